From an optimization exercise on the open Yosys and OpenROAD flow, aimed at small area; shortcuts taken in it are not production practice.
At most, simulation tests tie the RTL to the original design; equivalence was not proved.
The runs stand in the order in which they began. Some may have run side by side, so a run need not build on the results above it, and the first need not be the original design.
The series may have gaps, and a smaller design here may also do less where the tests do not look.
Function not checked in runs 3 to 6: the RTL went through the layout flow alone.
In runs 10 to 20 the design's own scripts or RTL, not TritonCTS, make the clock network.
No driver is modelled on the clock port, so clock power and skew are understated where the tree is cut down; a real chip needs a root buffer or a tree.
No activity file was given, so power comes from the tool's default toggle rates.

<file path="flow/config.mk">
export PLATFORM = sky130hd
export DESIGN_NAME = LED_top
export DESIGN_NICKNAME = LED_top
export VERILOG_FILES = /design/flow/design.v
export SDC_FILE = /design/flow/constraint.sdc
export NUM_CORES = 4
export LEC_CHECK = 0
export CAP_MARGIN = 20
export CORE_MARGIN = 2
export CORE_UTILIZATION = 40
export SLEW_MARGIN = 20
</file>
<file path="flow/constraint.sdc">
create_clock -name core_clock -period 12.0 [get_ports {clk}]
set_input_delay 2.4000 -clock core_clock [delete_from_list [all_inputs] [get_ports {clk}]]
set_output_delay 2.4000 -clock core_clock [all_outputs]
set_load 0.01 [all_outputs]
</file>
<file path="flow/design.v">
module LED_top (
    input clk,
    input rst,
    input btn1in,
    input btn2in,
    input btn3in,
    output A,
    output B,
    output C,
    output D,
    output R0,
    output G0,
    output B0,
    output R1,
    output G1,
    output B1,
    output OE,
    output LAT,
    output clk_shft
);
reg [2:0] p;
always @(posedge clk or posedge rst)
    if (rst) p <= 3'd0;
    else     p <= p + 3'd1;
assign clk_shft = p[2];
wire tick = (p == 3'd3);
reg       h;
reg [4:0] k;
reg [1:0] y;
always @(posedge clk or posedge rst)
    if (rst) begin
        h <= 1'b0;
        k <= 5'd25;
        y <= 2'd0;
    end else if (tick) begin
        if (k == (h ? 5'd23 : 5'd25)) begin
            k <= 5'd0;
            h <= ~h;
            if (!h) y <= y + 2'd1;
        end else
            k <= k + 5'd1;
    end
wire game_tick = (p == 3'd7) && !h && (k == 5'd25) && (y == 2'd2);
reg [4:0] z;
reg       go;
always @(posedge clk or posedge rst)
    if (rst) begin
        z  <= 5'd0;
        go <= 1'b0;
    end else if (game_tick) begin
        z <= z + 5'd1;
        if (z == 5'd31) go <= 1'b1;
    end
wire first  = (z == 5'd0);
wire ready  = first && (y == 2'd1) && h && (k <= 5'd6);
wire md     = !(first && (y == 2'd0));
wire anybtn = btn1in | btn2in | btn3in;
reg [1:0] d;    
always @(posedge clk or posedge rst)
    if (rst) d <= 2'd0;
    else if (tick)
        case (d)
            2'd0: d <= (md && anybtn) ? 2'd1 : 2'd0;
            2'd1: d <= 2'd2;
            default: d <= anybtn ? 2'd3 : 2'd0;
        endcase
wire shift = (d == 2'd2);
wire Shift = shift | ready;
reg [1:0] lfsr, rnd;
always @(posedge clk or posedge rst)
    if (rst) begin
        lfsr <= 2'd1;
        rnd  <= 2'd0;
    end else if (tick && Shift) begin
        lfsr <= {lfsr[0], lfsr[1] ^ h};
        rnd  <= (lfsr == 2'd2) ? 2'd3 : (lfsr == 2'd1) ? 2'd2 : 2'd1;
    end
reg [1:0] m5, c4, c3, c2, c1, c0;
reg [1:0] i4, i3, i2, i1, i0;
always @(posedge clk or posedge rst)
    if (rst) begin
        m5 <= 2'd0;
        c4 <= 2'd0; c3 <= 2'd0; c2 <= 2'd0; c1 <= 2'd0; c0 <= 2'd0;
        i4 <= 2'd0; i3 <= 2'd0; i2 <= 2'd0; i1 <= 2'd0; i0 <= 2'd0;
    end else if (tick) begin
        if (go) begin
            m5 <= 2'd0;
            i4 <= 2'd0; i3 <= 2'd0; i2 <= 2'd0; i1 <= 2'd0; i0 <= 2'd0;
        end else begin
            if (Shift) m5 <= rnd;
            i4 <= c4; i3 <= c3; i2 <= c2; i1 <= c1; i0 <= c0;
        end
        if (Shift) begin
            c4 <= m5; c3 <= c4; c2 <= c3; c1 <= c2; c0 <= c1;
        end
    end
reg [2:0] tile;
reg [3:0] cm;
reg [3:0] row;
always @(posedge clk or posedge rst)
    if (rst) begin
        tile <= 3'd6;
        cm   <= 4'd6;
        row  <= 4'd0;
    end else if (tick) begin
        if (tile == 3'd6 && cm == 4'd7) begin
            tile <= 3'd0;
            cm   <= 4'd0;
        end else if (cm == 4'd9) begin
            tile <= tile + 3'd1;
            cm   <= 4'd0;
        end else
            cm <= cm + 4'd1;
        if (tile == 3'd6 && cm == 4'd5)
            row <= row + 4'd1;
    end
assign {D, C, B, A} = row - 4'd1;
assign OE  = !(tile == 3'd6 && cm[3:1] == 3'd3);
assign LAT = (tile == 3'd6 && cm == 4'd5);
wire [159:0] down_pic =
{ 160'b0000000000_0000100000_0101000110_0111101000_0010111110_0011110000_0010111110_0111101000_0101000110_0000100000_0000000000_0000000000_0000000000_0001111110_0011111000_0110101100};
wire [159:0] up_pic =
{ 160'b0111101000_0110101100_0011111000_0001111110_0000000000_0000000000_0000100000_0001111100_0010111110_0110111000_0011001110_0110111000_0010111110_0001111100_0000100000_0000000000 };
reg [1:0] code;
always @(*)
    case (tile)
        3'd0: code = i0;
        3'd1: code = i1;
        3'd2: code = i2;
        3'd3: code = i3;
        3'd4: code = i4;
        3'd5: code = m5;
        default: code = 2'd0;
    endcase
wire [7:0] pix = row * 4'd10 + cm;
wire up_bit = ((code == 2'd1 && row < 4'd10) || (code == 2'd2 && row >= 4'd10)) && up_pic[pix];
wire dn_bit = (code == 2'd2 && row < 4'd5 && down_pic[pix]) ||
              (code == 2'd3 && row >= 4'd4 && row != 4'd15 && down_pic[pix + 8'd10]);
reg U, L;
always @(posedge clk or posedge rst)
    if (rst) begin
        U <= 1'b0;
        L <= 1'b0;
    end else if (tick) begin
        U <= up_bit;
        L <= dn_bit;
    end
wire top_band = (row >= 4'd11);
assign R0 = U & top_band;
assign G0 = U & top_band;
assign B0 = U & !top_band;
assign R1 = L;
assign G1 = L & (row < 4'd6);
assign B1 = L & (row >= 4'd6);
endmodule
</file>
<file path="flow/run.sh">
#!/bin/bash
# synth_recipe.tcl (not shown) runs the flow's synth.tcl, then flattens the netlist and writes it again
# the make line also repeats each setting of config.mk as NAME=value (left out here)
make -C /OpenROAD-flow-scripts/flow DESIGN_CONFIG=/design/flow/config.mk WORK_HOME=/design/flow/orfs CLKGATE_MAP_FILE= SYNTH_SCRIPT=/design/flow/synth_recipe.tcl finish
</file>
==> results of run 1 <==
-- report_power, final --
group          internal [mW]  switching [mW]
logic                0.00324         0.00582
clock network         0.0800          0.0743
registers              0.199         0.00188
-- final cells by class --
type	count	area [µm²]	share of cell area
tap	136	170.2	0.03681
clock buffer	13	148.9	0.03221
clock inverter	3	17.52	0.003789
inverter	42	157.7	0.03410
multi-input combinational	351	2475	0.5353
sequential	58	1461	0.3161
timing repair buffer	20	192.7	0.04168
-- per-stage QoR --
step	hold slack [ns]	util	power, mW	instance area [µm²]	cells
floorplan	0.4006	-	0.2094	4203	475
global placement	0.4168	0.4337	0.2131	4457	607
detailed placement	0.4282	0.4337	0.2135	4457	607
CTS	0.4343	0.4498	0.3718	4623	623
global route	0.4850	0.4498	0.3802	4623	623
finish	0.4359	0.4498	0.3639	4623	623
-- registers in the layout (all words and copies together) (netlist names), 3 cells and up --
register	count
k	5
cm	4
z	5
p	3
tile	3
row	4
-- logic make-up (layout without fill, tap and decap cells) --
family / count (synthesis) / after routing / synth area share
compound gates: 116 / 116 / 0.1822
xor+xnor: 26 / 26 / 0.06817
fa+ha+maj: 40 / 40 / 0.1227
buf+inv: 66 / 78 / 0.06341
flops: 58 / 58 / 0.3477
mux: 14 / 14 / 0.03721
simple gates: 155 / 155 / 0.1786
-- synthesized netlist by cell type, drive strengths merged (7+ instances only) --
cell / count / share of area
buf: 9 / 0.013
o21ai: 47 / 0.056
nand2: 79 / 0.071
nand3: 10 / 0.012
a21oi: 16 / 0.021
dfrtp: 50 / 0.30
dfstp: 8 / 0.050
xnor2: 18 / 0.041
clkbuf: 15 / 0.013
and3: 7 / 0.010
inv: 42 / 0.038
mux2i: 10 / 0.024
nor3: 13 / 0.018
ha: 38 / 0.11
nor2: 14 / 0.014
-- metal layers --
| layer | vias up | global-route usage |
|---|---|---|
| li1 | 1684 | - |
| met1 | 1606 | 0.2492 |
| met3 | 12 | 0.03556 |
| met5 | - | 0 |
| met4 | 0 | 0.04453 |
| met2 | 71 | 0.2610 |
-- critical path: stages, from the launching register on --
cell             delay (ns)
dfstp_2                0.56
ha_1                   0.19
nand2_1                0.06
nor3_1                 0.34
and2_1                 0.22
clkdlybuf4s50_1        0.55
-- worst max path at each step --
stage / startpoint / end / cells past startpoint
3_5_place_dp: tile[1] / LAT / 5
4_1_cts: tile[1] / LAT / 5
2_1_floorplan: rst / L / 1
3_3_place_gp: tile[1] / LAT / 5
5_1_grt: tile[1] / LAT / 5
6_report: tile[1] / LAT / 5
==> run summary, run 1 <==
fill count 1028; RSZ-0062 raised after global routing false; r2r setup slk 8.05 ns; Cells after Synth 475; detailed placer's ending HPWL 6379 µm; min-delay src p[0]; worst hold path cell count 1; clock sink count 58; setup repair bufs after CTS 0; area grow syn2layout 10.00%; Hold-fix buffers, CTS 0; worst slack, placed 7.715 ns; Post-Syn Area 4203 µm²; routed vias/inst 5.414; antenna fix cells 0; critical path type flip-flop to primary output; Worst Path Required 9.60 ns; initial drt markers 199; yosys warns 1; headroom to the max-slew limit 0.4754; Min Clock Period, post-route 4.650 ns; crit path DAT 2.25 ns; chip height 106.5 µm; Total Neg Setup Slack 0 ns; first-pass GRT wire length 15840 µm; gr usage total 0.1717; Critical Path Start Type flip-flop; DR WL met2 3947 µm; synth unique cells 68; core area 10280 µm²; CTS max path bufs 2; Row Count 37; number of global-route vias before repair 3273; Pwr Density 78.70 nW/µm²; Vias 3373; final hold viol count 0; top layer in use met4; predominant post-synthesis flop cell dfrtp_1; final clock skew 0.01026 ns; grt total ovfl 0; commonest non-fill, non-tap cell in the layout nand2_1; Top Ports 18; Reg-to-Reg End L; Min-Delay Path Class flip-flop to flip-flop; post-cts repair resize count 0; r2r startpoint cm[1]; Reg clk slew, reported paths 0.06 ns; Post-Syn Nets 520; H-tree lvl count 3; cells on worst reg2reg path 12; outcome timing/DRC/antenna clean; maximum VDD drop 0.03966 mV; Port Buf Inserts 17; die area 11340 µm²; Root Driver clkbuf_8; largest net degree at the start of global routing 59; Max FO, Critical Path 5; wirelength, routed 8978 µm; CP Capture Type primary output; Initial Util 0.4089; period utilization 0.3875; most frequent cells in the layout nand2_1, dfrtp_1, o21ai_0; Final Max Slew Viols 0; FF+latch count, synth 58; TritonCTS clock tree yes; Lkg Pwr 2.077 nW; metal1 wirelength 4553 µm; post-route antenna net violation count 0; DRC Markers 0; max frequency 215.1 MHz; clock insertion delay at the later pin of the skew report 0.33 ns; Synth async-reset ratio 1.000; worst hold endpoint p[0]; Die Wd 106.5 µm; routed wl met3 370 µm; Final Setup Violations 0; Avg Synthesized Cell Area 8.848 µm²; total of max-cap violations 0; Worst Tran Pin Value 0.7831 ns; Placer Congestion 0.8985; fin nets 527; Routed WL per cell 14.41 µm; CTS buffer count 9; fin worst setup slack 7.350 ns; number of synthesized flops with an enable pin 0; initial antenna violation count 0; layout cell share with drive strength beyond 1 0.09651; register area share after synthesis 0.3477; drt pass-1 iters 5
==> run 2: changes to the inputs <==
==> flow/design.v (replaced) <==
module LED_top (
    input clk,
    input rst,
    input btn1in,
    input btn2in,
    input btn3in,
    output A,
    output B,
    output C,
    output D,
    output R0,
    output G0,
    output B0,
    output R1,
    output G1,
    output B1,
    output OE,
    output LAT,
    output clk_shft
);
reg [2:0] p;
always @(posedge clk or posedge rst)
    if (rst) p <= 3'd0;
    else     p <= p + 3'd1;
assign clk_shft = p[2];
wire tick = (p == 3'd3);
reg       h;
reg [4:0] k;
wire kwrap = h ? (k == 5'd23) : (k == 5'd25);
wire cnt0  = !h && (k == 5'd25);
always @(posedge clk or posedge rst)
    if (rst) begin
        h <= 1'b0;
        k <= 5'd25;
    end else begin
        k <= (tick && kwrap) ? 5'd0 : k + {4'd0, tick};
        h <= h ^ (tick && kwrap);
    end
reg [6:0] w;
always @(posedge clk or posedge rst)
    if (rst) w <= 7'd0;
    else     w <= w + {6'd0, tick && cnt0};
reg gx;
always @(posedge clk or posedge rst)
    if (rst) gx <= 1'b0;
    else if (tick && cnt0 && (w == 7'd126)) gx <= 1'b1;
wire ready  = (w == 7'd1) && h && (k <= 5'd6);
wire md     = (w != 7'd0);
wire anybtn = btn1in | btn2in | btn3in;
reg [1:0] d;    
always @(posedge clk or posedge rst)
    if (rst) d <= 2'd0;
    else if (tick)
        case (d)
            2'd0: d <= (md && anybtn) ? 2'd1 : 2'd0;
            2'd1: d <= 2'd2;
            default: d <= anybtn ? 2'd3 : 2'd0;
        endcase
wire shift = (d == 2'd2);
wire Shift = shift | ready;
reg [1:0] lfsr, rnd;
always @(posedge clk or posedge rst)
    if (rst) begin
        lfsr <= 2'd1;
        rnd  <= 2'd0;
    end else if (tick && Shift) begin
        lfsr <= {lfsr[0], lfsr[1] ^ h};
        rnd  <= {lfsr[1] ^ lfsr[0], lfsr[1] | ~lfsr[0]};    
    end
reg [1:0] m5, m5d, i4, i3, i2, i1, i0;
reg ls;
always @(posedge clk or posedge rst)
    if (rst) begin
        m5 <= 2'd0; m5d <= 2'd0;
        i4 <= 2'd0; i3 <= 2'd0; i2 <= 2'd0; i1 <= 2'd0; i0 <= 2'd0;
        ls <= 1'b0;
    end else if (tick) begin
        ls  <= Shift;
        m5d <= m5;
        if (Shift) m5 <= rnd;
        if (ls) begin
            i4 <= m5d; i3 <= i4; i2 <= i3; i1 <= i2; i0 <= i1;
        end
    end
reg [2:0] tile;
reg [3:0] cm;
reg [3:0] rm;
wire t6     = (tile == 3'd6);
wire cmwrap = t6 ? (cm == 4'd7) : (cm == 4'd9);
wire xmit   = t6 && (cm == 4'd5);
always @(posedge clk or posedge rst)
    if (rst) begin
        tile <= 3'd6;
        cm   <= 4'd6;
        rm   <= 4'd15;
    end else begin
        cm   <= (tick && cmwrap) ? 4'd0 : cm + {3'd0, tick};
        tile <= (tick && cmwrap && t6) ? 3'd0 : tile + {2'd0, tick && cmwrap};
        rm   <= rm + {3'd0, tick && xmit};
    end
assign {D, C, B, A} = rm;
assign OE  = !(t6 && cm[3:1] == 3'd3);
assign LAT = xmit;
reg [1:0] code;
always @(*)
    if (gx)
        code = 2'd0;
    else
        case (tile)
            3'd0: code = i0;
            3'd1: code = i1;
            3'd2: code = i2;
            3'd3: code = i3;
            3'd4: code = i4;
            3'd5: code = m5;
            default: code = 2'd0;
        endcase
reg pix_up, pix_dn;
always @(*)
    case ({code, rm, cm})
        10'd0: {pix_up, pix_dn} = 2'b00;
        10'd1: {pix_up, pix_dn} = 2'b00;
        10'd2: {pix_up, pix_dn} = 2'b00;
        10'd3: {pix_up, pix_dn} = 2'b00;
        10'd4: {pix_up, pix_dn} = 2'b00;
        10'd5: {pix_up, pix_dn} = 2'b00;
        10'd6: {pix_up, pix_dn} = 2'b00;
        10'd7: {pix_up, pix_dn} = 2'b00;
        10'd8: {pix_up, pix_dn} = 2'b00;
        10'd9: {pix_up, pix_dn} = 2'b00;
        10'd10: {pix_up, pix_dn} = 2'bxx;
        10'd11: {pix_up, pix_dn} = 2'bxx;
        10'd12: {pix_up, pix_dn} = 2'bxx;
        10'd13: {pix_up, pix_dn} = 2'bxx;
        10'd14: {pix_up, pix_dn} = 2'bxx;
        10'd15: {pix_up, pix_dn} = 2'bxx;
        10'd16: {pix_up, pix_dn} = 2'b00;
        10'd17: {pix_up, pix_dn} = 2'b00;
        10'd18: {pix_up, pix_dn} = 2'b00;
        10'd19: {pix_up, pix_dn} = 2'b00;
        10'd20: {pix_up, pix_dn} = 2'b00;
        10'd21: {pix_up, pix_dn} = 2'b00;
        10'd22: {pix_up, pix_dn} = 2'b00;
        10'd23: {pix_up, pix_dn} = 2'b00;
        10'd24: {pix_up, pix_dn} = 2'b00;
        10'd25: {pix_up, pix_dn} = 2'b00;
        10'd26: {pix_up, pix_dn} = 2'bxx;
        10'd27: {pix_up, pix_dn} = 2'bxx;
        10'd28: {pix_up, pix_dn} = 2'bxx;
        10'd29: {pix_up, pix_dn} = 2'bxx;
        10'd30: {pix_up, pix_dn} = 2'bxx;
        10'd31: {pix_up, pix_dn} = 2'bxx;
        10'd32: {pix_up, pix_dn} = 2'b00;
        10'd33: {pix_up, pix_dn} = 2'b00;
        10'd34: {pix_up, pix_dn} = 2'b00;
        10'd35: {pix_up, pix_dn} = 2'b00;
        10'd36: {pix_up, pix_dn} = 2'b00;
        10'd37: {pix_up, pix_dn} = 2'b00;
        10'd38: {pix_up, pix_dn} = 2'b00;
        10'd39: {pix_up, pix_dn} = 2'b00;
        10'd40: {pix_up, pix_dn} = 2'b00;
        10'd41: {pix_up, pix_dn} = 2'b00;
        10'd42: {pix_up, pix_dn} = 2'bxx;
        10'd43: {pix_up, pix_dn} = 2'bxx;
        10'd44: {pix_up, pix_dn} = 2'bxx;
        10'd45: {pix_up, pix_dn} = 2'bxx;
        10'd46: {pix_up, pix_dn} = 2'bxx;
        10'd47: {pix_up, pix_dn} = 2'bxx;
        10'd48: {pix_up, pix_dn} = 2'b00;
        10'd49: {pix_up, pix_dn} = 2'b00;
        10'd50: {pix_up, pix_dn} = 2'b00;
        10'd51: {pix_up, pix_dn} = 2'b00;
        10'd52: {pix_up, pix_dn} = 2'b00;
        10'd53: {pix_up, pix_dn} = 2'b00;
        10'd54: {pix_up, pix_dn} = 2'b00;
        10'd55: {pix_up, pix_dn} = 2'b00;
        10'd56: {pix_up, pix_dn} = 2'b00;
        10'd57: {pix_up, pix_dn} = 2'b00;
        10'd58: {pix_up, pix_dn} = 2'bxx;
        10'd59: {pix_up, pix_dn} = 2'bxx;
        10'd60: {pix_up, pix_dn} = 2'bxx;
        10'd61: {pix_up, pix_dn} = 2'bxx;
        10'd62: {pix_up, pix_dn} = 2'bxx;
        10'd63: {pix_up, pix_dn} = 2'bxx;
        10'd64: {pix_up, pix_dn} = 2'b00;
        10'd65: {pix_up, pix_dn} = 2'b00;
        10'd66: {pix_up, pix_dn} = 2'b00;
        10'd67: {pix_up, pix_dn} = 2'b00;
        10'd68: {pix_up, pix_dn} = 2'b00;
        10'd69: {pix_up, pix_dn} = 2'b00;
        10'd70: {pix_up, pix_dn} = 2'b00;
        10'd71: {pix_up, pix_dn} = 2'b00;
        10'd72: {pix_up, pix_dn} = 2'b00;
        10'd73: {pix_up, pix_dn} = 2'b00;
        10'd74: {pix_up, pix_dn} = 2'bxx;
        10'd75: {pix_up, pix_dn} = 2'bxx;
        10'd76: {pix_up, pix_dn} = 2'bxx;
        10'd77: {pix_up, pix_dn} = 2'bxx;
        10'd78: {pix_up, pix_dn} = 2'bxx;
        10'd79: {pix_up, pix_dn} = 2'bxx;
        10'd80: {pix_up, pix_dn} = 2'b00;
        10'd81: {pix_up, pix_dn} = 2'b00;
        10'd82: {pix_up, pix_dn} = 2'b00;
        10'd83: {pix_up, pix_dn} = 2'b00;
        10'd84: {pix_up, pix_dn} = 2'b00;
        10'd85: {pix_up, pix_dn} = 2'b00;
        10'd86: {pix_up, pix_dn} = 2'b00;
        10'd87: {pix_up, pix_dn} = 2'b00;
        10'd88: {pix_up, pix_dn} = 2'b00;
        10'd89: {pix_up, pix_dn} = 2'b00;
        10'd90: {pix_up, pix_dn} = 2'bxx;
        10'd91: {pix_up, pix_dn} = 2'bxx;
        10'd92: {pix_up, pix_dn} = 2'bxx;
        10'd93: {pix_up, pix_dn} = 2'bxx;
        10'd94: {pix_up, pix_dn} = 2'bxx;
        10'd95: {pix_up, pix_dn} = 2'bxx;
        10'd96: {pix_up, pix_dn} = 2'b00;
        10'd97: {pix_up, pix_dn} = 2'b00;
        10'd98: {pix_up, pix_dn} = 2'b00;
        10'd99: {pix_up, pix_dn} = 2'b00;
        10'd100: {pix_up, pix_dn} = 2'b00;
        10'd101: {pix_up, pix_dn} = 2'b00;
        10'd102: {pix_up, pix_dn} = 2'b00;
        10'd103: {pix_up, pix_dn} = 2'b00;
        10'd104: {pix_up, pix_dn} = 2'b00;
        10'd105: {pix_up, pix_dn} = 2'b00;
        10'd106: {pix_up, pix_dn} = 2'bxx;
        10'd107: {pix_up, pix_dn} = 2'bxx;
        10'd108: {pix_up, pix_dn} = 2'bxx;
        10'd109: {pix_up, pix_dn} = 2'bxx;
        10'd110: {pix_up, pix_dn} = 2'bxx;
        10'd111: {pix_up, pix_dn} = 2'bxx;
        10'd112: {pix_up, pix_dn} = 2'b00;
        10'd113: {pix_up, pix_dn} = 2'b00;
        10'd114: {pix_up, pix_dn} = 2'b00;
        10'd115: {pix_up, pix_dn} = 2'b00;
        10'd116: {pix_up, pix_dn} = 2'b00;
        10'd117: {pix_up, pix_dn} = 2'b00;
        10'd118: {pix_up, pix_dn} = 2'b00;
        10'd119: {pix_up, pix_dn} = 2'b00;
        10'd120: {pix_up, pix_dn} = 2'b00;
        10'd121: {pix_up, pix_dn} = 2'b00;
        10'd122: {pix_up, pix_dn} = 2'bxx;
        10'd123: {pix_up, pix_dn} = 2'bxx;
        10'd124: {pix_up, pix_dn} = 2'bxx;
        10'd125: {pix_up, pix_dn} = 2'bxx;
        10'd126: {pix_up, pix_dn} = 2'bxx;
        10'd127: {pix_up, pix_dn} = 2'bxx;
        10'd128: {pix_up, pix_dn} = 2'b00;
        10'd129: {pix_up, pix_dn} = 2'b00;
        10'd130: {pix_up, pix_dn} = 2'b00;
        10'd131: {pix_up, pix_dn} = 2'b00;
        10'd132: {pix_up, pix_dn} = 2'b00;
        10'd133: {pix_up, pix_dn} = 2'b00;
        10'd134: {pix_up, pix_dn} = 2'b00;
        10'd135: {pix_up, pix_dn} = 2'b00;
        10'd136: {pix_up, pix_dn} = 2'b00;
        10'd137: {pix_up, pix_dn} = 2'b00;
        10'd138: {pix_up, pix_dn} = 2'bxx;
        10'd139: {pix_up, pix_dn} = 2'bxx;
        10'd140: {pix_up, pix_dn} = 2'bxx;
        10'd141: {pix_up, pix_dn} = 2'bxx;
        10'd142: {pix_up, pix_dn} = 2'bxx;
        10'd143: {pix_up, pix_dn} = 2'bxx;
        10'd144: {pix_up, pix_dn} = 2'b00;
        10'd145: {pix_up, pix_dn} = 2'b00;
        10'd146: {pix_up, pix_dn} = 2'b00;
        10'd147: {pix_up, pix_dn} = 2'b00;
        10'd148: {pix_up, pix_dn} = 2'b00;
        10'd149: {pix_up, pix_dn} = 2'b00;
        10'd150: {pix_up, pix_dn} = 2'b00;
        10'd151: {pix_up, pix_dn} = 2'b00;
        10'd152: {pix_up, pix_dn} = 2'b00;
        10'd153: {pix_up, pix_dn} = 2'b00;
        10'd154: {pix_up, pix_dn} = 2'bxx;
        10'd155: {pix_up, pix_dn} = 2'bxx;
        10'd156: {pix_up, pix_dn} = 2'bxx;
        10'd157: {pix_up, pix_dn} = 2'bxx;
        10'd158: {pix_up, pix_dn} = 2'bxx;
        10'd159: {pix_up, pix_dn} = 2'bxx;
        10'd160: {pix_up, pix_dn} = 2'b00;
        10'd161: {pix_up, pix_dn} = 2'b00;
        10'd162: {pix_up, pix_dn} = 2'b00;
        10'd163: {pix_up, pix_dn} = 2'b00;
        10'd164: {pix_up, pix_dn} = 2'b00;
        10'd165: {pix_up, pix_dn} = 2'b00;
        10'd166: {pix_up, pix_dn} = 2'b00;
        10'd167: {pix_up, pix_dn} = 2'b00;
        10'd168: {pix_up, pix_dn} = 2'b00;
        10'd169: {pix_up, pix_dn} = 2'b00;
        10'd170: {pix_up, pix_dn} = 2'bxx;
        10'd171: {pix_up, pix_dn} = 2'bxx;
        10'd172: {pix_up, pix_dn} = 2'bxx;
        10'd173: {pix_up, pix_dn} = 2'bxx;
        10'd174: {pix_up, pix_dn} = 2'bxx;
        10'd175: {pix_up, pix_dn} = 2'bxx;
        10'd176: {pix_up, pix_dn} = 2'b00;
        10'd177: {pix_up, pix_dn} = 2'b00;
        10'd178: {pix_up, pix_dn} = 2'b00;
        10'd179: {pix_up, pix_dn} = 2'b00;
        10'd180: {pix_up, pix_dn} = 2'b00;
        10'd181: {pix_up, pix_dn} = 2'b00;
        10'd182: {pix_up, pix_dn} = 2'b00;
        10'd183: {pix_up, pix_dn} = 2'b00;
        10'd184: {pix_up, pix_dn} = 2'b00;
        10'd185: {pix_up, pix_dn} = 2'b00;
        10'd186: {pix_up, pix_dn} = 2'bxx;
        10'd187: {pix_up, pix_dn} = 2'bxx;
        10'd188: {pix_up, pix_dn} = 2'bxx;
        10'd189: {pix_up, pix_dn} = 2'bxx;
        10'd190: {pix_up, pix_dn} = 2'bxx;
        10'd191: {pix_up, pix_dn} = 2'bxx;
        10'd192: {pix_up, pix_dn} = 2'b00;
        10'd193: {pix_up, pix_dn} = 2'b00;
        10'd194: {pix_up, pix_dn} = 2'b00;
        10'd195: {pix_up, pix_dn} = 2'b00;
        10'd196: {pix_up, pix_dn} = 2'b00;
        10'd197: {pix_up, pix_dn} = 2'b00;
        10'd198: {pix_up, pix_dn} = 2'b00;
        10'd199: {pix_up, pix_dn} = 2'b00;
        10'd200: {pix_up, pix_dn} = 2'b00;
        10'd201: {pix_up, pix_dn} = 2'b00;
        10'd202: {pix_up, pix_dn} = 2'bxx;
        10'd203: {pix_up, pix_dn} = 2'bxx;
        10'd204: {pix_up, pix_dn} = 2'bxx;
        10'd205: {pix_up, pix_dn} = 2'bxx;
        10'd206: {pix_up, pix_dn} = 2'bxx;
        10'd207: {pix_up, pix_dn} = 2'bxx;
        10'd208: {pix_up, pix_dn} = 2'b00;
        10'd209: {pix_up, pix_dn} = 2'b00;
        10'd210: {pix_up, pix_dn} = 2'b00;
        10'd211: {pix_up, pix_dn} = 2'b00;
        10'd212: {pix_up, pix_dn} = 2'b00;
        10'd213: {pix_up, pix_dn} = 2'b00;
        10'd214: {pix_up, pix_dn} = 2'b00;
        10'd215: {pix_up, pix_dn} = 2'b00;
        10'd216: {pix_up, pix_dn} = 2'b00;
        10'd217: {pix_up, pix_dn} = 2'b00;
        10'd218: {pix_up, pix_dn} = 2'bxx;
        10'd219: {pix_up, pix_dn} = 2'bxx;
        10'd220: {pix_up, pix_dn} = 2'bxx;
        10'd221: {pix_up, pix_dn} = 2'bxx;
        10'd222: {pix_up, pix_dn} = 2'bxx;
        10'd223: {pix_up, pix_dn} = 2'bxx;
        10'd224: {pix_up, pix_dn} = 2'b00;
        10'd225: {pix_up, pix_dn} = 2'b00;
        10'd226: {pix_up, pix_dn} = 2'b00;
        10'd227: {pix_up, pix_dn} = 2'b00;
        10'd228: {pix_up, pix_dn} = 2'b00;
        10'd229: {pix_up, pix_dn} = 2'b00;
        10'd230: {pix_up, pix_dn} = 2'b00;
        10'd231: {pix_up, pix_dn} = 2'b00;
        10'd232: {pix_up, pix_dn} = 2'b00;
        10'd233: {pix_up, pix_dn} = 2'b00;
        10'd234: {pix_up, pix_dn} = 2'bxx;
        10'd235: {pix_up, pix_dn} = 2'bxx;
        10'd236: {pix_up, pix_dn} = 2'bxx;
        10'd237: {pix_up, pix_dn} = 2'bxx;
        10'd238: {pix_up, pix_dn} = 2'bxx;
        10'd239: {pix_up, pix_dn} = 2'bxx;
        10'd240: {pix_up, pix_dn} = 2'b00;
        10'd241: {pix_up, pix_dn} = 2'b00;
        10'd242: {pix_up, pix_dn} = 2'b00;
        10'd243: {pix_up, pix_dn} = 2'b00;
        10'd244: {pix_up, pix_dn} = 2'b00;
        10'd245: {pix_up, pix_dn} = 2'b00;
        10'd246: {pix_up, pix_dn} = 2'b00;
        10'd247: {pix_up, pix_dn} = 2'b00;
        10'd248: {pix_up, pix_dn} = 2'b00;
        10'd249: {pix_up, pix_dn} = 2'b00;
        10'd250: {pix_up, pix_dn} = 2'bxx;
        10'd251: {pix_up, pix_dn} = 2'bxx;
        10'd252: {pix_up, pix_dn} = 2'bxx;
        10'd253: {pix_up, pix_dn} = 2'bxx;
        10'd254: {pix_up, pix_dn} = 2'bxx;
        10'd255: {pix_up, pix_dn} = 2'bxx;
        10'd256: {pix_up, pix_dn} = 2'b00;
        10'd257: {pix_up, pix_dn} = 2'b00;
        10'd258: {pix_up, pix_dn} = 2'b00;
        10'd259: {pix_up, pix_dn} = 2'b00;
        10'd260: {pix_up, pix_dn} = 2'b00;
        10'd261: {pix_up, pix_dn} = 2'b10;
        10'd262: {pix_up, pix_dn} = 2'b00;
        10'd263: {pix_up, pix_dn} = 2'b00;
        10'd264: {pix_up, pix_dn} = 2'b00;
        10'd265: {pix_up, pix_dn} = 2'b00;
        10'd266: {pix_up, pix_dn} = 2'bxx;
        10'd267: {pix_up, pix_dn} = 2'bxx;
        10'd268: {pix_up, pix_dn} = 2'bxx;
        10'd269: {pix_up, pix_dn} = 2'bxx;
        10'd270: {pix_up, pix_dn} = 2'bxx;
        10'd271: {pix_up, pix_dn} = 2'bxx;
        10'd272: {pix_up, pix_dn} = 2'b00;
        10'd273: {pix_up, pix_dn} = 2'b00;
        10'd274: {pix_up, pix_dn} = 2'b10;
        10'd275: {pix_up, pix_dn} = 2'b10;
        10'd276: {pix_up, pix_dn} = 2'b10;
        10'd277: {pix_up, pix_dn} = 2'b10;
        10'd278: {pix_up, pix_dn} = 2'b10;
        10'd279: {pix_up, pix_dn} = 2'b00;
        10'd280: {pix_up, pix_dn} = 2'b00;
        10'd281: {pix_up, pix_dn} = 2'b00;
        10'd282: {pix_up, pix_dn} = 2'bxx;
        10'd283: {pix_up, pix_dn} = 2'bxx;
        10'd284: {pix_up, pix_dn} = 2'bxx;
        10'd285: {pix_up, pix_dn} = 2'bxx;
        10'd286: {pix_up, pix_dn} = 2'bxx;
        10'd287: {pix_up, pix_dn} = 2'bxx;
        10'd288: {pix_up, pix_dn} = 2'b00;
        10'd289: {pix_up, pix_dn} = 2'b10;
        10'd290: {pix_up, pix_dn} = 2'b10;
        10'd291: {pix_up, pix_dn} = 2'b10;
        10'd292: {pix_up, pix_dn} = 2'b10;
        10'd293: {pix_up, pix_dn} = 2'b10;
        10'd294: {pix_up, pix_dn} = 2'b00;
        10'd295: {pix_up, pix_dn} = 2'b10;
        10'd296: {pix_up, pix_dn} = 2'b00;
        10'd297: {pix_up, pix_dn} = 2'b00;
        10'd298: {pix_up, pix_dn} = 2'bxx;
        10'd299: {pix_up, pix_dn} = 2'bxx;
        10'd300: {pix_up, pix_dn} = 2'bxx;
        10'd301: {pix_up, pix_dn} = 2'bxx;
        10'd302: {pix_up, pix_dn} = 2'bxx;
        10'd303: {pix_up, pix_dn} = 2'bxx;
        10'd304: {pix_up, pix_dn} = 2'b00;
        10'd305: {pix_up, pix_dn} = 2'b00;
        10'd306: {pix_up, pix_dn} = 2'b00;
        10'd307: {pix_up, pix_dn} = 2'b10;
        10'd308: {pix_up, pix_dn} = 2'b10;
        10'd309: {pix_up, pix_dn} = 2'b10;
        10'd310: {pix_up, pix_dn} = 2'b00;
        10'd311: {pix_up, pix_dn} = 2'b10;
        10'd312: {pix_up, pix_dn} = 2'b10;
        10'd313: {pix_up, pix_dn} = 2'b00;
        10'd314: {pix_up, pix_dn} = 2'bxx;
        10'd315: {pix_up, pix_dn} = 2'bxx;
        10'd316: {pix_up, pix_dn} = 2'bxx;
        10'd317: {pix_up, pix_dn} = 2'bxx;
        10'd318: {pix_up, pix_dn} = 2'bxx;
        10'd319: {pix_up, pix_dn} = 2'bxx;
        10'd320: {pix_up, pix_dn} = 2'b00;
        10'd321: {pix_up, pix_dn} = 2'b10;
        10'd322: {pix_up, pix_dn} = 2'b10;
        10'd323: {pix_up, pix_dn} = 2'b10;
        10'd324: {pix_up, pix_dn} = 2'b00;
        10'd325: {pix_up, pix_dn} = 2'b00;
        10'd326: {pix_up, pix_dn} = 2'b10;
        10'd327: {pix_up, pix_dn} = 2'b10;
        10'd328: {pix_up, pix_dn} = 2'b00;
        10'd329: {pix_up, pix_dn} = 2'b00;
        10'd330: {pix_up, pix_dn} = 2'bxx;
        10'd331: {pix_up, pix_dn} = 2'bxx;
        10'd332: {pix_up, pix_dn} = 2'bxx;
        10'd333: {pix_up, pix_dn} = 2'bxx;
        10'd334: {pix_up, pix_dn} = 2'bxx;
        10'd335: {pix_up, pix_dn} = 2'bxx;
        10'd336: {pix_up, pix_dn} = 2'b00;
        10'd337: {pix_up, pix_dn} = 2'b00;
        10'd338: {pix_up, pix_dn} = 2'b00;
        10'd339: {pix_up, pix_dn} = 2'b10;
        10'd340: {pix_up, pix_dn} = 2'b10;
        10'd341: {pix_up, pix_dn} = 2'b10;
        10'd342: {pix_up, pix_dn} = 2'b00;
        10'd343: {pix_up, pix_dn} = 2'b10;
        10'd344: {pix_up, pix_dn} = 2'b10;
        10'd345: {pix_up, pix_dn} = 2'b00;
        10'd346: {pix_up, pix_dn} = 2'bxx;
        10'd347: {pix_up, pix_dn} = 2'bxx;
        10'd348: {pix_up, pix_dn} = 2'bxx;
        10'd349: {pix_up, pix_dn} = 2'bxx;
        10'd350: {pix_up, pix_dn} = 2'bxx;
        10'd351: {pix_up, pix_dn} = 2'bxx;
        10'd352: {pix_up, pix_dn} = 2'b00;
        10'd353: {pix_up, pix_dn} = 2'b10;
        10'd354: {pix_up, pix_dn} = 2'b10;
        10'd355: {pix_up, pix_dn} = 2'b10;
        10'd356: {pix_up, pix_dn} = 2'b10;
        10'd357: {pix_up, pix_dn} = 2'b10;
        10'd358: {pix_up, pix_dn} = 2'b00;
        10'd359: {pix_up, pix_dn} = 2'b10;
        10'd360: {pix_up, pix_dn} = 2'b00;
        10'd361: {pix_up, pix_dn} = 2'b00;
        10'd362: {pix_up, pix_dn} = 2'bxx;
        10'd363: {pix_up, pix_dn} = 2'bxx;
        10'd364: {pix_up, pix_dn} = 2'bxx;
        10'd365: {pix_up, pix_dn} = 2'bxx;
        10'd366: {pix_up, pix_dn} = 2'bxx;
        10'd367: {pix_up, pix_dn} = 2'bxx;
        10'd368: {pix_up, pix_dn} = 2'b00;
        10'd369: {pix_up, pix_dn} = 2'b00;
        10'd370: {pix_up, pix_dn} = 2'b10;
        10'd371: {pix_up, pix_dn} = 2'b10;
        10'd372: {pix_up, pix_dn} = 2'b10;
        10'd373: {pix_up, pix_dn} = 2'b10;
        10'd374: {pix_up, pix_dn} = 2'b10;
        10'd375: {pix_up, pix_dn} = 2'b00;
        10'd376: {pix_up, pix_dn} = 2'b00;
        10'd377: {pix_up, pix_dn} = 2'b00;
        10'd378: {pix_up, pix_dn} = 2'bxx;
        10'd379: {pix_up, pix_dn} = 2'bxx;
        10'd380: {pix_up, pix_dn} = 2'bxx;
        10'd381: {pix_up, pix_dn} = 2'bxx;
        10'd382: {pix_up, pix_dn} = 2'bxx;
        10'd383: {pix_up, pix_dn} = 2'bxx;
        10'd384: {pix_up, pix_dn} = 2'b00;
        10'd385: {pix_up, pix_dn} = 2'b00;
        10'd386: {pix_up, pix_dn} = 2'b00;
        10'd387: {pix_up, pix_dn} = 2'b00;
        10'd388: {pix_up, pix_dn} = 2'b00;
        10'd389: {pix_up, pix_dn} = 2'b10;
        10'd390: {pix_up, pix_dn} = 2'b00;
        10'd391: {pix_up, pix_dn} = 2'b00;
        10'd392: {pix_up, pix_dn} = 2'b00;
        10'd393: {pix_up, pix_dn} = 2'b00;
        10'd394: {pix_up, pix_dn} = 2'bxx;
        10'd395: {pix_up, pix_dn} = 2'bxx;
        10'd396: {pix_up, pix_dn} = 2'bxx;
        10'd397: {pix_up, pix_dn} = 2'bxx;
        10'd398: {pix_up, pix_dn} = 2'bxx;
        10'd399: {pix_up, pix_dn} = 2'bxx;
        10'd400: {pix_up, pix_dn} = 2'b00;
        10'd401: {pix_up, pix_dn} = 2'b00;
        10'd402: {pix_up, pix_dn} = 2'b00;
        10'd403: {pix_up, pix_dn} = 2'b00;
        10'd404: {pix_up, pix_dn} = 2'b00;
        10'd405: {pix_up, pix_dn} = 2'b00;
        10'd406: {pix_up, pix_dn} = 2'b00;
        10'd407: {pix_up, pix_dn} = 2'b00;
        10'd408: {pix_up, pix_dn} = 2'b00;
        10'd409: {pix_up, pix_dn} = 2'b00;
        10'd410: {pix_up, pix_dn} = 2'bxx;
        10'd411: {pix_up, pix_dn} = 2'bxx;
        10'd412: {pix_up, pix_dn} = 2'bxx;
        10'd413: {pix_up, pix_dn} = 2'bxx;
        10'd414: {pix_up, pix_dn} = 2'bxx;
        10'd415: {pix_up, pix_dn} = 2'bxx;
        10'd416: {pix_up, pix_dn} = 2'b00;
        10'd417: {pix_up, pix_dn} = 2'b00;
        10'd418: {pix_up, pix_dn} = 2'b00;
        10'd419: {pix_up, pix_dn} = 2'b00;
        10'd420: {pix_up, pix_dn} = 2'b00;
        10'd421: {pix_up, pix_dn} = 2'b00;
        10'd422: {pix_up, pix_dn} = 2'b00;
        10'd423: {pix_up, pix_dn} = 2'b00;
        10'd424: {pix_up, pix_dn} = 2'b00;
        10'd425: {pix_up, pix_dn} = 2'b00;
        10'd426: {pix_up, pix_dn} = 2'bxx;
        10'd427: {pix_up, pix_dn} = 2'bxx;
        10'd428: {pix_up, pix_dn} = 2'bxx;
        10'd429: {pix_up, pix_dn} = 2'bxx;
        10'd430: {pix_up, pix_dn} = 2'bxx;
        10'd431: {pix_up, pix_dn} = 2'bxx;
        10'd432: {pix_up, pix_dn} = 2'b00;
        10'd433: {pix_up, pix_dn} = 2'b00;
        10'd434: {pix_up, pix_dn} = 2'b00;
        10'd435: {pix_up, pix_dn} = 2'b00;
        10'd436: {pix_up, pix_dn} = 2'b00;
        10'd437: {pix_up, pix_dn} = 2'b00;
        10'd438: {pix_up, pix_dn} = 2'b00;
        10'd439: {pix_up, pix_dn} = 2'b00;
        10'd440: {pix_up, pix_dn} = 2'b00;
        10'd441: {pix_up, pix_dn} = 2'b00;
        10'd442: {pix_up, pix_dn} = 2'bxx;
        10'd443: {pix_up, pix_dn} = 2'bxx;
        10'd444: {pix_up, pix_dn} = 2'bxx;
        10'd445: {pix_up, pix_dn} = 2'bxx;
        10'd446: {pix_up, pix_dn} = 2'bxx;
        10'd447: {pix_up, pix_dn} = 2'bxx;
        10'd448: {pix_up, pix_dn} = 2'b00;
        10'd449: {pix_up, pix_dn} = 2'b00;
        10'd450: {pix_up, pix_dn} = 2'b00;
        10'd451: {pix_up, pix_dn} = 2'b00;
        10'd452: {pix_up, pix_dn} = 2'b00;
        10'd453: {pix_up, pix_dn} = 2'b00;
        10'd454: {pix_up, pix_dn} = 2'b00;
        10'd455: {pix_up, pix_dn} = 2'b00;
        10'd456: {pix_up, pix_dn} = 2'b00;
        10'd457: {pix_up, pix_dn} = 2'b00;
        10'd458: {pix_up, pix_dn} = 2'bxx;
        10'd459: {pix_up, pix_dn} = 2'bxx;
        10'd460: {pix_up, pix_dn} = 2'bxx;
        10'd461: {pix_up, pix_dn} = 2'bxx;
        10'd462: {pix_up, pix_dn} = 2'bxx;
        10'd463: {pix_up, pix_dn} = 2'bxx;
        10'd464: {pix_up, pix_dn} = 2'b00;
        10'd465: {pix_up, pix_dn} = 2'b00;
        10'd466: {pix_up, pix_dn} = 2'b00;
        10'd467: {pix_up, pix_dn} = 2'b00;
        10'd468: {pix_up, pix_dn} = 2'b00;
        10'd469: {pix_up, pix_dn} = 2'b00;
        10'd470: {pix_up, pix_dn} = 2'b00;
        10'd471: {pix_up, pix_dn} = 2'b00;
        10'd472: {pix_up, pix_dn} = 2'b00;
        10'd473: {pix_up, pix_dn} = 2'b00;
        10'd474: {pix_up, pix_dn} = 2'bxx;
        10'd475: {pix_up, pix_dn} = 2'bxx;
        10'd476: {pix_up, pix_dn} = 2'bxx;
        10'd477: {pix_up, pix_dn} = 2'bxx;
        10'd478: {pix_up, pix_dn} = 2'bxx;
        10'd479: {pix_up, pix_dn} = 2'bxx;
        10'd480: {pix_up, pix_dn} = 2'b00;
        10'd481: {pix_up, pix_dn} = 2'b00;
        10'd482: {pix_up, pix_dn} = 2'b00;
        10'd483: {pix_up, pix_dn} = 2'b00;
        10'd484: {pix_up, pix_dn} = 2'b00;
        10'd485: {pix_up, pix_dn} = 2'b00;
        10'd486: {pix_up, pix_dn} = 2'b00;
        10'd487: {pix_up, pix_dn} = 2'b00;
        10'd488: {pix_up, pix_dn} = 2'b00;
        10'd489: {pix_up, pix_dn} = 2'b00;
        10'd490: {pix_up, pix_dn} = 2'bxx;
        10'd491: {pix_up, pix_dn} = 2'bxx;
        10'd492: {pix_up, pix_dn} = 2'bxx;
        10'd493: {pix_up, pix_dn} = 2'bxx;
        10'd494: {pix_up, pix_dn} = 2'bxx;
        10'd495: {pix_up, pix_dn} = 2'bxx;
        10'd496: {pix_up, pix_dn} = 2'b00;
        10'd497: {pix_up, pix_dn} = 2'b00;
        10'd498: {pix_up, pix_dn} = 2'b00;
        10'd499: {pix_up, pix_dn} = 2'b00;
        10'd500: {pix_up, pix_dn} = 2'b00;
        10'd501: {pix_up, pix_dn} = 2'b00;
        10'd502: {pix_up, pix_dn} = 2'b00;
        10'd503: {pix_up, pix_dn} = 2'b00;
        10'd504: {pix_up, pix_dn} = 2'b00;
        10'd505: {pix_up, pix_dn} = 2'b00;
        10'd506: {pix_up, pix_dn} = 2'bxx;
        10'd507: {pix_up, pix_dn} = 2'bxx;
        10'd508: {pix_up, pix_dn} = 2'bxx;
        10'd509: {pix_up, pix_dn} = 2'bxx;
        10'd510: {pix_up, pix_dn} = 2'bxx;
        10'd511: {pix_up, pix_dn} = 2'bxx;
        10'd512: {pix_up, pix_dn} = 2'b00;
        10'd513: {pix_up, pix_dn} = 2'b00;
        10'd514: {pix_up, pix_dn} = 2'b00;
        10'd515: {pix_up, pix_dn} = 2'b01;
        10'd516: {pix_up, pix_dn} = 2'b01;
        10'd517: {pix_up, pix_dn} = 2'b01;
        10'd518: {pix_up, pix_dn} = 2'b01;
        10'd519: {pix_up, pix_dn} = 2'b01;
        10'd520: {pix_up, pix_dn} = 2'b00;
        10'd521: {pix_up, pix_dn} = 2'b00;
        10'd522: {pix_up, pix_dn} = 2'bxx;
        10'd523: {pix_up, pix_dn} = 2'bxx;
        10'd524: {pix_up, pix_dn} = 2'bxx;
        10'd525: {pix_up, pix_dn} = 2'bxx;
        10'd526: {pix_up, pix_dn} = 2'bxx;
        10'd527: {pix_up, pix_dn} = 2'bxx;
        10'd528: {pix_up, pix_dn} = 2'b00;
        10'd529: {pix_up, pix_dn} = 2'b01;
        10'd530: {pix_up, pix_dn} = 2'b01;
        10'd531: {pix_up, pix_dn} = 2'b01;
        10'd532: {pix_up, pix_dn} = 2'b01;
        10'd533: {pix_up, pix_dn} = 2'b01;
        10'd534: {pix_up, pix_dn} = 2'b01;
        10'd535: {pix_up, pix_dn} = 2'b00;
        10'd536: {pix_up, pix_dn} = 2'b00;
        10'd537: {pix_up, pix_dn} = 2'b00;
        10'd538: {pix_up, pix_dn} = 2'bxx;
        10'd539: {pix_up, pix_dn} = 2'bxx;
        10'd540: {pix_up, pix_dn} = 2'bxx;
        10'd541: {pix_up, pix_dn} = 2'bxx;
        10'd542: {pix_up, pix_dn} = 2'bxx;
        10'd543: {pix_up, pix_dn} = 2'bxx;
        10'd544: {pix_up, pix_dn} = 2'b00;
        10'd545: {pix_up, pix_dn} = 2'b00;
        10'd546: {pix_up, pix_dn} = 2'b00;
        10'd547: {pix_up, pix_dn} = 2'b00;
        10'd548: {pix_up, pix_dn} = 2'b00;
        10'd549: {pix_up, pix_dn} = 2'b00;
        10'd550: {pix_up, pix_dn} = 2'b00;
        10'd551: {pix_up, pix_dn} = 2'b00;
        10'd552: {pix_up, pix_dn} = 2'b00;
        10'd553: {pix_up, pix_dn} = 2'b00;
        10'd554: {pix_up, pix_dn} = 2'bxx;
        10'd555: {pix_up, pix_dn} = 2'bxx;
        10'd556: {pix_up, pix_dn} = 2'bxx;
        10'd557: {pix_up, pix_dn} = 2'bxx;
        10'd558: {pix_up, pix_dn} = 2'bxx;
        10'd559: {pix_up, pix_dn} = 2'bxx;
        10'd560: {pix_up, pix_dn} = 2'b00;
        10'd561: {pix_up, pix_dn} = 2'b00;
        10'd562: {pix_up, pix_dn} = 2'b00;
        10'd563: {pix_up, pix_dn} = 2'b00;
        10'd564: {pix_up, pix_dn} = 2'b00;
        10'd565: {pix_up, pix_dn} = 2'b00;
        10'd566: {pix_up, pix_dn} = 2'b00;
        10'd567: {pix_up, pix_dn} = 2'b00;
        10'd568: {pix_up, pix_dn} = 2'b00;
        10'd569: {pix_up, pix_dn} = 2'b00;
        10'd570: {pix_up, pix_dn} = 2'bxx;
        10'd571: {pix_up, pix_dn} = 2'bxx;
        10'd572: {pix_up, pix_dn} = 2'bxx;
        10'd573: {pix_up, pix_dn} = 2'bxx;
        10'd574: {pix_up, pix_dn} = 2'bxx;
        10'd575: {pix_up, pix_dn} = 2'bxx;
        10'd576: {pix_up, pix_dn} = 2'b00;
        10'd577: {pix_up, pix_dn} = 2'b00;
        10'd578: {pix_up, pix_dn} = 2'b00;
        10'd579: {pix_up, pix_dn} = 2'b00;
        10'd580: {pix_up, pix_dn} = 2'b00;
        10'd581: {pix_up, pix_dn} = 2'b00;
        10'd582: {pix_up, pix_dn} = 2'b00;
        10'd583: {pix_up, pix_dn} = 2'b00;
        10'd584: {pix_up, pix_dn} = 2'b00;
        10'd585: {pix_up, pix_dn} = 2'b00;
        10'd586: {pix_up, pix_dn} = 2'bxx;
        10'd587: {pix_up, pix_dn} = 2'bxx;
        10'd588: {pix_up, pix_dn} = 2'bxx;
        10'd589: {pix_up, pix_dn} = 2'bxx;
        10'd590: {pix_up, pix_dn} = 2'bxx;
        10'd591: {pix_up, pix_dn} = 2'bxx;
        10'd592: {pix_up, pix_dn} = 2'b00;
        10'd593: {pix_up, pix_dn} = 2'b00;
        10'd594: {pix_up, pix_dn} = 2'b00;
        10'd595: {pix_up, pix_dn} = 2'b00;
        10'd596: {pix_up, pix_dn} = 2'b00;
        10'd597: {pix_up, pix_dn} = 2'b00;
        10'd598: {pix_up, pix_dn} = 2'b00;
        10'd599: {pix_up, pix_dn} = 2'b00;
        10'd600: {pix_up, pix_dn} = 2'b00;
        10'd601: {pix_up, pix_dn} = 2'b00;
        10'd602: {pix_up, pix_dn} = 2'bxx;
        10'd603: {pix_up, pix_dn} = 2'bxx;
        10'd604: {pix_up, pix_dn} = 2'bxx;
        10'd605: {pix_up, pix_dn} = 2'bxx;
        10'd606: {pix_up, pix_dn} = 2'bxx;
        10'd607: {pix_up, pix_dn} = 2'bxx;
        10'd608: {pix_up, pix_dn} = 2'b00;
        10'd609: {pix_up, pix_dn} = 2'b00;
        10'd610: {pix_up, pix_dn} = 2'b00;
        10'd611: {pix_up, pix_dn} = 2'b00;
        10'd612: {pix_up, pix_dn} = 2'b00;
        10'd613: {pix_up, pix_dn} = 2'b00;
        10'd614: {pix_up, pix_dn} = 2'b00;
        10'd615: {pix_up, pix_dn} = 2'b00;
        10'd616: {pix_up, pix_dn} = 2'b00;
        10'd617: {pix_up, pix_dn} = 2'b00;
        10'd618: {pix_up, pix_dn} = 2'bxx;
        10'd619: {pix_up, pix_dn} = 2'bxx;
        10'd620: {pix_up, pix_dn} = 2'bxx;
        10'd621: {pix_up, pix_dn} = 2'bxx;
        10'd622: {pix_up, pix_dn} = 2'bxx;
        10'd623: {pix_up, pix_dn} = 2'bxx;
        10'd624: {pix_up, pix_dn} = 2'b00;
        10'd625: {pix_up, pix_dn} = 2'b00;
        10'd626: {pix_up, pix_dn} = 2'b00;
        10'd627: {pix_up, pix_dn} = 2'b00;
        10'd628: {pix_up, pix_dn} = 2'b00;
        10'd629: {pix_up, pix_dn} = 2'b00;
        10'd630: {pix_up, pix_dn} = 2'b00;
        10'd631: {pix_up, pix_dn} = 2'b00;
        10'd632: {pix_up, pix_dn} = 2'b00;
        10'd633: {pix_up, pix_dn} = 2'b00;
        10'd634: {pix_up, pix_dn} = 2'bxx;
        10'd635: {pix_up, pix_dn} = 2'bxx;
        10'd636: {pix_up, pix_dn} = 2'bxx;
        10'd637: {pix_up, pix_dn} = 2'bxx;
        10'd638: {pix_up, pix_dn} = 2'bxx;
        10'd639: {pix_up, pix_dn} = 2'bxx;
        10'd640: {pix_up, pix_dn} = 2'b00;
        10'd641: {pix_up, pix_dn} = 2'b00;
        10'd642: {pix_up, pix_dn} = 2'b00;
        10'd643: {pix_up, pix_dn} = 2'b00;
        10'd644: {pix_up, pix_dn} = 2'b00;
        10'd645: {pix_up, pix_dn} = 2'b00;
        10'd646: {pix_up, pix_dn} = 2'b00;
        10'd647: {pix_up, pix_dn} = 2'b00;
        10'd648: {pix_up, pix_dn} = 2'b00;
        10'd649: {pix_up, pix_dn} = 2'b00;
        10'd650: {pix_up, pix_dn} = 2'bxx;
        10'd651: {pix_up, pix_dn} = 2'bxx;
        10'd652: {pix_up, pix_dn} = 2'bxx;
        10'd653: {pix_up, pix_dn} = 2'bxx;
        10'd654: {pix_up, pix_dn} = 2'bxx;
        10'd655: {pix_up, pix_dn} = 2'bxx;
        10'd656: {pix_up, pix_dn} = 2'b00;
        10'd657: {pix_up, pix_dn} = 2'b00;
        10'd658: {pix_up, pix_dn} = 2'b00;
        10'd659: {pix_up, pix_dn} = 2'b00;
        10'd660: {pix_up, pix_dn} = 2'b00;
        10'd661: {pix_up, pix_dn} = 2'b00;
        10'd662: {pix_up, pix_dn} = 2'b00;
        10'd663: {pix_up, pix_dn} = 2'b00;
        10'd664: {pix_up, pix_dn} = 2'b00;
        10'd665: {pix_up, pix_dn} = 2'b00;
        10'd666: {pix_up, pix_dn} = 2'bxx;
        10'd667: {pix_up, pix_dn} = 2'bxx;
        10'd668: {pix_up, pix_dn} = 2'bxx;
        10'd669: {pix_up, pix_dn} = 2'bxx;
        10'd670: {pix_up, pix_dn} = 2'bxx;
        10'd671: {pix_up, pix_dn} = 2'bxx;
        10'd672: {pix_up, pix_dn} = 2'b00;
        10'd673: {pix_up, pix_dn} = 2'b00;
        10'd674: {pix_up, pix_dn} = 2'b00;
        10'd675: {pix_up, pix_dn} = 2'b00;
        10'd676: {pix_up, pix_dn} = 2'b00;
        10'd677: {pix_up, pix_dn} = 2'b00;
        10'd678: {pix_up, pix_dn} = 2'b00;
        10'd679: {pix_up, pix_dn} = 2'b00;
        10'd680: {pix_up, pix_dn} = 2'b00;
        10'd681: {pix_up, pix_dn} = 2'b00;
        10'd682: {pix_up, pix_dn} = 2'bxx;
        10'd683: {pix_up, pix_dn} = 2'bxx;
        10'd684: {pix_up, pix_dn} = 2'bxx;
        10'd685: {pix_up, pix_dn} = 2'bxx;
        10'd686: {pix_up, pix_dn} = 2'bxx;
        10'd687: {pix_up, pix_dn} = 2'bxx;
        10'd688: {pix_up, pix_dn} = 2'b00;
        10'd689: {pix_up, pix_dn} = 2'b10;
        10'd690: {pix_up, pix_dn} = 2'b10;
        10'd691: {pix_up, pix_dn} = 2'b10;
        10'd692: {pix_up, pix_dn} = 2'b10;
        10'd693: {pix_up, pix_dn} = 2'b10;
        10'd694: {pix_up, pix_dn} = 2'b10;
        10'd695: {pix_up, pix_dn} = 2'b00;
        10'd696: {pix_up, pix_dn} = 2'b00;
        10'd697: {pix_up, pix_dn} = 2'b00;
        10'd698: {pix_up, pix_dn} = 2'bxx;
        10'd699: {pix_up, pix_dn} = 2'bxx;
        10'd700: {pix_up, pix_dn} = 2'bxx;
        10'd701: {pix_up, pix_dn} = 2'bxx;
        10'd702: {pix_up, pix_dn} = 2'bxx;
        10'd703: {pix_up, pix_dn} = 2'bxx;
        10'd704: {pix_up, pix_dn} = 2'b00;
        10'd705: {pix_up, pix_dn} = 2'b00;
        10'd706: {pix_up, pix_dn} = 2'b00;
        10'd707: {pix_up, pix_dn} = 2'b10;
        10'd708: {pix_up, pix_dn} = 2'b10;
        10'd709: {pix_up, pix_dn} = 2'b10;
        10'd710: {pix_up, pix_dn} = 2'b10;
        10'd711: {pix_up, pix_dn} = 2'b10;
        10'd712: {pix_up, pix_dn} = 2'b00;
        10'd713: {pix_up, pix_dn} = 2'b00;
        10'd714: {pix_up, pix_dn} = 2'bxx;
        10'd715: {pix_up, pix_dn} = 2'bxx;
        10'd716: {pix_up, pix_dn} = 2'bxx;
        10'd717: {pix_up, pix_dn} = 2'bxx;
        10'd718: {pix_up, pix_dn} = 2'bxx;
        10'd719: {pix_up, pix_dn} = 2'bxx;
        10'd720: {pix_up, pix_dn} = 2'b00;
        10'd721: {pix_up, pix_dn} = 2'b00;
        10'd722: {pix_up, pix_dn} = 2'b10;
        10'd723: {pix_up, pix_dn} = 2'b10;
        10'd724: {pix_up, pix_dn} = 2'b00;
        10'd725: {pix_up, pix_dn} = 2'b10;
        10'd726: {pix_up, pix_dn} = 2'b00;
        10'd727: {pix_up, pix_dn} = 2'b10;
        10'd728: {pix_up, pix_dn} = 2'b10;
        10'd729: {pix_up, pix_dn} = 2'b00;
        10'd730: {pix_up, pix_dn} = 2'bxx;
        10'd731: {pix_up, pix_dn} = 2'bxx;
        10'd732: {pix_up, pix_dn} = 2'bxx;
        10'd733: {pix_up, pix_dn} = 2'bxx;
        10'd734: {pix_up, pix_dn} = 2'bxx;
        10'd735: {pix_up, pix_dn} = 2'bxx;
        10'd736: {pix_up, pix_dn} = 2'b00;
        10'd737: {pix_up, pix_dn} = 2'b00;
        10'd738: {pix_up, pix_dn} = 2'b00;
        10'd739: {pix_up, pix_dn} = 2'b10;
        10'd740: {pix_up, pix_dn} = 2'b00;
        10'd741: {pix_up, pix_dn} = 2'b10;
        10'd742: {pix_up, pix_dn} = 2'b10;
        10'd743: {pix_up, pix_dn} = 2'b10;
        10'd744: {pix_up, pix_dn} = 2'b10;
        10'd745: {pix_up, pix_dn} = 2'b00;
        10'd746: {pix_up, pix_dn} = 2'bxx;
        10'd747: {pix_up, pix_dn} = 2'bxx;
        10'd748: {pix_up, pix_dn} = 2'bxx;
        10'd749: {pix_up, pix_dn} = 2'bxx;
        10'd750: {pix_up, pix_dn} = 2'bxx;
        10'd751: {pix_up, pix_dn} = 2'bxx;
        10'd752: {pix_up, pix_dn} = 2'b00;
        10'd753: {pix_up, pix_dn} = 2'b00;
        10'd754: {pix_up, pix_dn} = 2'b01;
        10'd755: {pix_up, pix_dn} = 2'b01;
        10'd756: {pix_up, pix_dn} = 2'b00;
        10'd757: {pix_up, pix_dn} = 2'b01;
        10'd758: {pix_up, pix_dn} = 2'b00;
        10'd759: {pix_up, pix_dn} = 2'b01;
        10'd760: {pix_up, pix_dn} = 2'b01;
        10'd761: {pix_up, pix_dn} = 2'b00;
        10'd762: {pix_up, pix_dn} = 2'bxx;
        10'd763: {pix_up, pix_dn} = 2'bxx;
        10'd764: {pix_up, pix_dn} = 2'bxx;
        10'd765: {pix_up, pix_dn} = 2'bxx;
        10'd766: {pix_up, pix_dn} = 2'bxx;
        10'd767: {pix_up, pix_dn} = 2'bxx;
        10'd768: {pix_up, pix_dn} = 2'b00;
        10'd769: {pix_up, pix_dn} = 2'b00;
        10'd770: {pix_up, pix_dn} = 2'b00;
        10'd771: {pix_up, pix_dn} = 2'b00;
        10'd772: {pix_up, pix_dn} = 2'b00;
        10'd773: {pix_up, pix_dn} = 2'b00;
        10'd774: {pix_up, pix_dn} = 2'b00;
        10'd775: {pix_up, pix_dn} = 2'b00;
        10'd776: {pix_up, pix_dn} = 2'b00;
        10'd777: {pix_up, pix_dn} = 2'b00;
        10'd778: {pix_up, pix_dn} = 2'bxx;
        10'd779: {pix_up, pix_dn} = 2'bxx;
        10'd780: {pix_up, pix_dn} = 2'bxx;
        10'd781: {pix_up, pix_dn} = 2'bxx;
        10'd782: {pix_up, pix_dn} = 2'bxx;
        10'd783: {pix_up, pix_dn} = 2'bxx;
        10'd784: {pix_up, pix_dn} = 2'b00;
        10'd785: {pix_up, pix_dn} = 2'b00;
        10'd786: {pix_up, pix_dn} = 2'b00;
        10'd787: {pix_up, pix_dn} = 2'b00;
        10'd788: {pix_up, pix_dn} = 2'b00;
        10'd789: {pix_up, pix_dn} = 2'b00;
        10'd790: {pix_up, pix_dn} = 2'b00;
        10'd791: {pix_up, pix_dn} = 2'b00;
        10'd792: {pix_up, pix_dn} = 2'b00;
        10'd793: {pix_up, pix_dn} = 2'b00;
        10'd794: {pix_up, pix_dn} = 2'bxx;
        10'd795: {pix_up, pix_dn} = 2'bxx;
        10'd796: {pix_up, pix_dn} = 2'bxx;
        10'd797: {pix_up, pix_dn} = 2'bxx;
        10'd798: {pix_up, pix_dn} = 2'bxx;
        10'd799: {pix_up, pix_dn} = 2'bxx;
        10'd800: {pix_up, pix_dn} = 2'b00;
        10'd801: {pix_up, pix_dn} = 2'b00;
        10'd802: {pix_up, pix_dn} = 2'b00;
        10'd803: {pix_up, pix_dn} = 2'b00;
        10'd804: {pix_up, pix_dn} = 2'b00;
        10'd805: {pix_up, pix_dn} = 2'b00;
        10'd806: {pix_up, pix_dn} = 2'b00;
        10'd807: {pix_up, pix_dn} = 2'b00;
        10'd808: {pix_up, pix_dn} = 2'b00;
        10'd809: {pix_up, pix_dn} = 2'b00;
        10'd810: {pix_up, pix_dn} = 2'bxx;
        10'd811: {pix_up, pix_dn} = 2'bxx;
        10'd812: {pix_up, pix_dn} = 2'bxx;
        10'd813: {pix_up, pix_dn} = 2'bxx;
        10'd814: {pix_up, pix_dn} = 2'bxx;
        10'd815: {pix_up, pix_dn} = 2'bxx;
        10'd816: {pix_up, pix_dn} = 2'b00;
        10'd817: {pix_up, pix_dn} = 2'b00;
        10'd818: {pix_up, pix_dn} = 2'b00;
        10'd819: {pix_up, pix_dn} = 2'b00;
        10'd820: {pix_up, pix_dn} = 2'b00;
        10'd821: {pix_up, pix_dn} = 2'b00;
        10'd822: {pix_up, pix_dn} = 2'b00;
        10'd823: {pix_up, pix_dn} = 2'b00;
        10'd824: {pix_up, pix_dn} = 2'b00;
        10'd825: {pix_up, pix_dn} = 2'b00;
        10'd826: {pix_up, pix_dn} = 2'bxx;
        10'd827: {pix_up, pix_dn} = 2'bxx;
        10'd828: {pix_up, pix_dn} = 2'bxx;
        10'd829: {pix_up, pix_dn} = 2'bxx;
        10'd830: {pix_up, pix_dn} = 2'bxx;
        10'd831: {pix_up, pix_dn} = 2'bxx;
        10'd832: {pix_up, pix_dn} = 2'b00;
        10'd833: {pix_up, pix_dn} = 2'b00;
        10'd834: {pix_up, pix_dn} = 2'b00;
        10'd835: {pix_up, pix_dn} = 2'b00;
        10'd836: {pix_up, pix_dn} = 2'b00;
        10'd837: {pix_up, pix_dn} = 2'b01;
        10'd838: {pix_up, pix_dn} = 2'b00;
        10'd839: {pix_up, pix_dn} = 2'b00;
        10'd840: {pix_up, pix_dn} = 2'b00;
        10'd841: {pix_up, pix_dn} = 2'b00;
        10'd842: {pix_up, pix_dn} = 2'bxx;
        10'd843: {pix_up, pix_dn} = 2'bxx;
        10'd844: {pix_up, pix_dn} = 2'bxx;
        10'd845: {pix_up, pix_dn} = 2'bxx;
        10'd846: {pix_up, pix_dn} = 2'bxx;
        10'd847: {pix_up, pix_dn} = 2'bxx;
        10'd848: {pix_up, pix_dn} = 2'b00;
        10'd849: {pix_up, pix_dn} = 2'b01;
        10'd850: {pix_up, pix_dn} = 2'b01;
        10'd851: {pix_up, pix_dn} = 2'b00;
        10'd852: {pix_up, pix_dn} = 2'b00;
        10'd853: {pix_up, pix_dn} = 2'b00;
        10'd854: {pix_up, pix_dn} = 2'b01;
        10'd855: {pix_up, pix_dn} = 2'b00;
        10'd856: {pix_up, pix_dn} = 2'b01;
        10'd857: {pix_up, pix_dn} = 2'b00;
        10'd858: {pix_up, pix_dn} = 2'bxx;
        10'd859: {pix_up, pix_dn} = 2'bxx;
        10'd860: {pix_up, pix_dn} = 2'bxx;
        10'd861: {pix_up, pix_dn} = 2'bxx;
        10'd862: {pix_up, pix_dn} = 2'bxx;
        10'd863: {pix_up, pix_dn} = 2'bxx;
        10'd864: {pix_up, pix_dn} = 2'b00;
        10'd865: {pix_up, pix_dn} = 2'b00;
        10'd866: {pix_up, pix_dn} = 2'b00;
        10'd867: {pix_up, pix_dn} = 2'b01;
        10'd868: {pix_up, pix_dn} = 2'b00;
        10'd869: {pix_up, pix_dn} = 2'b01;
        10'd870: {pix_up, pix_dn} = 2'b01;
        10'd871: {pix_up, pix_dn} = 2'b01;
        10'd872: {pix_up, pix_dn} = 2'b01;
        10'd873: {pix_up, pix_dn} = 2'b00;
        10'd874: {pix_up, pix_dn} = 2'bxx;
        10'd875: {pix_up, pix_dn} = 2'bxx;
        10'd876: {pix_up, pix_dn} = 2'bxx;
        10'd877: {pix_up, pix_dn} = 2'bxx;
        10'd878: {pix_up, pix_dn} = 2'bxx;
        10'd879: {pix_up, pix_dn} = 2'bxx;
        10'd880: {pix_up, pix_dn} = 2'b00;
        10'd881: {pix_up, pix_dn} = 2'b01;
        10'd882: {pix_up, pix_dn} = 2'b01;
        10'd883: {pix_up, pix_dn} = 2'b01;
        10'd884: {pix_up, pix_dn} = 2'b01;
        10'd885: {pix_up, pix_dn} = 2'b01;
        10'd886: {pix_up, pix_dn} = 2'b00;
        10'd887: {pix_up, pix_dn} = 2'b01;
        10'd888: {pix_up, pix_dn} = 2'b00;
        10'd889: {pix_up, pix_dn} = 2'b00;
        10'd890: {pix_up, pix_dn} = 2'bxx;
        10'd891: {pix_up, pix_dn} = 2'bxx;
        10'd892: {pix_up, pix_dn} = 2'bxx;
        10'd893: {pix_up, pix_dn} = 2'bxx;
        10'd894: {pix_up, pix_dn} = 2'bxx;
        10'd895: {pix_up, pix_dn} = 2'bxx;
        10'd896: {pix_up, pix_dn} = 2'b00;
        10'd897: {pix_up, pix_dn} = 2'b00;
        10'd898: {pix_up, pix_dn} = 2'b00;
        10'd899: {pix_up, pix_dn} = 2'b00;
        10'd900: {pix_up, pix_dn} = 2'b01;
        10'd901: {pix_up, pix_dn} = 2'b01;
        10'd902: {pix_up, pix_dn} = 2'b01;
        10'd903: {pix_up, pix_dn} = 2'b01;
        10'd904: {pix_up, pix_dn} = 2'b00;
        10'd905: {pix_up, pix_dn} = 2'b00;
        10'd906: {pix_up, pix_dn} = 2'bxx;
        10'd907: {pix_up, pix_dn} = 2'bxx;
        10'd908: {pix_up, pix_dn} = 2'bxx;
        10'd909: {pix_up, pix_dn} = 2'bxx;
        10'd910: {pix_up, pix_dn} = 2'bxx;
        10'd911: {pix_up, pix_dn} = 2'bxx;
        10'd912: {pix_up, pix_dn} = 2'b00;
        10'd913: {pix_up, pix_dn} = 2'b01;
        10'd914: {pix_up, pix_dn} = 2'b01;
        10'd915: {pix_up, pix_dn} = 2'b01;
        10'd916: {pix_up, pix_dn} = 2'b01;
        10'd917: {pix_up, pix_dn} = 2'b01;
        10'd918: {pix_up, pix_dn} = 2'b00;
        10'd919: {pix_up, pix_dn} = 2'b01;
        10'd920: {pix_up, pix_dn} = 2'b00;
        10'd921: {pix_up, pix_dn} = 2'b00;
        10'd922: {pix_up, pix_dn} = 2'bxx;
        10'd923: {pix_up, pix_dn} = 2'bxx;
        10'd924: {pix_up, pix_dn} = 2'bxx;
        10'd925: {pix_up, pix_dn} = 2'bxx;
        10'd926: {pix_up, pix_dn} = 2'bxx;
        10'd927: {pix_up, pix_dn} = 2'bxx;
        10'd928: {pix_up, pix_dn} = 2'b00;
        10'd929: {pix_up, pix_dn} = 2'b00;
        10'd930: {pix_up, pix_dn} = 2'b00;
        10'd931: {pix_up, pix_dn} = 2'b01;
        10'd932: {pix_up, pix_dn} = 2'b00;
        10'd933: {pix_up, pix_dn} = 2'b01;
        10'd934: {pix_up, pix_dn} = 2'b01;
        10'd935: {pix_up, pix_dn} = 2'b01;
        10'd936: {pix_up, pix_dn} = 2'b01;
        10'd937: {pix_up, pix_dn} = 2'b00;
        10'd938: {pix_up, pix_dn} = 2'bxx;
        10'd939: {pix_up, pix_dn} = 2'bxx;
        10'd940: {pix_up, pix_dn} = 2'bxx;
        10'd941: {pix_up, pix_dn} = 2'bxx;
        10'd942: {pix_up, pix_dn} = 2'bxx;
        10'd943: {pix_up, pix_dn} = 2'bxx;
        10'd944: {pix_up, pix_dn} = 2'b00;
        10'd945: {pix_up, pix_dn} = 2'b01;
        10'd946: {pix_up, pix_dn} = 2'b01;
        10'd947: {pix_up, pix_dn} = 2'b00;
        10'd948: {pix_up, pix_dn} = 2'b00;
        10'd949: {pix_up, pix_dn} = 2'b00;
        10'd950: {pix_up, pix_dn} = 2'b01;
        10'd951: {pix_up, pix_dn} = 2'b00;
        10'd952: {pix_up, pix_dn} = 2'b01;
        10'd953: {pix_up, pix_dn} = 2'b00;
        10'd954: {pix_up, pix_dn} = 2'bxx;
        10'd955: {pix_up, pix_dn} = 2'bxx;
        10'd956: {pix_up, pix_dn} = 2'bxx;
        10'd957: {pix_up, pix_dn} = 2'bxx;
        10'd958: {pix_up, pix_dn} = 2'bxx;
        10'd959: {pix_up, pix_dn} = 2'bxx;
        10'd960: {pix_up, pix_dn} = 2'b00;
        10'd961: {pix_up, pix_dn} = 2'b00;
        10'd962: {pix_up, pix_dn} = 2'b00;
        10'd963: {pix_up, pix_dn} = 2'b00;
        10'd964: {pix_up, pix_dn} = 2'b00;
        10'd965: {pix_up, pix_dn} = 2'b01;
        10'd966: {pix_up, pix_dn} = 2'b00;
        10'd967: {pix_up, pix_dn} = 2'b00;
        10'd968: {pix_up, pix_dn} = 2'b00;
        10'd969: {pix_up, pix_dn} = 2'b00;
        10'd970: {pix_up, pix_dn} = 2'bxx;
        10'd971: {pix_up, pix_dn} = 2'bxx;
        10'd972: {pix_up, pix_dn} = 2'bxx;
        10'd973: {pix_up, pix_dn} = 2'bxx;
        10'd974: {pix_up, pix_dn} = 2'bxx;
        10'd975: {pix_up, pix_dn} = 2'bxx;
        10'd976: {pix_up, pix_dn} = 2'b00;
        10'd977: {pix_up, pix_dn} = 2'b00;
        10'd978: {pix_up, pix_dn} = 2'b00;
        10'd979: {pix_up, pix_dn} = 2'b00;
        10'd980: {pix_up, pix_dn} = 2'b00;
        10'd981: {pix_up, pix_dn} = 2'b00;
        10'd982: {pix_up, pix_dn} = 2'b00;
        10'd983: {pix_up, pix_dn} = 2'b00;
        10'd984: {pix_up, pix_dn} = 2'b00;
        10'd985: {pix_up, pix_dn} = 2'b00;
        10'd986: {pix_up, pix_dn} = 2'bxx;
        10'd987: {pix_up, pix_dn} = 2'bxx;
        10'd988: {pix_up, pix_dn} = 2'bxx;
        10'd989: {pix_up, pix_dn} = 2'bxx;
        10'd990: {pix_up, pix_dn} = 2'bxx;
        10'd991: {pix_up, pix_dn} = 2'bxx;
        10'd992: {pix_up, pix_dn} = 2'b00;
        10'd993: {pix_up, pix_dn} = 2'b00;
        10'd994: {pix_up, pix_dn} = 2'b00;
        10'd995: {pix_up, pix_dn} = 2'b00;
        10'd996: {pix_up, pix_dn} = 2'b00;
        10'd997: {pix_up, pix_dn} = 2'b00;
        10'd998: {pix_up, pix_dn} = 2'b00;
        10'd999: {pix_up, pix_dn} = 2'b00;
        10'd1000: {pix_up, pix_dn} = 2'b00;
        10'd1001: {pix_up, pix_dn} = 2'b00;
        10'd1002: {pix_up, pix_dn} = 2'bxx;
        10'd1003: {pix_up, pix_dn} = 2'bxx;
        10'd1004: {pix_up, pix_dn} = 2'bxx;
        10'd1005: {pix_up, pix_dn} = 2'bxx;
        10'd1006: {pix_up, pix_dn} = 2'bxx;
        10'd1007: {pix_up, pix_dn} = 2'bxx;
        10'd1008: {pix_up, pix_dn} = 2'b00;
        10'd1009: {pix_up, pix_dn} = 2'b00;
        10'd1010: {pix_up, pix_dn} = 2'b00;
        10'd1011: {pix_up, pix_dn} = 2'b00;
        10'd1012: {pix_up, pix_dn} = 2'b00;
        10'd1013: {pix_up, pix_dn} = 2'b00;
        10'd1014: {pix_up, pix_dn} = 2'b00;
        10'd1015: {pix_up, pix_dn} = 2'b00;
        10'd1016: {pix_up, pix_dn} = 2'b00;
        10'd1017: {pix_up, pix_dn} = 2'b00;
        10'd1018: {pix_up, pix_dn} = 2'bxx;
        10'd1019: {pix_up, pix_dn} = 2'bxx;
        10'd1020: {pix_up, pix_dn} = 2'bxx;
        10'd1021: {pix_up, pix_dn} = 2'bxx;
        10'd1022: {pix_up, pix_dn} = 2'bxx;
        10'd1023: {pix_up, pix_dn} = 2'bxx;
    endcase
reg U, L;
always @(posedge clk or posedge rst)
    if (rst) begin
        U <= 1'b0;
        L <= 1'b0;
    end else if (tick) begin
        U <= pix_up;
        L <= pix_dn;
    end
wire top_band = (rm >= 4'd10) && (rm != 4'd15);
wire low_band = (rm <= 4'd4) || (rm == 4'd15);
assign R0 = U & top_band;
assign G0 = U & top_band;
assign B0 = U & !top_band;
assign R1 = L;
assign G1 = L & low_band;
assign B1 = L & !low_band;
endmodule
==> run 2 against run 1 <==
Compared with the run above: still clean on timing, DRC and antenna; sequential share of layout area grew 7.8 points; worst setup slack gained 0.17 ns; routed wire length shrank 43%; sequential power shrank 12%; critical path depth is the same; design area shrank 29%.
==> run summary, run 2 <==
Total Neg Setup Slack 0 ns (unchanged); headroom to the max-slew limit 0.4160 (-0.05939); post-synth top area cell dfrtp_1; Post-Syn Nets 291 (-44%); Final Max Slew Viols 0 (unchanged); Die Wd 89.54 µm (-16%); placed inst area 3158 µm² (-29%); clock sink count 51 (-12%); layout cell share with drive strength beyond 1 0.1821 (+0.08563); post-route antenna net violation count 0 (unchanged); maximum VDD drop 0.07421 mV (+87%); Port Buf Inserts 17 (unchanged); critical path type flip-flop to primary output; grt total ovfl 0 (unchanged); most numerous cell in the Yosys netlist dfrtp_1; CTS max path bufs 2 (unchanged); die area 8017 µm² (-29%); initial drt markers 116 (-42%); CP Buf/Inv Count 2 (+1); Pwr Density 94.08 nW/µm² (+20%); Routed WL per cell 13.44 µm (-6.8%); setup repair bufs after CTS 0 (unchanged); area grow syn2layout 11.97%; clock insertion delay at the later pin of the skew report 0.30 ns (-0.03 ns); H-tree lvl count 2 (-1); max reg flops 7; total of max-cap violations 0 (unchanged); RSZ-0062 raised after global routing false; Synth top area share 0.3335 (+0.03577); fill count 669 (-35%); Min Clock Period, post-route 4.481 ns (-0.1689 ns); predominant post-synthesis flop cell dfrtp_1; Tot Pwr 0.3083 mW (-15%); Lkg Pwr 1.473 nW (-29%); Post-Syn Area 2927 µm² (-30%); Top Ports 18 (unchanged); routed vias/inst 5.190 (-4.1%); Critical Path Start Type flip-flop; Synth area leaders dfrtp_1, dfstp_2, ha_1; CTS buffer count 5 (-4); detailed placer's ending HPWL 3585 µm (-44%); Reg clk slew, reported paths 0.09 ns (+0.03 ns); synth unique cells 60 (-12%); register area share after synthesis 0.4412 (+0.09349); TritonCTS clock tree yes; Cell Chain, Critical Path inv_1, a21oi_1, o21a_1, and2_1, clkdlybuf4s50_1; final clock skew 0.008394 ns (-0.001869 ns); crit path DAT 2.08 ns (-0.17 ns); Worst Path Required 9.60 ns (about the same); FF+latch count, synth 51 (-12%); outcome timing/DRC/antenna clean; Worst Tran Pin Value 0.8750 ns (+0.09192 ns); most frequent cells in the layout dfrtp_1, ha_1, clkdlybuf4s50_1; Final Setup Violations 0 (unchanged); kind of cell adding the most delay to the critical path flip-flops; Hold-fix buffers, CTS 0 (unchanged); fin worst setup slack 7.519 ns (+0.1689 ns); top cells by count, synth dfrtp_1, ha_1, inv_1, mux2_2; Most flops, register w; initial antenna violation count 0 (unchanged); Row Count 31 (-16%); period utilization 0.3734 (-0.01407); final hold viol count 0 (unchanged); drt pass-1 iters 4 (-1); Cells after Synth 267 (-44%); max frequency 223.2 MHz (+3.8%); first-pass GRT wire length 8887 µm (-44%); top flop regs w (7), k (5); min-delay src p[0]; commonest non-fill, non-tap cell in the layout dfrtp_1; Final Cell Area 3277 µm² (-29%); wirelength, routed 5093 µm (-43%); chip height 89.54 µm (-16%); worst setup path startpoint rm[1]; CP Capture Type primary output; gr usage total 0.1420 (-0.02969); number of synthesized flops with an enable pin 0 (unchanged); fin nets 303 (-43%); Vias 1967 (-42%); Max FO, Critical Path 17 (+12); Root Driver clkbuf_8; core area 7176 µm² (-30%); r2r startpoint p[0]; largest net degree at the start of global routing 52 (-12%); Max stage delay on crit path 0.72 ns (+0.16 ns); Min-Delay Path Class flip-flop to flip-flop; number of global-route vias before repair 1864 (-43%); antenna fix cells 0 (unchanged); yosys warns 1 (unchanged); DRC Markers 0 (unchanged); Avg Synthesized Cell Area 10.96 µm² (+24%); Synth async-reset ratio 1.000 (unchanged); worst slack, placed 7.858 ns (+0.1434 ns); CP max stage cell dfstp_2; Initial Util 0.4078 (-0.001089); Placer Congestion 0.7682 (-15%); post-cts repair resize count 0 (unchanged)
run 2: metrics by stage:
stage          cells    util  hold WS (ns)
6_report         379  0.4567        0.4402
5_1_grt          379  0.4567        0.4519
4_1_cts          379  0.4565        0.4400
3_5_place_dp     371  0.4401        0.4255
3_3_place_gp     371  0.4401        0.4196
2_1_floorplan    267       -        0.4006
run 2: power breakdown:
part / internal (mW) / switching [mW]
Combinational: 0.00360 / 0.00528
Sequential: 0.174 / 0.00186
Clock: 0.0675 / 0.0557
run 2: worst reg2reg max path, cell delays in order, from the launching register on:
cell	delay, ns
dfrtp_1	0.37
ha_1	0.15
ha_1	0.46
inv_1	0.41
a211oi_2	0.56
ha_1	0.24
ha_1	0.15
xnor2_1	0.06
a21oi_1	0.14
run 2: path summary, 6_finish.rpt:
check | cells past startpoint | end | slack (ns)
min in group asynchronous | 2 | k[2] | 2.57
hold / removal | 1 | p[0] | 0.44
hold reg to reg | 1 | p[0] | 0.44
setup reg to reg | 8 | tile[2] | 9.40
max in group asynchronous | 2 | U | 8.92
setup / recovery | 5 | B1 | 7.52
run 2: logic make-up after synthesis:
logic type / after synthesis / share of synthesized area
simple gates: 82 / 0.1727
buf+inv: 29 / 0.04318
xor+xnor: 15 / 0.04489
flops: 51 / 0.4412
fa+ha+maj: 19 / 0.08123
compound gates: 48 / 0.1206
mux: 23 / 0.09619
run 2: area by class of cell:
| class | count | area [µm²] | area share |
|---|---|---|---|
| inverter | 17 | 65.06 | 0.01985 |
| tap | 99 | 123.9 | 0.03780 |
| clock inverter | 2 | 35.03 | 0.01069 |
| timing repair buffer | 17 | 170.2 | 0.05193 |
| multi-input combinational | 187 | 1509 | 0.4605 |
| sequential | 51 | 1291 | 0.3940 |
| clock buffer | 6 | 82.58 | 0.02520 |
run 2: per-layer routing:
metal,share of wire,vias up,GRT usage
li1,-,988,-
met1,0.51,935,0.2025
met2,0.44,33,0.2135
met3,0.031,11,0.02955
met4,0.021,0,0.05292
met5,0,-,0
==> run 3: changes to the inputs <==
--- a/flow/design.v
+++ b/flow/design.v
@@ -38,11 +38,8 @@
     end
 reg [6:0] w;
+wire gx = &w;
 always @(posedge clk or posedge rst)
     if (rst) w <= 7'd0;
-    else     w <= w + {6'd0, tick && cnt0};
-reg gx;
-always @(posedge clk or posedge rst)
-    if (rst) gx <= 1'b0;
-    else if (tick && cnt0 && (w == 7'd126)) gx <= 1'b1;
+    else     w <= w + {6'd0, tick && cnt0 && !gx};
 wire ready  = (w == 7'd1) && h && (k <= 5'd6);
 wire md     = (w != 7'd0);
@@ -86,19 +83,20 @@
 reg [3:0] cm;
 reg [3:0] rm;
-wire t6     = (tile == 3'd6);
-wire cmwrap = t6 ? (cm == 4'd7) : (cm == 4'd9);
-wire xmit   = t6 && (cm == 4'd5);
+wire t6     = tile[2] & tile[1];           
+wire t5     = tile[2] & tile[0];
+wire cmwrap = cm[3] & cm[0];               
+wire xmit   = t6 && (cm[2:0] == 3'd7);
 always @(posedge clk or posedge rst)
     if (rst) begin
         tile <= 3'd6;
-        cm   <= 4'd6;
+        cm   <= 4'd8;
         rm   <= 4'd15;
     end else begin
-        cm   <= (tick && cmwrap) ? 4'd0 : cm + {3'd0, tick};
+        cm   <= (tick && cmwrap) ? {2'd0, t5, 1'b0} : cm + {3'd0, tick};
         tile <= (tick && cmwrap && t6) ? 3'd0 : tile + {2'd0, tick && cmwrap};
         rm   <= rm + {3'd0, tick && xmit};
     end
 assign {D, C, B, A} = rm;
-assign OE  = !(t6 && cm[3:1] == 3'd3);
+assign OE  = !(t6 && cm[3]);
 assign LAT = xmit;
 reg [1:0] code;
--- a/flow/config.mk
+++ b/flow/config.mk
@@ -9,3 +9,6 @@
 export CORE_MARGIN = 2
 export CORE_UTILIZATION = 40
+export CTS_BUF_LIST = sky130_fd_sc_hd__clkbuf_8
+export CTS_CLUSTER_DIAMETER = 100
+export CTS_CLUSTER_SIZE = 26
 export SLEW_MARGIN = 20
==> run 3 against run 2 <==
Compared with the run above: utilization rose by 0.69 points; flip-flop and latch count shrank 1; routed wire length shrank 1.1%; synthesized cell count increased by 0.75%; critical path depth down 1; critical path type unchanged.
==> run summary, run 3 <==
synth unique cells 48 (-20%); layout cell share with drive strength beyond 1 0.1111 (-0.07103); cell-internal power 0.2266 mW (-7.7%); DRC Markers 0 (unchanged); Min-Delay Path Class flip-flop to flip-flop; Synth area leaders dfrtp_1, dfstp_2, ha_1; post-synth top area cell dfrtp_1; commonest non-fill, non-tap cell in the layout dfrtp_1; Total Neg Setup Slack 0 ns (unchanged); initial drt markers 43 (-63%); yosys warns 1 (unchanged); Initial Util 0.4158 (+0.007904); Tot Pwr 0.2923 mW (-5.2%); CP Buf/Inv Count 1 (-1); mux contribution to synthesized area 0.1084 (+0.01218); clock insertion delay at the later pin of the skew report 0.30 ns (about the same); Routed WL per cell 13.43 µm (about the same); worst setup path startpoint rm[1]; Cell Chain, Critical Path nand4_1, o21ai_1, and2_1, clkdlybuf4s50_1; Root Driver clkbuf_8; final clock skew 0.01030 ns (+0.001906 ns); die area 7791 µm² (-2.8%); maximum VDD drop 0.05319 mV (-28%); CP Capture Type primary output; switching fraction of total power 0.2249 (+0.02114); Sequential Power Share 0.604 (+0.032); TritonCTS clock tree yes; Port Buf Inserts 17 (unchanged); CTS buffer count 5 (unchanged); clock power share 0.353 (-0.047); top flop regs w (7), k (5); kind of cell adding the most delay to the critical path flip-flops; Synth Area in Simple Gates 0.1753 (+0.002607); headroom to the max-slew limit 0.4434 (+0.02738); XOR/XNOR share of the synthesized area 0.04009 (-0.004803); detailed placer's ending HPWL 3623 µm (+1.1%); register area share after synthesis 0.4454 (+0.004160); fill count 649 (-3.0%); Hold-fix buffers, CTS 0 (unchanged); Vias 1919 (-2.4%); most numerous cell in the Yosys netlist dfrtp_1; final hold viol count 0 (unchanged); largest family of logic cells by synthesized area simple AND/OR/NAND/NOR gates; most frequent cells in the layout dfrtp_1, nor2_1, ha_1; Worst Path Required 9.60 ns (about the same); Top Ports 18 (unchanged); post-cts repair resize count 0 (unchanged); FF+latch count, synth 50 (-2.0%); Die Wd 88.27 µm (-1.4%); predominant post-synthesis flop cell dfrtp_1; min-delay src p[0]; setup repair bufs after CTS 0 (unchanged); Lkg Pwr 1.449 nW (-1.6%); Critical Path Start Type flip-flop; post-route antenna net violation count 0 (unchanged); Synth Area in Adders 0.08370 (+0.002469); Logic pwr share 0.042 (+0.013); routed vias/inst 5.117 (-1.4%); outcome timing/DRC/antenna clean; Reg clk slew, reported paths 0.09 ns (about the same); Final Setup Violations 0 (unchanged); Final Max Slew Viols 0 (unchanged); CTS max path bufs 2 (unchanged); grt total ovfl 0 (unchanged); Post-Syn Area 2840 µm² (-2.9%); number of synthesized flops with an enable pin 0 (unchanged); RSZ-0062 raised after global routing false; first-pass GRT wire length 8997 µm (+1.2%); Synth async-reset ratio 1.000 (unchanged); H-tree lvl count 2 (unchanged); Min Clock Period, post-route 4.434 ns (-0.04721 ns); Max FO, Critical Path 20 (+3); chip height 88.27 µm (-1.4%); wirelength, routed 5037 µm (-1.1%); gr usage total 0.1467 (+0.004644); antenna fix cells 0 (unchanged); fin nets 302 (-0.33%); clock sink count 50 (-2.0%); max frequency 225.6 MHz (+1.1%); number of global-route vias before repair 1884 (+1.1%); drt pass-1 iters 5 (+1); largest net degree at the start of global routing 51 (-1.9%); period utilization 0.3695 (-0.003934); Cells after Synth 269 (+0.75%); total of max-cap violations 0 (unchanged); max reg flops 7 (unchanged); Post-Syn Nets 293 (+0.69%); r2r startpoint p[0]; CP max stage cell dfstp_2; Synth top area share 0.3436 (+0.01014); Most flops, register w; area grow syn2layout 11.50%; total net switching power 0.06574 mW (+4.7%); core area 6832 µm² (-4.8%); Row Count 30 (-3.2%); Max stage delay on crit path 0.74 ns (+0.02 ns); Avg Synthesized Cell Area 10.56 µm² (-3.7%); Placer Congestion 0.8075 (+5.1%); initial antenna violation count 0 (unchanged); area fraction in compound gates after synthesis 0.1097 (-0.01087); crit path DAT 2.03 ns (-0.05 ns); Pwr Density 92.31 nW/µm² (-1.9%); Worst Tran Pin Value 0.8339 ns (-0.04102 ns); critical path type flip-flop to primary output; top cells by count, synth dfrtp_1, nor2_1, ha_1, mux2_1, nor2b_1
## run 3: power by group through the flow
stage	clock, mW	combinational, mW	sequential, mW
floorplan	0	0.00928	0.179
global placement	0	0.0126	0.180
detailed placement	0	0.0128	0.180
CTS	0.108	0.0129	0.177
global route	0.115	0.0147	0.177
finish	0.103	0.0123	0.177
## run 3: metrics by stage
| stage | worst slack (ns) | instances | hold slack, ns | util | instance area (µm²) |
|---|---|---|---|---|---|
| 6_report | 7.566 | 375 | 0.4315 | 0.4636 | 3167 |
| 5_1_grt | 7.440 | 375 | 0.4539 | 0.4636 | 3167 |
| 4_1_cts | 7.557 | 375 | 0.4411 | 0.4634 | 3166 |
| 3_5_place_dp | 7.905 | 367 | 0.4269 | 0.4487 | 3065 |
| 3_3_place_gp | 7.918 | 367 | 0.4149 | 0.4487 | 3065 |
| 2_1_floorplan | 7.926 | 269 | 0.4006 | - | 2840 |
## run 3: area by class of cell
cell class | instances | area (µm²) | share of cell area
clock buffers | 6 | 82.58 | 0.02608
multi-input cells | 193 | 1469 | 0.4638
well taps | 96 | 120.1 | 0.03793
clock inverters | 2 | 17.52 | 0.005531
inverters | 11 | 42.54 | 0.01343
repair buffers | 17 | 170.2 | 0.05373
flip-flops and latches | 50 | 1265 | 0.3994
## run 3: path summary, 6_finish.rpt
path	end	slack [ns]	cells past startpoint
min in group asynchronous	i4[1]	2.56	2
max reg2reg	w[6]	9.71	8
min	p[0]	0.43	1
max in group asynchronous	w[4]	8.96	2
max	G1	7.57	4
min reg2reg	p[0]	0.43	1
## run 3: kinds of logic (layout without fill, tap and decap cells)
group / Yosys count / after routing
DFF: 50 / 50
adders and majority gates: 19 / 19
AOI/OAI and AO/OA: 47 / 47
xor gates and xnor gates: 13 / 13
and+or+nand+nor: 89 / 89
muxes: 25 / 25
buffers and inverters: 26 / 36
## run 3: per-layer routing
metal,part of all wire,GRT usage,up-vias
met5,0,0,-
li1,-,-,966
met3,0.021,0.02892,6
met4,0.011,0.04545,0
met1,0.49,0.2014,928
met2,0.48,0.2358,19
## run 3: worst register-to-register path, cell delays in order (launching register included)
cell and delay [ns]:
dfrtp_1 0.36, ha_1 0.15, ha_1 0.47, nand3_1 0.24, nor3_1 0.23, ha_1 0.23
ha_1 0.23, nand3_1 0.12, xnor2_1 0.15
==> run 4: changes to the inputs <==
==> flow/design.v (replaced) <==
module LED_top (
    input clk,
    input rst,
    input btn1in,
    input btn2in,
    input btn3in,
    output A,
    output B,
    output C,
    output D,
    output R0,
    output G0,
    output B0,
    output R1,
    output G1,
    output B1,
    output OE,
    output LAT,
    output clk_shft
);
reg [2:0] p;
always @(posedge clk or posedge rst)
    if (rst) p <= 3'd0;
    else     p <= p + 3'd1;
assign clk_shft = p[2];
wire tick = (p == 3'd3);
reg       h;
reg [4:0] k;
wire kwrap = h ? (k == 5'd23) : (k == 5'd25);
wire cnt0  = !h && (k == 5'd25);
always @(posedge clk or posedge rst)
    if (rst) begin
        h <= 1'b0;
        k <= 5'd25;
    end else begin
        k <= (tick && kwrap) ? 5'd0 : k + {4'd0, tick};
        h <= h ^ (tick && kwrap);
    end
reg [6:0] w;
wire gx = &w;
always @(posedge clk or posedge rst)
    if (rst) w <= 7'd0;
    else     w <= w + {6'd0, tick && cnt0 && !gx};
wire ready  = (w == 7'd1) && h && (k <= 5'd6);
wire md     = (w != 7'd0);
wire anybtn = btn1in | btn2in | btn3in;
reg [1:0] d;    
always @(posedge clk or posedge rst)
    if (rst) d <= 2'd0;
    else if (tick)
        case (d)
            2'd0: d <= (md && anybtn) ? 2'd1 : 2'd0;
            2'd1: d <= 2'd2;
            default: d <= anybtn ? 2'd3 : 2'd0;
        endcase
wire shift = (d == 2'd2);
wire Shift = shift | ready;
reg [1:0] lfsr, rnd;
always @(posedge clk or posedge rst)
    if (rst) begin
        lfsr <= 2'd1;
        rnd  <= 2'd0;
    end else if (tick && Shift) begin
        lfsr <= {lfsr[0], lfsr[1] ^ h};
        rnd  <= {lfsr[1] ^ lfsr[0], lfsr[1] | ~lfsr[0]};    
    end
reg [1:0] m5, m5d, i4, i3, i2, i1, i0;
reg ls;
always @(posedge clk or posedge rst)
    if (rst) begin
        m5 <= 2'd0; m5d <= 2'd0;
        i4 <= 2'd0; i3 <= 2'd0; i2 <= 2'd0; i1 <= 2'd0; i0 <= 2'd0;
        ls <= 1'b0;
    end else if (tick) begin
        ls  <= Shift;
        m5d <= m5;
        if (Shift) m5 <= rnd;
        if (ls) begin
            i4 <= m5d; i3 <= i4; i2 <= i3; i1 <= i2; i0 <= i1;
        end
    end
reg [2:0] tile;
reg [3:0] cm;
reg [3:0] rm;
wire t6     = tile[2] & tile[1];           
wire t5     = tile[2] & tile[0];
wire cmwrap = cm[3] & cm[0];               
wire xmit   = t6 && (cm[2:0] == 3'd7);
always @(posedge clk or posedge rst)
    if (rst) begin
        tile <= 3'd6;
        cm   <= 4'd8;
        rm   <= 4'd15;
    end else begin
        cm   <= (tick && cmwrap) ? {2'd0, t5, 1'b0} : cm + {3'd0, tick};
        tile <= (tick && cmwrap && t6) ? 3'd0 : tile + {2'd0, tick && cmwrap};
        rm   <= rm + {3'd0, tick && xmit};
    end
assign {D, C, B, A} = rm;
assign OE  = !(t6 && cm[3]);
assign LAT = xmit;
reg [1:0] code;
always @(*)
    if (gx)
        code = 2'd0;
    else
        case (tile)
            3'd0: code = i0;
            3'd1: code = i1;
            3'd2: code = i2;
            3'd3: code = i3;
            3'd4: code = i4;
            3'd5: code = m5;
            default: code = 2'd0;
        endcase
wire pix_up, pix_dn;
wire rom_000, rom_001, rom_002, rom_003, rom_004, rom_005, rom_006, rom_007, rom_008, rom_009, rom_010, rom_011, rom_012, rom_013, rom_014, rom_015, rom_016, rom_017, rom_018, rom_019, rom_020, rom_021, rom_022, rom_023, rom_024, rom_025, rom_026, rom_027, rom_028, rom_029, rom_030, rom_031, rom_032, rom_033, rom_034, rom_035, rom_036, rom_037, rom_038, rom_039, rom_040, rom_041, rom_042, rom_043, rom_044, rom_045, rom_046, rom_047, rom_048, rom_049, rom_050, rom_051, rom_052, rom_053, rom_054, rom_055, rom_056, rom_057, rom_058, rom_059, rom_060, rom_061, rom_062, rom_063, rom_064, rom_065, rom_066, rom_067, rom_068, rom_069, rom_070, rom_071, rom_072, rom_073, rom_074, rom_075, rom_076;
assign rom_000 = ~(cm[2] | rm[0]);
assign rom_001 = ~(rom_000 | cm[3]);
assign rom_002 = cm[0] & cm[1];
assign rom_003 = ~(rm[1] | rm[0]);
assign rom_004 = cm[2] & ~cm[1];
assign rom_005 = ~(rom_004 | rom_003);
assign rom_006 = rom_005 & ~rom_002;
assign rom_007 = rom_006 & rom_001;
assign rom_008 = ~(rm[2] | rm[1]);
assign rom_009 = rm[2] & rm[1];
assign rom_010 = rom_009 & rm[0];
assign rom_011 = ~(rom_010 | rom_008);
assign rom_012 = rom_004 & rom_003;
assign rom_013 = ~rom_012 & rom_011;
assign rom_014 = rom_013 & ~rom_007;
assign rom_015 = ~cm[3] & rm[0];
assign rom_016 = rom_015 & rom_014;
assign rom_017 = cm[2] & rm[0];
assign rom_018 = rom_017 & ~cm[0];
assign rom_019 = ~rom_018 & rom_001;
assign rom_020 = ~(rom_019 | rom_011);
assign rom_021 = rom_003 & rm[2];
assign rom_022 = ~(rom_021 | rom_020);
assign rom_023 = ~(cm[3] | cm[1]);
assign rom_024 = ~(rom_023 | rom_022);
assign rom_025 = rm[2] & rm[3];
assign rom_026 = rom_025 & ~rom_003;
assign rom_027 = ~(rm[2] | rm[3]);
assign rom_028 = ~(rom_027 | rom_026);
assign rom_029 = rom_028 & ~rom_024;
assign rom_030 = rom_029 & ~rom_016;
assign rom_031 = ~rom_030 & code[0];
assign rom_032 = ~(cm[2] | cm[1]);
assign rom_033 = ~(rom_032 | rom_018);
assign rom_034 = ~rom_033 & rom_025;
assign rom_035 = ~rom_002 & rom_000;
assign rom_036 = ~(rom_035 | rom_034);
assign rom_037 = ~(rom_036 | cm[3]);
assign rom_038 = cm[3] & cm[0];
assign rom_039 = rom_023 & ~cm[0];
assign rom_040 = rom_039 & ~cm[2];
assign rom_041 = ~(rom_040 | rom_038);
assign rom_042 = rom_041 & code[1];
assign rom_043 = rom_042 & ~rom_037;
assign rom_044 = rom_017 & rom_002;
assign rom_045 = rm[3] & ~code[0];
assign rom_046 = rom_008 & ~cm[3];
assign rom_047 = rom_046 & ~rom_045;
assign rom_048 = rom_047 & ~rom_044;
assign rom_049 = rom_010 & rm[3];
assign rom_050 = rom_039 & ~rm[0];
assign rom_051 = ~rom_050 & code[0];
assign rom_052 = ~(rom_051 | rom_049);
assign rom_053 = rom_052 & ~rom_048;
assign rom_054 = ~rom_053 & rom_043;
assign pix_dn = rom_054 & ~rom_031;
assign rom_055 = ~rom_044 & rom_015;
assign rom_056 = cm[0] & ~cm[1];
assign rom_057 = ~(rom_056 | rom_055);
assign rom_058 = ~(rom_009 | rom_008);
assign rom_059 = ~(rom_058 | rom_032);
assign rom_060 = rom_059 & ~rom_057;
assign rom_061 = ~(rom_060 | rom_014);
assign rom_062 = ~rom_012 & rm[3];
assign rom_063 = cm[3] & ~rm[0];
assign rom_064 = 4'h2 >> code;
assign rom_065 = rom_064 & ~rom_063;
assign rom_066 = rom_065 & ~rom_062;
assign rom_067 = rom_066 & rom_041;
assign rom_068 = rom_067 & ~rom_061;
assign rom_069 = rom_050 & rm[1];
assign rom_070 = ~(rom_055 | rm[2]);
assign rom_071 = rom_063 & ~rm[1];
assign rom_072 = ~rom_071 & rom_045;
assign rom_073 = rom_072 & rom_011;
assign rom_074 = rom_073 & ~rom_070;
assign rom_075 = rom_074 & ~rom_069;
assign rom_076 = rom_075 & rom_043;
assign pix_up = rom_076 | rom_068;
reg U, L;
always @(posedge clk or posedge rst)
    if (rst) begin
        U <= 1'b0;
        L <= 1'b0;
    end else if (tick) begin
        U <= pix_up;
        L <= pix_dn;
    end
wire top_band = (rm >= 4'd10) && (rm != 4'd15);
wire low_band = (rm <= 4'd4) || (rm == 4'd15);
assign R0 = U & top_band;
assign G0 = U & top_band;
assign B0 = U & !top_band;
assign R1 = L;
assign G1 = L & low_band;
assign B1 = L & !low_band;
endmodule
==> flow/flow/run.sh (new file) <==
#!/bin/bash
# Own layout flow: the standard flow (standard.sh) with three changes:
#  - synthesis maps with an area-oriented ABC script (flow/abc_area.script,
#    selected by ABC_AREA=1); everything else in synthesis is unchanged, so
#    the registers are those of the standard synthesis;
#  - port buffers are sky130_fd_sc_hd__buf_1 (the ports carry light loads);
#  - clock tree synthesis uses clkbuf_8 only and no dummy loads.
set -euo pipefail
here=$(pwd)
rm -rf "$here/scripts_own"
cp -r "$FLOW_HOME/scripts" "$here/scripts_own"
cp "$here/flow/abc_area.script" "$here/scripts_own/abc_area.script"
bash "$here/standard.sh" \
    "SCRIPTS_DIR=$here/scripts_own" \
    ABC_AREA=1 \
    "BUFFER_PORTS_ARGS=-buffer_cell sky130_fd_sc_hd__buf_1" \
    "CTS_ARGS=-sink_clustering_enable -repair_clock_nets -buf_list sky130_fd_sc_hd__clkbuf_8 -dont_use_dummy_load" \
    finish > "$here/flow_make.log" 2>&1
==> flow/flow/abc_area.script (new file) <==
strash
dch
amap
topo
==> flow/standard.sh (new file) <==
#!/bin/bash
# synth_recipe.tcl (not shown) runs the flow's synth.tcl, then flattens the netlist and writes it again
# the make line also repeats each setting of config.mk as NAME=value (left out here)
make -C /OpenROAD-flow-scripts/flow DESIGN_CONFIG=/design/flow/config.mk WORK_HOME=/design/flow/orfs CLKGATE_MAP_FILE= SYNTH_SCRIPT=/design/flow/synth_recipe.tcl "${@:-finish}"
--- a/flow/config.mk
+++ b/flow/config.mk
@@ -9,6 +9,3 @@
 export CORE_MARGIN = 2
 export CORE_UTILIZATION = 40
-export CTS_BUF_LIST = sky130_fd_sc_hd__clkbuf_8
-export CTS_CLUSTER_DIAMETER = 100
-export CTS_CLUSTER_SIZE = 26
 export SLEW_MARGIN = 20
removed: flow/run.sh
==> run 4 against run 3 <==
Compared with the run above: clock power shrank 15%; utilization shrank 0.74 points; synthesized cell count is 3.7% higher; area after synthesis down 11%; worst setup slack better by 0.21 ns; fmax up 5.1%; critical path depth is 2 higher; sequential share of layout area rose by 6.1 points; die area decreased by 10%; count of clock-buffer cells in the layout is 1 lower; critical endpoint unchanged; largest power group unchanged; highest routed layer unchanged.
==> run summary, run 4 <==
Placer Congestion 0.8896 (+10%); grt total ovfl 0 (unchanged); Worst Path Required 9.60 ns (about the same); Final Max Slew Viols 0 (unchanged); max frequency 237.0 MHz (+5.1%); RSZ-0062 raised after global routing false; core area 6026 µm² (-12%); Row Count 28 (-6.7%); critical path type flip-flop to primary output; TritonCTS clock tree yes; final clock skew 0.02155 ns (+0.01125 ns); Tot Pwr 0.2671 mW (-8.6%); Routed WL per cell 13.34 µm (-0.68%); initial antenna violation count 0 (unchanged); commonest non-fill, non-tap cell in the layout clkinv_1; Critical Path Start Type flip-flop; post-route antenna net violation count 0 (unchanged); chip height 83.51 µm (-5.4%); clock sink count 50 (unchanged); predominant post-synthesis flop cell dfrtp_1; FF+latch count, synth 50 (unchanged); largest net degree at the start of global routing 51 (unchanged); Cell Chain, Critical Path clkinv_1, nor2_1, nand3_1, o21ai_0, nor2b_1, buf_1; worst setup path startpoint rm[2]; Die Wd 83.51 µm (-5.4%); Max FO, Critical Path 8 (-60%); yosys warns 1 (unchanged); total of max-cap violations 0 (unchanged); synth unique cells 26 (-46%); post-cts repair resize count 0 (unchanged); maximum VDD drop 0.06882 mV (+29%); max reg flops 7 (unchanged); Post-Syn Nets 300 (+2.4%); r2r startpoint p[0]; top flop regs w (7), k (5); setup repair bufs after CTS 0 (unchanged); most frequent cells in the layout clkinv_1, dfrtp_1, o22ai_1; CTS max path bufs 2 (unchanged); outcome timing/DRC/antenna clean; Min-Delay Path Class flip-flop to flip-flop; Reg clk slew, reported paths 0.09 ns (about the same); die area 6974 µm² (-10%); routed vias/inst 5.419 (+5.9%); Vias 2032 (+5.9%); CTS buffer count 5 (unchanged); Cells after Synth 279 (+3.7%); area grow syn2layout 8.709%; Pwr Density 97.15 nW/µm² (+5.2%); Synth area leaders dfrtp_1, dfstp_2, ha_1; cells on worst reg2reg path 6 (-2); r2r setup slk 9.12 ns (-0.59 ns); initial drt markers 114 (+170%); placed cells 370 (+0.82%); top cells by count, synth clkinv_1, dfrtp_1, o22ai_1, nor2_1; fill count 588 (-9.4%); antenna fix cells 0 (unchanged); Reg-to-Reg End i3[0]; register area share after synthesis 0.5002 (+0.05487); first-pass GRT wire length 8645 µm (-3.9%); H-tree lvl count 2 (unchanged); CP Capture Type primary output; Worst Tran Pin Value 0.8446 ns (+0.01060 ns); final hold viol count 0 (unchanged); Total Neg Setup Slack 0 ns (unchanged); clock insertion delay at the later pin of the skew report 0.30 ns (about the same); Initial Util 0.4196 (+0.003892); wirelength, routed 5003 µm (-0.68%); Post-Syn Area 2529 µm² (-11%); non-filler instance count after layout 375 (unchanged); drt pass-1 iters 4 (-1); crit path DAT 1.82 ns (-0.21 ns); post-synth top area cell dfrtp_1; Top Ports 18 (unchanged); period utilization 0.3516 (-0.01785); number of global-route vias before repair 1889 (+0.27%); most numerous cell in the Yosys netlist clkinv_1; Synth async-reset ratio 1.000 (unchanged); Most flops, register w; headroom to the max-slew limit 0.4363 (-0.007077); gr usage total 0.1513 (+0.004640); Hold-fix buffers, CTS 0 (unchanged); fin nets 323 (+7.0%); Lkg Pwr 1.095 nW (-24%); Max stage delay on crit path 0.61 ns (-0.13 ns); Critical Path Sink G1; Min Clock Period, post-route 4.219 ns (-0.2142 ns); number of synthesized flops with an enable pin 0 (unchanged); Port Buf Inserts 17 (unchanged); layout cell share with drive strength beyond 1 0.05667 (-0.05444); Final Setup Violations 0 (unchanged); Synth top area share 0.3859 (+0.04234); DRC Markers 0 (unchanged); Avg Synthesized Cell Area 9.063 µm² (-14%); detailed placer's ending HPWL 3612 µm (-0.29%); Root Driver clkbuf_8; CP max stage cell dfstp_2
==> run 4: changes by cell type after synthesis, sizes merged, moves of 8 or more <==
cell | before | now
xnor2 | 8 | 0
clkbuf | 10 | 0
nor2b | 16 | 8
o22ai | 0 | 28
inv | 11 | 0
mux2 | 20 | 0
clkinv | 0 | 53
==> run 4: area by class of cell <==
type,instances,area (µm²),share of cell area
inverters,53,200.2,0.07283
flip-flops and latches,50,1265,0.4602
well taps,75,93.84,0.03414
multi-input cells,175,1057,0.3846
clock buffers,5,68.82,0.02503
repair buffers,17,63.81,0.02321
==> run 4: power by group <==
| group | internal (mW) | total [mW] | switching, mW |
|---|---|---|---|
| Sequential | 0.171 | 0.172 | 0.000974 |
| Combinational | 0.00192 | 0.00757 | 0.00565 |
| Clock | 0.0377 | 0.0876 | 0.0499 |
==> run 4: kinds of logic (layout without fill, tap and decap cells) <==
kind of cell,after synthesis,after routing,share of synthesized area
adder cells (fa/ha/maj),16,16,0.07917
AO/OA/AOI/OAI,72,72,0.1776
flip-flops,50,50,0.5003
AND/OR/NAND/NOR,87,87,0.1613
buffers and inverters,54,75,0.08164
==> run 4: how the worst min path moves through the flow <==
| stage | startpoint | to | slack (ns) | cells after the start |
|---|---|---|---|---|
| final | p[0] | p[0] | 0.45 | 1 |
| after global routing | p[0] | p[0] | 0.48 | 1 |
| after CTS | p[0] | p[0] | 0.46 | 1 |
| after detailed placement | p[0] | p[0] | 0.45 | 1 |
| after global placement | p[0] | p[0] | 0.45 | 1 |
| after floorplan | p[0] | p[0] | 0.43 | 1 |
==> run 4: through the flow <==
stage                     setup WS (ns)  area, µm²  hold WS, ns  utilization
after detailed placement          8.082       2679       0.4462       0.4446
after global placement            8.119       2679       0.4474       0.4446
after CTS                         7.763       2748       0.4630       0.4560
after floorplan                   8.240       2529       0.4272            -
final                             7.781       2749       0.4546       0.4562
after global routing              7.611       2749       0.4809       0.4562
==> run 4: layer usage <==
layer | up-vias | GRT usage | part of all wire
met5 | - | 0 | 0
met1 | 941 | 0.2056 | 0.48
met3 | 8 | 0.03858 | 0.041
li1 | 1035 | - | -
met2 | 48 | 0.2353 | 0.46
met4 | 0 | 0.05425 | 0.018
==> run 4: critical path: cells and delay by family, from the launching register on <==
family	cells	cell delay, ns
DFF	1	0.61
and+or+nand+nor	3	0.49
buffers and inverters	2	0.31
AOI/OAI and AO/OA	1	0.13
==> run 5: changes to the inputs <==
--- a/flow/design.v
+++ b/flow/design.v
@@ -56,28 +56,24 @@
 wire shift = (d == 2'd2);
 wire Shift = shift | ready;
-reg [1:0] lfsr, rnd;
+reg [1:0] lfsr, rnd, m5p, i4, i3, i2, i1, i0;
+reg ls;
+wire h_prev = h ^ (k == 5'd0);
 always @(posedge clk or posedge rst)
     if (rst) begin
         lfsr <= 2'd1;
         rnd  <= 2'd0;
-    end else if (tick && Shift) begin
-        lfsr <= {lfsr[0], lfsr[1] ^ h};
-        rnd  <= {lfsr[1] ^ lfsr[0], lfsr[1] | ~lfsr[0]};    
-    end
-reg [1:0] m5, m5d, i4, i3, i2, i1, i0;
-reg ls;
-always @(posedge clk or posedge rst)
-    if (rst) begin
-        m5 <= 2'd0; m5d <= 2'd0;
+        m5p  <= 2'd0;
         i4 <= 2'd0; i3 <= 2'd0; i2 <= 2'd0; i1 <= 2'd0; i0 <= 2'd0;
         ls <= 1'b0;
     end else if (tick) begin
-        ls  <= Shift;
-        m5d <= m5;
-        if (Shift) m5 <= rnd;
+        ls <= Shift;
         if (ls) begin
-            i4 <= m5d; i3 <= i4; i2 <= i3; i1 <= i2; i0 <= i1;
+            lfsr <= {lfsr[0], lfsr[1] ^ h_prev};
+            rnd  <= {lfsr[1] ^ lfsr[0], lfsr[1] | ~lfsr[0]};    
+            m5p  <= rnd;
+            i4 <= m5p; i3 <= i4; i2 <= i3; i1 <= i2; i0 <= i1;
         end
     end
+wire [1:0] m5 = ls ? rnd : m5p;
 reg [2:0] tile;
 reg [3:0] cm;
--- a/flow/flow/run.sh
+++ b/flow/flow/run.sh
@@ -15,4 +15,4 @@
     ABC_AREA=1 \
     "BUFFER_PORTS_ARGS=-buffer_cell sky130_fd_sc_hd__buf_1" \
-    "CTS_ARGS=-sink_clustering_enable -repair_clock_nets -buf_list sky130_fd_sc_hd__clkbuf_8 -dont_use_dummy_load" \
+    "CTS_ARGS=-sink_clustering_enable -repair_clock_nets -buf_list sky130_fd_sc_hd__clkbuf_16 -sink_clustering_size 60 -sink_clustering_max_diameter 500 -dont_use_dummy_load" \
     finish > "$here/flow_make.log" 2>&1
==> run 5 against run 4 <==
Compared with the run above: still clean; non-clock buffer count grew 1; sequential share of layout area is 2.2 points lower; via count is 0.54% higher; largest cell class unchanged; highest routed layer unchanged.
==> run summary, run 5 <==
Root Driver clkbuf_16; outcome timing/DRC/antenna clean; headroom to the max-slew limit 0.3383 (-0.09804); Worst Path Required 9.60 ns (about the same); initial drt markers 109 (-4.4%); worst slack, placed 8.097 ns (+0.01439 ns); wirelength, routed 4943 µm (-1.2%); period utilization 0.3488 (-0.002815); max frequency 238.9 MHz (+0.81%); clock insertion delay at the later pin of the skew report 0.29 ns (about the same); critical path type flip-flop to primary output; Post-Syn Nets 300 (unchanged); first-pass GRT wire length 8901 µm (+3.0%); final hold viol count 0 (unchanged); final clock skew 0.007197 ns (-0.01436 ns); fin nets 324 (+0.31%); most numerous cell in the Yosys netlist clkinv_1; post-cts repair resize count 0 (unchanged); FF+latch count, synth 48 (-4.0%); drt pass-1 iters 6 (+2); Worst Tran Pin Value 0.9889 ns (+0.1444 ns); non-filler instance count after layout 376 (+0.27%); TritonCTS clock tree yes; predominant post-synthesis flop cell dfrtp_1; Final Cell Area 2771 µm² (+0.82%); Port Buf Inserts 17 (unchanged); Row Count 28 (unchanged); placed cells 371 (+0.27%); top flop regs w (7), k (5); RSZ-0062 raised after global routing false; most frequent cells in the layout clkinv_1, dfrtp_1, nor2_1; post-synth top area cell dfrtp_1; Placer Congestion 0.8613 (-3.2%); layout cell share with drive strength beyond 1 0.05980 (+0.003134); Initial Util 0.4179 (-0.001786); Synth async-reset ratio 1.000 (unchanged); Pwr Density 113.7 nW/µm² (+17%); die area 6868 µm² (-1.5%); Top Ports 18 (unchanged); initial antenna violation count 0 (unchanged); crit path DAT 1.79 ns (-0.03 ns); Vias 2043 (+0.54%); grt total ovfl 0 (unchanged); top cells by count, synth clkinv_1, dfrtp_1, nor2_1, o22ai_1, ha_1; Die Wd 82.88 µm (-0.76%); Synth area leaders dfrtp_1, dfstp_2, ha_1; Final Setup Violations 0 (unchanged); CTS max path bufs 2 (unchanged); CP Capture Type primary output; number of synthesized flops with an enable pin 0 (unchanged); number of global-route vias before repair 1972 (+4.4%); post-route antenna net violation count 0 (unchanged); detailed placer's ending HPWL 3660 µm (+1.3%); DRC Markers 0 (unchanged); routed vias/inst 5.434 (+0.27%); max reg flops 7 (unchanged); gr usage total 0.1545 (+0.003232); largest net degree at the start of global routing 49 (-3.9%); area grow syn2layout 11.36%; post-layout util 0.4653 (+0.009148); CTS buffer count 5 (unchanged); Most flops, register w; setup repair bufs after CTS 0 (unchanged); Lkg Pwr 1.103 nW (+0.73%); register area share after synthesis 0.4882 (-0.01206); Final Max Slew Viols 0 (unchanged); Min-Delay Path Class flip-flop to flip-flop; Reg clk slew, reported paths 0.06 ns (-0.03 ns); Avg Synthesized Cell Area 8.920 µm² (-1.6%); Post-Syn Area 2489 µm² (-1.6%); Cell Chain, Critical Path clkinv_1, nor2_1, nand3_1, o21ai_0, nor2b_1, buf_1; yosys warns 1 (unchanged); placed inst area 2646 µm² (-1.2%); chip height 82.88 µm (-0.76%); Routed WL per cell 13.15 µm (-1.5%); final hold slack 0.4466 ns (-0.008042 ns); Total Neg Setup Slack 0 ns (unchanged); Max FO, Critical Path 9 (+1); maximum VDD drop 0.05167 mV (-25%); Max stage delay on crit path 0.61 ns (about the same); Cells after Synth 279 (unchanged); Min Clock Period, post-route 4.186 ns (-0.03378 ns); total of max-cap violations 0 (unchanged); commonest non-fill, non-tap cell in the layout clkinv_1; Tot Pwr 0.3150 mW (+18%); antenna fix cells 0 (unchanged); clock sink count 48 (-4.0%); fin worst setup slack 7.814 ns (+0.03378 ns); synth unique cells 29 (+12%); r2r setup slk 8.78 ns (-0.34 ns); CP max stage cell dfstp_2; Hold-fix buffers, CTS 0 (unchanged); core area 5956 µm² (-1.2%); Synth top area share 0.3720 (-0.01390); Critical Path Start Type flip-flop; H-tree lvl count 2 (unchanged)
## run 5: changes by cell type after synthesis, sizes merged, moves of 3 or more
cell and delta:
clkinv -5, nand2 -4, nor2 +9, nor3 +3
o32ai -3, or4 -3
## run 5: final timing paths
check,endpoint,startpoint,cells after the start
worst max-delay path,G1,rm[2],6
worst min-delay path,p[0],p[0],1
worst max register to register,i2[0],p[0],6
worst min register to register,p[0],p[0],1
max in group asynchronous,p[2],rst,3
min in group asynchronous,ls,rst,3
## run 5: final cells by class
| type | count | area [µm²] |
|---|---|---|
| clock buffers | 5 | 125.1 |
| fillers | 599 | 3184 |
| well taps | 75 | 93.84 |
| flip-flops and latches | 48 | 1215 |
| multi-input cells | 182 | 1086 |
| repair buffers | 18 | 71.32 |
| inverters | 48 | 180.2 |
## run 5: kinds of logic (layout without fill, tap and decap cells)
logic type / Yosys count / count (layout) / synth area share
flip-flops: 48 / 48 / 0.4882
adder cells (fa/ha/maj): 16 / 16 / 0.08044
XOR/XNOR: 1 / 1 / 0.003520
buffers and inverters: 49 / 71 / 0.07541
AO/OA/AOI/OAI: 72 / 72 / 0.1790
AND/OR/NAND/NOR: 93 / 93 / 0.1735
## run 5: power by group
| group | switching [mW] | internal (mW) |
|---|---|---|
| combinational | 0.00943 | 0.00577 |
| clock | 0.0548 | 0.0737 |
| sequential | 0.00334 | 0.168 |
## run 5: critical path, delay by kind of cell (launching register included)
family / cells / cell delay, ns
AND/OR/NAND/NOR: 3 / 0.48
AO/OA/AOI/OAI: 1 / 0.12
buffers and inverters: 2 / 0.29
flip-flops: 1 / 0.61
## run 5: layer usage
layer | global-route usage | vias to the layer above | routed length [µm]
met3 | 0.03479 | 6 | 147
met2 | 0.2544 | 32 | 2373
li1 | - | 1038 | -
met4 | 0.04471 | 0 | 62
met5 | 0 | - | 0
met1 | 0.2045 | 967 | 2360
==> run 6: changes to the inputs <==
--- a/flow/flow/run.sh
+++ b/flow/flow/run.sh
@@ -15,4 +15,4 @@
     ABC_AREA=1 \
     "BUFFER_PORTS_ARGS=-buffer_cell sky130_fd_sc_hd__buf_1" \
-    "CTS_ARGS=-sink_clustering_enable -repair_clock_nets -buf_list sky130_fd_sc_hd__clkbuf_16 -sink_clustering_size 60 -sink_clustering_max_diameter 500 -dont_use_dummy_load" \
+    "CTS_ARGS=-repair_clock_nets -buf_list sky130_fd_sc_hd__clkbuf_8 -dont_use_dummy_load" \
     finish > "$here/flow_make.log" 2>&1
==> run 6 against run 5 <==
Compared with the run above: still clean; combinational power barely moved; routed wire length hardly changed; global-route usage is essentially flat; flip-flop and latch count unchanged; die area is the same; via count decreased by 0.78%; sequential power about the same; design area is 2.0% lower; largest cell class unchanged; largest power group unchanged; highest routed layer unchanged.
==> run summary, run 6 <==
number of global-route vias before repair 1966 (-0.30%); H-tree lvl count 2 (unchanged); Hold-fix buffers, CTS 0 (unchanged); Cells after Synth 279 (unchanged); Final Cell Area 2715 µm² (-2.0%); chip height 82.88 µm (unchanged); commonest non-fill, non-tap cell in the layout clkinv_1; Synth top area share 0.3720 (unchanged); max frequency 238.4 MHz (-0.21%); Routed WL per cell 13.14 µm (about the same); Vias 2027 (-0.78%); headroom to the max-slew limit 0.3380 (about the same); Avg Synthesized Cell Area 8.920 µm² (unchanged); routed vias/inst 5.391 (-0.78%); Lkg Pwr 1.077 nW (-2.3%); Reg clk slew, reported paths 0.08 ns (+0.02 ns); grt total ovfl 0 (unchanged); Critical Path Start Type flip-flop; placed inst area 2646 µm² (unchanged); r2r startpoint p[0]; Most flops, register w; Worst Tran Pin Value 0.9893 ns (+0.0004055 ns); CP max stage cell dfstp_2; Max FO, Critical Path 9 (unchanged); core area 5956 µm² (unchanged); critical path type flip-flop to primary output; Min-Delay Path Class flip-flop to flip-flop; layout cell share with drive strength beyond 1 0.05980 (unchanged); first-pass GRT wire length 8928 µm (+0.30%); maximum VDD drop 0.04478 mV (-13%); Cell Chain, Critical Path clkinv_1, nor2_1, nand3_1, o21ai_0, nor2b_1, buf_1; Max stage delay on crit path 0.62 ns (about the same); post-cts repair resize count 0 (unchanged); period utilization 0.3495 (+0.0007400); fin nets 324 (unchanged); final hold viol count 0 (unchanged); Final Max Slew Viols 0 (unchanged); Placer Congestion 0.8613 (unchanged); r2r setup slk 8.78 ns (about the same); kind of cell adding the most delay to the critical path flip-flops; Die Wd 82.88 µm (unchanged); yosys warns 1 (unchanged); post-route antenna net violation count 0 (unchanged); clock sink count 48 (unchanged); CP Depth 6 (unchanged); predominant post-synthesis flop cell dfrtp_1; RSZ-0062 raised after global routing false; top flop regs w (7), k (5); clock insertion delay at the later pin of the skew report 0.30 ns (about the same); Root Driver clkbuf_8; largest net degree at the start of global routing 49 (unchanged); FF+latch count, synth 48 (unchanged); drt pass-1 iters 6 (unchanged); worst hold path cell count 1 (unchanged); setup repair bufs after CTS 0 (unchanged); Pwr Density 101.1 nW/µm² (-11%); fill count 603 (+0.67%); antenna fix cells 0 (unchanged); post-synth top area cell dfrtp_1; CP Capture Type primary output; Row Count 28 (unchanged); CTS max path bufs 2 (unchanged); area grow syn2layout 9.100%; CTS buffer count 5 (unchanged); Final Setup Violations 0 (unchanged); Top Ports 18 (unchanged); total of max-cap violations 0 (unchanged); die area 6868 µm² (unchanged); Synth area leaders dfrtp_1, dfstp_2, ha_1; Worst Path Required 9.60 ns (about the same); gr usage total 0.1548 (+0.0002108); TritonCTS clock tree yes; register area share after synthesis 0.4882 (unchanged); synth unique cells 29 (unchanged); wirelength, routed 4941 µm (about the same); final clock skew 0.01162 ns (+0.004423 ns); Synth async-reset ratio 1.000 (unchanged); DRC Markers 0 (unchanged); Reg-to-Reg End i2[0]; Post-Syn Nets 300 (unchanged); most frequent cells in the layout clkinv_1, dfrtp_1, nor2_1; worst hold endpoint p[0]; Initial Util 0.4179 (unchanged); most numerous cell in the Yosys netlist clkinv_1; Total Neg Setup Slack 0 ns (unchanged); worst setup path startpoint rm[2]; max reg flops 7 (unchanged); initial drt markers 114 (+4.6%); Post-Syn Area 2489 µm² (unchanged); min-delay src p[0]; detailed placer's ending HPWL 3660 µm (unchanged); top cells by count, synth clkinv_1, dfrtp_1, nor2_1, o22ai_1, ha_1; CP Buf/Inv Count 2 (unchanged); Min Clock Period, post-route 4.194 ns (+0.008880 ns); initial antenna violation count 0 (unchanged); outcome timing/DRC/antenna clean; Port Buf Inserts 17 (unchanged); cells on worst reg2reg path 6 (unchanged); crit path DAT 1.79 ns (about the same); number of synthesized flops with an enable pin 0 (unchanged)
==> run 6: layout make-up <==
class	count	area, µm²	area share
Timing Repair Buffer	18	71.32	0.02627
Multi-Input combinational cell	182	1086	0.4000
Inverter	48	180.2	0.06636
Clock buffer	5	68.82	0.02535
Tap cell	75	93.84	0.03456
Sequential cell	48	1215	0.4475
==> run 6: metrics by stage <==
step                      utilization  hold slack, ns  setup WS, ns  instances  total power [mW]
after floorplan                     -          0.4272         8.253        279            0.1852
after detailed placement       0.4443          0.4443         8.097        371            0.1897
after CTS                      0.4559          0.4586         7.768        376            0.2787
after global routing           0.4559          0.4807         7.597        376            0.2866
after global placement         0.4443          0.4470         8.133        371            0.1892
final                          0.4559          0.4531         7.806        376            0.2745
==> run 6: cell families (layout without fill, tap and decap cells) <==
kind of cell,after synthesis,count (layout),share of synthesized area
simple gates,93,93,0.1735
flops,48,48,0.4882
buf+inv,49,71,0.07541
compound gates,72,72,0.1790
xor+xnor,1,1,0.003520
fa+ha+maj,16,16,0.08044
==> run 6: how the worst max path moves through the flow <==
| stage | endpoint | slack, ns |
|---|---|---|
| 2_1_floorplan | R0 | 8.25 |
| 3_3_place_gp | G1 | 8.13 |
| 3_5_place_dp | G1 | 8.10 |
| 4_1_cts | G1 | 7.77 |
| 5_1_grt | G1 | 7.60 |
| 6_report | G1 | 7.81 |
==> run 6: layer usage <==
layer,global-route usage,vias up,share of wire
met5,0,-,0
met4,0.04471,0,0.012
met3,0.03479,7,0.033
met2,0.2566,35,0.48
met1,0.2032,951,0.48
li1,-,1034,-
==> run 6: where the power goes <==
group,leakage [nW],switching (mW),internal (mW)
clock network,0.0359,0.0505,0.0377
registers,0.592,0.00334,0.168
logic,0.449,0.00943,0.00577
==> run 7: changes to the inputs <==
--- a/flow/design.v
+++ b/flow/design.v
@@ -37,11 +37,37 @@
         h <= h ^ (tick && kwrap);
     end
-reg [6:0] w;
-wire gx = &w;
-always @(posedge clk or posedge rst)
-    if (rst) w <= 7'd0;
-    else     w <= w + {6'd0, tick && cnt0 && !gx};
-wire ready  = (w == 7'd1) && h && (k <= 5'd6);
-wire md     = (w != 7'd0);
+reg [2:0] tile;
+reg [3:0] cm;
+reg [3:0] rm;
+wire t6     = tile[2] & tile[1];           
+wire t5     = tile[2] & tile[0];
+wire cmwrap = cm[3] & cm[0];               
+wire xmit   = t6 && (cm[2:0] == 3'd7);
+always @(posedge clk or posedge rst)
+    if (rst) begin
+        tile <= 3'd6;
+        cm   <= 4'd8;
+        rm   <= 4'd15;
+    end else begin
+        cm   <= (tick && cmwrap) ? {2'd0, t5, 1'b0} : cm + {3'd0, tick};
+        tile <= (tick && cmwrap && t6) ? 3'd0 : tile + {2'd0, tick && cmwrap};
+        rm   <= rm + {3'd0, tick && xmit};
+    end
+assign {D, C, B, A} = rm;
+assign OE  = !(t6 && cm[3]);
+assign LAT = xmit;
+wire idle0 = (rm == 4'd15) && t6 && (cm == 4'd8) && cnt0;
+wire gend  = (rm == 4'd11) && (tile == 3'd4) && (cm == 4'd2) && cnt0;
+reg gx, R;
+always @(posedge clk or posedge rst)
+    if (rst) begin
+        gx <= 1'b0;
+        R  <= 1'b0;
+    end else if (tick) begin
+        if (gend) gx <= 1'b1;
+        R <= idle0 || (R && !(h && (k == 5'd6)));
+    end
+wire ready = R;
+wire md    = !idle0;
 wire anybtn = btn1in | btn2in | btn3in;
 reg [1:0] d;    
@@ -76,24 +102,4 @@
     end
 wire [1:0] m5 = ls ? rnd : m5p;
-reg [2:0] tile;
-reg [3:0] cm;
-reg [3:0] rm;
-wire t6     = tile[2] & tile[1];           
-wire t5     = tile[2] & tile[0];
-wire cmwrap = cm[3] & cm[0];               
-wire xmit   = t6 && (cm[2:0] == 3'd7);
-always @(posedge clk or posedge rst)
-    if (rst) begin
-        tile <= 3'd6;
-        cm   <= 4'd8;
-        rm   <= 4'd15;
-    end else begin
-        cm   <= (tick && cmwrap) ? {2'd0, t5, 1'b0} : cm + {3'd0, tick};
-        tile <= (tick && cmwrap && t6) ? 3'd0 : tile + {2'd0, tick && cmwrap};
-        rm   <= rm + {3'd0, tick && xmit};
-    end
-assign {D, C, B, A} = rm;
-assign OE  = !(t6 && cm[3]);
-assign LAT = xmit;
 reg [1:0] code;
 always @(*)
--- a/flow/flow/run.sh
+++ b/flow/flow/run.sh
@@ -5,5 +5,6 @@
 #    the registers are those of the standard synthesis;
 #  - port buffers are sky130_fd_sc_hd__buf_1 (the ports carry light loads);
-#  - clock tree synthesis uses clkbuf_8 only and no dummy loads.
+#  - clock tree synthesis uses clkbuf_8 only, without sink clustering or
+#    dummy loads.
 set -euo pipefail
 here=$(pwd)
==> run 7 against run 6 <==
Compared with the run above: utilization decreased by 0.14 points; hold slack gained 0.0059 ns; routed wire length is 0.14% lower; worst setup slack worse by 0.15 ns; first-iteration DRC count up 6.1%; non-clock buffer count rose by 1; still clean; highest routed layer unchanged.
==> run summary, run 7 <==
worst hold path cell count 1 (unchanged); Max FO, Critical Path 7 (-2); Most flops, register k; crit path DAT 1.95 ns (+0.16 ns); H-tree lvl count 2 (unchanged); post-layout util 0.4544 (-0.001440); predominant post-synthesis flop cell dfrtp_1; post-synth top area cell dfrtp_1; die area 6300 µm² (-8.3%); fill count 551 (-8.6%); Worst Path Required 9.60 ns (about the same); Hold-fix buffers, CTS 0 (unchanged); TritonCTS clock tree yes; Worst Tran Pin Value 0.6655 ns (-0.3239 ns); r2r startpoint p[0]; final hold viol count 0 (unchanged); post-route antenna net violation count 0 (unchanged); Avg Synthesized Cell Area 8.876 µm² (-0.49%); mux contribution to synthesized area 0 (unchanged); Final Setup Violations 0 (unchanged); top flop regs k (5), cm (4), rm (4); Max stage delay on crit path 0.60 ns (-0.02 ns); Reg clk slew, reported paths 0.08 ns (about the same); Post-Syn Area 2272 µm² (-8.7%); most numerous cell in the Yosys netlist clkinv_1; synth unique cells 29 (unchanged); Placer Congestion 0.9149 (+6.2%); largest net degree at the start of global routing 44 (-10%); Pwr Density 99.32 nW/µm² (-1.7%); r2r setup slk 9.28 ns (+0.50 ns); Synth top area share 0.3524 (-0.01962); XOR/XNOR share of the synthesized area 0.003855 (+0.0003353); first-pass GRT wire length 8307 µm (-7.0%); placed cells 346 (-6.7%); CTS max path bufs 2 (unchanged); Synth area leaders dfrtp_1, dfstp_2, ha_1; Vias 1928 (-4.9%); gr usage total 0.1701 (+0.01530); number of synthesized flops with an enable pin 0 (unchanged); CP max stage cell dfstp_2; most frequent cells in the layout clkinv_1, dfrtp_1, nor2_1; fin nets 300 (-7.4%); clock insertion delay at the later pin of the skew report 0.29 ns (about the same); Reg-to-Reg End tile[2]; maximum VDD drop 0.05214 mV (+16%); worst hold endpoint p[0]; Port Buf Inserts 17 (unchanged); DRC Markers 0 (unchanged); antenna fix cells 0 (unchanged); CP Capture Type primary output; routed vias/inst 5.493 (+1.9%); yosys warns 1 (unchanged); period utilization 0.3621 (+0.01258); Cells after Synth 256 (-8.2%); number of global-route vias before repair 1766 (-10%); Synth async-reset ratio 1.000 (unchanged); layout cell share with drive strength beyond 1 0.06452 (+0.004715); Final Cell Area 2502 µm² (-7.8%); wirelength, routed 4934 µm (-0.14%); Total Neg Setup Slack 0 ns (unchanged); fin worst setup slack 7.655 ns (-0.1510 ns); drt pass-1 iters 4 (-2); area grow syn2layout 10.13%; commonest non-fill, non-tap cell in the layout clkinv_1; initial drt markers 121 (+6.1%); post-cts repair resize count 0 (unchanged); non-filler instance count after layout 351 (-6.6%); max frequency 230.1 MHz (-3.5%); grt total ovfl 0 (unchanged); detailed placer's ending HPWL 3565 µm (-2.6%); Cell Chain, Critical Path clkinv_1, ha_1, a311oi_1, nor2b_1, buf_1; Initial Util 0.4126 (-0.005224); Synth Area in Simple Gates 0.1933 (+0.01983); max reg flops 5 (-2); RSZ-0062 raised after global routing false; placed inst area 2434 µm² (-8.0%); outcome timing/DRC/antenna clean; headroom to the max-slew limit 0.5529 (+0.2149); Routed WL per cell 14.06 µm (+7.0%); Critical Path Start Type flip-flop; largest family of logic cells by synthesized area simple AND/OR/NAND/NOR gates; area fraction in compound gates after synthesis 0.1751 (-0.003874); worst slack, placed 7.962 ns (-0.1349 ns); top cells by count, synth clkinv_1, dfrtp_1, nor2_1, o22ai_1; Row Count 27 (-3.6%); Min Clock Period, post-route 4.345 ns (+0.1510 ns); final clock skew 0.01242 ns (+0.0007996 ns); total of max-cap violations 0 (unchanged); min-delay src p[0]; Min-Delay Path Class flip-flop to flip-flop; CTS buffer count 5 (unchanged); Top Ports 18 (unchanged); register area share after synthesis 0.4796 (-0.008559); Synth Area in Adders 0.07709 (-0.003350); Final Max Slew Viols 0 (unchanged); setup repair bufs after CTS 0 (unchanged); cells on worst reg2reg path 8 (+2); core area 5507 µm² (-7.5%); FF+latch count, synth 43 (-10%); clock sink count 43 (-10%); Lkg Pwr 0.9476 nW (-12%); Post-Syn Nets 275 (-8.3%); chip height 79.37 µm (-4.2%); initial antenna violation count 0 (unchanged); Root Driver clkbuf_8; critical path type flip-flop to primary output; Die Wd 79.37 µm (-4.2%)
run 7: cell types whose count changed after synthesis, moves of 3 or more:
cell | previous run | this run
o22ai_1 | 29 | 19
clkinv_1 | 48 | 41
dfrtp_1 | 37 | 32
a21oi_1 | 10 | 6
nand2_1 | 12 | 16
nor2_1 | 36 | 32
a211oi_1 | 5 | 8
nor4_1 | 3 | 6
o21a_1 | 3 | 0
run 7: through the flow:
stage          hold WS (ns)  power (mW)
3_5_place_dp         0.4474      0.1692
2_1_floorplan        0.4272      0.1655
6_report             0.4590      0.2485
4_1_cts              0.4621      0.2537
3_3_place_gp         0.4472      0.1689
5_1_grt              0.4788      0.2613
run 7: worst max path at each step:
stage,from,endpoint,slack (ns)
3_5_place_dp,rm[1],B1,7.96
2_1_floorplan,rm[2],R0,8.11
3_3_place_gp,rm[1],B1,8.02
5_1_grt,rm[1],B1,7.52
4_1_cts,rm[1],B1,7.63
6_report,rm[1],B1,7.65
run 7: area by class of cell:
type | count | area (µm²) | share of cell area
sequential | 43 | 1090 | 0.4355
timing repair buffer | 19 | 78.83 | 0.03150
clock buffer | 5 | 68.82 | 0.02750
multi-input combinational | 171 | 1021 | 0.4080
inverter | 41 | 153.9 | 0.06150
tap | 72 | 90.09 | 0.03600
run 7: cell families after synthesis:
logic type,count (synthesis)
and+or+nand+nor,94
AOI/OAI and AO/OA,62
DFF,43
buffers and inverters,42
adders and majority gates,14
xor gates and xnor gates,1
run 7: routing by layer:
| layer | up-vias | wire length (µm) | share of wire | global-route usage |
|---|---|---|---|---|
| met5 | - | 0 | 0 | 0 |
| met2 | 46 | 2264 | 0.46 | 0.2703 |
| met4 | 0 | 125 | 0.025 | 0.06724 |
| li1 | 965 | - | - | - |
| met3 | 16 | 226 | 0.046 | 0.04412 |
| met1 | 901 | 2318 | 0.47 | 0.2220 |
run 7: critical path: cells and delay by family, from the launching register on:
kind	cells	cell delay, ns
DFF	1	0.60
buffers and inverters	2	0.31
and+or+nand+nor	1	0.17
adders and majority gates	1	0.22
AOI/OAI and AO/OA	1	0.34
run 7: power breakdown:
group          switching [mW]  leakage [nW]  internal, mW
combinational         0.00805         0.389       0.00500
sequential            0.00249         0.522         0.150
clock                  0.0450        0.0359        0.0376
total                  0.0556         0.948         0.193
==> run 8: changes to the inputs <==
==> flow/design.v (replaced) <==
module LED_top (
    input clk,
    input rst,
    input btn1in,
    input btn2in,
    input btn3in,
    output A,
    output B,
    output C,
    output D,
    output R0,
    output G0,
    output B0,
    output R1,
    output G1,
    output B1,
    output OE,
    output LAT,
    output clk_shft
);
reg [2:0] p;
always @(posedge clk or posedge rst)
    if (rst) p <= 3'd0;
    else     p <= p + 3'd1;
assign clk_shft = p[2];
wire tick = (p == 3'd3);
reg       h;
reg [4:0] k;
wire kwrap = h ? (k[4] & k[2] & k[1] & k[0]) : (k[4] & k[3] & k[0]);    
wire cnt0  = k[4] & k[3] & k[0];                                       
always @(posedge clk or posedge rst)
    if (rst) begin
        h <= 1'b0;
        k <= 5'd25;
    end else begin
        k <= (tick && kwrap) ? 5'd0 : k + {4'd0, tick};
        h <= h ^ (tick && kwrap);
    end
reg [2:0] tile;
reg [3:0] cm;
reg [3:0] rm;
wire t6     = tile[2] & tile[1];           
wire t5     = tile[2] & tile[0];
wire cmwrap = cm[3] & cm[0];               
wire xmit   = t6 && (cm[2:0] == 3'd7);
always @(posedge clk or posedge rst)
    if (rst) begin
        tile <= 3'd6;
        cm   <= 4'd8;
        rm   <= 4'd15;
    end else begin
        cm   <= (tick && cmwrap) ? {2'd0, t5, 1'b0} : cm + {3'd0, tick};
        tile <= (tick && cmwrap && t6) ? 3'd0 : tile + {2'd0, tick && cmwrap};
        rm   <= rm + {3'd0, tick && xmit};
    end
assign {D, C, B, A} = rm;
assign OE  = !(t6 && cm[3]);
assign LAT = xmit;
wire idle0 = (rm == 4'd15) && t6 && (cm == 4'd8) && cnt0;
wire gend  = (rm == 4'd11) && (tile == 3'd4) && (cm == 4'd2) && cnt0;
reg gx, R;
always @(posedge clk or posedge rst)
    if (rst) begin
        gx <= 1'b0;
        R  <= 1'b0;
    end else if (tick) begin
        if (gend) gx <= 1'b1;
        R <= idle0 || (R && !(k[2] && k[1]));    
    end
wire ready = R;
wire md    = !idle0;
wire anybtn = btn1in | btn2in | btn3in;
reg [1:0] d;    
always @(posedge clk or posedge rst)
    if (rst) d <= 2'd0;
    else if (tick)
        case (d)
            2'd0: d <= (md && anybtn) ? 2'd1 : 2'd0;
            2'd1: d <= 2'd2;
            default: d <= anybtn ? 2'd3 : 2'd0;
        endcase
wire shift = (d == 2'd2);
wire Shift = shift | ready;
reg [1:0] lfsr, rnd, m5p, i4, i3, i2, i1, i0;
reg ls;
wire h_prev = h ^ (k == 5'd0);
always @(posedge clk or posedge rst)
    if (rst) begin
        lfsr <= 2'd1;
        rnd  <= 2'd0;
        m5p  <= 2'd0;
        i4 <= 2'd0; i3 <= 2'd0; i2 <= 2'd0; i1 <= 2'd0; i0 <= 2'd0;
        ls <= 1'b0;
    end else if (tick) begin
        ls <= Shift;
        if (ls) begin
            lfsr <= {lfsr[0], lfsr[1] ^ h_prev};
            rnd  <= {lfsr[1] ^ lfsr[0], lfsr[1] | ~lfsr[0]};    
            m5p  <= rnd;
            i4 <= m5p; i3 <= i4; i2 <= i3; i1 <= i2; i0 <= i1;
        end
    end
wire pix_up, pix_dn;
wire rom_000, rom_001, rom_002, rom_003, rom_004, rom_005, rom_006, rom_007, rom_008, rom_009, rom_010, rom_011, rom_012, rom_013, rom_014, rom_015, rom_016, rom_017, rom_018, rom_019, rom_020, rom_021, rom_022, rom_023, rom_024, rom_025, rom_026, rom_027, rom_028, rom_029, rom_030, rom_031, rom_032, rom_033, rom_034, rom_035, rom_036, rom_037, rom_038, rom_039, rom_040, rom_041, rom_042, rom_043, rom_044, rom_045, rom_046, rom_047, rom_048, rom_049, rom_050, rom_051, rom_052, rom_053, rom_054, rom_055, rom_056, rom_057, rom_058, rom_059, rom_060, rom_061, rom_062, rom_063, rom_064, rom_065, rom_066, rom_067, rom_068, rom_069, rom_070, rom_071, rom_072, rom_073, rom_074, rom_075, rom_076, rom_077, rom_078, rom_079, rom_080, rom_081, rom_082, rom_083, rom_084, rom_085, rom_086, rom_087, rom_088, rom_089, rom_090, rom_091, rom_092, rom_093, rom_094, rom_095, rom_096, rom_097, rom_098, rom_099, rom_100, rom_101, rom_102, rom_103, rom_104, rom_105, rom_106, rom_107, rom_108, rom_109, rom_110, rom_111, rom_112;
assign rom_043 = rm[0] & ~rm[2];
assign rom_044 = rom_043 & rm[1];
assign rom_045 = ~rm[1] & rm[2];
assign rom_046 = ~(rom_045 | rom_044);
assign rom_047 = rm[1] & ~rm[0];
assign rom_048 = ~rom_047 & rom_046;
assign rom_049 = cm[0] & ~cm[1];
assign rom_050 = ~(cm[2] | cm[1]);
assign rom_051 = cm[2] & rm[0];
assign rom_052 = rom_051 & cm[0];
assign rom_053 = ~(rom_052 | rom_050);
assign rom_054 = ~(rom_053 | rom_049);
assign rom_055 = ~(rom_054 | cm[3]);
assign rom_056 = rom_055 & rom_044;
assign rom_057 = ~(rm[1] | rm[0]);
assign rom_058 = rom_057 & cm[2];
assign rom_059 = ~(rom_058 | cm[3]);
assign rom_060 = ~(rom_059 | cm[0]);
assign rom_061 = ~(cm[2] | rm[0]);
assign rom_062 = ~cm[0] & cm[1];
assign rom_063 = rom_062 & ~rom_051;
assign rom_064 = rom_063 & ~rom_061;
assign rom_065 = ~(rom_064 | rom_060);
assign rom_066 = ~(rom_050 | cm[3]);
assign rom_067 = rom_066 & cm[0];
assign rom_068 = ~rom_067 & rom_065;
assign rom_069 = ~rom_068 & rm[2];
assign rom_070 = ~(rom_069 | rom_056);
assign rom_071 = rom_057 & cm[3];
assign rom_072 = ~rom_071 & rm[3];
assign rom_073 = rom_072 & ~rom_070;
assign rom_074 = rom_073 & rom_048;
assign rom_075 = rom_068 & ~rm[0];
assign rom_076 = ls & ~rnd[0];
assign rom_077 = ~(ls | m5p[0]);
assign rom_078 = ~tile[1] & tile[2];
assign rom_079 = rom_078 & ~rom_077;
assign rom_080 = rom_079 & ~rom_076;
assign rom_081 = tile[1] & ~tile[2];
assign rom_082 = rom_081 & i3[0];
assign rom_083 = ~(tile[1] | tile[2]);
assign rom_084 = rom_083 & i1[0];
assign rom_085 = ~rom_084 & tile[0];
assign rom_086 = rom_085 & ~rom_082;
assign rom_087 = rom_086 & ~rom_080;
assign rom_088 = rom_078 & i4[0];
assign rom_089 = ~(rom_088 | tile[0]);
assign rom_090 = rom_081 & i2[0];
assign rom_091 = rom_083 & i0[0];
assign rom_092 = ~(rom_091 | rom_090);
assign rom_093 = rom_092 & rom_089;
assign rom_094 = ~(rom_093 | rom_087);
assign rom_095 = ~(rm[2] | rm[3]);
assign rom_096 = rom_095 & ~rm[1];
assign rom_097 = rom_096 & rom_055;
assign rom_098 = ~(rom_097 | rom_094);
assign rom_099 = ~(rom_098 | rom_075);
assign rom_100 = ~(rom_099 | rom_074);
assign rom_101 = rom_062 & ~rom_048;
assign rom_102 = rom_050 & cm[0];
assign rom_103 = ~(rom_102 | rom_057);
assign rom_104 = rom_103 & ~rom_101;
assign rom_105 = ~cm[1] & rm[2];
assign rom_106 = ~rom_105 & rom_057;
assign rom_107 = ~(rom_061 | cm[3]);
assign rom_108 = rom_107 & ~rom_106;
assign rom_109 = rom_108 & ~rom_104;
assign rom_110 = rom_065 & ~rom_046;
assign rom_111 = rom_062 & rom_051;
assign rom_112 = ~rom_111 & rom_066;
assign rom_000 = ~rom_112 & rom_048;
assign rom_001 = ~(rom_000 | rom_110);
assign rom_002 = ~(rom_001 | rom_109);
assign rom_003 = rm[2] & rm[3];
assign rom_004 = ~(rom_003 | rom_057);
assign rom_005 = ~cm[0] & rm[2];
assign rom_006 = ~rom_005 & rom_058;
assign rom_007 = ~(rom_006 | rom_004);
assign rom_008 = ~(rom_007 | rom_095);
assign rom_009 = rom_008 & ~rom_002;
assign rom_010 = ~rom_009 & rom_094;
assign rom_011 = ~rnd[1] & ls;
assign rom_012 = ~(m5p[1] | ls);
assign rom_013 = ~rom_012 & rom_078;
assign rom_014 = rom_013 & ~rom_011;
assign rom_015 = rom_083 & i1[1];
assign rom_016 = rom_081 & i3[1];
assign rom_017 = ~rom_016 & tile[0];
assign rom_018 = rom_017 & ~rom_015;
assign rom_019 = rom_018 & ~rom_014;
assign rom_020 = rom_078 & i4[1];
assign rom_021 = ~(rom_020 | tile[0]);
assign rom_022 = rom_083 & i0[1];
assign rom_023 = rom_081 & i2[1];
assign rom_024 = ~(rom_023 | rom_022);
assign rom_025 = rom_024 & rom_021;
assign rom_026 = ~(rom_025 | rom_019);
assign rom_027 = rom_026 & ~gx;
assign rom_028 = rom_027 & ~rom_010;
assign pix_dn = rom_028 & ~rom_100;
assign rom_029 = rom_027 & rom_073;
assign rom_030 = rom_029 & rom_100;
assign rom_031 = ~rom_046 & rm[0];
assign rom_032 = rom_031 & ~rom_068;
assign rom_033 = ~(rom_032 | rom_055);
assign rom_034 = rom_058 & rom_049;
assign rom_035 = rom_057 & ~rm[2];
assign rom_036 = ~(rom_035 | rm[3]);
assign rom_037 = ~(rom_036 | rom_034);
assign rom_038 = ~(rom_037 | gx);
assign rom_039 = rom_038 & rom_094;
assign rom_040 = rom_039 & ~rom_026;
assign rom_041 = rom_040 & ~rom_109;
assign rom_042 = rom_041 & ~rom_033;
assign pix_up = rom_042 | rom_030;
reg U, L;
always @(posedge clk or posedge rst)
    if (rst) begin
        U <= 1'b0;
        L <= 1'b0;
    end else if (tick) begin
        U <= pix_up;
        L <= pix_dn;
    end
wire top_band = (rm >= 4'd10) && (rm != 4'd15);
wire low_band = (rm <= 4'd4) || (rm == 4'd15);
assign R0 = U & top_band;
assign G0 = U & top_band;
assign B0 = U & !top_band;
assign R1 = L;
assign G1 = L & low_band;
assign B1 = L & !low_band;
endmodule
==> run 8 against run 7 <==
Compared with the run above: routed wire length is 10% lower; non-clock buffer count decreased by 1; largest cell class unchanged; utilization grew 0.97 points; combinational power about the same.
==> run summary, run 8 <==
outcome timing/DRC/antenna clean; post-cts repair resize count 0 (unchanged); r2r startpoint p[0]; critical path type flip-flop to primary output; Synth async-reset ratio 1.000 (unchanged); area grow syn2layout 10.03% (about the same); gr usage total 0.1647 (-0.005407); die area 6098 µm² (-3.2%); r2r setup slk 8.83 ns (-0.45 ns); Lkg Pwr 0.9437 nW (-0.40%); H-tree lvl count 2 (unchanged); Critical Path Start Type flip-flop; worst slack, placed 8.081 ns (+0.1189 ns); Total Neg Setup Slack 0 ns (unchanged); Avg Synthesized Cell Area 8.926 µm² (+0.57%); CP Capture Type primary output; TritonCTS clock tree yes; routed vias/inst 5.266 (-4.1%); period utilization 0.3520 (-0.01015); cells on worst reg2reg path 6 (-2); Max FO, Critical Path 7 (unchanged); Min Clock Period, post-route 4.224 ns (-0.1218 ns); max reg flops 5 (unchanged); Top Ports 18 (unchanged); Row Count 26 (-3.7%); initial antenna violation count 0 (unchanged); top cells by count, synth clkinv_1, dfrtp_1, nor2_1, o22ai_1, nand2_1; post-route antenna net violation count 0 (unchanged); setup repair bufs after CTS 0 (unchanged); Post-Syn Area 2196 µm² (-3.4%); Max stage delay on crit path 0.59 ns (about the same); predominant post-synthesis flop cell dfrtp_1; Hold-fix buffers, CTS 0 (unchanged); final hold viol count 0 (unchanged); yosys warns 1 (unchanged); number of synthesized flops with an enable pin 0 (unchanged); commonest non-fill, non-tap cell in the layout clkinv_1; total of max-cap violations 0 (unchanged); Initial Util 0.4219 (+0.009242); Port Buf Inserts 17 (unchanged); maximum VDD drop 0.05181 mV (-0.64%); Final Max Slew Viols 0 (unchanged); antenna fix cells 0 (unchanged); CTS buffer count 5 (unchanged); Root Driver clkbuf_8; detailed placer's ending HPWL 3324 µm (-6.8%); fin nets 286 (-4.7%); most frequent cells in the layout clkinv_1, dfrtp_1, nor2_1; layout cell share with drive strength beyond 1 0.06343 (-0.001083); wirelength, routed 4416 µm (-10%); CTS max path bufs 2 (unchanged); non-filler instance count after layout 338 (-3.7%); Vias 1780 (-7.7%); Synth area leaders dfrtp_1, dfstp_2, clkinv_1; crit path DAT 1.82 ns (-0.13 ns); worst setup path startpoint rm[2]; initial drt markers 106 (-12%); Post-Syn Nets 262 (-4.7%); fill count 538 (-2.4%); clock sink count 43 (unchanged); first-pass GRT wire length 8024 µm (-3.4%); max frequency 236.8 MHz (+2.9%); most numerous cell in the Yosys netlist clkinv_1; Final Setup Violations 0 (unchanged); register area share after synthesis 0.4963 (+0.01667); top flop regs k (5), cm (4), rm (4); Die Wd 78.09 µm (-1.6%); Most flops, register k; grt total ovfl 0 (unchanged); Cell Chain, Critical Path clkinv_1, nor2_1, nand3_1, o211ai_1, nor2b_1, buf_1; Placer Congestion 0.8853 (-3.2%); fin worst setup slack 7.776 ns (+0.1218 ns); number of global-route vias before repair 1671 (-5.4%); Reg clk slew, reported paths 0.08 ns (about the same); post-synth top area cell dfrtp_1; RSZ-0062 raised after global routing false; drt pass-1 iters 4 (unchanged); Worst Path Required 9.60 ns (about the same); Worst Tran Pin Value 0.9621 ns (+0.2966 ns); FF+latch count, synth 43 (unchanged); Pwr Density 102.7 nW/µm² (+3.4%); DRC Markers 0 (unchanged); Routed WL per cell 13.07 µm (-7.1%); CP max stage cell dfstp_2; core area 5205 µm² (-5.5%); headroom to the max-slew limit 0.3563 (-0.1967); clock insertion delay at the later pin of the skew report 0.29 ns (about the same); final hold slack 0.4517 ns (-0.007332 ns); Reg-to-Reg End i2[0]; placed cells 333 (-3.8%); Critical Path Sink G1; Min-Delay Path Class flip-flop to flip-flop; synth unique cells 29 (unchanged); Synth top area share 0.3647 (+0.01225); Tot Pwr 0.2481 mW (-0.18%); chip height 78.09 µm (-1.6%); largest net degree at the start of global routing 44 (unchanged); final clock skew 0.01112 ns (-0.001298 ns); Cells after Synth 246 (-3.9%)
[run 8: stage by stage]
step | utilization | cell area (µm²)
floorplan | - | 2196
global placement | 0.4510 | 2347
detailed placement | 0.4510 | 2347
CTS | 0.4642 | 2416
finish | 0.4642 | 2416
global route | 0.4642 | 2416
[run 8: cell type report]
type	instances	area (µm²)	area share
clock buffer	5	68.82	0.02848
timing repair buffer	18	71.32	0.02952
inverter	46	172.7	0.07147
tap	70	87.58	0.03625
multi-input combinational	156	925.9	0.3832
sequential	43	1090	0.4511
[run 8: power breakdown]
group / switching [mW] / total, mW / internal, mW
Combinational: 0.00819 / 0.0130 / 0.00480
Clock: 0.0441 / 0.0816 / 0.0375
Sequential: 0.00305 / 0.153 / 0.150
[run 8: cell families after synthesis]
logic type,synth area share
and+or+nand+nor,0.1527
DFF,0.4963
adders and majority gates,0.06268
AOI/OAI and AO/OA,0.2063
buffers and inverters,0.08205
[run 8: critical path: cells and delay by family (launching register included)]
family / cells / cell delay, ns
buf+inv: 2 / 0.34
compound gates: 1 / 0.13
flops: 1 / 0.59
simple gates: 3 / 0.48
[run 8: how the worst min path moves through the flow]
stage | startpoint | to | cells past startpoint
after floorplan | p[0] | p[0] | 1
after global placement | p[0] | p[0] | 1
after detailed placement | p[0] | p[0] | 1
after CTS | p[0] | p[0] | 1
after global routing | p[0] | p[0] | 1
final | p[0] | p[0] | 1
[run 8: per-layer routing]
layer / vias up / global-route usage / routed length [µm]
met1: 818 / 0.2334 / 2175
met3: 8 / 0.03448 / 146
met5: - / 0 / 0
met2: 29 / 0.2526 / 2017
li1: 925 / - / -
met4: 0 / 0.05439 / 77
==> run 9: changes to the inputs <==
--- a/flow/design.v
+++ b/flow/design.v
@@ -89,7 +89,5 @@
         lfsr <= 2'd1;
         rnd  <= 2'd0;
-        m5p  <= 2'd0;
-        i4 <= 2'd0; i3 <= 2'd0; i2 <= 2'd0; i1 <= 2'd0; i0 <= 2'd0;
-        ls <= 1'b0;
+        ls   <= 1'b0;
     end else if (tick) begin
         ls <= Shift;
@@ -97,8 +95,12 @@
             lfsr <= {lfsr[0], lfsr[1] ^ h_prev};
             rnd  <= {lfsr[1] ^ lfsr[0], lfsr[1] | ~lfsr[0]};    
-            m5p  <= rnd;
-            i4 <= m5p; i3 <= i4; i2 <= i3; i1 <= i2; i0 <= i1;
         end
     end
+always @(posedge clk)
+    if (tick && ls) begin
+        m5p <= rnd;
+        i4 <= m5p; i3 <= i4; i2 <= i3; i1 <= i2; i0 <= i1;
+    end
+wire blank = gx | R;
 wire pix_up, pix_dn;
 wire rom_000, rom_001, rom_002, rom_003, rom_004, rom_005, rom_006, rom_007, rom_008, rom_009, rom_010, rom_011, rom_012, rom_013, rom_014, rom_015, rom_016, rom_017, rom_018, rom_019, rom_020, rom_021, rom_022, rom_023, rom_024, rom_025, rom_026, rom_027, rom_028, rom_029, rom_030, rom_031, rom_032, rom_033, rom_034, rom_035, rom_036, rom_037, rom_038, rom_039, rom_040, rom_041, rom_042, rom_043, rom_044, rom_045, rom_046, rom_047, rom_048, rom_049, rom_050, rom_051, rom_052, rom_053, rom_054, rom_055, rom_056, rom_057, rom_058, rom_059, rom_060, rom_061, rom_062, rom_063, rom_064, rom_065, rom_066, rom_067, rom_068, rom_069, rom_070, rom_071, rom_072, rom_073, rom_074, rom_075, rom_076, rom_077, rom_078, rom_079, rom_080, rom_081, rom_082, rom_083, rom_084, rom_085, rom_086, rom_087, rom_088, rom_089, rom_090, rom_091, rom_092, rom_093, rom_094, rom_095, rom_096, rom_097, rom_098, rom_099, rom_100, rom_101, rom_102, rom_103, rom_104, rom_105, rom_106, rom_107, rom_108, rom_109, rom_110, rom_111, rom_112;
@@ -200,5 +202,5 @@
 assign rom_025 = rom_024 & rom_021;
 assign rom_026 = ~(rom_025 | rom_019);
-assign rom_027 = rom_026 & ~gx;
+assign rom_027 = rom_026 & ~blank;
 assign rom_028 = rom_027 & ~rom_010;
 assign pix_dn = rom_028 & ~rom_100;
@@ -212,5 +214,5 @@
 assign rom_036 = ~(rom_035 | rm[3]);
 assign rom_037 = ~(rom_036 | rom_034);
-assign rom_038 = ~(rom_037 | gx);
+assign rom_038 = ~(rom_037 | blank);
 assign rom_039 = rom_038 & rom_094;
 assign rom_040 = rom_039 & ~rom_026;
==> run 9 against run 8 <==
Compared with the run above: sequential power hardly changed; cell count is 6.5% lower; register-to-register slack better by 0.57 ns; utilization is 0.14 points lower; via count is 6.5% lower; still clean on timing, DRC and antenna; total power is 1.8% lower; design area is 1.6% lower.
==> run summary, run 9 <==
Synth area leaders dfrtp_1, edfxtp_1, dfstp_2; clock power share 0.339 (+0.010); Sequential Power Share 0.634 (+0.015); Cells after Synth 223 (-9.3%); predominant post-synthesis flop cell dfrtp_1; Routed WL per cell 13.63 µm (+4.3%); total net switching power 0.05126 mW (-7.3%); max frequency 235.5 MHz (-0.52%); met2 GRT Util 0.2478 (-0.004760); Min-Delay Path Class flip-flop to flip-flop; Cell Chain, Critical Path clkinv_1, nor2_1, nand3_1, o211ai_1, nor2b_1, buf_1; Final Max Slew Viols 0 (unchanged); CP Buf/Inv Count 2 (unchanged); post-cts repair resize count 0 (unchanged); crit path DAT 1.85 ns (+0.03 ns); Hold-fix buffers, CTS 0 (unchanged); cell-internal power 0.1924 mW (-0.20%); Root Driver clkbuf_8; yosys warns 1 (unchanged); drt pass-1 iters 5 (+1); Row Count 26 (unchanged); grt total ovfl 0 (unchanged); most numerous cell in the Yosys netlist clkinv_1; fin nets 264 (-7.7%); die area 5980 µm² (-1.9%); synth unique cells 32 (+10%); wirelength, routed 4308 µm (-2.4%); detailed placer's ending HPWL 3180 µm (-4.3%); Max FO, Critical Path 7 (unchanged); clock insertion delay at the later pin of the skew report 0.29 ns (about the same); chip height 77.33 µm (-0.97%); Logic pwr share 0.027 (-0.025); TritonCTS clock tree yes; post-route antenna net violation count 0 (unchanged); initial drt markers 85 (-20%); maximum VDD drop 0.05793 mV (+12%); Min Clock Period, post-route 4.246 ns (+0.02200 ns); GR Layer Usage met3 0.03488 (+0.0004010); Most flops, register k; largest net degree at the start of global routing 32 (-27%); H-tree lvl count 2 (unchanged); Critical Path Start Type flip-flop; layout cell share with drive strength beyond 1 0.07317 (+0.009738); Synth async-reset ratio 0.7209 (-0.2791); first-pass GRT wire length 7396 µm (-7.8%); CTS buffer count 5 (unchanged); most used routing layer met2; setup repair bufs after CTS 0 (unchanged); Vias 1664 (-6.5%); Port Buf Inserts 17 (unchanged); Initial Util 0.4185 (-0.003423); Post-Syn Nets 239 (-8.8%); core area 5140 µm² (-1.2%); CP Capture Type primary output; clock sink count 43 (unchanged); gr usage total 0.1576 (-0.007007); Pwr Density 102.4 nW/µm² (-0.23%); Worst Tran Pin Value 0.6525 ns (-0.3095 ns); Max stage delay on crit path 0.59 ns (about the same); max reg flops 5 (unchanged); critical path type flip-flop to primary output; register area share after synthesis 0.5346 (+0.03832); Final Cell Area 2379 µm² (-1.6%); Avg Synthesized Cell Area 9.645 µm² (+8.1%); outcome timing/DRC/antenna clean; number of synthesized flops with an enable pin 12 (+12); area grow syn2layout 10.59%; DRC Markers 0 (unchanged); commonest non-fill, non-tap cell in the layout clkinv_1; headroom to the max-slew limit 0.5616 (+0.2054); Top Ports 18 (unchanged); fill count 522 (-3.0%); CTS max path bufs 2 (unchanged); number of global-route vias before repair 1581 (-5.4%); Final Setup Violations 0 (unchanged); total of max-cap violations 0 (unchanged); CP max stage cell dfstp_2; routed vias/inst 5.266 (about the same); top cells by count, synth clkinv_1, nor2_1, dfrtp_1, nand2_1, o21ai_0; top flop regs k (5), cm (4), rm (4); Reg clk slew, reported paths 0.08 ns (about the same); Placer Congestion 0.9133 (+3.2%); register area 1150 µm² (+5.5%); initial antenna violation count 0 (unchanged); period utilization 0.3538 (+0.001833); switching fraction of total power 0.2104 (-0.01253); RSZ-0062 raised after global routing false; Die Wd 77.33 µm (-0.97%); Lkg Pwr 0.8748 nW (-7.3%); placed inst area 2310 µm² (-1.6%); post-synth top area cell dfrtp_1; footprint of the multi-input gates 877.1 µm² (-5.3%); Post-Syn Area 2151 µm² (-2.1%); Synth top area share 0.2327 (-0.1320); kind of cell adding the most delay to the critical path flip-flops; most frequent cells in the layout clkinv_1, nor2_1, dfrtp_1; antenna fix cells 0 (unchanged); met1 usage 0.2160 (-0.01738); Total Neg Setup Slack 0 ns (unchanged); Worst Path Required 9.60 ns (about the same); FF+latch count, synth 43 (unchanged); final hold viol count 0 (unchanged); final clock skew 0.009886 ns (-0.001236 ns)
[run 9: worst paths after layout]
path	startpoint	to	slack (ns)	depth (start not counted)
min in group asynchronous	rst	tile[0]	2.14	3
min reg2reg	i2[0]	i1[0]	0.44	0
max reg2reg	p[0]	tile[2]	9.40	8
min	i2[0]	i1[0]	0.44	0
max	rm[2]	G1	7.75	6
max in group asynchronous	rst	lfsr[0]	9.52	3
[run 9: stage by stage]
step	hold slack (ns)	std cells	worst slack, ns	power (mW)	util
floorplan	0.4211	223	8.260	0.1617	-
global placement	0.4309	311	8.126	0.1641	0.4494
detailed placement	0.4385	311	8.093	0.1644	0.4494
CTS	0.4500	316	7.752	0.2482	0.4628
global route	0.4629	316	7.584	0.2558	0.4628
finish	0.4441	316	7.754	0.2437	0.4628
[run 9: metal layers]
metal	routed length, µm	vias up
met5	0	-
met4	101	0
met3	139	11
met2	1976	29
met1	2091	766
li1	-	858
[run 9: cell type report]
class,instances,share of cell area
multi-input combinational,148,0.3688
timing repair buffer,19,0.03314
tap,70,0.03682
inverter,31,0.04892
sequential,43,0.4834
clock buffer,5,0.02893
[run 9: cells by family (layout without fill, tap and decap cells)]
family          after synthesis  in the layout  share of synthesized area
fa+ha+maj                    11             11                    0.06399
buf+inv                      32             55                    0.05759
flops                        43             43                     0.5346
simple gates                 76             76                     0.1617
compound gates               61             61                     0.1821
[run 9: power by group through the flow]
stage                     sequential, mW  clock [mW]  combinational (mW)
after CTS                          0.154      0.0867             0.00702
after floorplan                    0.157           0             0.00483
after global routing               0.155      0.0931             0.00798
after detailed placement           0.157           0             0.00698
after global placement             0.157           0             0.00682
final                              0.154      0.0825             0.00665
[run 9: worst register-to-register path, cell delays in order (launching register included)]
cell and delay [ns]:
dfrtp_1 0.35, ha_1 0.15, ha_1 0.32, clkinv_1 0.36
nor3_1 0.65, ha_1 0.28, ha_1 0.17, nor2_1 0.04
a211oi_1 0.20
==> run 10: changes to the inputs <==
==> flow/flow/run.sh (replaced) <==
#!/bin/bash
# Own layout flow: the standard flow (standard.sh) with three changes:
#  - synthesis maps with an area-oriented ABC script (flow/abc_area.script,
#    selected by ABC_AREA=1); everything else in synthesis is unchanged, so
#    the registers are those of the standard synthesis;
#  - port buffers are sky130_fd_sc_hd__buf_1 (the ports carry light loads);
#  - the clock tree is two clkbuf_16, each driving half of the flip-flops
#    (flow/manual_cts.tcl, in place of clock_tree_synthesis).
set -euo pipefail
here=$(pwd)
rm -rf "$here/scripts_own"
cp -r "$FLOW_HOME/scripts" "$here/scripts_own"
cp "$here/flow/abc_area.script" "$here/scripts_own/abc_area.script"
# clock tree: flow/manual_cts.tcl in place of clock_tree_synthesis
sed -i 's|^log_cmd clock_tree_synthesis {\*}\$cts_args$|source $::env(MANUAL_CTS_TCL)|' "$here/scripts_own/cts.tcl"
grep -q MANUAL_CTS_TCL "$here/scripts_own/cts.tcl"
bash "$here/standard.sh" \
    "SCRIPTS_DIR=$here/scripts_own" \
    ABC_AREA=1 \
    "BUFFER_PORTS_ARGS=-buffer_cell sky130_fd_sc_hd__buf_1" \
    "MANUAL_CTS_TCL=$here/flow/manual_cts.tcl" \
    finish > "$here/flow_make.log" 2>&1
==> flow/flow/manual_cts.tcl (new file) <==
# Clock tree: the clock port drives NBUF buffers (clkbuf_16), each driving the
# flip-flops of one vertical strip of the core (split by x at equal counts),
# placed at the centre of its flip-flops. detailed_placement in cts.tcl then
# legalizes them.
set cts_cell sky130_fd_sc_hd__clkbuf_16
set cts_nbuf 2
set block [ord::get_db_block]
set dbu [$block getDbUnitsPerMicron]
set loads {}
foreach p [get_pins -of_objects [get_nets clk] -filter "direction==input"] {
  set loc [[[sta::sta_to_db_pin $p] getInst] getLocation]
  lappend loads [list [lindex $loc 0] [lindex $loc 1] $p]
}
set loads [lsort -real -index 0 $loads]
set m [llength $loads]
for {set i 0} {$i < $cts_nbuf} {incr i} {
  set grp [lrange $loads [expr {$i * $m / $cts_nbuf}] [expr {($i + 1) * $m / $cts_nbuf - 1}]]
  set sx 0
  set sy 0
  set pins {}
  foreach g $grp {
    set sx [expr {$sx + [lindex $g 0]}]
    set sy [expr {$sy + [lindex $g 1]}]
    lappend pins [lindex $g 2]
  }
  set cx [expr {$sx / [llength $grp] / double($dbu)}]
  set cy [expr {$sy / [llength $grp] / double($dbu)}]
  insert_buffer -buffer_cell $cts_cell -net clk -load_pins $pins -location [list $cx $cy]
}
puts "manual clock tree: $cts_nbuf x $cts_cell for $m clock pins"
==> run 10 against run 9 <==
Compared with the run above: critical endpoint unchanged; still clean on timing, DRC and antenna; largest cell class unchanged; global-route usage shrank 1.1 points; highest routed layer unchanged; clock skew increased by 0.0055 ns; first-iteration DRC count down 4.7%; routed wire length down 0.95%.
==> run summary, run 10 <==
post-synth top area cell dfrtp_1; fin worst setup slack 7.892 ns (+0.1375 ns); top cells by count, synth clkinv_1, nor2_1, dfrtp_1, nand2_1, o21ai_0; commonest non-fill, non-tap cell in the layout clkinv_1; Max stage delay on crit path 0.60 ns (about the same); Worst Path Required 9.60 ns (about the same); Synth area leaders dfrtp_1, edfxtp_1, dfstp_2; Hold-fix buffers, CTS 0 (unchanged); synth unique cells 32 (unchanged); fin nets 261 (-1.1%); non-filler instance count after layout 313 (-0.95%); crit path DAT 1.71 ns (-0.14 ns); Min-Delay Path Class flip-flop to flip-flop; placed cells 311 (unchanged); first-pass GRT wire length 7341 µm (-0.74%); chip height 77.33 µm (unchanged); post-route antenna net violation count 0 (unchanged); footprint of the multi-input gates 877.1 µm² (unchanged); number of global-route vias before repair 1585 (+0.25%); max frequency 243.4 MHz (+3.3%); Placer Congestion 0.9133 (unchanged); Cell Chain, Critical Path clkinv_1, nor2_1, nand3_1, o211ai_1, nor2b_1, buf_1; Die Wd 77.33 µm (unchanged); gr usage total 0.1466 (-0.01103); final hold viol count 0 (unchanged); period utilization 0.3424 (-0.01145); predominant post-synthesis flop cell dfrtp_1; Initial Util 0.4185 (unchanged); total of max-cap violations 0 (unchanged); CP Capture Type primary output; area grow syn2layout 9.715%; worst slack, placed 8.093 ns (unchanged); headroom to the max-slew limit 0.5583 (-0.003348); Total Neg Setup Slack 0 ns (unchanged); core area 5140 µm² (unchanged); Row Count 26 (unchanged); fill count 521 (-0.19%); post-cts repair resize count 0 (unchanged); Port Buf Inserts 17 (unchanged); critical path type flip-flop to primary output; largest net degree at the start of global routing 32 (unchanged); Final Setup Violations 0 (unchanged); number of synthesized flops with an enable pin 12 (unchanged); post-layout util 0.4591 (-0.003652); max reg flops 5 (unchanged); Cells after Synth 223 (unchanged); Final Max Slew Viols 0 (unchanged); yosys warns 1 (unchanged); Worst Tran Pin Value 0.6575 ns (+0.004984 ns); layout cell share with drive strength beyond 1 0.06173 (-0.01144); Avg Synthesized Cell Area 9.645 µm² (unchanged); Lkg Pwr 0.8635 nW (-1.3%); detailed placer's ending HPWL 3180 µm (unchanged); setup repair bufs after CTS 0 (unchanged); register area share after synthesis 0.5346 (unchanged); Min Clock Period, post-route 4.108 ns (-0.1375 ns); placed inst area 2310 µm² (unchanged); Synth async-reset ratio 0.7209 (unchanged); Routed WL per cell 13.63 µm (about the same); routed vias/inst 5.310 (+0.84%); drt pass-1 iters 4 (-1); most frequent cells in the layout clkinv_1, nor2_1, dfrtp_1; clock insertion delay at the later pin of the skew report 0.16 ns (-0.13 ns); final clock skew 0.01543 ns (+0.005546 ns); Final Cell Area 2360 µm² (-0.79%); outcome timing/DRC/antenna clean; Vias 1662 (-0.12%); Most flops, register k; DRC Markers 0 (unchanged); FF+latch count, synth 43 (unchanged); Synth top area share 0.2327 (unchanged); Critical Path Start Type flip-flop; die area 5980 µm² (unchanged); Post-Syn Area 2151 µm² (unchanged); RSZ-0062 raised after global routing false; antenna fix cells 0 (unchanged); register area 1150 µm² (unchanged); Max FO, Critical Path 7 (unchanged); top flop regs k (5), cm (4), rm (4); most numerous cell in the Yosys netlist clkinv_1; Reg clk slew, reported paths 0.09 ns (about the same); Pwr Density 96.68 nW/µm² (-5.6%); Post-Syn Nets 239 (unchanged); grt total ovfl 0 (unchanged); Top Ports 18 (unchanged); wirelength, routed 4267 µm (-0.95%); initial drt markers 81 (-4.7%); initial antenna violation count 0 (unchanged); final hold slack 0.4534 ns (+0.009301 ns); CP max stage cell dfstp_2; Tot Pwr 0.2281 mW (-6.4%); maximum VDD drop 0.08788 mV (+52%)
[run 10: cell count changes in the layout (fill, tap and decap cells not counted)]
cell       change
clkbuf_8       -5
clkbuf_16      +2
[run 10: worst paths after layout]
kind	start	to	slack [ns]	depth (start not counted)
worst min-delay path	i2[1]	i1[1]	0.45	0
worst min register to register	i2[1]	i1[1]	0.45	0
max in group asynchronous	rst	k[0]	9.39	3
min in group asynchronous	rst	tile[0]	2.27	3
worst max-delay path	rm[2]	G1	7.89	6
worst max register to register	p[0]	tile[2]	9.41	8
[run 10: cell families (layout without fill, tap and decap cells)]
family                   Yosys count  after routing  synth area share
AND/OR/NAND/NOR                   76             76            0.1617
AO/OA/AOI/OAI                     61             61            0.1821
flip-flops                        43             43            0.5346
buffers and inverters             32             52           0.05759
adder cells (fa/ha/maj)           11             11           0.06399
[run 10: critical path: cells and delay by family (launching register included)]
family | cells | cell delay (ns)
compound gates | 1 | 0.15
buf+inv | 2 | 0.34
flops | 1 | 0.60
simple gates | 3 | 0.46
[run 10: final cells by class, clock buffers not listed]
class / count / area share
multi-input combinational: 148 / 0.3717
inverter: 31 / 0.04931
tap: 70 / 0.03712
timing repair buffer: 19 / 0.03340
sequential: 43 / 0.4873
[run 10: per-layer routing]
| metal | vias to the layer above | wire length [µm] | global-route usage |
|---|---|---|---|
| met4 | 0 | 101 | 0.03036 |
| li1 | 853 | - | - |
| met2 | 21 | 2025 | 0.2487 |
| met5 | - | 0 | 0 |
| met3 | 8 | 81 | 0.008140 |
| met1 | 780 | 2058 | 0.2099 |
[run 10: power breakdown]
group | switching [mW] | internal [mW]
clock | 0.0366 | 0.0304
sequential | 0.00181 | 0.153
combinational | 0.00445 | 0.00216
==> run 11: changes to the inputs <==
--- a/flow/flow/manual_cts.tcl
+++ b/flow/flow/manual_cts.tcl
@@ -3,6 +3,6 @@
 # placed at the centre of its flip-flops. detailed_placement in cts.tcl then
 # legalizes them.
-set cts_cell sky130_fd_sc_hd__clkbuf_16
-set cts_nbuf 2
+set cts_cell sky130_fd_sc_hd__clkbuf_8
+set cts_nbuf 3
 set block [ord::get_db_block]
 set dbu [$block getDbUnitsPerMicron]
==> run 11 against run 10 <==
Compared with the run above: utilization is 0.17 points lower; via count is 0.72% lower; routed wire length is 0.54% lower; area after synthesis stayed put; fmax is 0.50% lower; design area is 0.37% lower; clock power is 11% lower; synthesized cell count stayed put; sequential power hardly changed; hold slack worse by 0.016 ns; first-iteration DRC count is 2.5% higher; combinational power hardly changed.
==> run summary, run 11 <==
Worst Tran Pin Value 0.6529 ns (-0.004629 ns); Reg clk slew, reported paths 0.10 ns (about the same); fill count 524 (+0.58%); worst setup path startpoint rm[2]; r2r startpoint rm[2]; Critical Path Start Type flip-flop; number of synthesized flops with an enable pin 12 (unchanged); antenna fix cells 0 (unchanged); min-delay src i2[0]; post-route antenna net violation count 0 (unchanged); footprint of the multi-input gates 877.1 µm² (unchanged); max reg flops 5 (unchanged); period utilization 0.3441 (+0.001735); final clock skew 0.01803 ns (+0.002597 ns); maximum VDD drop 0.1056 mV (+20%); Total Neg Setup Slack 0 ns (unchanged); most numerous cell in the Yosys netlist clkinv_1; die area 5980 µm² (unchanged); Min Clock Period, post-route 4.129 ns (+0.02082 ns); drt pass-1 iters 4 (unchanged); post-synth top area cell dfrtp_1; layout cell share with drive strength beyond 1 0.06557 (+0.003845); Synth top area share 0.2327 (unchanged); crit path DAT 1.73 ns (+0.02 ns); Cells after Synth 223 (unchanged); gr usage total 0.1466 (unchanged); post-cts repair resize count 0 (unchanged); predominant post-synthesis flop cell dfrtp_1; first-pass GRT wire length 7348 µm (about the same); top cells by count, synth clkinv_1, nor2_1, dfrtp_1, nand2_1, o21ai_0; detailed placer's ending HPWL 3180 µm (unchanged); initial drt markers 83 (+2.5%); Worst Path Required 9.60 ns (about the same); commonest non-fill, non-tap cell in the layout clkinv_1; Avg Synthesized Cell Area 9.645 µm² (unchanged); Hold-fix buffers, CTS 0 (unchanged); Min-Delay Path Class flip-flop to flip-flop; clock insertion delay at the later pin of the skew report 0.16 ns (about the same); Top Ports 18 (unchanged); outcome timing/DRC/antenna clean; setup repair bufs after CTS 0 (unchanged); CP Capture Type primary output; headroom to the max-slew limit 0.5614 (+0.003110); Post-Syn Nets 239 (unchanged); chip height 77.33 µm (unchanged); area grow syn2layout 9.308%; register area share after synthesis 0.5346 (unchanged); Final Setup Violations 0 (unchanged); final hold viol count 0 (unchanged); Vias 1650 (-0.72%); Max FO, Critical Path 7 (unchanged); max frequency 242.2 MHz (-0.50%); most frequent cells in the layout clkinv_1, nor2_1, dfrtp_1; number of global-route vias before repair 1594 (+0.57%); largest net degree at the start of global routing 32 (unchanged); top flop regs k (5), cm (4), rm (4); synth unique cells 32 (unchanged); grt total ovfl 0 (unchanged); total of max-cap violations 0 (unchanged); Lkg Pwr 0.8604 nW (-0.36%); FF+latch count, synth 43 (unchanged); Synth area leaders dfrtp_1, edfxtp_1, dfstp_2; DRC Markers 0 (unchanged); yosys warns 1 (unchanged); wirelength, routed 4244 µm (-0.54%); initial antenna violation count 0 (unchanged); Placer Congestion 0.9133 (unchanged); Synth async-reset ratio 0.7209 (unchanged); Row Count 26 (unchanged); routed vias/inst 5.255 (-1.0%); Die Wd 77.33 µm (unchanged); core area 5140 µm² (unchanged); Port Buf Inserts 17 (unchanged); register area 1150 µm² (unchanged); Initial Util 0.4185 (unchanged); fin nets 262 (+0.38%); Most flops, register k; Final Max Slew Viols 0 (unchanged); critical path type flip-flop to primary output; Post-Syn Area 2151 µm² (unchanged); Routed WL per cell 13.52 µm (-0.86%); final hold slack 0.4371 ns (-0.01628 ns); Pwr Density 93.97 nW/µm² (-2.8%); RSZ-0062 raised after global routing false
run 11: cell counts after synthesis:
No cell type changed its count.
run 11: stage by stage:
step,setup WS (ns),util,instances,power (mW),cell area [µm²]
after floorplan,8.260,-,223,0.1617,2151
after global placement,8.126,0.4494,311,0.1641,2310
after detailed placement,8.093,0.4494,311,0.1644,2310
after CTS,8.082,0.4574,314,0.2087,2351
after global routing,7.715,0.4574,314,0.2307,2351
final,7.871,0.4574,314,0.2209,2351
run 11: worst paths after layout:
kind / slack, ns / depth (start not counted) / end
setup / recovery: 7.87 / 6 / B0
hold reg to reg: 0.44 / 0 / i1[0]
min in group asynchronous: 2.26 / 3 / tile[0]
setup reg to reg: 9.41 / 10 / U
hold / removal: 0.44 / 0 / i1[0]
max in group asynchronous: 9.39 / 3 / k[0]
run 11: cell type report, clock buffers not listed:
| cell class | instances | share of cell area |
|---|---|---|
| Multi-Input combinational cell | 148 | 0.3731 |
| Sequential cell | 43 | 0.4891 |
| Tap cell | 70 | 0.03725 |
| Inverter | 31 | 0.04949 |
| Timing Repair Buffer | 19 | 0.03353 |
run 11: routing by layer:
layer	vias to the layer above	GRT usage	wire length (µm)
li1	854	-	-
met1	770	0.2061	2079
met2	20	0.2583	2011
met3	6	0.006977	75
met4	0	0.02143	78
met5	-	0	0
run 11: power by group:
group / switching, mW / internal [mW] / leakage (nW)
Clock: 0.0367 / 0.0231 / 0.0216
Combinational: 0.00445 / 0.00216 / 0.379
Sequential: 0.00190 / 0.153 / 0.460
run 11: logic make-up (layout without fill, tap and decap cells):
group | after synthesis | in the layout | synth area share
buf+inv | 32 | 53 | 0.05759
fa+ha+maj | 11 | 11 | 0.06399
simple gates | 76 | 76 | 0.1617
compound gates | 61 | 61 | 0.1821
flops | 43 | 43 | 0.5346
run 11: worst max-delay path, cell delays in order, from the launching register on:
cell      delay, ns
dfstp_2        0.60
clkinv_1       0.18
nor2_1         0.17
nand3_1        0.15
o211ai_1       0.15
nor2b_1        0.16
buf_1          0.16
==> run 12: changes to the inputs <==
==> flow/design.v (replaced) <==
module LED_top (
    input clk,
    input rst,
    input btn1in,
    input btn2in,
    input btn3in,
    output A,
    output B,
    output C,
    output D,
    output R0,
    output G0,
    output B0,
    output R1,
    output G1,
    output B1,
    output OE,
    output LAT,
    output clk_shft
);
reg [2:0] p;
always @(posedge clk or posedge rst)
    if (rst) p <= 3'd0;
    else     p <= p + 3'd1;
assign clk_shft = p[2];
wire tick = (p == 3'd3);
reg       h;
reg [4:0] k;
wire kwrap = h ? (k[4] & k[2] & k[1] & k[0]) : (k[4] & k[3] & k[0]);    
wire cnt0  = k[4] & k[3] & k[0];                                       
always @(posedge clk or posedge rst)
    if (rst) begin
        h <= 1'b0;
        k <= 5'd25;
    end else begin
        k <= (tick && kwrap) ? 5'd0 : k + {4'd0, tick};
        h <= h ^ (tick && kwrap);
    end
reg [2:0] tile;
reg [3:0] cm;
reg [3:0] rm;
wire t6     = tile[2] & tile[1];           
wire t5     = tile[2] & tile[0];
wire cmwrap = cm[3] & cm[0];               
wire xmit   = t6 && (cm[2:0] == 3'd7);
always @(posedge clk or posedge rst)
    if (rst) begin
        tile <= 3'd6;
        cm   <= 4'd8;
        rm   <= 4'd15;
    end else begin
        cm   <= (tick && cmwrap) ? {2'd0, t5, 1'b0} : cm + {3'd0, tick};
        tile <= (tick && cmwrap && t6) ? 3'd0 : tile + {2'd0, tick && cmwrap};
        rm   <= rm + {3'd0, tick && xmit};
    end
assign {D, C, B, A} = rm;
assign OE  = !(t6 && cm[3]);
assign LAT = xmit;
wire idle0 = (rm == 4'd15) && t6 && (cm == 4'd8) && cnt0;
wire gend  = (rm == 4'd11) && (tile == 3'd4) && (cm == 4'd2) && cnt0;
reg gx, R;
always @(posedge clk or posedge rst)
    if (rst) begin
        gx <= 1'b0;
        R  <= 1'b0;
    end else if (tick) begin
        if (gend) gx <= 1'b1;
        R <= idle0 || (R && !(k[2] && k[1] && k[0]));    
    end
wire ready = R && !(k[2] && k[1] && k[0]);    
wire md    = !idle0;
wire anybtn = btn1in | btn2in | btn3in;
reg [1:0] d;    
always @(posedge clk or posedge rst)
    if (rst) d <= 2'd0;
    else if (tick)
        case (d)
            2'd0: d <= (md && anybtn) ? 2'd1 : 2'd0;
            2'd1: d <= 2'd2;
            default: d <= anybtn ? 2'd3 : 2'd0;
        endcase
wire shift = (d == 2'd2);
wire Shift = shift | ready;
reg [8:0] b;
reg ls;
wire h_prev = h ^ (k == 5'd0);
always @(posedge clk or posedge rst)
    if (rst) begin
        b[1:0] <= 2'b01;
        ls     <= 1'b0;
    end else if (tick) begin
        ls <= Shift;
        if (ls) b[1:0] <= {b[0], b[1] ^ h_prev};
    end
always @(posedge clk)
    if (tick && ls) b[8:2] <= b[7:1];
wire blank = gx | R;
wire pix_up, pix_dn;
wire rom_000, rom_001, rom_002, rom_003, rom_004, rom_005, rom_006, rom_007, rom_008, rom_009, rom_010, rom_011, rom_012, rom_013, rom_014, rom_015, rom_016, rom_017, rom_018, rom_019, rom_020, rom_021, rom_022, rom_023, rom_024, rom_025, rom_026, rom_027, rom_028, rom_029, rom_030, rom_031, rom_032, rom_033, rom_034, rom_035, rom_036, rom_037, rom_038, rom_039, rom_040, rom_041, rom_042, rom_043, rom_044, rom_045, rom_046, rom_047, rom_048, rom_049, rom_050, rom_051, rom_052, rom_053, rom_054, rom_055, rom_056, rom_057, rom_058, rom_059, rom_060, rom_061, rom_062, rom_063, rom_064, rom_065, rom_066, rom_067, rom_068, rom_069, rom_070, rom_071, rom_072, rom_073, rom_074, rom_075, rom_076, rom_077, rom_078, rom_079, rom_080, rom_081, rom_082, rom_083, rom_084, rom_085, rom_086, rom_087, rom_088, rom_089, rom_090, rom_091, rom_092, rom_093, rom_094, rom_095, rom_096, rom_097, rom_098, rom_099, rom_100, rom_101, rom_102, rom_103, rom_104, rom_105, rom_106, rom_107, rom_108, rom_109, rom_110, rom_111, rom_112, rom_113, rom_114, rom_115, rom_116, rom_117, rom_118, rom_119, rom_120, rom_121;
assign rom_046 = tile[2] & ~tile[1];
assign rom_047 = ~tile[2] & tile[0];
assign rom_048 = ~tile[2] & tile[1];
assign rom_049 = ~(rom_048 | rom_047);
assign rom_050 = rom_049 & ~rom_046;
assign rom_051 = rom_050 & b[8];
assign rom_052 = rom_046 & tile[0];
assign rom_053 = ~(ls | b[3]);
assign rom_054 = ls & ~b[2];
assign rom_055 = ~(rom_054 | rom_053);
assign rom_056 = rom_055 & rom_052;
assign rom_057 = b[7] & ~tile[1];
assign rom_058 = b[5] & tile[1];
assign rom_059 = ~(rom_058 | rom_057);
assign rom_060 = ~rom_059 & rom_047;
assign rom_061 = b[4] & tile[2];
assign rom_062 = b[6] & tile[1];
assign rom_063 = ~(rom_062 | rom_061);
assign rom_064 = ~(rom_063 | tile[0]);
assign rom_065 = ~(rom_064 | rom_060);
assign rom_066 = rom_065 & ~rom_056;
assign rom_067 = rom_066 & ~rom_051;
assign rom_068 = rom_050 & b[7];
assign rom_069 = ~b[4] & tile[1];
assign rom_070 = ~(b[6] | tile[1]);
assign rom_071 = ~rom_070 & rom_047;
assign rom_072 = rom_071 & ~rom_069;
assign rom_073 = ~(ls | b[2]);
assign rom_074 = ~b[1] & ls;
assign rom_075 = ~(rom_074 | rom_073);
assign rom_076 = rom_075 & rom_052;
assign rom_077 = b[3] & tile[2];
assign rom_078 = ~(rom_077 | rom_058);
assign rom_079 = ~(rom_078 | tile[0]);
assign rom_080 = ~(rom_079 | rom_076);
assign rom_081 = rom_080 & ~rom_072;
assign rom_082 = rom_081 & ~rom_068;
assign rom_083 = ~rom_082 & rom_067;
assign rom_084 = rm[1] & rm[0];
assign rom_085 = ~(cm[3] | cm[0]);
assign rom_086 = rom_085 & ~cm[1];
assign rom_087 = rom_086 & rm[1];
assign rom_088 = ~cm[2] & rm[0];
assign rom_089 = cm[2] & ~rm[0];
assign rom_090 = ~rom_089 & rom_085;
assign rom_091 = rom_090 & ~rom_088;
assign rom_092 = ~(cm[2] | cm[1]);
assign rom_093 = rom_092 & ~cm[3];
assign rom_094 = cm[3] & cm[0];
assign rom_095 = ~(rom_094 | rom_093);
assign rom_096 = rom_095 & ~rom_091;
assign rom_097 = rom_096 & ~rom_087;
assign rom_098 = ~(rm[1] | rm[0]);
assign rom_099 = rom_098 & cm[3];
assign rom_100 = rm[2] & rm[3];
assign rom_101 = rom_100 & ~rom_099;
assign rom_102 = rom_101 & rom_097;
assign rom_103 = rom_102 & ~rom_084;
assign rom_104 = ~rom_103 & rom_083;
assign rom_105 = rom_092 & ~cm[0];
assign rom_106 = cm[0] & rm[0];
assign rom_107 = cm[2] & cm[1];
assign rom_108 = rom_107 & rom_106;
assign rom_109 = ~(rom_108 | cm[3]);
assign rom_110 = rom_109 & ~rom_105;
assign rom_111 = ~(rm[1] | rm[2]);
assign rom_112 = rom_111 & ~rm[3];
assign rom_113 = rom_112 & rom_110;
assign rom_114 = ~(rom_113 | rom_102);
assign rom_115 = ~rom_114 & rom_104;
assign rom_116 = rom_082 & ~rom_067;
assign rom_117 = rom_091 & cm[1];
assign rom_118 = ~(rom_117 | cm[3]);
assign rom_119 = rm[1] & rm[2];
assign rom_120 = ~(rom_119 | rom_111);
assign rom_121 = ~rom_120 & rm[0];
assign rom_000 = ~(rom_121 | rom_098);
assign rom_001 = ~(rom_000 | rom_118);
assign rom_002 = ~(rm[2] | rm[3]);
assign rom_003 = rom_098 & cm[2];
assign rom_004 = cm[1] & rm[2];
assign rom_005 = ~rom_004 & rom_003;
assign rom_006 = ~(rom_100 | rom_098);
assign rom_007 = ~(rom_006 | rom_005);
assign rom_008 = ~(rom_007 | rom_002);
assign rom_009 = rom_008 & ~rom_001;
assign rom_010 = rom_009 & rom_116;
assign rom_011 = ~(rom_010 | rom_115);
assign rom_012 = ~(rom_097 | rm[0]);
assign rom_013 = ~(rom_120 | rom_092);
assign rom_014 = rom_106 & ~rom_093;
assign rom_015 = ~(rom_014 | rom_086);
assign rom_016 = ~(rom_015 | rom_013);
assign rom_017 = ~tile[0] & tile[1];
assign rom_018 = rom_017 & tile[2];
assign rom_019 = ~(rom_018 | blank);
assign rom_020 = rom_019 & ~rom_016;
assign rom_021 = rom_020 & ~rom_012;
assign pix_dn = rom_021 & ~rom_011;
assign rom_022 = rom_098 & ~rm[2];
assign rom_023 = ~(rom_107 | rom_088);
assign rom_024 = ~rom_023 & rom_085;
assign rom_025 = rom_024 & rom_000;
assign rom_026 = rom_003 & ~cm[1];
assign rom_027 = ~(rom_026 | rm[3]);
assign rom_028 = rom_027 & ~rom_025;
assign rom_029 = ~(rom_028 | rom_022);
assign rom_030 = rom_106 & ~rom_097;
assign rom_031 = rom_120 & rm[0];
assign rom_032 = ~(rom_031 | rom_110);
assign rom_033 = ~(rom_032 | rom_022);
assign rom_034 = rom_033 & ~rom_030;
assign rom_035 = ~cm[1] & cm[0];
assign rom_036 = rom_035 & rom_095;
assign rom_037 = ~(rom_036 | rom_034);
assign rom_038 = ~(rom_037 | rom_029);
assign rom_039 = ~(rom_038 | rom_083);
assign rom_040 = ~rm[2] & rm[3];
assign rom_041 = rom_040 & rom_084;
assign rom_042 = rom_041 & rom_110;
assign rom_043 = ~rom_042 & rom_104;
assign rom_044 = rom_019 & ~rom_116;
assign rom_045 = rom_044 & ~rom_043;
assign pix_up = rom_045 & ~rom_039;
reg U, L;
always @(posedge clk or posedge rst)
    if (rst) begin
        U <= 1'b0;
        L <= 1'b0;
    end else if (tick) begin
        U <= pix_up;
        L <= pix_dn;
    end
wire top_band = (rm >= 4'd10) && (rm != 4'd15);
wire low_band = (rm <= 4'd4) || (rm == 4'd15);
assign R0 = U & top_band;
assign G0 = U & top_band;
assign B0 = U & !top_band;
assign R1 = L;
assign G1 = L & low_band;
assign B1 = L & !low_band;
endmodule
--- a/flow/flow/run.sh
+++ b/flow/flow/run.sh
@@ -5,5 +5,5 @@
 #    the registers are those of the standard synthesis;
 #  - port buffers are sky130_fd_sc_hd__buf_1 (the ports carry light loads);
-#  - the clock tree is two clkbuf_16, each driving half of the flip-flops
+#  - the clock tree is three clkbuf_8, each driving a third of the flip-flops
 #    (flow/manual_cts.tcl, in place of clock_tree_synthesis).
 set -euo pipefail
--- a/flow/flow/manual_cts.tcl
+++ b/flow/flow/manual_cts.tcl
@@ -1,3 +1,3 @@
-# Clock tree: the clock port drives NBUF buffers (clkbuf_16), each driving the
+# Clock tree: the clock port drives cts_nbuf buffers (cts_cell), each driving the
 # flip-flops of one vertical strip of the core (split by x at equal counts),
 # placed at the centre of its flip-flops. detailed_placement in cts.tcl then
==> run 12 against run 11 <==
Compared with the run above: total power decreased by 17%; combinational power decreased by 35%; routed wire length is 5.2% lower; largest cell class unchanged; fmax is 1.4% lower; utilization decreased by 0.40 points; sequential share of layout area shrank 4.9 points; first-iteration DRC count down 17%.
==> run summary, run 12 <==
Routed WL per cell 13.28 µm (-1.8%); initial drt markers 69 (-17%); most frequent cells in the layout clkinv_1, nor2_1, dfrtp_1; Port Buf Inserts 17 (unchanged); Min Clock Period, post-route 4.187 ns (+0.05763 ns); detailed placer's ending HPWL 3012 µm (-5.3%); wirelength, routed 4023 µm (-5.2%); fill count 485 (-7.4%); post-cts repair resize count 0 (unchanged); Synth Area in Adders 0.08238 (+0.01839); gr usage total 0.1493 (+0.002646); grt total ovfl 0 (unchanged); mux contribution to synthesized area 0 (unchanged); number of global-route vias before repair 1499 (-6.0%); Hold-fix buffers, CTS 0 (unchanged); critical path type flip-flop to primary output; top cells by count, synth clkinv_1, nor2_1, dfrtp_1, nand2_1, o21ai_0; largest family of logic cells by synthesized area compound AO/OA/AOI/OAI gates; Placer Congestion 0.8723 (-4.5%); final hold viol count 0 (unchanged); Final Max Slew Viols 0 (unchanged); drt pass-1 iters 5 (+1); number of synthesized flops with an enable pin 7 (-5); Post-Syn Nets 235 (-1.7%); max reg flops 9 (+4); Vias 1583 (-4.1%); synth unique cells 31 (-3.1%); worst hold path cell count 1 (+1); cells on worst reg2reg path 8 (-2); layout cell share with drive strength beyond 1 0.06356 (-0.002014); yosys warns 1 (unchanged); final clock skew 0.01291 ns (-0.005117 ns); area grow syn2layout 9.189%; Avg Synthesized Cell Area 9.099 µm² (-5.7%); headroom to the max-slew limit 0.4770 (-0.08438); Min-Delay Path Class flip-flop to flip-flop; Worst Path Required 9.60 ns (about the same); Lkg Pwr 0.8078 nW (-6.1%); Row Count 25 (-3.8%); Most flops, register b; Die Wd 74.26 µm (-4.0%); commonest non-fill, non-tap cell in the layout clkinv_1; core area 4755 µm² (-7.5%); max frequency 238.9 MHz (-1.4%); Critical Path Start Type flip-flop; Final Setup Violations 0 (unchanged); top flop regs b (9), k (5); RSZ-0062 raised after global routing false; Synth area leaders dfrtp_1, dfstp_2, edfxtp_1; footprint of the multi-input gates 904.6 µm² (+3.1%); Synth Area in Simple Gates 0.1755 (+0.01382); most numerous cell in the Yosys netlist clkinv_1; FF+latch count, synth 36 (-16%); crit path DAT 1.79 ns (+0.06 ns); Top Ports 18 (unchanged); Tot Pwr 0.1837 mW (-17%); Pwr Density 85.20 nW/µm² (-9.3%); Reg clk slew, reported paths 0.09 ns (about the same); register area 949.7 µm² (-17%); outcome timing/DRC/antenna clean; maximum VDD drop 0.08005 mV (-24%); initial antenna violation count 0 (unchanged); routed vias/inst 5.224 (-0.58%); DRC Markers 0 (unchanged); Post-Syn Area 1974 µm² (-8.2%); Initial Util 0.4153 (-0.003189); Max FO, Critical Path 8 (+1); first-pass GRT wire length 6630 µm (-9.8%); Total Neg Setup Slack 0 ns (unchanged); CP Capture Type primary output; post-synth top area cell dfrtp_1; setup repair bufs after CTS 0 (unchanged); fin nets 256 (-2.3%); Worst Tran Pin Value 0.7798 ns (+0.1269 ns); period utilization 0.3489 (+0.004802); largest net degree at the start of global routing 30 (-6.3%); predominant post-synthesis flop cell dfrtp_1; chip height 74.26 µm (-4.0%); Synth async-reset ratio 0.8056 (+0.08463); die area 5514 µm² (-7.8%); XOR/XNOR share of the synthesized area 0 (unchanged); register area share after synthesis 0.4810 (-0.05362); total of max-cap violations 0 (unchanged); Cells after Synth 217 (-2.7%); Synth top area share 0.2281 (-0.004557); clock insertion delay at the later pin of the skew report 0.15 ns (about the same); post-route antenna net violation count 0 (unchanged); antenna fix cells 0 (unchanged); area fraction in compound gates after synthesis 0.2003 (+0.01817)
[run 12: final cells by class, clock buffers not listed]
cell class                      instances  area share
Inverter                               30     0.05223
Multi-Input combinational cell        150      0.4196
Sequential cell                        36      0.4405
Tap cell                               67     0.03889
Timing Repair Buffer                   17     0.02960
[run 12: where the power goes]
group | internal (mW) | switching, mW
clock network | 0.0229 | 0.0305
logic | 0.00120 | 0.00309
registers | 0.125 | 0.000853
total | 0.149 | 0.0345
[run 12: final timing paths]
check,start,to,slack [ns]
max,rm[2],B0,7.81
min,p[0],p[0],0.47
max reg2reg,p[0],tile[2],9.34
min reg2reg,p[0],p[0],0.47
max in group asynchronous,rst,p[1],9.26
min in group asynchronous,rst,cm[0],2.32
[run 12: kinds of logic (layout without fill, tap and decap cells)]
kind of cell / Yosys count / in the layout
buf+inv: 31 / 50
flops: 36 / 36
simple gates: 76 / 76
compound gates: 61 / 61
fa+ha+maj: 13 / 13
[run 12: critical path, cell delays in order (launching register included)]
cell and delay, ns:
dfstp_2 0.60, clkinv_1 0.17, ha_1 0.22, a211oi_1 0.33, nor3_1 0.08, nor2_1 0.09
buf_1 0.15
[run 12: per-stage QoR]
step | util | hold slack, ns | worst slack [ns] | area (µm²) | instances
floorplan | - | 0.4272 | 8.072 | 1974 | 217
finish | 0.4534 | 0.4741 | 7.813 | 2156 | 303
detailed placement | 0.4447 | 0.4611 | 7.988 | 2115 | 300
global route | 0.4534 | 0.4826 | 7.604 | 2156 | 303
global placement | 0.4447 | 0.4442 | 8.034 | 2115 | 300
CTS | 0.4534 | 0.4611 | 7.990 | 2156 | 303
[run 12: metal layers]
| layer | GRT usage | up-vias | share of wire |
|---|---|---|---|
| li1 | - | 827 | - |
| met1 | 0.2101 | 719 | 0.49 |
| met2 | 0.2579 | 29 | 0.46 |
| met3 | 0.01220 | 8 | 0.030 |
| met4 | 0.02381 | 0 | 0.016 |
| met5 | 0 | - | 0 |
==> run 13: changes to the inputs <==
--- a/flow/flow/manual_cts.tcl
+++ b/flow/flow/manual_cts.tcl
@@ -4,5 +4,5 @@
 # legalizes them.
 set cts_cell sky130_fd_sc_hd__clkbuf_8
-set cts_nbuf 3
+set cts_nbuf 2
 set block [ord::get_db_block]
 set dbu [$block getDbUnitsPerMicron]
==> run 13 against run 12 <==
Compared with the run above: clock skew barely moved; area after synthesis unchanged; design area shrank 0.64%; critical path type unchanged; largest cell class unchanged; highest routed layer unchanged.
==> run summary, run 13 <==
outcome timing/DRC/antenna clean; Post-Syn Area 1974 µm² (unchanged); max reg flops 9 (unchanged); core area 4755 µm² (unchanged); FF+latch count, synth 36 (unchanged); Final Cell Area 2142 µm² (-0.64%); most frequent cells in the layout clkinv_1, nor2_1, dfrtp_1; Initial Util 0.4153 (unchanged); Total Neg Setup Slack 0 ns (unchanged); DRC Markers 0 (unchanged); Top Ports 18 (unchanged); Routed WL per cell 13.33 µm (+0.43%); most numerous cell in the Yosys netlist clkinv_1; kind of cell adding the most delay to the critical path flip-flops; drt pass-1 iters 4 (-1); initial drt markers 71 (+2.9%); antenna fix cells 0 (unchanged); largest family of logic cells by synthesized area compound AO/OA/AOI/OAI gates; Placer Congestion 0.8723 (unchanged); placed cells 300 (unchanged); post-cts repair resize count 0 (unchanged); Port Buf Inserts 17 (unchanged); cells on worst reg2reg path 8 (unchanged); largest net degree at the start of global routing 30 (unchanged); Synth Area in Simple Gates 0.1755 (unchanged); Cell Chain, Critical Path clkinv_1, ha_1, a211oi_1, nor3_1, nor2_1, buf_1; routed vias/inst 5.245 (+0.39%); Avg Synthesized Cell Area 9.099 µm² (unchanged); total of max-cap violations 0 (unchanged); register area share after synthesis 0.4810 (unchanged); crit path DAT 1.82 ns (+0.03 ns); final clock skew 0.01319 ns (+0.0002790 ns); Min-Delay Path Class flip-flop to flip-flop; clock insertion delay at the later pin of the skew report 0.17 ns (+0.02 ns); commonest non-fill, non-tap cell in the layout clkinv_1; fin worst setup slack 7.778 ns (-0.03549 ns); initial antenna violation count 0 (unchanged); worst hold path cell count 1 (unchanged); setup repair bufs after CTS 0 (unchanged); Reg clk slew, reported paths 0.12 ns (+0.03 ns); final hold slack 0.4794 ns (+0.005354 ns); yosys warns 1 (unchanged); Synth Area in Adders 0.08238 (unchanged); fin nets 255 (-0.39%); Final Max Slew Viols 0 (unchanged); Cells after Synth 217 (unchanged); CP Depth 6 (unchanged); die area 5514 µm² (unchanged); period utilization 0.3518 (+0.002958); maximum VDD drop 0.09858 mV (+23%); Vias 1584 (+0.063%); Lkg Pwr 0.8006 nW (-0.89%); area fraction in compound gates after synthesis 0.2003 (unchanged); predominant post-synthesis flop cell dfrtp_1; grt total ovfl 0 (unchanged); max frequency 236.8 MHz (-0.84%); number of synthesized flops with an enable pin 7 (unchanged); chip height 74.26 µm (unchanged); worst slack, placed 7.988 ns (unchanged); Synth area leaders dfrtp_1, dfstp_2, edfxtp_1; Synth async-reset ratio 0.8056 (unchanged); gr usage total 0.1498 (+0.0005675); Post-Syn Nets 235 (unchanged); RSZ-0062 raised after global routing false; Min Clock Period, post-route 4.222 ns (+0.03549 ns); top flop regs b (9), k (5); Pwr Density 83.00 nW/µm² (-2.6%); critical path type flip-flop to primary output; fill count 484 (-0.21%); Synth top area share 0.2281 (unchanged); Tot Pwr 0.1778 mW (-3.2%); post-layout util 0.4505 (-0.002895); Worst Path Required 9.60 ns (about the same); Die Wd 74.26 µm (unchanged); non-filler instance count after layout 302 (-0.33%); Most flops, register b; Final Setup Violations 0 (unchanged); headroom to the max-slew limit 0.4843 (+0.007235); first-pass GRT wire length 6644 µm (+0.21%); Critical Path Start Type flip-flop; CP Capture Type primary output; XOR/XNOR share of the synthesized area 0 (unchanged); post-synth top area cell dfrtp_1; detailed placer's ending HPWL 3012 µm (unchanged); placed inst area 2115 µm² (unchanged); CP max stage cell dfstp_2; Row Count 25 (unchanged); number of global-route vias before repair 1477 (-1.5%); Hold-fix buffers, CTS 0 (unchanged); layout cell share with drive strength beyond 1 0.05957 (-0.003985); post-route antenna net violation count 0 (unchanged); synth unique cells 31 (unchanged); Max stage delay on crit path 0.62 ns (+0.02 ns); Worst Tran Pin Value 0.7690 ns (-0.01079 ns); top cells by count, synth clkinv_1, nor2_1, dfrtp_1, nand2_1, o21ai_0; wirelength, routed 4027 µm (about the same); final hold viol count 0 (unchanged); area grow syn2layout 8.492%; Max FO, Critical Path 8 (unchanged); mux contribution to synthesized area 0 (unchanged); CP Buf/Inv Count 2 (unchanged)
[run 13: cell counts after synthesis]
No cell type changed its count.
[run 13: worst paths after layout]
| path | from | endpoint | slack [ns] |
|---|---|---|---|
| max in group asynchronous | rst | p[1] | 9.29 |
| setup / recovery | rm[2] | B0 | 7.78 |
| min in group asynchronous | rst | gx | 2.28 |
| hold reg to reg | p[0] | p[0] | 0.48 |
| setup reg to reg | p[0] | tile[2] | 9.33 |
| hold / removal | p[0] | p[0] | 0.48 |
[run 13: power by group]
part / switching [mW] / internal (mW) / total (mW)
registers: 0.000849 / 0.125 / 0.126
clock network: 0.0319 / 0.0156 / 0.0475
logic: 0.00309 / 0.00120 / 0.00429
total: 0.0359 / 0.142 / 0.178
[run 13: cell families after synthesis]
kind of cell,Yosys count
AO/OA/AOI/OAI,61
adder cells (fa/ha/maj),13
buffers and inverters,31
flip-flops,36
AND/OR/NAND/NOR,76
[run 13: layout make-up, clock buffers not listed]
type                       count  area [µm²]  area share
inverter                      30       112.6     0.05257
multi-input combinational    150       904.6      0.4223
sequential                    36       949.7      0.4433
tap                           67       83.83     0.03914
timing repair buffer          17       63.81     0.02979
[run 13: layer usage]
metal	wire length [µm]	track usage	part of all wire	up-vias
met1	1991	0.2144	0.49	729
li1	-	-	-	824
met5	0	0	0	-
met3	134	0.01084	0.033	7
met4	51	0.01786	0.013	0
met2	1850	0.2589	0.46	24
[run 13: worst register-to-register path, delay by kind of cell (launching register included)]
kind / cells / cell delay, ns
adders and majority gates: 4 / 1.01
buffers and inverters: 1 / 0.36
and+or+nand+nor: 2 / 0.65
AOI/OAI and AO/OA: 1 / 0.21
DFF: 1 / 0.38
==> run 14: changes to the inputs <==
--- a/flow/design.v
+++ b/flow/design.v
@@ -25,16 +25,18 @@
 assign clk_shft = p[2];
 wire tick = (p == 3'd3);
-reg       h;
-reg [4:0] k;
-wire kwrap = h ? (k[4] & k[2] & k[1] & k[0]) : (k[4] & k[3] & k[0]);    
-wire cnt0  = k[4] & k[3] & k[0];                                       
-always @(posedge clk or posedge rst)
-    if (rst) begin
-        h <= 1'b0;
-        k <= 5'd25;
+reg       x;
+reg [4:0] y;
+wire y24 = y[4] & y[3];                    
+always @(posedge clk or posedge rst)
+    if (rst) begin
+        x <= 1'b0;
+        y <= 5'd0;
     end else begin
-        k <= (tick && kwrap) ? 5'd0 : k + {4'd0, tick};
-        h <= h ^ (tick && kwrap);
-    end
+        x <= x ^ tick;
+        y <= (tick && y24) ? 5'd0 : y + {4'd0, tick};
+    end
+wire h    = (y[0] == x) && (y != 5'd0);
+wire cnt0 = !x && (y == 5'd0);             
+wire h_prev = ((y[0] == x) && (y[4:1] != 4'd0)) || (x && (y == 5'd0));
 reg [2:0] tile;
 reg [3:0] cm;
@@ -66,7 +68,7 @@
     end else if (tick) begin
         if (gend) gx <= 1'b1;
-        R <= idle0 || (R && !(k[2] && k[1] && k[0]));    
-    end
-wire ready = R && !(k[2] && k[1] && k[0]);    
+        R <= idle0 || (R && !y[3]);    
+    end
+wire ready = R && !y[3];    
 wire md    = !idle0;
 wire anybtn = btn1in | btn2in | btn3in;
@@ -84,5 +86,4 @@
 reg [8:0] b;
 reg ls;
-wire h_prev = h ^ (k == 5'd0);
 always @(posedge clk or posedge rst)
     if (rst) begin
--- a/flow/flow/manual_cts.tcl
+++ b/flow/flow/manual_cts.tcl
@@ -4,5 +4,5 @@
 # legalizes them.
 set cts_cell sky130_fd_sc_hd__clkbuf_8
-set cts_nbuf 2
+set cts_nbuf 3
 set block [ord::get_db_block]
 set dbu [$block getDbUnitsPerMicron]
==> run 14 against run 13 <==
Compared with the run above: die area unchanged; global-route usage up 0.16 points; fmax up 1.4%; utilization up 0.29 points; clock power up 15%; combinational power up 92%; cell count down 0.33%; via count up 0.88%; highest routed layer unchanged.
==> run summary, run 14 <==
XOR/XNOR share of the synthesized area 0 (unchanged); Placer Congestion 0.9044 (+3.7%); worst setup path startpoint rm[2]; total of max-cap violations 0 (unchanged); worst slack, placed 8.051 ns (+0.06256 ns); core area 4755 µm² (unchanged); Tot Pwr 0.1933 mW (+8.7%); Synth area leaders dfrtp_1, dfstp_2, edfxtp_1; initial antenna violation count 0 (unchanged); gr usage total 0.1514 (+0.001574); Total Neg Setup Slack 0 ns (unchanged); placed inst area 2115 µm² (unchanged); setup repair bufs after CTS 0 (unchanged); post-route antenna net violation count 0 (unchanged); first-pass GRT wire length 6824 µm (+2.7%); Min Clock Period, post-route 4.163 ns (-0.05877 ns); Cells after Synth 215 (-0.92%); maximum VDD drop 0.07753 mV (-21%); Hold-fix buffers, CTS 0 (unchanged); Post-Syn Nets 233 (-0.85%); Final Cell Area 2156 µm² (+0.64%); r2r setup slk 9.34 ns (about the same); r2r startpoint p[0]; post-synth top area cell dfrtp_1; detailed placer's ending HPWL 2992 µm (-0.67%); largest family of logic cells by synthesized area compound AO/OA/AOI/OAI gates; drt pass-1 iters 4 (unchanged); die area 5514 µm² (unchanged); FF+latch count, synth 36 (unchanged); RSZ-0062 raised after global routing false; number of synthesized flops with an enable pin 7 (unchanged); Final Max Slew Viols 0 (unchanged); mux contribution to synthesized area 0 (unchanged); final hold viol count 0 (unchanged); Min-Delay Path Class flip-flop to flip-flop; initial drt markers 166 (+130%); area grow syn2layout 9.189%; max frequency 240.2 MHz (+1.4%); Post-Syn Area 1974 µm² (unchanged); Synth Area in Adders 0.08238 (unchanged); Most flops, register b; placed cells 298 (-0.67%); Die Wd 74.26 µm (unchanged); Synth Area in Simple Gates 0.1793 (+0.003802); Reg clk slew, reported paths 0.09 ns (-0.03 ns); predominant post-synthesis flop cell dfrtp_1; number of global-route vias before repair 1494 (+1.2%); outcome timing/DRC/antenna clean; CP Capture Type primary output; layout cell share with drive strength beyond 1 0.05128 (-0.008292); Top Ports 18 (unchanged); routed vias/inst 5.309 (+1.2%); Critical Path Start Type flip-flop; wirelength, routed 3981 µm (-1.1%); fin worst setup slack 7.837 ns (+0.05877 ns); non-filler instance count after layout 301 (-0.33%); Synth async-reset ratio 0.8056 (unchanged); Final Setup Violations 0 (unchanged); Routed WL per cell 13.23 µm (-0.81%); crit path DAT 1.76 ns (-0.06 ns); yosys warns 1 (unchanged); most numerous cell in the Yosys netlist nor2_1; Avg Synthesized Cell Area 9.183 µm² (+0.93%); Critical Path Sink B0; fin nets 254 (-0.39%); register area share after synthesis 0.4791 (-0.001901); commonest non-fill, non-tap cell in the layout nor2_1; Max FO, Critical Path 8 (unchanged); top flop regs b (9), y (5); cells on worst reg2reg path 8 (unchanged); post-cts repair resize count 0 (unchanged); final hold slack 0.4539 ns (-0.02554 ns); chip height 74.26 µm (unchanged); Synth top area share 0.2662 (+0.03802); synth unique cells 33 (+6.5%); area fraction in compound gates after synthesis 0.1984 (-0.001901); most frequent cells in the layout nor2_1, clkinv_1, dfrtp_1; Initial Util 0.4153 (unchanged); headroom to the max-slew limit 0.5286 (+0.04438); final clock skew 0.01721 ns (+0.004015 ns); top cells by count, synth nor2_1, clkinv_1, dfrtp_1, ha_1, nand2_1; grt total ovfl 0 (unchanged); Worst Path Required 9.60 ns (about the same); Pwr Density 89.64 nW/µm² (+8.0%); Vias 1598 (+0.88%); critical path type flip-flop to primary output; period utilization 0.3469 (-0.004897); Worst Tran Pin Value 0.7044 ns (-0.06454 ns); Lkg Pwr 0.8294 nW (+3.6%); DRC Markers 0 (unchanged); Port Buf Inserts 17 (unchanged); max reg flops 9 (unchanged); antenna fix cells 0 (unchanged); clock insertion delay at the later pin of the skew report 0.15 ns (-0.02 ns); Reg-to-Reg End tile[2]; post-layout util 0.4534 (+0.002895); Row Count 25 (unchanged); largest net degree at the start of global routing 30 (unchanged)
run 14: worst min path at each step:
| stage | start | endpoint | slack, ns | cells past startpoint |
|---|---|---|---|---|
| final | p[0] | p[0] | 0.45 | 1 |
| after global routing | p[0] | p[0] | 0.49 | 1 |
| after CTS | p[0] | p[0] | 0.45 | 1 |
| after detailed placement | p[0] | p[0] | 0.45 | 1 |
| after global placement | p[0] | p[0] | 0.45 | 1 |
| after floorplan | p[0] | p[0] | 0.43 | 1 |
run 14: cell type report, clock buffers not listed:
class,count,area [µm²]
Fill cell,484,2599
Inverter,30,112.6
Multi-Input combinational cell,148,908.4
Sequential cell,36,945.9
Tap cell,67,83.83
Timing Repair Buffer,17,63.81
run 14: per-layer routing:
metal	vias to the layer above	routed length (µm)	global-route usage
li1	812	-	-
met1	750	1905	0.2113
met2	30	1863	0.2639
met3	6	149	0.01220
met4	0	61	0.02381
met5	-	0	0
run 14: cells by family after synthesis:
family / count (synthesis)
adders and majority gates: 13
AOI/OAI and AO/OA: 57
DFF: 36
buffers and inverters: 31
and+or+nand+nor: 78
run 14: critical path, cell delays in order, from the launching register on:
cell and delay [ns]:
dfstp_2 0.61, clkinv_1 0.18, nor2_1 0.24, nand2_1 0.14, o211ai_1 0.13, nor2b_1 0.16, buf_1 0.16
run 14: power breakdown:
group          leakage, nW  internal, mW  switching [mW]  total (mW)
clock               0.0216        0.0230          0.0315      0.0545
sequential           0.401         0.128         0.00235       0.131
combinational        0.407       0.00300         0.00522     0.00822
total                0.829         0.154          0.0391       0.193
==> run 15: changes to the inputs <==
--- a/flow/design.v
+++ b/flow/design.v
@@ -37,5 +37,4 @@
     end
 wire h    = (y[0] == x) && (y != 5'd0);
-wire cnt0 = !x && (y == 5'd0);             
 wire h_prev = ((y[0] == x) && (y[4:1] != 4'd0)) || (x && (y == 5'd0));
 reg [2:0] tile;
@@ -59,6 +58,7 @@
 assign OE  = !(t6 && cm[3]);
 assign LAT = xmit;
-wire idle0 = (rm == 4'd15) && t6 && (cm == 4'd8) && cnt0;
-wire gend  = (rm == 4'd11) && (tile == 3'd4) && (cm == 4'd2) && cnt0;
+wire idle0 = cm[3] & rm[2] & tile[2] & tile[1] & (y == 5'd0);
+wire gend  = !cm[2] & cm[1] & !cm[0] & rm[3] & !rm[2] & rm[1] & rm[0] & !tile[1]
+             & !y[3] & !y[2] & !y[1];
 reg gx, R;
 always @(posedge clk or posedge rst)
@@ -73,14 +73,12 @@
 wire md    = !idle0;
 wire anybtn = btn1in | btn2in | btn3in;
-reg [1:0] d;    
+reg [1:0] d;
 always @(posedge clk or posedge rst)
     if (rst) d <= 2'd0;
-    else if (tick)
-        case (d)
-            2'd0: d <= (md && anybtn) ? 2'd1 : 2'd0;
-            2'd1: d <= 2'd2;
-            default: d <= anybtn ? 2'd3 : 2'd0;
-        endcase
-wire shift = (d == 2'd2);
+    else if (tick) begin
+        d[1] <= (!d[1] && d[0]) || (d[1] && anybtn);
+        d[0] <= !d[1] && (d[0] || (md && anybtn));
+    end
+wire shift = d[1] & d[0];
 wire Shift = shift | ready;
 reg [8:0] b;
==> run 15 against run 14 <==
Compared with the run above: sequential share of layout area is 1.2 points higher; routed wire length is 2.9% lower; global-route usage hardly changed; utilization is 0.60 points lower; clock skew is 0.0054 ns lower; hold slack hardly changed; sequential power hardly changed.
==> run summary, run 15 <==
grt total ovfl 0 (unchanged); Pwr Density 91.16 nW/µm² (+1.7%); Post-Syn Area 1934 µm² (-2.0%); chip height 73.54 µm (-0.96%); headroom to the max-slew limit 0.5453 (+0.01668); predominant post-synthesis flop cell dfrtp_1; Port Buf Inserts 17 (unchanged); post-synth top area cell dfrtp_1; number of synthesized flops with an enable pin 7 (unchanged); Most flops, register b; outcome timing/DRC/antenna clean; antenna fix cells 0 (unchanged); max frequency 235.5 MHz (-2.0%); Cells after Synth 212 (-1.4%); Avg Synthesized Cell Area 9.124 µm² (-0.64%); gr usage total 0.1510 (-0.0004383); maximum VDD drop 0.08401 mV (+8.4%); total of max-cap violations 0 (unchanged); Routed WL per cell 13.56 µm (+2.5%); Worst Tran Pin Value 0.6795 ns (-0.02492 ns); XOR/XNOR share of the synthesized area 0 (unchanged); area grow syn2layout 8.538%; Min-Delay Path Class flip-flop to flip-flop; layout cell share with drive strength beyond 1 0.05195 (+0.0006660); top flop regs b (9), y (5); post-cts repair resize count 0 (unchanged); CP Capture Type primary output; kind of cell adding the most delay to the critical path simple AND/OR/NAND/NOR gates; most frequent cell on the critical path nor2_1; largest net degree at the start of global routing 30 (unchanged); Logic pwr share 0.036 (-0.007); largest family of logic cells by synthesized area compound AO/OA/AOI/OAI gates; RSZ-0062 raised after global routing false; Worst Path Required 9.60 ns (about the same); switching fraction of total power 0.1998 (-0.002504); yosys warns 1 (unchanged); Max FO, Critical Path 7 (-1); max reg flops 9 (unchanged); Initial Util 0.4123 (-0.002997); clock power share 0.286 (+0.004); Total Neg Setup Slack 0 ns (unchanged); clock insertion delay at the later pin of the skew report 0.15 ns (about the same); crit path DAT 1.85 ns (+0.09 ns); wirelength, routed 3865 µm (-2.9%); Top Ports 18 (unchanged); Reg clk slew, reported paths 0.09 ns (about the same); Placer Congestion 0.8687 (-3.9%); first-pass GRT wire length 6651 µm (-2.5%); Cell Chain, Critical Path clkinv_1, nor2_1, clkinv_1, nor3_1, nor2_1, nor2_1, buf_1; final hold viol count 0 (unchanged); total net switching power 0.03823 mW (-2.2%); Lkg Pwr 0.7879 nW (-5.0%); most frequent cells in the layout nor2_1, clkinv_1, dfrtp_1; die area 5408 µm² (-1.9%); Row Count 25 (unchanged); setup repair bufs after CTS 0 (unchanged); mux contribution to synthesized area 0 (unchanged); Final Setup Violations 0 (unchanged); routed vias/inst 5.544 (+4.4%); commonest non-fill, non-tap cell in the layout nor2_1; Max stage delay on crit path 0.60 ns (about the same); post-route antenna net violation count 0 (unchanged); CP max stage cell dfstp_2; Hold-fix buffers, CTS 0 (unchanged); final clock skew 0.01182 ns (-0.005383 ns); fill count 465 (-3.9%); initial antenna violation count 0 (unchanged); Synth top area share 0.2717 (+0.005509); number of global-route vias before repair 1438 (-3.7%); Die Wd 73.54 µm (-0.96%); Final Max Slew Viols 0 (unchanged); drt pass-1 iters 4 (unchanged); FF+latch count, synth 36 (unchanged); Vias 1580 (-1.1%); area fraction in compound gates after synthesis 0.2005 (+0.002165); CP Buf/Inv Count 3 (+1); critical path type flip-flop to primary output; Min Clock Period, post-route 4.246 ns (+0.08293 ns); period utilization 0.3539 (+0.006911); Sequential Power Share 0.678 (+0.002); top cells by count, synth nor2_1, clkinv_1, dfrtp_1, a21oi_1, nor3_1; cell-internal power 0.1531 mW (-0.66%); Synth area leaders dfrtp_1, dfstp_2, edfxtp_1; DRC Markers 0 (unchanged); Tot Pwr 0.1914 mW (-0.97%); Post-Syn Nets 230 (-1.3%); synth unique cells 30 (-9.1%); detailed placer's ending HPWL 2900 µm (-3.1%); Synth Area in Simple Gates 0.1701 (-0.009225); Synth async-reset ratio 0.8056 (unchanged); initial drt markers 146 (-12%); register area share after synthesis 0.4890 (+0.009916); core area 4692 µm² (-1.3%); Synth Area in Adders 0.08409 (+0.001705); fin nets 251 (-1.2%); Critical Path Start Type flip-flop; most numerous cell in the Yosys netlist nor2_1
[run 15: changes by cell type after synthesis, sizes merged, moves of 2 or more]
cell	before	now
o21a	4	1
a21oi	9	18
nor3	11	15
nor2	35	32
clkinv	30	27
o22ai	7	5
nand4	2	0
nor4	2	4
nor2b	9	6
a31oi	2	4
[run 15: area by class of cell, clock buffers not listed]
class,count,area (µm²),share of cell area
flip-flops and latches,36,945.9,0.4505
well taps,54,67.56,0.03218
multi-input cells,148,879.6,0.4190
inverters,27,101.3,0.04827
repair buffers,17,63.81,0.03039
[run 15: per-stage QoR]
stage / std cells / setup slack, ns / area (µm²) / hold slack, ns / utilization
3_3_place_gp: 282 / 7.983 / 2058 / 0.4446 / 0.4387
2_1_floorplan: 212 / 8.045 / 1934 / 0.4272 / -
6_report: 285 / 7.754 / 2100 / 0.4539 / 0.4475
5_1_grt: 285 / 7.602 / 2100 / 0.4772 / 0.4475
3_5_place_dp: 282 / 7.921 / 2058 / 0.4501 / 0.4387
4_1_cts: 285 / 7.913 / 2100 / 0.4501 / 0.4475
[run 15: metal layers]
| metal | track usage | part of all wire |
|---|---|---|
| met1 | 0.2289 | 0.49 |
| met4 | 0.01212 | 0.0080 |
| met5 | 0 | 0 |
| met2 | 0.2480 | 0.46 |
| met3 | 0.009602 | 0.047 |
[run 15: cells by family after synthesis]
| kind of cell | after synthesis |
|---|---|
| adders and majority gates | 13 |
| AOI/OAI and AO/OA | 61 |
| buffers and inverters | 28 |
| DFF | 36 |
| and+or+nand+nor | 74 |
[run 15: power groups by stage]
stage / combinational [mW] / sequential (mW) / clock (mW)
3_3_place_gp: 0.00707 / 0.132 / 0
4_1_cts: 0.00719 / 0.132 / 0.0407
6_report: 0.00687 / 0.130 / 0.0547
3_5_place_dp: 0.00718 / 0.132 / 0
2_1_floorplan: 0.00547 / 0.132 / 0
5_1_grt: 0.00824 / 0.130 / 0.0595
[run 15: path summary, 6_finish.rpt]
| path | from | endpoint | slack, ns | cells past startpoint |
|---|---|---|---|---|
| worst min register to register | p[0] | p[0] | 0.45 | 1 |
| worst max register to register | p[0] | tile[2] | 9.26 | 8 |
| worst min-delay path | p[0] | p[0] | 0.45 | 1 |
| min in group asynchronous | rst | cm[2] | 2.29 | 2 |
| max in group asynchronous | rst | p[0] | 9.32 | 2 |
| worst max-delay path | rm[0] | G1 | 7.75 | 7 |
==> run 16: changes to the inputs <==
--- a/flow/design.v
+++ b/flow/design.v
@@ -25,17 +25,4 @@
 assign clk_shft = p[2];
 wire tick = (p == 3'd3);
-reg       x;
-reg [4:0] y;
-wire y24 = y[4] & y[3];                    
-always @(posedge clk or posedge rst)
-    if (rst) begin
-        x <= 1'b0;
-        y <= 5'd0;
-    end else begin
-        x <= x ^ tick;
-        y <= (tick && y24) ? 5'd0 : y + {4'd0, tick};
-    end
-wire h    = (y[0] == x) && (y != 5'd0);
-wire h_prev = ((y[0] == x) && (y[4:1] != 4'd0)) || (x && (y == 5'd0));
 reg [2:0] tile;
 reg [3:0] cm;
@@ -58,4 +45,12 @@
 assign OE  = !(t6 && cm[3]);
 assign LAT = xmit;
+reg [4:0] y;
+wire x   = cm[0];
+wire y24 = y[4] & y[3];                    
+always @(posedge clk or posedge rst)
+    if (rst) y <= 5'd0;
+    else     y <= (tick && y24) ? 5'd0 : y + {4'd0, tick};
+wire h    = (y[0] == x) && (y != 5'd0);
+wire h_prev = ((y[0] == x) && (y[4:1] != 4'd0)) || (x && (y == 5'd0));
 wire idle0 = cm[3] & rm[2] & tile[2] & tile[1] & (y == 5'd0);
 wire gend  = !cm[2] & cm[1] & !cm[0] & rm[3] & !rm[2] & rm[1] & rm[0] & !tile[1]
==> run 16 against run 15 <==
Compared with the run above: highest routed layer unchanged; sequential share of layout area fell by 0.69 points; clock power shrank 5.3%; worst setup slack got worse by 0.051 ns; largest power group unchanged.
==> run summary, run 16 <==
outcome timing/DRC/antenna clean; post-cts repair resize count 0 (unchanged); detailed placer's ending HPWL 2855 µm (-1.6%); Lkg Pwr 0.7834 nW (-0.57%); Worst Tran Pin Value 0.6900 ns (+0.01047 ns); Post-Syn Area 1911 µm² (-1.2%); register area 920.9 µm² (-2.6%); Port Buf Inserts 17 (unchanged); Initial Util 0.4099 (-0.002334); Min-Delay Path Class flip-flop to flip-flop; Final Max Slew Viols 0 (unchanged); critical path type flip-flop to primary output; Critical Path Start Type flip-flop; crit path DAT 1.90 ns (+0.05 ns); fill count 456 (-1.9%); fin nets 249 (-0.80%); number of global-route vias before repair 1384 (-3.8%); clock insertion delay at the later pin of the skew report 0.14 ns (about the same); core area 4661 µm² (-0.67%); Avg Synthesized Cell Area 9.098 µm² (-0.29%); fin worst setup slack 7.702 ns (-0.05139 ns); Placer Congestion 0.9033 (+4.0%); register area share after synthesis 0.4820 (-0.007013); DRC Markers 0 (unchanged); Routed WL per cell 13.40 µm (-1.2%); initial drt markers 149 (+2.1%); final hold viol count 0 (unchanged); most used routing layer met2; Reg clk slew, reported paths 0.08 ns (about the same); Worst Path Required 9.60 ns (about the same); CP Capture Type primary output; Post-Syn Nets 228 (-0.87%); met1 usage 0.2158 (-0.01316); worst hold endpoint p[0]; Vias 1576 (-0.25%); Synth top area share 0.2620 (-0.009717); worst hold path cell count 1 (unchanged); max reg flops 9 (unchanged); most frequent cells in the layout nor2_1, clkinv_1, dfrtp_1; most numerous cell in the Yosys netlist nor2_1; setup repair bufs after CTS 0 (unchanged); RSZ-0062 raised after global routing false; Synth area leaders dfrtp_1, dfstp_2, edfxtp_1; chip height 73.11 µm (-0.58%); Max FO, Critical Path 9 (+2); headroom to the max-slew limit 0.5383 (-0.007004); antenna fix cells 0 (unchanged); yosys warns 1 (unchanged); Final Setup Violations 0 (unchanged); Top Ports 18 (unchanged); number of synthesized flops with an enable pin 7 (unchanged); Die Wd 73.11 µm (-0.58%); top flop regs b (9), y (5); post-synth top area cell dfrtp_1; drt pass-1 iters 4 (unchanged); final clock skew 0.01287 ns (+0.001048 ns); die area 5345 µm² (-1.2%); period utilization 0.3581 (+0.004282); Cells after Synth 210 (-0.94%); met2 GRT Util 0.2382 (-0.009778); maximum VDD drop 0.09287 mV (+11%); Most flops, register b; GR Layer Usage met3 0.01105 (+0.001448); gr usage total 0.1444 (-0.006534); top cells by count, synth nor2_1, clkinv_1, dfrtp_1, a21oi_1, ha_1; Reg-to-Reg End tile[2]; placed inst area 2034 µm² (-1.2%); layout cell share with drive strength beyond 1 0.05240 (+0.0004537); first-pass GRT wire length 6306 µm (-5.2%); min-delay src p[0]; Synth async-reset ratio 0.8000 (-0.005556); footprint of the multi-input gates 877.1 µm² (-0.28%); largest net degree at the start of global routing 29 (-3.3%); total of max-cap violations 0 (unchanged); area grow syn2layout 8.644% (about the same); predominant post-synthesis flop cell dfrtp_1; final hold slack 0.4585 ns (+0.004671 ns); Min Clock Period, post-route 4.298 ns (+0.05139 ns); Hold-fix buffers, CTS 0 (unchanged); Pwr Density 89.38 nW/µm² (-2.0%); r2r setup slk 9.33 ns (+0.07 ns); synth unique cells 32 (+6.7%); FF+latch count, synth 35 (-2.8%); grt total ovfl 0 (unchanged); Final Cell Area 2076 µm² (-1.1%); worst slack, placed 7.858 ns (-0.06320 ns); Total Neg Setup Slack 0 ns (unchanged); initial antenna violation count 0 (unchanged); max frequency 232.7 MHz (-1.2%); cells on worst reg2reg path 8 (unchanged); Row Count 25 (unchanged); post-route antenna net violation count 0 (unchanged); commonest non-fill, non-tap cell in the layout nor2_1; wirelength, routed 3792 µm (-1.9%); routed vias/inst 5.569 (+0.45%); r2r startpoint p[0]
[run 16: critical path, cell delays in order, from the launching register on]
cell and delay (ns):
dfstp_2 0.61, clkinv_1 0.21, nor4_1 0.57, nor2_1 0.10
nor2_1 0.10, buf_1 0.15
[run 16: layout make-up, clock buffers not listed]
class / instances / share of cell area
inverter: 28 / 0.05063
timing repair buffer: 17 / 0.03074
tap: 54 / 0.03255
sequential: 35 / 0.4436
multi-input combinational: 146 / 0.4225
[run 16: cells by family (layout without fill, tap and decap cells)]
kind of cell,Yosys count,count (layout),share of synthesized area
simple gates,75,75,0.1762
compound gates,58,58,0.1978
flops,35,35,0.4820
buf+inv,29,48,0.05894
fa+ha+maj,13,13,0.08514
[run 16: power by group]
part	total (mW)	leakage [nW]	internal [mW]	switching, mW
registers	0.127	0.389	0.124	0.00240
logic	0.00719	0.373	0.00280	0.00439
clock network	0.0518	0.0216	0.0229	0.0289
total	0.186	0.783	0.150	0.0357
[run 16: stage by stage]
step                      instances    util  total power [mW]
after global routing            283  0.4454            0.1932
after global placement          280  0.4365            0.1356
final                           283  0.4454            0.1855
after CTS                       283  0.4454            0.1763
after floorplan                 210       -            0.1336
after detailed placement        280  0.4365            0.1359
[run 16: worst max-delay path by stage]
| stage | endpoint | start | slack [ns] |
|---|---|---|---|
| after floorplan | R0 | rm[2] | 7.97 |
| after global placement | B0 | rm[2] | 7.93 |
| after detailed placement | B0 | rm[2] | 7.86 |
| after CTS | B0 | rm[2] | 7.86 |
| after global routing | G1 | rm[2] | 7.52 |
| final | G1 | rm[2] | 7.70 |
[run 16: routing by layer]
metal	share of wire	vias up
met2	0.46	38
met3	0.046	2
met4	0.0092	0
met5	0	-
li1	-	799
met1	0.48	737
==> run 17: changes to the inputs <==
--- a/flow/design.v
+++ b/flow/design.v
@@ -225,6 +225,7 @@
         L <= pix_dn;
     end
-wire top_band = (rm >= 4'd10) && (rm != 4'd15);
-wire low_band = (rm <= 4'd4) || (rm == 4'd15);
+wire top_band = rm[3] & (rm[2] | rm[1]);                     
+wire low_band = rm[3] ? (rm[2] & (rm[1] | rm[0]))            
+                      : !(rm[2] & (rm[1] | rm[0]));          
 assign R0 = U & top_band;
 assign G0 = U & top_band;
==> run 17 against run 16 <==
Compared with the run above: via count shrank 3.2%; cell count shrank 2.1%; area after synthesis shrank 1.4%; routed wire length grew 2.4%; combinational power shrank 5.8%; sequential share of layout area grew 0.62 points; largest power group unchanged; design area shrank 1.4%; utilization grew 1.5 points.
==> run summary, run 17 <==
Tot Pwr 0.1875 mW (+1.1%); Most flops, register b; Hold-fix buffers, CTS 0 (unchanged); RSZ-0062 raised after global routing false; number of global-route vias before repair 1433 (+3.5%); core area 4444 µm² (-4.6%); setup repair bufs after CTS 0 (unchanged); CP Capture Type primary output; most frequent cells in the layout nor2_1, clkinv_1, dfrtp_1; initial drt markers 123 (-17%); Routed WL per cell 14.01 µm (+4.6%); initial antenna violation count 0 (unchanged); yosys warns 1 (unchanged); Cells after Synth 206 (-1.9%); period utilization 0.3419 (-0.01626); Post-Syn Area 1884 µm² (-1.4%); headroom to the max-slew limit 0.4603 (-0.07804); total of max-cap violations 0 (unchanged); predominant post-synthesis flop cell dfrtp_1; Max FO, Critical Path 8 (-1); post-cts repair resize count 0 (unchanged); cell-internal power 0.1495 mW (-0.23%); Critical Path Start Type flip-flop; Total Neg Setup Slack 0 ns (unchanged); detailed placer's ending HPWL 2896 µm (+1.4%); Pwr Density 91.61 nW/µm² (+2.5%); chip height 72.64 µm (-0.65%); Row Count 24 (-4.0%); max reg flops 9 (unchanged); wirelength, routed 3882 µm (+2.4%); Lkg Pwr 0.7935 nW (+1.3%); die area 5276 µm² (-1.3%); fin nets 244 (-2.0%); Worst Tran Pin Value 0.7994 ns (+0.1095 ns); first-pass GRT wire length 6658 µm (+5.6%); Min-Delay Path Class flip-flop to flip-flop; outcome timing/DRC/antenna clean; Final Max Slew Viols 0 (unchanged); total net switching power 0.03805 mW (+6.5%); post-layout util 0.4606 (+0.01522); largest net degree at the start of global routing 29 (unchanged); most numerous cell in the Yosys netlist nor2_1; layout cell share with drive strength beyond 1 0.05333 (+0.0009316); Final Setup Violations 0 (unchanged); commonest non-fill, non-tap cell in the layout nor2_1; Die Wd 72.64 µm (-0.65%); Vias 1526 (-3.2%); top flop regs b (9), y (5); maximum VDD drop 0.1153 mV (+24%); DRC Markers 0 (unchanged); non-filler instance count after layout 277 (-2.1%); area grow syn2layout 8.632% (about the same); post-synth top area cell dfrtp_1; Placer Congestion 0.9231 (+2.2%); drt pass-1 iters 4 (unchanged); synth unique cells 32 (unchanged); gr usage total 0.1522 (+0.007730); Min Clock Period, post-route 4.103 ns (-0.1952 ns); clock power share 0.291 (+0.012); Top Ports 18 (unchanged); FF+latch count, synth 35 (unchanged); final hold viol count 0 (unchanged); top cells by count, synth nor2_1, clkinv_1, dfrtp_1, nand2_1, ha_1; fill count 430 (-5.7%); Avg Synthesized Cell Area 9.147 µm² (+0.54%); routed vias/inst 5.509 (-1.1%); clock insertion delay at the later pin of the skew report 0.15 ns (about the same); placed inst area 2006 µm² (-1.4%); Synth area leaders dfrtp_1, dfstp_2, edfxtp_1; post-route antenna net violation count 0 (unchanged); final clock skew 0.01533 ns (+0.002463 ns); number of synthesized flops with an enable pin 7 (unchanged); max frequency 243.8 MHz (+4.8%); grt total ovfl 0 (unchanged); placed cells 274 (-2.1%); Synth top area share 0.2656 (+0.003653); Port Buf Inserts 17 (unchanged); Worst Path Required 9.60 ns (about the same); Final Cell Area 2047 µm² (-1.4%); switching fraction of total power 0.2029 (+0.01041); register area share after synthesis 0.4887 (+0.006721); Post-Syn Nets 223 (-2.2%); Logic pwr share 0.036 (-0.003); Synth async-reset ratio 0.8000 (unchanged); Sequential Power Share 0.673 (-0.009); Reg clk slew, reported paths 0.09 ns (about the same); crit path DAT 1.70 ns (-0.20 ns); critical path type flip-flop to primary output; antenna fix cells 0 (unchanged); Initial Util 0.4240 (+0.01405)
==> run 17: path summary, 6_finish.rpt <==
path | from | endpoint | slack [ns] | cells after the start
setup / recovery | rm[2] | G1 | 7.90 | 6
hold / removal | p[0] | p[0] | 0.45 | 1
setup reg to reg | p[0] | tile[2] | 9.33 | 8
hold reg to reg | p[0] | p[0] | 0.45 | 1
max in group asynchronous | rst | b[1] | 9.31 | 2
min in group asynchronous | rst | y[2] | 2.29 | 2
==> run 17: final cells by class, clock buffers not listed <==
type,count,area [µm²],share of cell area
Tap cell,52,65.06,0.03178
Timing Repair Buffer,17,63.81,0.03117
Multi-Input combinational cell,143,854.6,0.4175
Sequential cell,35,920.9,0.4499
Inverter,27,101.3,0.04951
==> run 17: power by group through the flow <==
stage	Sequential (mW)	Clock, mW	Combinational, mW
after floorplan	0.128	0	0.00528
after global placement	0.128	0	0.00692
after detailed placement	0.129	0	0.00701
after CTS	0.129	0.0402	0.00703
after global routing	0.127	0.0603	0.00801
final	0.126	0.0545	0.00677
==> run 17: critical path, stage by stage (launching register included) <==
cell and delay, ns:
dfstp_2 0.63, clkinv_1 0.18, nor2_1 0.16, nor2_1 0.08, a22oi_1 0.22, nor2b_1 0.15, buf_1 0.15
==> run 17: logic make-up after synthesis <==
logic type / after synthesis / synth area share
adder cells (fa/ha/maj): 12 / 0.07968
AO/OA/AOI/OAI: 57 / 0.2039
flip-flops: 35 / 0.4887
buffers and inverters: 28 / 0.05777
AND/OR/NAND/NOR: 74 / 0.1700
==> run 17: layer usage <==
layer | track usage | up-vias | wire length (µm)
met2 | 0.2535 | 43 | 1737
met3 | 0.01243 | 4 | 177
met5 | 0 | - | 0
met4 | 0.01440 | 0 | 43
met1 | 0.2258 | 697 | 1924
li1 | - | 782 | -
==> run 17: stage by stage <==
stage	hold WS [ns]	setup WS [ns]
floorplan	0.4272	8.078
global placement	0.4472	8.125
detailed placement	0.4452	8.077
CTS	0.4452	8.084
global route	0.4783	7.736
finish	0.4489	7.897
==> run 18: changes to the inputs <==
==> flow/design.v (replaced) <==
module LED_top (
    input clk,
    input rst,
    input btn1in,
    input btn2in,
    input btn3in,
    output A,
    output B,
    output C,
    output D,
    output R0,
    output G0,
    output B0,
    output R1,
    output G1,
    output B1,
    output OE,
    output LAT,
    output clk_shft
);
reg [2:0] p;
always @(posedge clk or posedge rst)
    if (rst) p <= 3'd0;
    else     p <= p + 3'd1;
assign clk_shft = p[2];
wire tick = (p == 3'd3);
reg [2:0] tile;
reg [3:0] cm;
reg [3:0] rm;
wire t6     = tile[2] & tile[1];           
wire t5     = tile[2] & tile[0];
wire cmwrap = cm[3] & cm[0];               
wire xmit   = t6 && (cm[2:0] == 3'd7);
always @(posedge clk or posedge rst)
    if (rst) begin
        tile <= 3'd6;
        cm   <= 4'd8;
        rm   <= 4'd15;
    end else begin
        cm   <= (tick && cmwrap) ? {2'd0, t5, 1'b0} : cm + {3'd0, tick};
        tile <= (tick && cmwrap && t6) ? 3'd0 : tile + {2'd0, tick && cmwrap};
        rm   <= rm + {3'd0, tick && xmit};
    end
assign {D, C, B, A} = rm;
assign OE  = !(t6 && cm[3]);
assign LAT = xmit;
reg [4:0] y;
wire x   = cm[0];
wire y24 = y[4] & y[3];                    
always @(posedge clk or posedge rst)
    if (rst) y <= 5'd0;
    else     y <= (tick && y24) ? 5'd0 : y + {4'd0, tick};
wire h    = (y[0] == x) && (y != 5'd0);
wire h_prev = ((y[0] == x) && (y[4:1] != 4'd0)) || (x && (y == 5'd0));
wire idle0 = cm[3] & rm[2] & tile[2] & tile[1] & (y == 5'd0);
wire gend  = !cm[2] & cm[1] & !cm[0] & rm[3] & !rm[2] & rm[1] & rm[0] & !tile[1]
             & !y[3] & !y[2] & !y[1];
reg gx, R;
always @(posedge clk or posedge rst)
    if (rst) begin
        gx <= 1'b0;
        R  <= 1'b0;
    end else if (tick) begin
        if (gend) gx <= 1'b1;
        R <= idle0 || (R && !y[3]);    
    end
wire ready = R && !y[3];    
wire md    = !idle0;
wire anybtn = btn1in | btn2in | btn3in;
reg [1:0] d;
always @(posedge clk or posedge rst)
    if (rst) d <= 2'd0;
    else if (tick) begin
        d[1] <= (!d[1] && d[0]) || (d[1] && anybtn);
        d[0] <= !d[1] && (d[0] || (md && anybtn));
    end
wire shift = d[1] & d[0];
wire Shift = shift | ready;
reg [8:0] b;
reg ls;
always @(posedge clk or posedge rst)
    if (rst) begin
        b[1:0] <= 2'b01;
        ls     <= 1'b0;
    end else if (tick) begin
        ls <= Shift;
        if (ls) b[1:0] <= {b[0], b[1] ^ h_prev};
    end
always @(posedge clk)
    if (tick && ls) b[8:2] <= b[7:1];
wire blank = gx | R;
wire pix_up, pix_dn;
wire rom_000, rom_001, rom_002, rom_003, rom_004, rom_005, rom_006, rom_007, rom_008, rom_009, rom_010, rom_011, rom_012, rom_013, rom_014, rom_015, rom_016, rom_017, rom_018, rom_019, rom_020, rom_021, rom_022, rom_023, rom_024, rom_025, rom_026, rom_027, rom_028, rom_029, rom_030, rom_031, rom_032, rom_033, rom_034, rom_035, rom_036, rom_037, rom_038, rom_039, rom_040, rom_041, rom_042, rom_043, rom_044, rom_045, rom_046, rom_047, rom_048, rom_049, rom_050, rom_051, rom_052, rom_053, rom_054, rom_055, rom_056, rom_057, rom_058, rom_059, rom_060, rom_061, rom_062, rom_063, rom_064, rom_065, rom_066, rom_067, rom_068, rom_069, rom_070, rom_071, rom_072, rom_073, rom_074, rom_075, rom_076, rom_077, rom_078, rom_079, rom_080, rom_081, rom_082, rom_083, rom_084, rom_085, rom_086, rom_087, rom_088, rom_089, rom_090, rom_091, rom_092, rom_093, rom_094, rom_095, rom_096, rom_097, rom_098, rom_099, rom_100, rom_101, rom_102, rom_103, rom_104, rom_105, rom_106, rom_107, rom_108, rom_109, rom_110, rom_111, rom_112, rom_113, rom_114, rom_115, rom_116;
assign rom_041 = b[7] & ~tile[1];
assign rom_042 = b[5] & tile[1];
assign rom_043 = ~(rom_042 | tile[2]);
assign rom_044 = rom_043 & ~rom_041;
assign rom_045 = ls & b[2];
assign rom_046 = ~ls & b[3];
assign rom_047 = ~tile[1] & tile[2];
assign rom_048 = rom_047 & ~rom_046;
assign rom_049 = rom_048 & ~rom_045;
assign rom_050 = ~(rom_049 | rom_044);
assign rom_051 = ~rom_050 & tile[0];
assign rom_052 = ~(tile[0] | tile[1]);
assign rom_053 = ~(rom_052 | tile[2]);
assign rom_054 = ~(rom_047 | b[8]);
assign rom_055 = rom_054 & ~rom_053;
assign rom_056 = ~tile[0] & tile[1];
assign rom_057 = rom_056 & ~b[6];
assign rom_058 = ~tile[0] & tile[2];
assign rom_059 = rom_058 & ~b[4];
assign rom_060 = ~(rom_059 | rom_057);
assign rom_061 = rom_060 & ~rom_055;
assign rom_062 = rom_061 & ~rom_051;
assign rom_063 = ~(rom_044 | tile[0]);
assign rom_064 = ~(b[6] | tile[1]);
assign rom_065 = ~b[4] & tile[1];
assign rom_066 = ~rom_065 & tile[0];
assign rom_067 = rom_066 & ~rom_064;
assign rom_068 = ~(rom_067 | tile[2]);
assign rom_069 = b[1] & ls;
assign rom_070 = ~ls & b[2];
assign rom_071 = ~rom_070 & rom_047;
assign rom_072 = rom_071 & ~rom_069;
assign rom_073 = ~(rom_072 | rom_068);
assign rom_074 = ~(rom_073 | rom_063);
assign rom_075 = tile[1] & tile[2];
assign rom_076 = rom_075 & ~b[7];
assign rom_077 = rom_058 & ~b[3];
assign rom_078 = ~(rom_077 | rom_076);
assign rom_079 = rom_078 & ~rom_074;
assign rom_080 = rom_079 & ~rom_062;
assign rom_081 = cm[3] & ~cm[0];
assign rom_082 = ~(rm[0] | rm[1]);
assign rom_083 = rm[2] & rm[3];
assign rom_084 = rom_083 & ~rom_082;
assign rom_085 = rom_084 & rom_081;
assign rom_086 = ~(cm[1] | cm[2]);
assign rom_087 = rom_086 & ~cm[0];
assign rom_088 = ~(rom_087 | cm[3]);
assign rom_089 = ~rom_086 & cm[0];
assign rom_090 = ~cm[1] & rm[1];
assign rom_091 = ~rom_090 & cm[2];
assign rom_092 = ~(rom_091 | rm[0]);
assign rom_093 = rom_092 & ~rom_089;
assign rom_094 = ~rom_093 & rom_088;
assign rom_095 = cm[0] & cm[2];
assign rom_096 = ~rom_095 & rm[0];
assign rom_097 = cm[0] & ~cm[1];
assign rom_098 = ~(rom_097 | rom_096);
assign rom_099 = rom_098 & rm[0];
assign rom_100 = rm[0] & rm[3];
assign rom_101 = ~rom_100 & rm[1];
assign rom_102 = rm[1] & ~rm[2];
assign rom_103 = ~(rm[2] | rm[3]);
assign rom_104 = ~(rom_103 | rom_102);
assign rom_105 = ~(rom_104 | rom_101);
assign rom_106 = rom_105 & ~rom_099;
assign rom_107 = rom_096 & cm[2];
assign rom_108 = ~rom_086 & rom_083;
assign rom_109 = rom_108 & ~rom_107;
assign rom_110 = ~(rom_109 | rom_106);
assign rom_111 = ~rom_110 & rom_094;
assign rom_112 = ~(rom_111 | rom_085);
assign rom_113 = rom_112 & rom_080;
assign rom_114 = rom_075 & ~tile[0];
assign rom_115 = ~(rom_114 | blank);
assign rom_116 = rom_115 & ~rom_113;
assign rom_000 = rm[0] & rm[1];
assign rom_001 = ~rom_000 & rm[2];
assign rom_002 = ~(rom_001 | rom_102);
assign rom_003 = rom_002 & rom_080;
assign rom_004 = ~rom_079 & rom_062;
assign rom_005 = cm[2] & rm[1];
assign rom_006 = ~(rom_005 | rm[0]);
assign rom_007 = ~cm[1] & cm[2];
assign rom_008 = ~(rom_007 | rom_089);
assign rom_009 = rom_008 & ~rom_006;
assign rom_010 = ~rom_009 & rom_088;
assign rom_011 = ~rom_002 & rm[0];
assign rom_012 = rom_011 & rom_010;
assign rom_013 = ~rom_002 & rom_081;
assign rom_014 = ~(rom_013 | rom_094);
assign rom_015 = rom_107 & cm[1];
assign rom_016 = rom_015 & rom_002;
assign rom_017 = cm[2] & ~rm[2];
assign rom_018 = ~rom_097 & rom_082;
assign rom_019 = rom_018 & ~rom_017;
assign rom_020 = ~(rom_103 | rom_084);
assign rom_021 = rom_020 & ~rom_019;
assign rom_022 = rom_021 & ~rom_016;
assign rom_023 = rom_022 & ~rom_014;
assign rom_024 = rom_023 & ~rom_012;
assign rom_025 = rom_024 & rom_004;
assign rom_026 = ~(rom_025 | rom_003);
assign pix_dn = ~rom_026 & rom_116;
assign rom_027 = ~(rom_086 | cm[3]);
assign rom_028 = rom_027 & ~rom_100;
assign rom_029 = rom_028 & ~rom_098;
assign rom_030 = rom_029 & ~rom_080;
assign rom_031 = ~rom_030 & rom_002;
assign rom_032 = rom_081 & rm[0];
assign rom_033 = ~(rom_032 | rom_010);
assign rom_034 = rom_007 & rom_082;
assign rom_035 = ~(rom_034 | rm[3]);
assign rom_036 = rom_035 & ~rom_033;
assign rom_037 = ~(rom_036 | rom_002);
assign rom_038 = rom_037 & ~rom_080;
assign rom_039 = ~(rom_038 | rom_004);
assign rom_040 = rom_039 & rom_116;
assign pix_up = rom_040 & ~rom_031;
reg U, L;
always @(posedge clk or posedge rst)
    if (rst) begin
        U <= 1'b0;
        L <= 1'b0;
    end else if (tick) begin
        U <= pix_up;
        L <= pix_dn;
    end
wire top_band = rm[3] & (rm[2] | rm[1]);                     
wire low_band = rm[3] ? (rm[2] & (rm[1] | rm[0]))            
                      : !(rm[2] & (rm[1] | rm[0]));          
assign R0 = U & top_band;
assign G0 = U & top_band;
assign B0 = U & !top_band;
assign R1 = L;
assign G1 = L & low_band;
assign B1 = L & !low_band;
endmodule
==> run 18 against run 17 <==
Compared with the run above: highest routed layer unchanged; still clean on timing, DRC and antenna; register-to-register slack lost 0.10 ns; via count up 0.52%; critical path depth down 1.
==> run summary, run 18 <==
Port Buf Inserts 17 (unchanged); layout cell share with drive strength beyond 1 0.05479 (+0.001461); total net switching power 0.03444 mW (-9.5%); DRC Markers 0 (unchanged); area grow syn2layout 8.790%; detailed placer's ending HPWL 2857 µm (-1.3%); Synth async-reset ratio 0.8000 (unchanged); outcome timing/DRC/antenna clean; Max FO, Critical Path 6 (-2); Top Ports 18 (unchanged); footprint of the multi-input gates 820.8 µm² (-4.0%); clock insertion delay at the later pin of the skew report 0.14 ns (about the same); first-pass GRT wire length 6403 µm (-3.8%); antenna fix cells 0 (unchanged); register area 920.9 µm² (unchanged); Most flops, register b; largest net degree at the start of global routing 29 (unchanged); Initial Util 0.4192 (-0.004769); fill count 435 (+1.2%); Hold-fix buffers, CTS 0 (unchanged); post-route antenna net violation count 0 (unchanged); number of global-route vias before repair 1346 (-6.1%); Min-Delay Path Class flip-flop to flip-flop; period utilization 0.3353 (-0.006562); commonest non-fill, non-tap cell in the layout nor2_1; max frequency 248.5 MHz (+2.0%); chip height 72.02 µm (-0.85%); total of max-cap violations 0 (unchanged); Tot Pwr 0.1828 mW (-2.5%); Routed WL per cell 13.84 µm (-1.2%); CP Capture Type primary output; Worst Tran Pin Value 0.7403 ns (-0.05915 ns); gr usage total 0.1482 (-0.003991); maximum VDD drop 0.08978 mV (-22%); core area 4414 µm² (-0.68%); initial drt markers 87 (-29%); top flop regs b (9), y (5); most frequent cells in the layout nor2_1, clkinv_1, dfrtp_1; most numerous cell in the Yosys netlist nor2_1; clock power share 0.284 (-0.007); switching fraction of total power 0.1884 (-0.01457); wirelength, routed 3751 µm (-3.4%); worst slack, placed 8.137 ns (+0.06040 ns); Die Wd 72.02 µm (-0.85%); post-synth top area cell dfrtp_1; Pwr Density 90.81 nW/µm² (-0.86%); routed vias/inst 5.661 (+2.7%); fin worst setup slack 7.976 ns (+0.07874 ns); number of synthesized flops with an enable pin 7 (unchanged); Final Setup Violations 0 (unchanged); register area share after synthesis 0.4976 (+0.008922); RSZ-0062 raised after global routing false; Synth top area share 0.2705 (+0.004849); crit path DAT 1.62 ns (-0.08 ns); Vias 1534 (+0.52%); Post-Syn Nets 215 (-3.6%); predominant post-synthesis flop cell dfrtp_1; Total Neg Setup Slack 0 ns (unchanged); grt total ovfl 0 (unchanged); Logic pwr share 0.031 (-0.005); initial antenna violation count 0 (unchanged); Cells after Synth 200 (-2.9%); synth unique cells 32 (unchanged); Critical Path Start Type flip-flop; Sequential Power Share 0.685 (+0.012); critical path type flip-flop to primary output; Final Max Slew Viols 0 (unchanged); Placer Congestion 0.8596 (-6.9%); Avg Synthesized Cell Area 9.253 µm² (+1.2%); final clock skew 0.007049 ns (-0.008285 ns); post-cts repair resize count 0 (unchanged); setup repair bufs after CTS 0 (unchanged); yosys warns 1 (unchanged); Min Clock Period, post-route 4.024 ns (-0.07874 ns); headroom to the max-slew limit 0.5046 (+0.04437); final hold viol count 0 (unchanged); FF+latch count, synth 35 (unchanged); Reg clk slew, reported paths 0.07 ns (-0.02 ns); Row Count 24 (unchanged); drt pass-1 iters 4 (unchanged); Worst Path Required 9.60 ns (about the same); fin nets 236 (-3.3%); Lkg Pwr 0.7466 nW (-5.9%); die area 5186 µm² (-1.7%); max reg flops 9 (unchanged); top cells by count, synth nor2_1, clkinv_1, dfrtp_1, nand2_1; cell-internal power 0.1484 mW (-0.72%); Synth area leaders dfrtp_1, dfstp_2, edfxtp_1; Post-Syn Area 1851 µm² (-1.8%)
## run 18: through the flow
step | util | cells | instance area, µm² | hold WS (ns)
after floorplan | - | 200 | 1851 | 0.4267
after global placement | 0.4467 | 268 | 1972 | 0.4472
after detailed placement | 0.4467 | 268 | 1972 | 0.4519
after CTS | 0.4561 | 271 | 2013 | 0.4528
after global routing | 0.4561 | 271 | 2013 | 0.4845
final | 0.4561 | 271 | 2013 | 0.4637
## run 18: final timing paths
check,startpoint,end,slack (ns),cells past startpoint
worst min register to register,p[0],p[0],0.46,1
min in group asynchronous,rst,U,2.29,2
worst max register to register,p[0],tile[2],9.23,8
worst min-delay path,p[0],p[0],0.46,1
worst max-delay path,tile[1],LAT,7.98,5
max in group asynchronous,rst,b[1],9.32,2
## run 18: area by class of cell, clock buffers not listed
cell class,instances,share of cell area
Multi-Input combinational cell,137,0.4077
Inverter,27,0.05034
Sequential cell,35,0.4574
Tap cell,52,0.03232
Timing Repair Buffer,17,0.03170
## run 18: per-layer routing
| metal | vias to the layer above | global-route usage | wire length (µm) |
|---|---|---|---|
| met5 | - | 0 | 0 |
| met4 | 0 | 0.02096 | 63 |
| met3 | 8 | 0.009722 | 180 |
| met2 | 40 | 0.2294 | 1635 |
| met1 | 718 | 0.2339 | 1872 |
| li1 | 768 | - | - |
## run 18: logic make-up after synthesis
logic type,Yosys count,share of synthesized area
flops,35,0.4976
buf+inv,28,0.05883
simple gates,73,0.1758
fa+ha+maj,10,0.06761
compound gates,54,0.2001
## run 18: worst max-delay path, cell delays in order (launching register included)
cell,delay (ns)
dfstp_2,0.59
clkinv_1,0.15
nor2_1,0.19
clkinv_1,0.18
nor3_1,0.20
buf_1,0.18
## run 18: power by group through the flow
stage	sequential, mW	combinational, mW	clock, mW
6_report	0.125	0.00570	0.0519
5_1_grt	0.126	0.00689	0.0578
4_1_cts	0.128	0.00599	0.0402
3_5_place_dp	0.128	0.00598	0
3_3_place_gp	0.127	0.00579	0
2_1_floorplan	0.127	0.00429	0
==> run 19: changes to the inputs <==
--- a/flow/design.v
+++ b/flow/design.v
@@ -49,11 +49,10 @@
 wire y24 = y[4] & y[3];                    
 always @(posedge clk or posedge rst)
-    if (rst) y <= 5'd0;
+    if (rst) y <= 5'd24;
     else     y <= (tick && y24) ? 5'd0 : y + {4'd0, tick};
-wire h    = (y[0] == x) && (y != 5'd0);
-wire h_prev = ((y[0] == x) && (y[4:1] != 4'd0)) || (x && (y == 5'd0));
-wire idle0 = cm[3] & rm[2] & tile[2] & tile[1] & (y == 5'd0);
-wire gend  = !cm[2] & cm[1] & !cm[0] & rm[3] & !rm[2] & rm[1] & rm[0] & !tile[1]
-             & !y[3] & !y[2] & !y[1];
+wire h_prev = (y[0] != x) && (y != 5'd0);
+wire idle0 = cm[3] & rm[2] & tile[2] & tile[1] & y24;
+wire gend  = !cm[2] & cm[1] & !cm[0] & rm[3] & rm[1] & rm[0] & !tile[1] & y24;
+wire y7 = y[2] & y[1] & y[0];             
 reg gx, R;
 always @(posedge clk or posedge rst)
@@ -63,7 +62,7 @@
     end else if (tick) begin
         if (gend) gx <= 1'b1;
-        R <= idle0 || (R && !y[3]);    
-    end
-wire ready = R && !y[3];    
+        R <= idle0 || (R && !y7);    
+    end
+wire ready = R && !y7;    
 wire md    = !idle0;
 wire anybtn = btn1in | btn2in | btn3in;
--- a/flow/flow/run.sh
+++ b/flow/flow/run.sh
@@ -1,5 +1,6 @@
 #!/bin/bash
 # Own layout flow: the standard flow (standard.sh) with three changes:
-#  - synthesis maps with an area-oriented ABC script (flow/abc_area.script,
+#  - synthesis maps with an area-oriented ABC script (flow/abc_area.script:
+#    a fixed number of &deepsyn iterations, then dch and amap;
 #    selected by ABC_AREA=1); everything else in synthesis is unchanged, so
 #    the registers are those of the standard synthesis;
==> flow/flow/abc_area.script (replaced) <==
strash
&get -n
&deepsyn -I 10 -J 50
&put
dch
amap
topo
==> run 19 against run 18 <==
Compared with the run above: sequential share of layout area rose by 0.41 points; first-iteration DRC count up 83%; area after synthesis down 0.68%; critical path depth increased by 2; die area decreased by 0.64%; design area shrank 0.62%; fmax rose by 0.72%; clock power increased by 2%; global-route usage up 0.94 points; routed wire length is 2.2% higher; cell count down 2.6%; worst setup slack improved by 0.029 ns; critical endpoint is now B1; largest cell class unchanged.
==> run summary, run 19 <==
outcome timing/DRC/antenna clean; clock insertion delay at the later pin of the skew report 0.14 ns (about the same); RSZ-0062 raised after global routing false; Max FO, Critical Path 6 (unchanged); Pwr Density 91.47 nW/µm² (+0.72%); final hold slack 0.4599 ns (-0.003769 ns); DRC Markers 0 (unchanged); initial drt markers 159 (+83%); predominant post-synthesis flop cell dfrtp_1; area grow syn2layout 8.850% (about the same); most numerous cell in the Yosys netlist clkinv_1; placed inst area 1959 µm² (-0.63%); core area 4384 µm² (-0.68%); drt pass-1 iters 4 (unchanged); mux contribution to synthesized area 0 (unchanged); register area share after synthesis 0.5024 (+0.004749); chip height 71.79 µm (-0.32%); FF+latch count, synth 35 (unchanged); Min Clock Period, post-route 3.995 ns (-0.02869 ns); Synth area leaders dfrtp_1, dfstp_2, edfxtp_1; register area 923.4 µm² (+0.27%); Cells after Synth 193 (-3.5%); Routed WL per cell 14.53 µm (+5.0%); area fraction in compound gates after synthesis 0.2185 (+0.01838); gr usage total 0.1576 (+0.009381); Worst Path Required 9.60 ns (about the same); max frequency 250.3 MHz (+0.72%); non-filler instance count after layout 264 (-2.6%); first-pass GRT wire length 6596 µm (+3.0%); final clock skew 0.009783 ns (+0.002734 ns); final hold viol count 0 (unchanged); number of synthesized flops with an enable pin 7 (unchanged); XOR/XNOR share of the synthesized area 0 (unchanged); headroom to the max-slew limit 0.5204 (+0.01575); top flop regs b (9), y (5); post-layout util 0.4563 (about the same); crit path DAT 1.60 ns (-0.02 ns); Final Setup Violations 0 (unchanged); Synth async-reset ratio 0.8000 (unchanged); Final Max Slew Viols 0 (unchanged); Initial Util 0.4192 (about the same); Lkg Pwr 0.7308 nW (-2.1%); CP Capture Type primary output; total of max-cap violations 0 (unchanged); Synth Area in Simple Gates 0.1498 (-0.02603); initial antenna violation count 0 (unchanged); Vias 1466 (-4.4%); Reg clk slew, reported paths 0.08 ns (about the same); worst slack, placed 8.188 ns (+0.05011 ns); Top Ports 18 (unchanged); Min-Delay Path Class flip-flop to flip-flop; critical path type flip-flop to primary output; post-route antenna net violation count 0 (unchanged); fill count 436 (+0.23%); antenna fix cells 0 (unchanged); Row Count 24 (unchanged); Placer Congestion 0.8775 (+2.1%); Tot Pwr 0.1830 mW (about the same); placed cells 261 (-2.6%); Port Buf Inserts 17 (unchanged); Synth top area share 0.2451 (-0.02539); wirelength, routed 3835 µm (+2.2%); largest family of logic cells by synthesized area compound AO/OA/AOI/OAI gates; detailed placer's ending HPWL 2912 µm (+1.9%); routed vias/inst 5.553 (-1.9%); footprint of the multi-input gates 802.0 µm² (-2.3%); Avg Synthesized Cell Area 9.523 µm² (+2.9%); Total Neg Setup Slack 0 ns (unchanged); most frequent cells in the layout clkinv_1, nor2_1, dfrtp_1; Post-Syn Nets 208 (-3.3%); Worst Tran Pin Value 0.7168 ns (-0.02353 ns); die area 5153 µm² (-0.64%); Die Wd 71.79 µm (-0.32%); top cells by count, synth clkinv_1, nor2_1, dfrtp_1, a21oi_1, nand2_1; maximum VDD drop 0.07307 mV (-19%); Post-Syn Area 1838 µm² (-0.68%); post-synth top area cell dfrtp_1; grt total ovfl 0 (unchanged); Hold-fix buffers, CTS 0 (unchanged); largest net degree at the start of global routing 29 (unchanged); Critical Path Start Type flip-flop; Most flops, register b; post-cts repair resize count 0 (unchanged); number of global-route vias before repair 1411 (+4.8%); period utilization 0.3329 (-0.002391); fin worst setup slack 8.005 ns (+0.02869 ns); Final Cell Area 2001 µm² (-0.62%); yosys warns 1 (unchanged); Synth Area in Adders 0.06807 (+0.0004603); max reg flops 9 (unchanged); synth unique cells 36 (+13%); setup repair bufs after CTS 0 (unchanged); layout cell share with drive strength beyond 1 0.06604 (+0.01124); fin nets 229 (-3.0%)
[run 19: cell types whose count changed in the layout (fill, tap and decap cells not counted), moves of 3 or more]
cell and delta:
a221oi_1 +3, o21ai_0 -3, nand2_1 -7, o21a_1 +3, nor4_1 -3, o22a_1 +3
[run 19: routing by layer]
layer | up-vias | GRT usage | routed length, µm
met5 | - | 0 | 0
met4 | 0 | 0.03983 | 103
met3 | 8 | 0.007032 | 105
met2 | 28 | 0.2582 | 1747
met1 | 687 | 0.2308 | 1878
li1 | 743 | - | -
[run 19: power breakdown]
part           internal [mW]  switching [mW]  total [mW]
combinational        0.00173         0.00325     0.00498
clock                 0.0229          0.0300      0.0529
sequential             0.123         0.00168       0.125
total                  0.148          0.0349       0.183
[run 19: layout make-up, clock buffers not listed]
cell class	instances	share of cell area
Inverter	28	0.05253
Sequential cell	35	0.4615
Multi-Input combinational cell	129	0.4009
Tap cell	52	0.03252
Timing Repair Buffer	17	0.03189
[run 19: path summary, 6_finish.rpt]
kind	start	to	slack (ns)	cells past startpoint
min in group asynchronous	rst	U	2.30	2
setup reg to reg	p[0]	tile[2]	9.29	8
hold reg to reg	p[0]	p[0]	0.46	1
max in group asynchronous	rst	y[0]	9.30	2
setup / recovery	rm[2]	B1	8.00	7
hold / removal	p[0]	p[0]	0.46	1
[run 19: worst max-delay path: stages (launching register included)]
cell and delay, ns:
dfstp_2 0.59, clkinv_1 0.16, nor2_1 0.17, nand2_1 0.08
o21ai_0 0.11, a21oi_1 0.09, nor2b_1 0.14, buf_1 0.12
[run 19: kinds of logic (layout without fill, tap and decap cells)]
group / after synthesis / in the layout
and+or+nand+nor: 61 / 61
AOI/OAI and AO/OA: 58 / 58
DFF: 35 / 35
buffers and inverters: 29 / 48
adders and majority gates: 10 / 10
==> run 20: changes to the inputs <==
--- a/flow/design.v
+++ b/flow/design.v
@@ -31,27 +31,26 @@
 wire t5     = tile[2] & tile[0];
 wire cmwrap = cm[3] & cm[0];               
-wire xmit   = t6 && (cm[2:0] == 3'd7);
+wire pre_x  = t6 && cm[2] && cm[1] && !cm[0];    
 always @(posedge clk or posedge rst)
     if (rst) begin
         tile <= 3'd6;
-        cm   <= 4'd8;
+        cm   <= 4'd7;
         rm   <= 4'd15;
     end else begin
         cm   <= (tick && cmwrap) ? {2'd0, t5, 1'b0} : cm + {3'd0, tick};
         tile <= (tick && cmwrap && t6) ? 3'd0 : tile + {2'd0, tick && cmwrap};
-        rm   <= rm + {3'd0, tick && xmit};
+        rm   <= rm + {3'd0, tick && pre_x};
     end
 assign {D, C, B, A} = rm;
-assign OE  = !(t6 && cm[3]);
-assign LAT = xmit;
+assign OE  = !(t6 && ((cm[3] && !cm[0]) || (cm[2] && cm[1] && cm[0])));
+assign LAT = pre_x;
 reg [4:0] y;
-wire x   = cm[0];
 wire y24 = y[4] & y[3];                    
 always @(posedge clk or posedge rst)
-    if (rst) y <= 5'd24;
+    if (rst) y <= 5'd23;
     else     y <= (tick && y24) ? 5'd0 : y + {4'd0, tick};
-wire h_prev = (y[0] != x) && (y != 5'd0);
-wire idle0 = cm[3] & rm[2] & tile[2] & tile[1] & y24;
-wire gend  = !cm[2] & cm[1] & !cm[0] & rm[3] & rm[1] & rm[0] & !tile[1] & y24;
+wire h_pp = (y[0] != cm[0]) && (y != 5'd0);
+wire idle0 = rm[3] & rm[2] & rm[0] & tile[2] & tile[1] & y[4] & y[2];
+wire gend  = rm[3] & !rm[2] & rm[1] & rm[0] & tile[2] & !cm[2] & !cm[0] & y24;
 wire y7 = y[2] & y[1] & y[0];             
 reg gx, R;
@@ -62,7 +61,7 @@
     end else if (tick) begin
         if (gend) gx <= 1'b1;
-        R <= idle0 || (R && !y7);    
-    end
-wire ready = R && !y7;    
+        R <= idle0 || (R && !y7);
+    end
+wire ready = R && !(y[2] && y[1]);        
 wire md    = !idle0;
 wire anybtn = btn1in | btn2in | btn3in;
@@ -77,12 +76,14 @@
 wire Shift = shift | ready;
 reg [8:0] b;
-reg ls;
+reg ls1, ls;
 always @(posedge clk or posedge rst)
     if (rst) begin
         b[1:0] <= 2'b01;
+        ls1    <= 1'b0;
         ls     <= 1'b0;
     end else if (tick) begin
-        ls <= Shift;
-        if (ls) b[1:0] <= {b[0], b[1] ^ h_prev};
+        ls1 <= Shift;
+        ls  <= ls1;
+        if (ls) b[1:0] <= {b[0], b[1] ^ h_pp};
     end
 always @(posedge clk)
@@ -210,13 +211,6 @@
 assign rom_040 = rom_039 & rom_116;
 assign pix_up = rom_040 & ~rom_031;
-reg U, L;
-always @(posedge clk or posedge rst)
-    if (rst) begin
-        U <= 1'b0;
-        L <= 1'b0;
-    end else if (tick) begin
-        U <= pix_up;
-        L <= pix_dn;
-    end
+wire U = pix_up;
+wire L = pix_dn;
 wire top_band = rm[3] & (rm[2] | rm[1]);                     
 wire low_band = rm[3] ? (rm[2] & (rm[1] | rm[0]))            
--- a/flow/flow/run.sh
+++ b/flow/flow/run.sh
@@ -2,5 +2,5 @@
 # Own layout flow: the standard flow (standard.sh) with three changes:
 #  - synthesis maps with an area-oriented ABC script (flow/abc_area.script:
-#    a fixed number of &deepsyn iterations, then dch and amap;
+#    a fixed number of &deepsyn iterations, then dch -f and amap;
 #    selected by ABC_AREA=1); everything else in synthesis is unchanged, so
 #    the registers are those of the standard synthesis;
==> flow/flow/abc_area.script (replaced) <==
strash
&get -n
&deepsyn -I 10 -J 50
&put
dch -f
amap
topo
==> run 20 against run 19 <==
Compared with the run above: still clean; global-route usage shrank 1.2 points; via count fell by 0.34%; routed wire length down 7.3%; worst setup slack worse by 1.2 ns; clock power down 0.8%; critical endpoint is now G1.
==> run summary, run 20 <==
switching fraction of total power 0.1941 (+0.003165); Worst Path Required 9.60 ns (about the same); total of max-cap violations 0 (unchanged); RSZ-0062 raised after global routing false; Die Wd 71.72 µm (about the same); Final Max Slew Viols 0 (unchanged); Routed WL per cell 12.97 µm (-11%); placed inst area 1956 µm² (-0.19%); routed vias/inst 5.332 (-4.0%); Synth async-reset ratio 0.7941 (-0.005882); top cells by count, synth clkinv_1, nor2_1, nand2_1, o21ai_0, dfstp_2; most numerous cell in the Yosys netlist clkinv_1; Pwr Density 90.79 nW/µm² (-0.74%); Sequential Power Share 0.675 (-0.009); Top Ports 18 (unchanged); initial drt markers 130 (-18%); post-synth top area cell dfstp_2; max reg flops 9 (unchanged); cell-internal power 0.1461 mW (-1.3%); commonest non-fill, non-tap cell in the layout clkinv_1; CP Buf/Inv Count 4 (+2); detailed placer's ending HPWL 2743 µm (-5.8%); gr usage total 0.1460 (-0.01160); most used routing layer met2; top flop regs b (9), y (5); final clock skew 0.01588 ns (+0.006096 ns); antenna fix cells 0 (unchanged); Cells after Synth 203 (+5.2%); kind of cell adding the most delay to the critical path compound AO/OA/AOI/OAI gates; Vias 1461 (-0.34%); Worst Tran Pin Value 0.7296 ns (+0.01279 ns); Min-Delay Path Class flip-flop to flip-flop; Max FO, Critical Path 10 (+4); number of synthesized flops with an enable pin 7 (unchanged); area grow syn2layout 8.868% (about the same); CP Capture Type primary output; Lkg Pwr 0.7753 nW (+6.1%); fin worst setup slack 6.768 ns (-1.237 ns); CP max stage cell o32ai_1; register area share after synthesis 0.4925 (-0.009886); Row Count 24 (unchanged); Synth area leaders dfstp_2, dfrtp_1, edfxtp_1; most frequent cells in the layout clkinv_1, nor2_1, nand2_1; clock power share 0.290 (about the same); Post-Syn Nets 218 (+4.8%); worst slack, placed 6.959 ns (-1.229 ns); period utilization 0.4360 (+0.1031); final hold slack 0.4494 ns (-0.01049 ns); Avg Synthesized Cell Area 9.036 µm² (-5.1%); headroom to the max-slew limit 0.5118 (-0.008559); DRC Markers 0 (unchanged); Post-Syn Area 1834 µm² (-0.20%); Synth top area share 0.2005 (-0.04452); max frequency 191.1 MHz (-24%); largest net degree at the start of global routing 28 (-3.4%); setup repair bufs after CTS 0 (unchanged); predominant post-synthesis flop cell dfstp_2; placed cells 271 (+3.8%); Initial Util 0.4184 (-0.0008563); critical path type flip-flop to primary output; post-route antenna net violation count 0 (unchanged); GR Layer Usage met3 0.01125 (+0.004219); maximum VDD drop 0.08253 mV (+13%); core area 4384 µm² (unchanged); Final Cell Area 1997 µm² (-0.19%); synth unique cells 32 (-11%); Placer Congestion 0.9051 (+3.1%); die area 5143 µm² (-0.20%); most frequent cell on the critical path clkinv_1; Critical Path Start Type flip-flop; Final Setup Violations 0 (unchanged); grt total ovfl 0 (unchanged); post-layout util 0.4555 (-0.0008570); Port Buf Inserts 17 (unchanged); FF+latch count, synth 34 (-2.9%); post-cts repair resize count 0 (unchanged); fin nets 239 (+4.4%); initial antenna violation count 0 (unchanged); Reg clk slew, reported paths 0.09 ns (about the same); Hold-fix buffers, CTS 0 (unchanged); layout cell share with drive strength beyond 1 0.08108 (+0.01504); Logic pwr share 0.036 (+0.009); Max stage delay on crit path 0.66 ns (+0.07 ns); Total Neg Setup Slack 0 ns (unchanged); chip height 71.72 µm (about the same); number of global-route vias before repair 1363 (-3.4%); final hold viol count 0 (unchanged); yosys warns 1 (unchanged); outcome timing/DRC/antenna clean; crit path DAT 2.83 ns (+1.23 ns); drt pass-1 iters 5 (+1); Min Clock Period, post-route 5.232 ns (+1.237 ns); total net switching power 0.03520 mW (+0.72%); clock insertion delay at the later pin of the skew report 0.15 ns (about the same); fill count 434 (-0.46%); Tot Pwr 0.1813 mW (-0.92%); wirelength, routed 3554 µm (-7.3%); non-filler instance count after layout 274 (+3.8%); met1 usage 0.2158 (-0.01494); met2 GRT Util 0.2387 (-0.01955); Cell Chain, Critical Path clkinv_1, o32ai_1, clkinv_1, o221a_1, nor2_1, a22oi_1, nor2_1, clkinv_1, nor2b_1, buf_1; first-pass GRT wire length 6272 µm (-4.9%); Most flops, register b
-- run 20: area by class of cell, clock buffers not listed --
| type | count | area, µm² | area share |
|---|---|---|---|
| sequential | 34 | 903.4 | 0.4524 |
| timing repair buffer | 17 | 63.81 | 0.03195 |
| multi-input combinational | 135 | 799.5 | 0.4004 |
| tap | 52 | 65.06 | 0.03258 |
| inverter | 33 | 123.9 | 0.06203 |
-- run 20: final timing paths --
path,end,slack (ns),cells after the start,startpoint
min in group asynchronous,gx,2.28,2,rst
setup reg to reg,b[1],9.74,6,p[0]
hold / removal,p[0],0.45,1,p[0]
setup / recovery,G1,6.77,10,rm[2]
hold reg to reg,p[0],0.45,1,p[0]
max in group asynchronous,y[2],9.33,2,rst
-- run 20: cells by family after synthesis --
family / share of synthesized area
DFF: 0.4925
AOI/OAI and AO/OA: 0.1951
buffers and inverters: 0.07163
and+or+nand+nor: 0.1726
adders and majority gates: 0.06821
-- run 20: per-layer routing --
layer | vias to the layer above | share of wire
li1 | 760 | -
met4 | 0 | 0.019
met1 | 662 | 0.51
met5 | - | 0
met2 | 33 | 0.43
met3 | 6 | 0.039
-- run 20: power groups by stage --
stage | clock network, mW | registers, mW | logic, mW
6_report | 0.0525 | 0.122 | 0.00646
5_1_grt | 0.0602 | 0.123 | 0.00769
4_1_cts | 0.0396 | 0.124 | 0.00663
3_5_place_dp | 0 | 0.124 | 0.00660
3_3_place_gp | 0 | 0.124 | 0.00649
2_1_floorplan | 0 | 0.124 | 0.00499
-- run 20: worst reg2reg max path, cell delays in order (launching register included) --
cell and delay, ns:
dfrtp_1 0.35, ha_1 0.16, ha_1 0.35, clkinv_1 0.27, nor2_1 0.63, clkinv_1 0.20
o22a_1 0.19

-- re-timing with driven ports --
In the flow no input, the clock included, has a driving cell. The finished layouts below were timed again as built, in two steps.
Step 1 sets driving cells, clkbuf_16 on the clock port and buf_2 on the other inputs (assumed; they add their load-dependent delay and slew).
Step 2, shift: input delay + t, output delay - t, t = (earliest + latest rising clock arrival at the registers) / 2. This alone moves slack from input paths to output paths.
Slacks: no drivers / after step 1 / after step 2; pairs: no drivers / after step 1.
| run | shift t [ns] | setup slack, ns | latest minus earliest clock arrival (ns) |
|---|---|---|---|
| run 1 | 0.355 | 7.350 / 7.320 / 7.675 | 0.011 / 0.010 |
| run 2 | 0.324 | 7.519 / 7.493 / 7.816 | 0.008 / 0.009 |
| run 3 | 0.326 | 7.566 / 7.539 / 7.864 | 0.011 / 0.011 |
| run 4 | 0.322 | 7.781 / 7.752 / 8.074 | 0.022 / 0.022 |
| run 5 | 0.314 | 7.814 / 7.782 / 8.096 | 0.008 / 0.008 |
| run 6 | 0.318 | 7.806 / 7.778 / 8.095 | 0.012 / 0.011 |
| run 7 | 0.313 | 7.655 / 7.628 / 7.941 | 0.012 / 0.012 |
| run 8 | 0.311 | 7.776 / 7.749 / 8.061 | 0.011 / 0.011 |
| run 9 | 0.312 | 7.754 / 7.728 / 8.040 | 0.010 / 0.010 |
| run 10 | 0.192 | 7.892 / 7.849 / 8.040 | 0.015 / 0.015 |
| run 11 | 0.192 | 7.871 / 7.831 / 8.022 | 0.019 / 0.019 |
| run 12 | 0.182 | 7.813 / 7.772 / 7.954 | 0.014 / 0.013 |
| run 13 | 0.202 | 7.778 / 7.742 / 7.944 | 0.013 / 0.013 |
| run 14 | 0.186 | 7.837 / 7.794 / 7.980 | 0.018 / 0.018 |
| run 15 | 0.187 | 7.754 / 7.709 / 7.896 | 0.012 / 0.012 |
| run 16 | 0.181 | 7.702 / 7.657 / 7.838 | 0.013 / 0.013 |
| run 17 | 0.180 | 7.897 / 7.856 / 8.036 | 0.015 / 0.016 |
| run 18 | 0.179 | 7.976 / 7.934 / 8.114 | 0.007 / 0.007 |
| run 19 | 0.179 | 8.005 / 7.964 / 8.143 | 0.010 / 0.009 |
| run 20 | 0.180 | 6.768 / 6.726 / 6.906 | 0.016 / 0.016 |
After both steps setup and hold are still met in every run listed.
